Context: an optimization exercise on an open-source flow, tuned for small area and a short achievable clock period. The choices shown serve that exercise and are no tape-out recipe. RTL that was checked went through simulation tests only; none was proved equivalent to the original. The runs stand in the order in which they began. Some may have run side by side, so a run need not build on the results above it, and the first need not be the original design. Some runs may be left out. An edit can pass the tests and still lose a function that they never use. The RTL of runs 11 to 14 and 21 was laid out without a check of its function. Power is estimated from default activity; no workload was simulated.

===== config.mk =====
export PLATFORM = sky130hd
export DESIGN_NAME = SPI_Wrapper
export DESIGN_NICKNAME = SPI_Wrapper
export VERILOG_FILES = /design/flow/design.v
export SDC_FILE = /design/flow/constraint.sdc
export NUM_CORES = 4
export LEC_CHECK = 0
export CAP_MARGIN = 20
export CORE_MARGIN = 2
export CORE_UTILIZATION = 45
export PLACE_DENSITY = 0.6
export SLEW_MARGIN = 20

===== constraint.sdc =====
create_clock -name core_clock -period 6.0 [get_ports {clk}]
set_input_delay 1.2000 -clock core_clock [delete_from_list [all_inputs] [get_ports {clk}]]
set_output_delay 1.2000 -clock core_clock [all_outputs]
set_load 0.01 [all_outputs]

===== design.v =====
module SPI_Slave(MOSI, MISO, SS_n, clk, rst_n, rx_data, rx_valid, tx_data, tx_valid);
	parameter IDLE = 3'b000;
	parameter CHK_CMD = 3'b001;
	parameter WRITE = 3'b010;
	parameter READ_ADD = 3'b011;
	parameter READ_DATA = 3'b100;
	parameter DONE = 3'b101;
	input MOSI, SS_n, clk, rst_n, tx_valid;
	input [7:0] tx_data;
	output reg rx_valid, MISO;
	output [9:0] rx_data;
	reg [2:0] CS, NS;
	reg read_add_received;
	reg [3:0] counter1;
	reg [2:0] counter2;
	reg tx_busy;
	reg [9:0] temp;
	assign rx_data = temp;
	always @(posedge clk or negedge rst_n) begin
		if (~rst_n)
			CS <= IDLE;
		else
			CS <= NS;
	end
	always @(*) begin
		NS = CS;
		case (CS)
			IDLE :
				if (~SS_n)
					NS = CHK_CMD;
			CHK_CMD :
				if (SS_n)
					NS = IDLE;
				else if (~MOSI)
					NS = WRITE;
				else if (~read_add_received)
					NS = READ_ADD;
				else
					NS = READ_DATA;
			WRITE, READ_ADD, READ_DATA :
				if (SS_n)
					NS = IDLE;
				else if (counter1 == 4'd9)
					NS = DONE;
			DONE :
				if (SS_n)
					NS = IDLE;
			default :
				NS = IDLE;
		endcase
	end
	always @(posedge clk or negedge rst_n) begin
		if (~rst_n) begin
			rx_valid <= 1'b0;
			temp <= 10'd0;
			counter1 <= 4'd0;
			read_add_received <= 1'b0;
		end
		else begin
			rx_valid <= 1'b0;
			if (CS == CHK_CMD)
				counter1 <= 4'd0;
			else if (((CS == WRITE) || (CS == READ_ADD) || (CS == READ_DATA)) && ~SS_n) begin
				temp <= {temp[8:0], MOSI};
				counter1 <= counter1 + 4'd1;
				if (counter1 == 4'd9) begin
					rx_valid <= 1'b1;
					if (CS == READ_ADD)
						read_add_received <= 1'b1;
					else if (CS == READ_DATA)
						read_add_received <= 1'b0;
				end
			end
		end
	end
	always @(posedge clk or negedge rst_n) begin
		if (~rst_n) begin
			MISO <= 1'b0;
			counter2 <= 3'd7;
			tx_busy <= 1'b0;
		end
		else if (tx_valid) begin
			MISO <= tx_data[7];
			counter2 <= 3'd6;
			tx_busy <= 1'b1;
		end
		else if (tx_busy) begin
			MISO <= tx_data[counter2];
			counter2 <= counter2 - 3'd1;
			if (counter2 == 3'd0)
				tx_busy <= 1'b0;
		end
		else
			MISO <= 1'b0;
	end
endmodule
module RAM(clk, rst_n, din, rx_valid, dout, tx_valid);
	parameter MEM_DEPTH = 256;
	parameter ADDR_SIZE = 8;
	input clk, rst_n, rx_valid;
	input [9:0] din;
	output reg tx_valid;
	output reg [7:0] dout;
	reg [ADDR_SIZE-1:0] wr_add, rd_add;
	reg [7:0] mem [MEM_DEPTH-1:0];
	always @(posedge clk or negedge rst_n) begin
		if (~rst_n) begin
			dout <= 8'd0;
			tx_valid <= 1'b0;
			wr_add <= {ADDR_SIZE{1'b0}};
			rd_add <= {ADDR_SIZE{1'b0}};
		end
		else begin
			tx_valid <= 1'b0;
			if (rx_valid) begin
				case (din[9:8])
					2'b00 : wr_add <= din[7:0];
					2'b10 : rd_add <= din[7:0];
					2'b11 : begin dout <= mem[rd_add]; tx_valid <= 1'b1; end
					default : ;
				endcase
			end
		end
	end
	always @(posedge clk) begin
		if (rx_valid && (din[9:8] == 2'b01))
			mem[wr_add] <= din[7:0];
	end
endmodule
module SPI_Wrapper(clk, rst_n, MOSI, MISO, SS_n);
	input clk, rst_n, MOSI, SS_n;
	output  MISO;
	wire [9:0] data_from_SPI_to_RAM;
	wire [7:0] data_from_RAM_to_SPI;
	wire data_from_SPI_to_RAM_valid, data_from_RAM_to_SPI_valid;
	SPI_Slave SPI (
		.MOSI(MOSI),
		.MISO(MISO),
		.SS_n(SS_n),
		.clk(clk),
		.rst_n(rst_n),
		.rx_data(data_from_SPI_to_RAM),
		.rx_valid(data_from_SPI_to_RAM_valid),
		.tx_data(data_from_RAM_to_SPI),
		.tx_valid(data_from_RAM_to_SPI_valid)
	);
	RAM RAM1 (
		.clk(clk),
		.rst_n(rst_n),
		.din(data_from_SPI_to_RAM),
		.rx_valid(data_from_SPI_to_RAM_valid),
		.dout(data_from_RAM_to_SPI),
		.tx_valid(data_from_RAM_to_SPI_valid)
	);
endmodule

===== run.sh =====
#!/bin/bash
# synth_recipe.tcl (not shown) runs the flow's synth.tcl, then flattens the netlist and writes it again
# the make line also repeats each setting of config.mk as NAME=value (left out here)
make -C /OpenROAD-flow-scripts/flow DESIGN_CONFIG=/design/flow/config.mk WORK_HOME=/design/flow/orfs CLKGATE_MAP_FILE= SYNTH_SCRIPT=/design/flow/synth_recipe.tcl finish

==> results of run 1 <==
## area by class of cell
class | count | area, sq um
multi-input combinational | 1845 | 17800
sequential | 2097 | 62800
clock inverter | 102 | 973
fill | 14504 | 90100
inverter | 10 | 42.5
clock buffer | 275 | 5510
timing repair buffer | 99 | 943
tap | 2370 | 2970
## worst min-delay path by stage
stage | startpoint | end | slack, ps | depth (start not counted)
floorplan | RAM1.tx_valid$_DFF_PN0_ | SPI.counter2[0]$_DFFE_PN1P_ | 430 | 1
global placement | RAM1.dout[4]$_DFFE_PN0P_ | RAM1.dout[4]$_DFFE_PN0P_ | 480 | 2
detailed placement | RAM1.tx_valid$_DFF_PN0_ | SPI.counter2[0]$_DFFE_PN1P_ | 480 | 1
CTS | RAM1.tx_valid$_DFF_PN0_ | SPI.counter2[0]$_DFFE_PN1P_ | 490 | 1
global route | RAM1.tx_valid$_DFF_PN0_ | SPI.counter2[0]$_DFFE_PN1P_ | 530 | 1
finish | rst_n | SPI.rx_valid$_DFF_PN0_ | 490 | 2
## sequential cells by signal, indices dropped and copies added, names as in the netlist
name / count
RAM1.dout: 8
SPI.rx_valid: 1
RAM1.tx_valid: 1
SPI.counter2: 3
RAM1.rd_add: 8
SPI.tx_busy: 1
SPI.MISO: 1
RAM1.mem: 2048
SPI.temp: 10
SPI.read_add_received: 1
SPI.CS: 3
RAM1.wr_add: 8
SPI.counter1: 4
## critical path, cell delays in order, from the launching register on
cell	delay [ps]
dfrtp_4	940
buf_4	640
nand3_1	740
buf_4	460
o22ai_1	120
a211oi_1	90
a211oi_1	780
o2111ai_1	300
o311ai_1	200
## cells by family after synthesis
group	synth area share
and+or+nand+nor	0.0308
adders and majority gates	0.000731
buffers and inverters	0.0206
AOI/OAI and AO/OA	0.0415
DFF	0.763
xor gates and xnor gates	0.000320
muxes	0.143
## stage by stage
stage	instance area [sq um]	utilization	power [mW]
floorplan	82200	-	19.8
global placement	84500	0.467	20.6
detailed placement	84500	0.467	20.8
CTS	91000	0.502	33.0
global route	91100	0.503	33.7
finish	91100	0.503	32.8
## cell usage after synthesis (all sizes together), types with 10 or more instances
cell type	number	area [sq um]
a221oi	19	166
nand2	158	596
mux2	34	383
mux4	333	7520
nor2	292	1100
mux2i	383	3830
a2111oi	26	245
a22oi	10	75.1
o221ai	67	587
dfrtp	46	1150
a21oi	87	435
nor2b	13	81.3
clkbuf	105	394
a31oi	11	68.8
o21ai	59	295
and2	10	62.6
nor3	20	100
or3	12	75.1
nand4	10	62.6
nand2b	15	93.8
a211oi	40	300
buf	153	1260
a211o	14	123
o22ai	124	776
nand3	36	180
edfxtp	2048	61500
inv	10	37.5
## layer usage
| metal | GRT usage | vias up |
|---|---|---|
| li1 | - | 17365 |
| met1 | 0.334 | 22341 |
| met2 | 0.370 | 1955 |
| met3 | 0.0429 | 381 |
| met4 | 0.0823 | 4 |
| met5 | 0 | - |
## power groups by stage
stage | logic (mW) | registers (mW) | clock network, mW
after floorplan | 0.0814 | 19.7 | 0
after detailed placement | 1.84 | 18.9 | 0
after global placement | 1.74 | 18.9 | 0
after global routing | 1.97 | 18.6 | 13.1
after CTS | 1.83 | 18.6 | 12.6
final | 1.82 | 18.6 | 12.4
==> results.sh, run 1 <==
export IMPL_globalRoute_totalOverflow=0
export IMPL_powerDensity_nw_per_um2=360
export IMPL_r2r_setup_slack_ps=1560
export IMPL_nets=4267
export IMPL_synthFlopType="edfxtp_1"
export IMPL_post_cts_buffers=0
export IMPL_cp_data_arrival_time_ps=5190
export IMPL_start_kind="register"
export IMPL_setup_tns_ps=0
export IMPL_slew_viol_final=0
export IMPL_vias=42046
export IMPL_ios=5
export IMPL_drive_gt1_frac=0.175
export IMPL_top_layer="met5"
export IMPL_worstMarginPinSlew_ps=1260
export IMPL_fin_crit_ps=4440
export IMPL_avgRoutedWirePerCell_um=32.3
export IMPL_grt_pass1_vias=41416
export IMPL_hpwl_mm=133
export IMPL_vdd_drop_max_uv=595
export IMPL_yosysSeqAreaShare=0.763
export IMPL_critPathCapture="RAM1.dout[4]$_DFFE_PN0P_"
export IMPL_rsz0062_at_grt="false"
export IMPL_syn_area_per_cell_sq_um=19.5
export IMPL_final_cell_mix="2048 x edfxtp_1, 383 x mux2i_1, 327 x mux4_2"
export IMPL_cts_sinks=2097
export IMPL_dp_cells=6420
export IMPL_dr_wl_met2_mm=104
export IMPL_reg2reg_to="RAM1.dout[4]$_DFFE_PN0P_"
export IMPL_insertion_delay_ps=870
export IMPL_synth_edf_count=2048
export IMPL_dieArea_sq_um=186000
export IMPL_pre_cts_ws_ps=1600
export IMPL_grt_usage=0.236
export IMPL_slew_headroom=0.160
export IMPL_drt_iter0_markers=5840
export IMPL_instances_no_fill=6798
export IMPL_synth_nets=4218
export IMPL_antenna_cells=0
export IMPL_p_switching_mw=7.73
export IMPL_synth_cells=4210
export IMPL_routabilityCongestion=0.844
export IMPL_cp_startpoint="RAM1.rd_add[0]$_DFFE_PN0P_"
export IMPL_hold_viol=0
export IMPL_p_sw_frac=0.236
export IMPL_fp_row_count=156
export IMPL_holdWs_ps=493
export IMPL_seqPwrFrac=0.566
export IMPL_wirelength_mm=219
export IMPL_cp_end_kind="register"
export IMPL_required_ps=6750
export IMPL_skew_ps=42.1
export IMPL_max_cap_violations=0
export IMPL_cts_root_buf="clkbuf_16"
export IMPL_reg2reg_depth=8
export IMPL_wl_met1_mm=89.1
export IMPL_run_status="no timing/DRC/antenna violations"
export IMPL_ys_warn_count=2
export IMPL_p_int_mw=25.1
export IMPL_areaGrowthSynthToFinish_pct=10.8
export IMPL_start_util=0.454
export IMPL_wl_met3_mm=18.7
export IMPL_synth_distinct_cells=67
export IMPL_fmax_mhz=225
export IMPL_die_w_um=431
export IMPL_numCtsBuffers=206
export IMPL_crit_type="register to register"
export IMPL_htreeDepth=4
export IMPL_setup_viol=0
export IMPL_r2r_start="RAM1.rd_add[0]$_DFFE_PN0P_"
export IMPL_cts_hold_buf=0
export IMPL_leakage_nw=27.1
export IMPL_viasPerCell=6.19
export IMPL_clk_path_buf_depth=3
export IMPL_combinationalPowerShare=0.056
export IMPL_coreArea_sq_um=181000
export IMPL_final_common_cell="edfxtp_1"
export IMPL_crit_path_max_fanout=33
export IMPL_die_height_um=431
export IMPL_power_frac_clock=0.378
export IMPL_syn_area_sq_um=82200
export IMPL_hp_class="primary input to async pin"
export IMPL_drc=0
export IMPL_synthArstFlopShare=0.0234
export IMPL_fin_crit_sh=0.740
export IMPL_drtAntennaViolNets=0
export IMPL_cts_tree="built"
export IMPL_antenna_found_initial=8
export IMPL_clk_pin_slew_ps=60
export IMPL_grt_max_degree=247
export IMPL_numPortBuffers=4
export IMPL_firstDrtPassIters=6
export IMPL_ys_ff_latch=2097
export IMPL_setup_slack_ps=1560
export IMPL_grt_pass1_wl_mm=313
export IMPL_ctsResizeCount=0
==> inputs of run 2 (changes only) <==
==> design.v (replaced) <==
module SPI_Slave(MOSI, MISO, SS_n, clk, rst_n, rx_data, rx_valid, tx_data, tx_valid);
	input MOSI, SS_n, clk, rst_n, tx_valid;
	input [7:0] tx_data;
	output reg rx_valid, MISO;
	output [9:0] rx_data;
	reg [3:0] st;
	reg [9:0] temp;
	reg [2:0] counter2;
	reg tx_busy;
	assign rx_data = temp;
	always @(posedge clk)
		temp <= {temp[8:0], MOSI};
	always @(posedge clk or negedge rst_n) begin
		if (~rst_n) begin
			st <= 4'd0;
			rx_valid <= 1'b0;
		end
		else begin
			rx_valid <= ~SS_n && (st == 4'd11);
			if (SS_n)
				st <= 4'd0;
			else if (st != 4'd12)
				st <= st + 4'd1;
		end
	end
	always @(posedge clk or negedge rst_n) begin
		if (~rst_n) begin
			MISO <= 1'b0;
			counter2 <= 3'd7;
			tx_busy <= 1'b0;
		end
		else if (tx_valid) begin
			counter2 <= 3'd7;
			tx_busy <= 1'b1;
			MISO <= 1'b0;
		end
		else if (tx_busy) begin
			MISO <= tx_data[counter2];
			counter2 <= counter2 - 3'd1;
			if (counter2 == 3'd0)
				tx_busy <= 1'b0;
		end
		else
			MISO <= 1'b0;
	end
endmodule
module RAM(clk, rst_n, din, rx_valid, dout, tx_valid);
	parameter MEM_DEPTH = 256;
	parameter ADDR_SIZE = 8;
	input clk, rst_n, rx_valid;
	input [9:0] din;
	output tx_valid;
	output [7:0] dout;
	reg [2047:0] ring;           
	reg [2:0] ph;
	reg [7:0] wr_add;            
	reg wr_zero;                 
	reg [7:0] rd_add;
	reg pend;
	reg [7:0] pdata;
	reg [7:0] rb;
	wire do_wa = rx_valid && (din[9:8] == 2'b00);
	wire do_wr = rx_valid && (din[9:8] == 2'b01);
	wire do_ra = rx_valid && (din[9:8] == 2'b10);
	assign tx_valid = rx_valid && (din[9:8] == 2'b11);
	assign dout = rb;
	wire land = pend && (wr_add[2:0] == ph);
	wire [2:0] ph1 = ph + 3'd1;
	wire refresh = (rd_add[2:0] == ph1);
	integer g, s;
	always @(posedge clk) begin
		for (g = 0; g < 32; g = g + 1) begin
			for (s = 7; s > 0; s = s - 1)
				ring[(g*8+s)*8 +: 8] <= ring[(g*8+s-1)*8 +: 8];
			if (land && (wr_add[7:3] == g))
				ring[(g*8)*8 +: 8] <= pdata;
			else
				ring[(g*8)*8 +: 8] <= ring[(g*8+7)*8 +: 8];
		end
	end
	always @(posedge clk) begin
		ph <= ph - 3'd1;
		if (refresh)
			rb <= ring[(rd_add[7:3]*8)*8 +: 8];
		if (do_wr) begin
			pend <= 1'b1;
			pdata <= din[7:0];
		end
		else if (land)
			pend <= 1'b0;
		if (do_wa)
			wr_add <= din[7:0];
		else if (do_wr && wr_zero)
			wr_add <= 8'd0;
	end
	always @(posedge clk or negedge rst_n) begin
		if (~rst_n) begin
			wr_zero <= 1'b1;
			rd_add <= {ADDR_SIZE{1'b0}};
		end
		else begin
			if (do_wa || do_wr)
				wr_zero <= 1'b0;
			if (do_ra)
				rd_add <= din[7:0];
		end
	end
endmodule
module SPI_Wrapper(clk, rst_n, MOSI, MISO, SS_n);
	input clk, rst_n, MOSI, SS_n;
	output  MISO;
	wire [9:0] data_from_SPI_to_RAM;
	wire [7:0] data_from_RAM_to_SPI;
	wire data_from_SPI_to_RAM_valid, data_from_RAM_to_SPI_valid;
	SPI_Slave SPI (
		.MOSI(MOSI),
		.MISO(MISO),
		.SS_n(SS_n),
		.clk(clk),
		.rst_n(rst_n),
		.rx_data(data_from_SPI_to_RAM),
		.rx_valid(data_from_SPI_to_RAM_valid),
		.tx_data(data_from_RAM_to_SPI),
		.tx_valid(data_from_RAM_to_SPI_valid)
	);
	RAM RAM1 (
		.clk(clk),
		.rst_n(rst_n),
		.din(data_from_SPI_to_RAM),
		.rx_valid(data_from_SPI_to_RAM_valid),
		.dout(data_from_RAM_to_SPI),
		.tx_valid(data_from_RAM_to_SPI_valid)
	);
endmodule
==> results.sh, run 2 <==
export IMPL_start_kind="register"
export IMPL_rsz0062_at_grt="false"
export IMPL_clk_pin_slew_ps=60
export IMPL_vias=18682
export IMPL_ys_warn_count=2
export IMPL_cp_data_arrival_time_ps=3860
export IMPL_syn_area_sq_um=48400
export IMPL_drtAntennaViolNets=0
export IMPL_slew_viol_final=0
export IMPL_run_status="no timing/DRC/antenna violations"
export IMPL_fin_crit_sh=0.560
export IMPL_hold_viol=0
export IMPL_firstDrtPassIters=4
export IMPL_grt_usage=0.147
export IMPL_hpwl_mm=46.4
export IMPL_r2r_setup_slack_ps=2640
export IMPL_crit_type="register to register"
export IMPL_fp_row_count=120
export IMPL_drc=0
export IMPL_ctsResizeCount=0
export IMPL_worstMarginPinSlew_ps=1180
export IMPL_final_common_cell="dfxtp_1"
export IMPL_max_cap_violations=0
export IMPL_crit_path_max_fanout=43
export IMPL_cts_root_buf="clkbuf_16"
export IMPL_cts_sinks=2105
export IMPL_top_regs="RAM1.ring: 2048 flops, SPI.temp: 10 flops"
export IMPL_synth_edf_count=24
export IMPL_n_fill_cell=8465
export IMPL_yosysTopAreaCell="dfxtp_1"
export IMPL_synthFlopType="dfxtp_1"
export IMPL_nets=2786
export IMPL_synth_distinct_cells=38
export IMPL_synth_top_area_frac=0.854
export IMPL_grt_pass1_wl_mm=121
export IMPL_clk_path_buf_depth=3
export IMPL_numCtsBuffers=179
export IMPL_drt_iter0_markers=807
export IMPL_synth_most_common_cell="dfxtp_1"
export IMPL_final_cell_mix="2062 x dfxtp_1, 185 x mux2_2, 183 x clkbuf_16"
export IMPL_cts_hold_buf=0
export IMPL_cts_tree="built"
export IMPL_ys_ff_latch=2105
export IMPL_start_util=0.452
export IMPL_dieArea_sq_um=110000
export IMPL_globalRoute_totalOverflow=0
export IMPL_ys_top_cells_by_count="2062 x dfxtp_1, 185 x mux2_2, 87 x mux2_1"
export IMPL_syn_area_per_cell_sq_um=18.4
export IMPL_wirelength_mm=79.0
export IMPL_fmax_mhz=298
export IMPL_grt_max_degree=66
export IMPL_skew_ps=31.5
export IMPL_grt_pass1_vias=19527
export IMPL_hp_class="register to register"
export IMPL_htreeDepth=4
export IMPL_routabilityCongestion=0.764
export IMPL_setup_viol=0
export IMPL_slew_headroom=0.216
export IMPL_die_height_um=332
export IMPL_avgRoutedWirePerCell_um=18.3
export IMPL_largest_reg_flops=2048
export IMPL_required_ps=6500
export IMPL_drive_gt1_frac=0.198
export IMPL_die_w_um=332
export IMPL_numPortBuffers=4
export IMPL_yosysSeqAreaShare=0.878
export IMPL_areaGrowthSynthToFinish_pct=15.7
export IMPL_synthArstFlopShare=0.00903
export IMPL_setup_tns_ps=0
export IMPL_fin_crit_ps=3360
export IMPL_post_cts_buffers=0
export IMPL_synth_top_cells_by_area="dfxtp_1 85%, mux2_2 4.3%, mux4_2 3.8%, mux2_1 2.0%, edfxtp_1 1.5%"
export IMPL_synth_cells=2632
export IMPL_cp_end_kind="register"
export IMPL_synth_nets=2642
export IMPL_largest_register="RAM1.ring"
export IMPL_antenna_found_initial=4
export IMPL_ios=5
export IMPL_viasPerCell=4.33
export IMPL_insertion_delay_ps=750
export IMPL_coreArea_sq_um=107000
-- run 2: per-stage QoR --
step	hold slack [ps]	instance area [sq um]	worst slack, ps	std cells	util
2_1_floorplan	310	48400	3640	2632	-
3_3_place_gp	310	50000	2640	3998	0.468
3_5_place_dp	312	50000	2550	3998	0.468
4_1_cts	293	55900	2540	4313	0.523
5_1_grt	311	55900	2450	4313	0.523
6_report	299	55900	2640	4318	0.523
-- run 2: area by class of cell --
| type | count | area [sq um] | area share |
|---|---|---|---|
| flip-flops and latches | 2105 | 42500 | 0.759 |
| multi-input cells | 467 | 5620 | 0.100 |
| clock buffers | 257 | 5220 | 0.0933 |
| well taps | 1403 | 1760 | 0.0314 |
| clock inverters | 58 | 711 | 0.0127 |
| repair buffers | 13 | 103 | 0.00183 |
| inverters | 10 | 37.5 | 0.000671 |
| diodes | 5 | 12.5 | 0.000224 |
-- run 2: worst paths after layout --
kind / startpoint / end / depth (start not counted)
hold reg to reg: RAM1.ring[409]$_DFF_P_ / RAM1.ring[417]$_DFF_P_ / 0
hold / removal: RAM1.ring[409]$_DFF_P_ / RAM1.ring[417]$_DFF_P_ / 0
setup reg to reg: RAM1.rd_add[4]$_DFFE_PN0P_ / RAM1.rb[5]$_DFFE_PN_ / 4
max in group asynchronous: rst_n / RAM1.rd_add[4]$_DFFE_PN0P_ / 1
setup / recovery: RAM1.rd_add[4]$_DFFE_PN0P_ / RAM1.rb[5]$_DFFE_PN_ / 4
min in group asynchronous: rst_n / SPI.st[1]$_DFFE_PN0P_ / 1
-- run 2: cell families (layout without fill, tap and decap cells) --
kind of cell             Yosys count  after routing  share of synthesized area
adder cells (fa/ha/maj)            6              6                    0.00155
AND/OR/NAND/NOR                   86             86                    0.00973
XOR/XNOR                          10             10                    0.00181
multiplexers                     356            356                      0.102
AO/OA/AOI/OAI                      9              9                    0.00101
buffers and inverters             60            338                    0.00561
flip-flops                      2105           2105                      0.878
other                              0              5                          0
-- run 2: routing by layer --
layer | GRT usage | part of all wire | vias to the layer above
met5 | 0 | 0 | -
met4 | 0.0579 | 0.027 | 0
met3 | 0.0344 | 0.044 | 139
met2 | 0.209 | 0.42 | 326
met1 | 0.216 | 0.51 | 9254
li1 | - | - | 8963
-- run 2: critical path: stages (launching register included) --
cell,delay [ps]
dfrtp_4,1090
buf_4,560
mux4_2,590
mux4_2,510
mux2_2,280
Power of run 2 is not shown: the default activity estimate is doubtful for this run.
==> inputs of run 3 (changes only) <==
--- a/config.mk
+++ b/config.mk
@@ -9,4 +9,5 @@
 export CORE_MARGIN = 2
 export CORE_UTILIZATION = 45
 export PLACE_DENSITY = 0.6
+export SETUP_SLACK_MARGIN = 3.5
 export SLEW_MARGIN = 20
==> results.sh, run 3 <==
export IMPL_setup_tns_ps=0
export IMPL_required_ps=4800
export IMPL_hp_class="register to register"
export IMPL_ys_top_cells_by_count="2062 x dfxtp_1, 185 x mux2_2, 87 x mux2_1"
export IMPL_slew_headroom=0.300
export IMPL_numPortBuffers=4
export IMPL_viasPerCell=4.33
export IMPL_grt_usage=0.149
export IMPL_die_w_um=332
export IMPL_instances_no_fill=4323
export IMPL_drtAntennaViolNets=0
export IMPL_start_util=0.452
export IMPL_grt_max_degree=33
export IMPL_yosysSeqAreaShare=0.878
export IMPL_synthFlopType="dfxtp_1"
export IMPL_numCtsBuffers=179
export IMPL_rsz0062_at_grt="true"
export IMPL_hpwl_mm=46.4
export IMPL_cts_sinks=2105
export IMPL_final_cell_area_sq_um=56100
export IMPL_coreArea_sq_um=107000
export IMPL_synth_distinct_cells=38
export IMPL_drt_iter0_markers=768
export IMPL_routabilityCongestion=0.764
export IMPL_use_met2=0.211
export IMPL_pre_cts_ws_ps=2550
export IMPL_ys_ff_latch=2105
export IMPL_cp_end_kind="output pin"
export IMPL_place_area_sq_um=50000
export IMPL_final_cell_mix="2062 x dfxtp_1, 185 x mux2_2, 183 x clkbuf_16"
export IMPL_worstPathCellList="buf_2"
export IMPL_met1_usage=0.218
export IMPL_synth_edf_count=24
export IMPL_cts_tree="built"
export IMPL_clk_path_buf_depth=3
export IMPL_crit_path_max_fanout=1
export IMPL_slew_viol_final=0
export IMPL_hold_viol=0
export IMPL_syn_area_sq_um=48400
export IMPL_dieArea_sq_um=110000
export IMPL_synthArstFlopShare=0.00903
export IMPL_setup_slack_ps=3500
export IMPL_synth_cells=2632
export IMPL_htreeDepth=4
export IMPL_syn_area_per_cell_sq_um=18.4
export IMPL_die_height_um=332
export IMPL_synth_top_area_frac=0.854
export IMPL_drive_gt1_frac=0.202
export IMPL_yosysTopAreaCell="dfxtp_1"
export IMPL_crit_type="register to output pin"
export IMPL_insertion_delay_ps=750
export IMPL_clk_pin_slew_ps=60
export IMPL_start_kind="register"
export IMPL_nets=2792
export IMPL_cts_root_buf="clkbuf_16"
export IMPL_setup_viol=0
export IMPL_largest_register="RAM1.ring"
export IMPL_final_common_cell="dfxtp_1"
export IMPL_synth_top_cells_by_area="dfxtp_1 85%, mux2_2 4.3%, mux4_2 3.8%, mux2_1 2.0%, edfxtp_1 1.5%"
export IMPL_critPathBufInv=1
export IMPL_cts_hold_buf=0
export IMPL_grt_pass1_wl_mm=122
export IMPL_busiest_layer="met1"
export IMPL_fin_crit_ps=2500
export IMPL_slowest_delay_ps=400
export IMPL_fp_row_count=120
export IMPL_areaGrowthSynthToFinish_pct=16.1
export IMPL_max_cap_violations=0
export IMPL_globalRoute_totalOverflow=0
export IMPL_synth_nets=2642
export IMPL_synth_most_common_cell="dfxtp_1"
export IMPL_fmax_mhz=400
export IMPL_worstMarginPinSlew_ps=1040
export IMPL_antenna_found_initial=4
export IMPL_grtUsageMet3=0.0369
export IMPL_skew_ps=32.6
export IMPL_ios=5
export IMPL_dp_cells=3998
export IMPL_wirelength_mm=79.8
export IMPL_grt_pass1_vias=19573
export IMPL_firstDrtPassIters=5
export IMPL_largest_reg_flops=2048
export IMPL_run_status="no timing/DRC/antenna violations"
export IMPL_vias=18711
export IMPL_crit_family="flip-flops"
export IMPL_fin_crit_sh=0.416
export IMPL_cp_data_arrival_time_ps=1300
export IMPL_ys_warn_count=2
export IMPL_drc=0
export IMPL_top_regs="RAM1.ring: 2048 flops, SPI.temp: 10 flops"
export IMPL_avgRoutedWirePerCell_um=18.5
export IMPL_crit_slowest_cell="dfrtp_1"
## run 3: cell counts after synthesis
Identical to the previous run, type by type.
## run 3: final timing paths
path / startpoint / end / slack [ps] / cells after the start
setup / recovery: SPI.MISO$_DFF_PN0_ / MISO / 3500 / 1
hold / removal: RAM1.ring[409]$_DFF_P_ / RAM1.ring[417]$_DFF_P_ / 300 / 0
setup reg to reg: RAM1.rd_add[4]$_DFFE_PN0P_ / RAM1.rb[1]$_DFFE_PN_ / 3530 / 4
hold reg to reg: RAM1.ring[409]$_DFF_P_ / RAM1.ring[417]$_DFF_P_ / 300 / 0
max in group asynchronous: rst_n / SPI.counter2[2]$_DFFE_PN1P_ / 4800 / 2
min in group asynchronous: rst_n / SPI.st[2]$_DFFE_PN0P_ / 690 / 1
## run 3: per-layer routing
layer,wire length (um),share of wire,vias up
met5,0,0,-
li1,-,-,8975
met2,33200,0.42,359
met3,4050,0.051,135
met1,40400,0.51,9242
met4,2220,0.028,0
## run 3: timing repair
item / CTS / global route
setup buffers: 5 / 0
gates resized for setup: 10 / 9
setup endpoints to repair: 41 / 136
## run 3: layout make-up
cell class,count,area [sq um]
Timing Repair Buffer,19,230
Clock inverter,58,711
Tap cell,1403,1760
Multi-Input combinational cell,467,5680
Inverter,10,37.5
Sequential cell,2105,42500
Clock buffer,257,5220
Antenna cell,4,10.0
Fill cell,8447,50800
## run 3: stage by stage
stage	hold slack, ps	utilization
2_1_floorplan	310	-
3_3_place_gp	310	0.468
4_1_cts	293	0.524
6_report	301	0.525
5_1_grt	311	0.525
3_5_place_dp	312	0.468
## run 3: cell families (layout without fill, tap and decap cells)
group | after synthesis | count (layout) | synth area share
other | 0 | 4 | 0
AND/OR/NAND/NOR | 86 | 86 | 0.00973
multiplexers | 356 | 356 | 0.102
adder cells (fa/ha/maj) | 6 | 6 | 0.00155
XOR/XNOR | 10 | 10 | 0.00181
buffers and inverters | 60 | 344 | 0.00561
flip-flops | 2105 | 2105 | 0.878
AO/OA/AOI/OAI | 9 | 9 | 0.00101
Power of run 3 is not shown: the default activity estimate is doubtful for this run.
==> inputs of run 4 (changes only) <==
--- a/config.mk
+++ b/config.mk
@@ -7,7 +7,7 @@
 export LEC_CHECK = 0
 export CAP_MARGIN = 20
 export CORE_MARGIN = 2
-export CORE_UTILIZATION = 45
-export PLACE_DENSITY = 0.6
-export SETUP_SLACK_MARGIN = 3.5
+export CORE_UTILIZATION = 65
+export PLACE_DENSITY = 0.75
+export SETUP_SLACK_MARGIN = 3.0
 export SLEW_MARGIN = 20
==> results.sh, run 4 <==
export IMPL_run_status="no timing/DRC/antenna violations"
export IMPL_final_cell_area_sq_um=55600
export IMPL_crit_type="register to output pin"
export IMPL_avgRoutedWirePerCell_um=21.5
export IMPL_yosysTopAreaCell="dfxtp_1"
export IMPL_synth_top_cells_by_area="dfxtp_1 85%, mux2_2 4.3%, mux4_2 3.8%, mux2_1 2.0%, edfxtp_1 1.5%"
export IMPL_holdCritStartpoint="RAM1.ring[866]$_DFF_P_"
export IMPL_firstDrtPassIters=5
export IMPL_dieArea_sq_um=76600
export IMPL_synthFlopType="dfxtp_1"
export IMPL_synthArstFlopShare=0.00903
export IMPL_slew_viol_final=0
export IMPL_hpwl_mm=45.8
export IMPL_coreArea_sq_um=74100
export IMPL_globalRoute_totalOverflow=0
export IMPL_syn_area_sq_um=48400
export IMPL_viasPerCell=4.96
export IMPL_r2r_setup_slack_ps=3150
export IMPL_whs_path_depth=0
export IMPL_hold_viol=0
export IMPL_clk_path_buf_depth=3
export IMPL_final_common_cell="dfxtp_1"
export IMPL_final_cell_mix="2062 x dfxtp_1, 185 x mux2_2, 181 x clkbuf_16"
export IMPL_fmax_mhz=340
export IMPL_clk_pin_slew_ps=70
export IMPL_cp_end_kind="output pin"
export IMPL_syn_area_per_cell_sq_um=18.4
export IMPL_n_fill_cell=3877
export IMPL_top_regs="RAM1.ring: 2048 flops, SPI.temp: 10 flops"
export IMPL_insertion_delay_ps=750
export IMPL_cts_sinks=2105
export IMPL_worstMarginPinSlew_ps=1100
export IMPL_grt_pass1_wl_mm=128
export IMPL_ios=5
export IMPL_htreeDepth=4
export IMPL_drtAntennaViolNets=0
export IMPL_fin_crit_sh=0.490
export IMPL_grt_max_degree=66
export IMPL_numCtsBuffers=175
export IMPL_synth_distinct_cells=38
export IMPL_synth_edf_count=24
export IMPL_routabilityCongestion=0.833
export IMPL_reg2reg_depth=4
export IMPL_yosysSeqAreaShare=0.878
export IMPL_r2r_start="RAM1.rd_add[4]$_DFFE_PN0P_"
export IMPL_setup_tns_ps=0
export IMPL_start_kind="register"
export IMPL_whs_endpoint="RAM1.ring[874]$_DFF_P_"
export IMPL_ys_ff_latch=2105
export IMPL_grt_usage=0.224
export IMPL_synth_nets=2642
export IMPL_slowest_delay_ps=570
export IMPL_areaGrowthSynthToFinish_pct=14.9
export IMPL_place_area_sq_um=49500
export IMPL_drc=0
export IMPL_drive_gt1_frac=0.201
export IMPL_skew_ps=17.7
export IMPL_synth_most_common_cell="dfxtp_1"
export IMPL_synth_top_area_frac=0.854
export IMPL_largest_register="RAM1.ring"
export IMPL_die_w_um=277
export IMPL_critPathBufInv=1
export IMPL_grt_pass1_vias=20598
export IMPL_slew_headroom=0.263
export IMPL_reg2reg_to="RAM1.rb[4]$_DFFE_PN_"
export IMPL_hp_class="register to register"
export IMPL_largest_reg_flops=2048
export IMPL_cts_root_buf="clkbuf_16"
export IMPL_antenna_found_initial=4
export IMPL_nets=2785
export IMPL_cts_tree="built"
export IMPL_cp_data_arrival_time_ps=1740
export IMPL_crit_path_max_fanout=1
export IMPL_fp_row_count=100
export IMPL_start_util=0.653
export IMPL_synth_cells=2632
export IMPL_die_height_um=277
export IMPL_crit_slowest_cell="clkdlybuf4s50_1"
export IMPL_ys_warn_count=2
export IMPL_worstPathCellList="clkdlybuf4s50_1"
export IMPL_wirelength_mm=83.6
export IMPL_max_cap_violations=0
export IMPL_required_ps=4800
export IMPL_drt_iter0_markers=1350
export IMPL_rsz0062_at_grt="false"
export IMPL_setup_viol=0
export IMPL_ys_top_cells_by_count="2062 x dfxtp_1, 185 x mux2_2, 87 x mux2_1"
export IMPL_fin_crit_ps=2940
export IMPL_cts_hold_buf=0
export IMPL_crit_family="buffers and inverters"
export IMPL_numPortBuffers=4
export IMPL_vias=19298
-- run 4: cell counts after synthesis --
No cell type changed its count.
-- run 4: area by class of cell --
class	instances	area (sq um)	area share
antenna	1	2.50	0.0000450
clock buffer	266	5370	0.0966
clock inverter	56	702	0.0126
inverter	10	37.5	0.000676
multi-input combinational	467	5610	0.101
sequential	2105	42500	0.765
tap	969	1210	0.0218
timing repair buffer	16	141	0.00254
-- run 4: metrics by stage --
stage | cells | setup WS, ps | hold WS [ps] | util
5_1_grt | 3889 | 3020 | 313 | 0.750
3_5_place_dp | 3566 | 2730 | 312 | 0.668
2_1_floorplan | 2632 | 3640 | 310 | -
3_3_place_gp | 3566 | 2820 | 310 | 0.668
4_1_cts | 3889 | 3010 | 305 | 0.750
6_report | 3890 | 3060 | 317 | 0.750
-- run 4: how the worst max path moves through the flow --
| stage | start | endpoint | slack [ps] | cells after the start |
|---|---|---|---|---|
| after floorplan | RAM1.rd_add[4]$_DFFE_PN0P_ | RAM1.rb[0]$_DFFE_PN_ | 3640 | 4 |
| after global placement | RAM1.rd_add[4]$_DFFE_PN0P_ | RAM1.rb[1]$_DFFE_PN_ | 2820 | 4 |
| after detailed placement | RAM1.rd_add[4]$_DFFE_PN0P_ | RAM1.rb[4]$_DFFE_PN_ | 2730 | 4 |
| after CTS | SPI.MISO$_DFF_PN0_ | MISO | 3010 | 1 |
| after global routing | SPI.MISO$_DFF_PN0_ | MISO | 3020 | 1 |
| final | SPI.MISO$_DFF_PN0_ | MISO | 3060 | 1 |
-- run 4: layer usage --
layer	wire length (um)	GRT usage	vias up
met2	38000	0.342	492
met3	4180	0.0460	139
met5	0	0	-
li1	-	-	8949
met4	2040	0.0757	0
met1	39400	0.325	9718
-- run 4: timing repair --
| item | CTS | global route |
|---|---|---|
| gates resized for setup | 2 | 0 |
| setup buffers | 1 | 0 |
| endpoints found under the setup margin | 9 | 0 |
-- run 4: logic make-up (layout without fill, tap and decap cells) --
family          Yosys count  in the layout  share of synthesized area
buf+inv                  60            348                    0.00561
other cells               0              1                          0
simple gates             86             86                    0.00973
mux                     356            356                      0.102
xor+xnor                 10             10                    0.00181
flops                  2105           2105                      0.878
compound gates            9              9                    0.00101
fa+ha+maj                 6              6                    0.00155
Power of run 4 is not shown: the default activity estimate is doubtful for this run.
==> inputs of run 5 (changes only) <==
--- a/config.mk
+++ b/config.mk
@@ -8,6 +8,8 @@
 export CAP_MARGIN = 20
 export CORE_MARGIN = 2
 export CORE_UTILIZATION = 65
+export CTS_BUF_LIST = sky130_fd_sc_hd__clkbuf_8
+export CTS_CLUSTER_SIZE = 24
 export PLACE_DENSITY = 0.75
-export SETUP_SLACK_MARGIN = 3.0
+export SETUP_SLACK_MARGIN = 3.8
 export SLEW_MARGIN = 20
==> results.sh, run 5 <==
export IMPL_largest_reg_flops=2048
export IMPL_reg2reg_depth=6
export IMPL_skew_ps=70.1
export IMPL_viasPerCell=4.87
export IMPL_cp_data_arrival_time_ps=1490
export IMPL_synth_edf_count=24
export IMPL_synth_top_cells_by_area="dfxtp_1 85%, mux2_2 4.3%, mux4_2 3.8%, mux2_1 2.0%, edfxtp_1 1.5%"
export IMPL_slew_headroom=0.382
export IMPL_run_status="no timing/DRC/antenna violations"
export IMPL_routabilityCongestion=0.811
export IMPL_final_cell_mix="2062 x dfxtp_1, 371 x clkbuf_8, 183 x mux2_2"
export IMPL_syn_area_sq_um=48400
export IMPL_hold_viol=0
export IMPL_vias=20037
export IMPL_firstDrtPassIters=5
export IMPL_start_kind="register"
export IMPL_rsz0062_at_grt="true"
export IMPL_setup_viol=0
export IMPL_r2r_setup_slack_ps=3490
export IMPL_grt_pass1_wl_mm=128
export IMPL_drc=0
export IMPL_required_ps=4800
export IMPL_max_cap_violations=0
export IMPL_die_w_um=277
export IMPL_clk_path_buf_depth=4
export IMPL_coreArea_sq_um=74100
export IMPL_synth_top_area_frac=0.854
export IMPL_ios=5
export IMPL_grt_usage=0.224
export IMPL_grt_max_degree=33
export IMPL_fp_row_count=100
export IMPL_areaGrowthSynthToFinish_pct=16.0
export IMPL_cts_hold_buf=0
export IMPL_synth_nets=2642
export IMPL_start_util=0.653
export IMPL_critPathBufInv=1
export IMPL_cts_tree="built"
export IMPL_fmax_mhz=372
export IMPL_die_height_um=277
export IMPL_r2r_start="RAM1.rd_add[4]$_DFFE_PN0P_"
export IMPL_final_common_cell="dfxtp_1"
export IMPL_dieArea_sq_um=76600
export IMPL_fin_crit_ps=2690
export IMPL_grt_pass1_vias=21632
export IMPL_drtAntennaViolNets=0
export IMPL_synth_distinct_cells=38
export IMPL_slew_viol_final=0
export IMPL_clk_pin_slew_ps=70
export IMPL_nets=2941
export IMPL_insertion_delay_ps=930
export IMPL_drive_gt1_frac=0.248
export IMPL_synth_cells=2632
export IMPL_globalRoute_totalOverflow=0
export IMPL_cts_root_buf="clkbuf_8"
export IMPL_crit_family="flip-flops"
export IMPL_antenna_found_initial=7
export IMPL_cp_end_kind="output pin"
export IMPL_cts_sinks=2105
export IMPL_hpwl_mm=46.2
export IMPL_synthArstFlopShare=0.00903
export IMPL_top_regs="RAM1.ring: 2048 flops, SPI.temp: 10 flops"
export IMPL_fin_crit_sh=0.448
export IMPL_wirelength_mm=85.3
export IMPL_crit_path_max_fanout=1
export IMPL_syn_area_per_cell_sq_um=18.4
export IMPL_numCtsBuffers=302
export IMPL_setup_tns_ps=0
export IMPL_hp_class="primary input to async pin"
export IMPL_largest_register="RAM1.ring"
export IMPL_ys_top_cells_by_count="2062 x dfxtp_1, 185 x mux2_2, 87 x mux2_1"
export IMPL_ys_ff_latch=2105
export IMPL_drt_iter0_markers=1223
export IMPL_synth_most_common_cell="dfxtp_1"
export IMPL_htreeDepth=5
export IMPL_crit_type="register to output pin"
export IMPL_slowest_delay_ps=450
export IMPL_synthFlopType="dfxtp_1"
export IMPL_reg2reg_to="RAM1.rb[3]$_DFFE_PN_"
export IMPL_worstPathCellList="buf_6"
export IMPL_crit_slowest_cell="dfrtp_2"
export IMPL_worstMarginPinSlew_ps=926
export IMPL_yosysSeqAreaShare=0.878
export IMPL_avgRoutedWirePerCell_um=20.7
export IMPL_yosysTopAreaCell="dfxtp_1"
export IMPL_ys_warn_count=2
export IMPL_numPortBuffers=4
==> run 5: changes by cell type in the layout (fill, tap and decap cells not counted), moves of 11 or more <==
cell	previous run	this run
nor2_4	0	12
buf_12	1	17
clkbuf_8	52	371
nor2_2	11	0
clkbuf_1	33	0
clkbuf_16	181	1
inv_1	10	100
nand2_2	0	14
nand2_1	26	12
==> run 5: final cells by class <==
class                      instances  area, sq um
clock buffer                     371         5110
clock inverter                   139          768
timing repair buffer              45          666
tap                              969         1210
inverter                          10         37.5
multi-input combinational        467         5810
antenna                            5         12.5
sequential                      2105        42500
fill                            3728        18000
==> run 5: kinds of logic after synthesis <==
logic type	count (synthesis)	share of synthesized area
fa+ha+maj	6	0.00155
compound gates	9	0.00101
simple gates	86	0.00973
xor+xnor	10	0.00181
mux	356	0.102
buf+inv	60	0.00561
flops	2105	0.878
==> run 5: worst max-delay path by stage <==
stage	start	to	slack, ps	cells past startpoint
3_5_place_dp	RAM1.rd_add[4]$_DFFE_PN0P_	RAM1.rb[6]$_DFFE_PN_	2660	4
3_3_place_gp	RAM1.rd_add[4]$_DFFE_PN0P_	RAM1.rb[7]$_DFFE_PN_	2800	4
4_1_cts	SPI.MISO$_DFF_PN0_	MISO	3230	1
6_report	SPI.MISO$_DFF_PN0_	MISO	3310	1
2_1_floorplan	RAM1.rd_add[4]$_DFFE_PN0P_	RAM1.rb[0]$_DFFE_PN_	3830	5
5_1_grt	SPI.MISO$_DFF_PN0_	MISO	3280	1
==> run 5: per-stage QoR <==
stage	instance area (sq um)	utilization	hold slack, ps	setup WS (ps)	instances
detailed placement	49500	0.668	312	2660	3565
floorplan	48400	-	310	3830	2632
finish	56100	0.757	278	3310	4111
global placement	49500	0.668	310	2800	3565
global route	56100	0.757	266	3280	4107
CTS	55900	0.755	271	3230	4098
==> run 5: timing repair <==
item,CTS,global route
cloned,3,2
resized for setup,50,18
pin swaps,13,4
endpoints found under the setup margin,229,192
buffers inserted,20,6
==> run 5: layer usage <==
metal,track usage,share of wire,wire [um]
met5,0,0.00015,13
met4,0.0893,0.027,2290
met3,0.0639,0.056,4810
met2,0.326,0.45,38200
met1,0.319,0.47,40000
Power of run 5 is not shown: the default activity estimate is doubtful for this run.
==> inputs of run 6 (changes only) <==
--- a/config.mk
+++ b/config.mk
@@ -8,8 +8,7 @@
 export CAP_MARGIN = 20
 export CORE_MARGIN = 2
 export CORE_UTILIZATION = 65
-export CTS_BUF_LIST = sky130_fd_sc_hd__clkbuf_8
-export CTS_CLUSTER_SIZE = 24
+export CTS_BUF_LIST = sky130_fd_sc_hd__clkbuf_4 sky130_fd_sc_hd__clkbuf_8
 export PLACE_DENSITY = 0.75
 export SETUP_SLACK_MARGIN = 3.8
 export SLEW_MARGIN = 20
==> results.sh, run 6 <==
export IMPL_synth_most_common_cell="dfxtp_1"
export IMPL_globalRoute_totalOverflow=0
export IMPL_numCtsBuffers=302
export IMPL_reg2reg_to="RAM1.rb[4]$_DFFE_PN_"
export IMPL_setup_tns_ps=0
export IMPL_holdCritStartpoint="RAM1.ring[112]$_DFF_P_"
export IMPL_synth_xor_area_share=0.00181
export IMPL_drc=0
export IMPL_top_regs="RAM1.ring: 2048 flops, SPI.temp: 10 flops"
export IMPL_required_ps=4800
export IMPL_syn_area_per_cell_sq_um=18.4
export IMPL_whs_endpoint="RAM1.ring[120]$_DFF_P_"
export IMPL_synth_cells=2632
export IMPL_antenna_found_initial=4
export IMPL_setup_viol=0
export IMPL_final_cell_mix="2062 x dfxtp_1, 370 x clkbuf_8, 182 x mux2_2"
export IMPL_syn_area_sq_um=48400
export IMPL_cts_root_buf="clkbuf_8"
export IMPL_largest_reg_flops=2048
export IMPL_utilization=0.763
export IMPL_yosys_area_share_simple=0.00973
export IMPL_die_height_um=277
export IMPL_hold_viol=0
export IMPL_synthArstFlopShare=0.00903
export IMPL_clk_path_buf_depth=4
export IMPL_fin_crit_sh=0.448
export IMPL_nets=2950
export IMPL_synth_top_family_by_area="multiplexers"
export IMPL_cts_hold_buf=0
export IMPL_dieArea_sq_um=76600
export IMPL_fin_crit_ps=2690
export IMPL_clk_pin_slew_ps=70
export IMPL_die_w_um=277
export IMPL_routabilityCongestion=0.811
export IMPL_reg2reg_depth=5
export IMPL_fmax_mhz=372
export IMPL_crit_slowest_cell="dfrtp_2"
export IMPL_numPortBuffers=4
export IMPL_cts_tree="built"
export IMPL_avgRoutedWirePerCell_um=20.9
export IMPL_drt_iter0_markers=1220
export IMPL_crit_type="register to output pin"
export IMPL_worstPathCellList="buf_6"
export IMPL_max_cap_violations=0
export IMPL_largest_register="RAM1.ring"
export IMPL_crit_path_max_fanout=1
export IMPL_grt_usage=0.230
export IMPL_synthFlopType="dfxtp_1"
export IMPL_n_fill_cell=3698
export IMPL_worstMarginPinSlew_ps=916
export IMPL_instances_no_fill=4123
export IMPL_pre_cts_ws_ps=2660
export IMPL_wirelength_mm=86.2
export IMPL_hpwl_mm=46.2
export IMPL_grt_max_degree=33
export IMPL_hp_class="register to register"
export IMPL_skew_ps=50.6
export IMPL_start_kind="register"
export IMPL_ios=5
export IMPL_firstDrtPassIters=6
export IMPL_crit_family="flip-flops"
export IMPL_dp_cells=3565
export IMPL_htreeDepth=5
export IMPL_synth_top_cells_by_area="dfxtp_1 85%, mux2_2 4.3%, mux4_2 3.8%, mux2_1 2.0%, edfxtp_1 1.5%"
export IMPL_ys_top_cells_by_count="2062 x dfxtp_1, 185 x mux2_2, 87 x mux2_1"
export IMPL_insertion_delay_ps=920
export IMPL_setup_slack_ps=3310
export IMPL_grt_pass1_vias=21905
export IMPL_slowest_delay_ps=450
export IMPL_synth_edf_count=24
export IMPL_final_common_cell="dfxtp_1"
export IMPL_start_util=0.653
export IMPL_cts_sinks=2105
export IMPL_viasPerCell=4.89
export IMPL_critPathBufInv=1
export IMPL_fp_row_count=100
export IMPL_path_depth=1
export IMPL_whs_path_depth=0
export IMPL_r2r_start="RAM1.rd_add[4]$_DFFE_PN0P_"
export IMPL_cp_data_arrival_time_ps=1490
export IMPL_synth_top_area_frac=0.854
export IMPL_drive_gt1_frac=0.279
export IMPL_slew_headroom=0.390
export IMPL_ys_warn_count=2
export IMPL_rsz0062_at_grt="true"
export IMPL_coreArea_sq_um=74100
export IMPL_r2r_setup_slack_ps=3520
export IMPL_synth_nets=2642
export IMPL_grt_pass1_wl_mm=130
export IMPL_slew_viol_final=0
export IMPL_synthMuxAreaShare=0.102
export IMPL_drtAntennaViolNets=0
export IMPL_vias=20175
export IMPL_run_status="no timing/DRC/antenna violations"
export IMPL_synth_compound_area_frac=0.00101
export IMPL_synthAdderAreaFrac=0.00155
export IMPL_yosysSeqAreaShare=0.878
export IMPL_areaGrowthSynthToFinish_pct=16.9
export IMPL_ys_ff_latch=2105
export IMPL_synth_distinct_cells=38
export IMPL_yosysTopAreaCell="dfxtp_1"
export IMPL_cp_end_kind="output pin"
-- run 6: cell type report --
type | count | area (sq um) | area share
clock inverters | 49 | 430 | 0.00762
diodes | 7 | 17.5 | 0.000310
flip-flops and latches | 2105 | 42500 | 0.752
multi-input cells | 467 | 5810 | 0.103
well taps | 969 | 1210 | 0.0215
repair buffers | 54 | 731 | 0.0129
inverters | 10 | 37.5 | 0.000664
clock buffers | 462 | 5780 | 0.102
-- run 6: how the worst max path moves through the flow --
stage | startpoint | to | slack (ps)
floorplan | RAM1.rd_add[4]$_DFFE_PN0P_ | RAM1.rb[0]$_DFFE_PN_ | 3830
global placement | RAM1.rd_add[4]$_DFFE_PN0P_ | RAM1.rb[7]$_DFFE_PN_ | 2800
finish | SPI.MISO$_DFF_PN0_ | MISO | 3310
detailed placement | RAM1.rd_add[4]$_DFFE_PN0P_ | RAM1.rb[6]$_DFFE_PN_ | 2660
global route | SPI.MISO$_DFF_PN0_ | MISO | 3270
CTS | SPI.MISO$_DFF_PN0_ | MISO | 3220
-- run 6: layer usage --
layer	up-vias	GRT usage	wire length, um
met5	-	0	0
li1	9331	-	-
met1	10054	0.323	39700
met2	617	0.338	38500
met3	173	0.0637	5420
met4	0	0.0984	2650
-- run 6: kinds of logic after synthesis --
kind of cell / after synthesis
multiplexers: 356
XOR/XNOR: 10
AO/OA/AOI/OAI: 9
flip-flops: 2105
adder cells (fa/ha/maj): 6
AND/OR/NAND/NOR: 86
buffers and inverters: 60
-- run 6: repair_timing --
action	CTS	global route
pin swaps	13	3
gates cloned	4	1
setup buffers	24	11
endpoints found under the setup margin	201	233
resized for setup	51	24
-- run 6: metrics by stage --
step / area, sq um / hold WS [ps]
global route: 56500 / 269
global placement: 49500 / 310
CTS: 56300 / 279
detailed placement: 49500 / 312
floorplan: 48400 / 310
finish: 56500 / 291
Power of run 6 is not shown: the default activity estimate is doubtful for this run.
==> inputs of run 7 (changes only) <==
--- a/config.mk
+++ b/config.mk
@@ -8,7 +8,9 @@
 export CAP_MARGIN = 20
 export CORE_MARGIN = 2
 export CORE_UTILIZATION = 65
-export CTS_BUF_LIST = sky130_fd_sc_hd__clkbuf_4 sky130_fd_sc_hd__clkbuf_8
+export CTS_BUF_LIST = sky130_fd_sc_hd__clkbuf_8
+export CTS_CLUSTER_DIAMETER = 80
+export CTS_CLUSTER_SIZE = 20
 export PLACE_DENSITY = 0.75
 export SETUP_SLACK_MARGIN = 3.8
 export SLEW_MARGIN = 20
==> results.sh, run 7 <==
export IMPL_skew_ps=29.5
export IMPL_ys_top_cells_by_count="2062 x dfxtp_1, 185 x mux2_2, 87 x mux2_1"
export IMPL_grt_pass1_vias=18585
export IMPL_cts_sinks=2105
export IMPL_synthFlopType="dfxtp_1"
export IMPL_fin_crit_ps=2550
export IMPL_crit_path_max_fanout=1
export IMPL_numPortBuffers=4
export IMPL_n_fill_cell=4436
export IMPL_multiInputGateArea_sq_um=5830
export IMPL_die_w_um=277
export IMPL_synth_top_area_frac=0.854
export IMPL_syn_area_per_cell_sq_um=18.4
export IMPL_avgRoutedWirePerCell_um=19.7
export IMPL_crit_slowest_cell="dfrtp_2"
export IMPL_antenna_found_initial=6
export IMPL_nets=2758
export IMPL_required_ps=4800
export IMPL_start_util=0.653
export IMPL_grt_usage=0.194
export IMPL_hpwl_mm=46.2
export IMPL_worstMarginPinSlew_ps=850
export IMPL_fmax_mhz=392
export IMPL_synth_top_cells_by_area="dfxtp_1 85%, mux2_2 4.3%, mux4_2 3.8%, mux2_1 2.0%, edfxtp_1 1.5%"
export IMPL_cp_data_arrival_time_ps=1350
export IMPL_start_kind="register"
export IMPL_cts_hold_buf=0
export IMPL_synth_cells=2632
export IMPL_top_regs="RAM1.ring: 2048 flops, SPI.temp: 10 flops"
export IMPL_drive_gt1_frac=0.176
export IMPL_coreArea_sq_um=74100
export IMPL_synth_nets=2642
export IMPL_fin_crit_sh=0.425
export IMPL_rsz0062_at_grt="true"
export IMPL_routabilityCongestion=0.811
export IMPL_synth_most_common_cell="dfxtp_1"
export IMPL_ys_ff_latch=2105
export IMPL_ios=5
export IMPL_clk_pin_slew_ps=120
export IMPL_insertion_delay_ps=760
export IMPL_final_common_cell="dfxtp_1"
export IMPL_yosysTopAreaCell="dfxtp_1"
export IMPL_clk_path_buf_depth=3
export IMPL_crit_family="flip-flops"
export IMPL_ys_warn_count=2
export IMPL_worstPathCellList="buf_6"
export IMPL_numCtsBuffers=115
export IMPL_slew_viol_final=0
export IMPL_firstDrtPassIters=4
export IMPL_syn_area_sq_um=48400
export IMPL_die_height_um=277
export IMPL_setup_viol=0
export IMPL_grt_max_degree=33
export IMPL_synthArstFlopShare=0.00903
export IMPL_wirelength_mm=73.7
export IMPL_cts_tree="built"
export IMPL_slew_headroom=0.434
export IMPL_drc=0
export IMPL_final_cell_mix="2062 x dfxtp_1, 180 x mux2_2, 117 x clkbuf_8"
export IMPL_crit_type="register to output pin"
export IMPL_hold_viol=0
export IMPL_largest_reg_flops=2048
export IMPL_hp_class="register to register"
export IMPL_grt_pass1_wl_mm=111
export IMPL_fp_row_count=100
export IMPL_setup_tns_ps=0
export IMPL_max_cap_violations=0
export IMPL_drt_iter0_markers=1215
export IMPL_vias=18235
export IMPL_cts_root_buf="clkbuf_8"
export IMPL_critPathBufInv=1
export IMPL_slowest_delay_ps=470
export IMPL_run_status="no timing/DRC/antenna violations"
export IMPL_largest_register="RAM1.ring"
export IMPL_dieArea_sq_um=76600
export IMPL_globalRoute_totalOverflow=0
export IMPL_drtAntennaViolNets=0
export IMPL_viasPerCell=4.87
export IMPL_regArea_sq_um=42500
export IMPL_areaGrowthSynthToFinish_pct=7.48
export IMPL_htreeDepth=3
export IMPL_cp_end_kind="output pin"
export IMPL_yosysSeqAreaShare=0.878
export IMPL_synth_edf_count=24
export IMPL_synth_distinct_cells=38
[run 7: changes by cell type in the layout (fill, tap and decap cells not counted), moves of 3 or more]
cell / delta
clkbuf_8: -253
buf_4: -6
buf_6: +3
inv_6: -4
bufinv_16: -6
clkinvlp_4: -3
clkbuf_4: -92
clkinv_2: -29
inv_1: +13
[run 7: worst paths after layout]
| path | startpoint | to | slack [ps] | cells after the start |
|---|---|---|---|---|
| min reg2reg | RAM1.ring[1899]$_DFF_P_ | RAM1.ring[1907]$_DFF_P_ | 310 | 0 |
| max in group asynchronous | rst_n | RAM1.rd_add[5]$_DFFE_PN0P_ | 5190 | 1 |
| min in group asynchronous | rst_n | RAM1.rd_add[7]$_DFFE_PN0P_ | 410 | 1 |
| max reg2reg | RAM1.rd_add[4]$_DFFE_PN0P_ | RAM1.rb[4]$_DFFE_PN_ | 3480 | 6 |
| max | SPI.MISO$_DFF_PN0_ | MISO | 3450 | 1 |
| min | RAM1.ring[1899]$_DFF_P_ | RAM1.ring[1907]$_DFF_P_ | 310 | 0 |
[run 7: kinds of logic (layout without fill, tap and decap cells)]
family / count (synthesis) / after routing / share of synthesized area
multiplexers: 356 / 356 / 0.102
adder cells (fa/ha/maj): 6 / 6 / 0.00155
XOR/XNOR: 10 / 10 / 0.00181
other: 0 / 6 / 0
AND/OR/NAND/NOR: 86 / 86 / 0.00973
AO/OA/AOI/OAI: 9 / 9 / 0.00101
flip-flops: 2105 / 2105 / 0.878
buffers and inverters: 60 / 195 / 0.00561
[run 7: metrics by stage]
step	hold slack, ps	instances	area (sq um)	worst slack (ps)	util
after floorplan	310	2632	48400	3830	-
after global placement	310	3565	49500	2800	0.668
after detailed placement	312	3565	49500	2660	0.668
after CTS	314	3724	51800	3340	0.699
after global routing	312	3737	52000	3370	0.702
final	312	3742	52000	3450	0.702
[run 7: area by class of cell]
cell class / count / share of cell area
timing repair buffer: 49 / 0.0132
clock buffer: 117 / 0.0310
antenna: 6 / 0.000289
inverter: 10 / 0.000722
tap: 969 / 0.0233
sequential: 2105 / 0.817
multi-input combinational: 467 / 0.112
clock inverter: 19 / 0.00202
[run 7: timing repair]
item / 4_1_cts / 5_1_grt
endpoints found under the setup margin: 203 / 240
resized for setup: 50 / 22
pin swaps: 11 / 6
gates cloned: 4 / 0
setup buffers: 19 / 12
[run 7: routing by layer]
layer  GRT usage  vias up  wire [um]
li1            -     8744          -
met1       0.308     9051      37900
met2       0.268      326      30300
met3      0.0368      114       3560
met4      0.0645        0       1880
met5           0        -          0
Power of run 7 is not shown: the default activity estimate is doubtful for this run.
==> inputs of run 8 (changes only) <==
--- a/config.mk
+++ b/config.mk
@@ -8,9 +8,9 @@
 export CAP_MARGIN = 20
 export CORE_MARGIN = 2
 export CORE_UTILIZATION = 65
-export CTS_BUF_LIST = sky130_fd_sc_hd__clkbuf_8
-export CTS_CLUSTER_DIAMETER = 80
-export CTS_CLUSTER_SIZE = 20
+export CTS_BUF_LIST = sky130_fd_sc_hd__clkbuf_16
+export CTS_CLUSTER_DIAMETER = 100
+export CTS_CLUSTER_SIZE = 30
 export PLACE_DENSITY = 0.75
 export SETUP_SLACK_MARGIN = 3.8
 export SLEW_MARGIN = 20
==> results.sh, run 8 <==
export IMPL_run_status="no timing/DRC/antenna violations"
export IMPL_slew_headroom=0.300
export IMPL_fin_crit_sh=0.410
export IMPL_wirelength_mm=75.4
export IMPL_drt_iter0_markers=1319
export IMPL_crit_path_max_fanout=1
export IMPL_syn_area_sq_um=48400
export IMPL_numPortBuffers=4
export IMPL_hpwl_mm=46.2
export IMPL_ys_warn_count=2
export IMPL_ios=5
export IMPL_grt_max_degree=33
export IMPL_largest_register="RAM1.ring"
export IMPL_drive_gt1_frac=0.161
export IMPL_fmax_mhz=407
export IMPL_hold_viol=0
export IMPL_routabilityCongestion=0.811
export IMPL_synth_nets=2642
export IMPL_worstPathCellList="buf_6"
export IMPL_die_height_um=277
export IMPL_grt_pass1_wl_mm=112
export IMPL_clk_path_buf_depth=3
export IMPL_slowest_delay_ps=470
export IMPL_crit_slowest_cell="dfrtp_2"
export IMPL_rsz0062_at_grt="true"
export IMPL_synth_cells=2632
export IMPL_globalRoute_totalOverflow=0
export IMPL_cts_tree="built"
export IMPL_synth_most_common_cell="dfxtp_1"
export IMPL_cp_end_kind="output pin"
export IMPL_coreArea_sq_um=74100
export IMPL_top_regs="RAM1.ring: 2048 flops, SPI.temp: 10 flops"
export IMPL_synthArstFlopShare=0.00903
export IMPL_setup_tns_ps=0
export IMPL_synth_top_cells_by_area="dfxtp_1 85%, mux2_2 4.3%, mux4_2 3.8%, mux2_1 2.0%, edfxtp_1 1.5%"
export IMPL_insertion_delay_ps=660
export IMPL_ys_top_cells_by_count="2062 x dfxtp_1, 185 x mux2_2, 87 x mux2_1"
export IMPL_worstMarginPinSlew_ps=1050
export IMPL_clk_pin_slew_ps=110
export IMPL_nets=2719
export IMPL_syn_area_per_cell_sq_um=18.4
export IMPL_synth_top_area_frac=0.854
export IMPL_skew_ps=27.1
export IMPL_synthFlopType="dfxtp_1"
export IMPL_synth_distinct_cells=38
export IMPL_areaGrowthSynthToFinish_pct=8.31
export IMPL_final_common_cell="dfxtp_1"
export IMPL_drc=0
export IMPL_crit_type="register to output pin"
export IMPL_yosysTopAreaCell="dfxtp_1"
export IMPL_dieArea_sq_um=76600
export IMPL_drtAntennaViolNets=0
export IMPL_fin_crit_ps=2460
export IMPL_max_cap_violations=0
export IMPL_required_ps=4800
export IMPL_numCtsBuffers=80
export IMPL_antenna_found_initial=5
export IMPL_avgRoutedWirePerCell_um=20.4
export IMPL_fp_row_count=100
export IMPL_largest_reg_flops=2048
export IMPL_die_w_um=277
export IMPL_firstDrtPassIters=5
export IMPL_crit_family="flip-flops"
export IMPL_grt_usage=0.197
export IMPL_cp_data_arrival_time_ps=1260
export IMPL_start_kind="register"
export IMPL_slew_viol_final=0
export IMPL_final_cell_mix="2062 x dfxtp_1, 180 x mux2_2, 87 x mux2_1"
export IMPL_ys_ff_latch=2105
export IMPL_critPathBufInv=1
export IMPL_setup_viol=0
export IMPL_vias=18207
export IMPL_cts_sinks=2105
export IMPL_grt_pass1_vias=18363
export IMPL_start_util=0.653
export IMPL_yosysSeqAreaShare=0.878
export IMPL_synth_edf_count=24
export IMPL_viasPerCell=4.92
export IMPL_hp_class="register to register"
export IMPL_cts_root_buf="clkbuf_16"
export IMPL_htreeDepth=3
run 8: cell counts after synthesis:
No cell type changed its count.
run 8: stage by stage:
| step | worst slack (ps) | std cells | utilization | hold slack (ps) | cell area (sq um) |
|---|---|---|---|---|---|
| final | 3540 | 3698 | 0.707 | 309 | 52400 |
| after global routing | 3500 | 3692 | 0.707 | 314 | 52400 |
| after CTS | 3490 | 3682 | 0.704 | 311 | 52200 |
| after detailed placement | 2660 | 3565 | 0.668 | 312 | 49500 |
| after global placement | 2800 | 3565 | 0.668 | 310 | 49500 |
| after floorplan | 3830 | 2632 | - | 310 | 48400 |
run 8: what timing repair did:
item	CTS	global route
setup buffers	18	9
hold endpoints to repair	0	0
gates cloned	3	1
hold buffers	0	0
endpoints found under the setup margin	193	205
pin swaps	8	4
resized for setup	43	23
run 8: cells by family (layout without fill, tap and decap cells):
group                      Yosys count  count (layout)  share of synthesized area
AOI/OAI and AO/OA                    9               9                    0.00101
xor gates and xnor gates            10              10                    0.00181
adders and majority gates            6               6                    0.00155
buffers and inverters               60             151                    0.00561
DFF                               2105            2105                      0.878
muxes                              356             356                      0.102
other                                0               6                          0
and+or+nand+nor                     86              86                    0.00973
run 8: area by class of cell:
type / count / area (sq um)
Timing Repair Buffer: 45 / 633
Fill cell: 4372 / 21700
Inverter: 10 / 37.5
Sequential cell: 2105 / 42500
Multi-Input combinational cell: 467 / 5800
Antenna cell: 6 / 15.0
Clock inverter: 12 / 88.8
Tap cell: 969 / 1210
Clock buffer: 84 / 2100
run 8: routing by layer:
layer | vias to the layer above | global-route usage | part of all wire
met4 | 0 | 0.0531 | 0.022
met1 | 9032 | 0.310 | 0.50
li1 | 8682 | - | -
met5 | - | 0 | 0
met2 | 376 | 0.281 | 0.43
met3 | 117 | 0.0356 | 0.050
run 8: worst paths after layout:
check                                           startpoint                    endpoint  slack, ps  cells after the start
worst max-delay path                    SPI.MISO$_DFF_PN0_                        MISO       3540                      1
worst min-delay path               RAM1.ring[1899]$_DFF_P_     RAM1.ring[1907]$_DFF_P_        310                      0
worst max register to register  RAM1.rd_add[4]$_DFFE_PN0P_        RAM1.rb[4]$_DFFE_PN_       3570                      5
worst min register to register     RAM1.ring[1899]$_DFF_P_     RAM1.ring[1907]$_DFF_P_        310                      0
max in group asynchronous                            rst_n  RAM1.rd_add[4]$_DFFE_PN0P_       4130                      1
min in group asynchronous                            rst_n  RAM1.rd_add[6]$_DFFE_PN0P_       1110                      1
Power of run 8 is not shown: the default activity estimate is doubtful for this run.
==> inputs of run 9 (changes only) <==
--- a/config.mk
+++ b/config.mk
@@ -12,5 +12,5 @@
 export CTS_CLUSTER_DIAMETER = 100
 export CTS_CLUSTER_SIZE = 30
 export PLACE_DENSITY = 0.75
-export SETUP_SLACK_MARGIN = 3.8
+export SETUP_SLACK_MARGIN = 4.0
 export SLEW_MARGIN = 20
==> results.sh, run 9 <==
export IMPL_coreArea_sq_um=74100
export IMPL_syn_area_per_cell_sq_um=18.4
export IMPL_n_fill_cell=4343
export IMPL_dieArea_sq_um=76600
export IMPL_r2r_start="RAM1.rd_add[4]$_DFFE_PN0P_"
export IMPL_synth_nets=2642
export IMPL_top_regs="RAM1.ring: 2048 flops, SPI.temp: 10 flops"
export IMPL_numPortBuffers=4
export IMPL_globalRoute_totalOverflow=0
export IMPL_drt_iter0_markers=1151
export IMPL_grt_max_degree=33
export IMPL_hold_viol=0
export IMPL_crit_path_max_fanout=8
export IMPL_rsz0062_at_grt="true"
export IMPL_vias=18372
export IMPL_synth_most_common_cell="dfxtp_1"
export IMPL_final_common_cell="dfxtp_1"
export IMPL_multiInputGateArea_sq_um=5900
export IMPL_reg2reg_to="RAM1.rb[7]$_DFFE_PN_"
export IMPL_slew_viol_final=0
export IMPL_cts_root_buf="clkbuf_16"
export IMPL_die_height_um=277
export IMPL_cts_hold_buf=0
export IMPL_slew_headroom=0.354
export IMPL_r2r_setup_slack_ps=3540
export IMPL_max_cap_violations=0
export IMPL_skew_ps=37.2
export IMPL_reg2reg_depth=5
export IMPL_final_cell_mix="2061 x dfxtp_1, 181 x mux2_2, 87 x mux2_1"
export IMPL_drive_gt1_frac=0.170
export IMPL_htreeDepth=3
export IMPL_fp_row_count=100
export IMPL_die_w_um=277
export IMPL_clk_pin_slew_ps=120
export IMPL_fin_crit_ps=2460
export IMPL_wirelength_mm=77.8
export IMPL_whs_endpoint="RAM1.ring[1630]$_DFF_P_"
export IMPL_syn_area_sq_um=48400
export IMPL_yosysSeqAreaShare=0.878
export IMPL_cp_end_kind="register"
export IMPL_viasPerCell=4.95
export IMPL_start_util=0.653
export IMPL_cp_startpoint="RAM1.rd_add[4]$_DFFE_PN0P_"
export IMPL_start_kind="register"
export IMPL_ys_top_cells_by_count="2062 x dfxtp_1, 185 x mux2_2, 87 x mux2_1"
export IMPL_synthArstFlopShare=0.00903
export IMPL_ys_warn_count=2
export IMPL_synthFlopType="dfxtp_1"
export IMPL_antenna_found_initial=4
export IMPL_holdCritStartpoint="RAM1.ring[1622]$_DFF_P_"
export IMPL_routabilityCongestion=0.803
export IMPL_drtAntennaViolNets=0
export IMPL_run_status="no timing/DRC/antenna violations"
export IMPL_largest_register="RAM1.ring"
export IMPL_synth_top_cells_by_area="dfxtp_1 85%, mux2_2 4.3%, mux4_2 3.8%, mux2_1 2.0%, edfxtp_1 1.5%"
export IMPL_fin_crit_sh=0.411
export IMPL_grt_pass1_vias=18801
export IMPL_nets=2733
export IMPL_ys_ff_latch=2105
export IMPL_synth_top_area_frac=0.854
export IMPL_synth_cells=2632
export IMPL_whs_path_depth=0
export IMPL_setup_tns_ps=0
export IMPL_grt_usage=0.203
export IMPL_synth_edf_count=24
export IMPL_insertion_delay_ps=680
export IMPL_worstMarginPinSlew_ps=969
export IMPL_cts_sinks=2105
export IMPL_avgRoutedWirePerCell_um=21.0
export IMPL_largest_reg_flops=2048
export IMPL_clk_path_buf_depth=3
export IMPL_drc=0
export IMPL_required_ps=6430
export IMPL_synth_distinct_cells=38
export IMPL_yosysTopAreaCell="dfxtp_1"
export IMPL_firstDrtPassIters=5
export IMPL_crit_type="register to register"
export IMPL_cp_data_arrival_time_ps=2900
export IMPL_setup_viol=0
export IMPL_grt_pass1_wl_mm=116
export IMPL_hpwl_mm=46.6
export IMPL_regArea_sq_um=42500
export IMPL_fmax_mhz=406
export IMPL_cts_tree="built"
export IMPL_numCtsBuffers=80
export IMPL_ios=5
export IMPL_hp_class="register to register"
export IMPL_areaGrowthSynthToFinish_pct=8.73
run 9: critical path: stages (launching register included):
cell,delay (ps)
dfrtp_4,490
buf_12,140
buf_12,150
mux4_2,560
mux4_2,580
mux2_2,290
run 9: worst max-delay path by stage:
stage / end / slack (ps) / cells past startpoint
floorplan: RAM1.rb[0]$_DFFE_PN_ / 3860 / 5
global placement: RAM1.rb[1]$_DFFE_PN_ / 2810 / 4
detailed placement: RAM1.rb[0]$_DFFE_PN_ / 2730 / 4
CTS: MISO / 3510 / 1
global route: RAM1.rb[7]$_DFFE_PN_ / 3510 / 5
finish: RAM1.rb[7]$_DFFE_PN_ / 3540 / 5
run 9: kinds of logic (layout without fill, tap and decap cells):
kind of cell	after synthesis	in the layout	share of synthesized area
buf+inv	60	167	0.00561
xor+xnor	10	10	0.00181
simple gates	86	86	0.00973
flops	2105	2105	0.878
fa+ha+maj	6	6	0.00155
mux	356	356	0.102
compound gates	9	9	0.00101
other cells	0	3	0
run 9: per-layer routing:
layer / share of wire / track usage / vias up
li1: - / - / 8733
met1: 0.49 / 0.312 / 9161
met2: 0.44 / 0.295 / 364
met3: 0.046 / 0.0336 / 112
met4: 0.028 / 0.0701 / 2
met5: 0.00017 / 0 / -
run 9: through the flow:
stage / hold WS, ps / cells / area, sq um / utilization / worst slack (ps)
2_1_floorplan: 310 / 2632 / 48400 / - / 3860
3_3_place_gp: 310 / 3566 / 49500 / 0.668 / 2810
3_5_place_dp: 312 / 3566 / 49500 / 0.668 / 2730
4_1_cts: 305 / 3695 / 52400 / 0.707 / 3510
5_1_grt: 302 / 3708 / 52600 / 0.710 / 3510
6_report: 302 / 3711 / 52600 / 0.710 / 3540
run 9: final cells by class:
| type | count | area share |
|---|---|---|
| clock inverter | 13 | 0.00162 |
| sequential | 2105 | 0.808 |
| antenna | 3 | 0.000143 |
| multi-input combinational | 467 | 0.112 |
| timing repair buffer | 59 | 0.0139 |
| clock buffer | 85 | 0.0404 |
| tap | 969 | 0.0231 |
| inverter | 10 | 0.000714 |
run 9: what timing repair did:
action                                  4_1_cts  5_1_grt
pin swaps                                    16       10
endpoints found under the setup margin      265      218
gates cloned                                  1        0
resized for setup                            59       22
buffers inserted                             30       13
endpoints found under the hold margin         0        0
Power of run 9 is not shown: the default activity estimate is doubtful for this run.
==> inputs of run 10 (changes only) <==
--- a/config.mk
+++ b/config.mk
@@ -12,5 +12,5 @@
 export CTS_CLUSTER_DIAMETER = 100
 export CTS_CLUSTER_SIZE = 30
 export PLACE_DENSITY = 0.75
-export SETUP_SLACK_MARGIN = 4.0
+export SETUP_SLACK_MARGIN = 3.65
 export SLEW_MARGIN = 20
==> results.sh, run 10 <==
export IMPL_run_status="no timing/DRC/antenna violations"
export IMPL_setup_viol=0
export IMPL_cts_hold_buf=0
export IMPL_hold_viol=0
export IMPL_ys_ff_latch=2105
export IMPL_vias=18044
export IMPL_nets=2706
export IMPL_required_ps=4800
export IMPL_crit_path_max_fanout=1
export IMPL_insertion_delay_ps=680
export IMPL_synth_nets=2642
export IMPL_clk_pin_slew_ps=110
export IMPL_yosysSeqAreaShare=0.878
export IMPL_htreeDepth=3
export IMPL_syn_area_sq_um=48400
export IMPL_start_util=0.653
export IMPL_syn_area_per_cell_sq_um=18.4
export IMPL_avgRoutedWirePerCell_um=19.9
export IMPL_holdCritStartpoint="RAM1.ring[1750]$_DFF_P_"
export IMPL_worstMarginPinSlew_ps=881
export IMPL_cp_end_kind="output pin"
export IMPL_crit_type="register to output pin"
export IMPL_grt_usage=0.195
export IMPL_rsz0062_at_grt="true"
export IMPL_dieArea_sq_um=76600
export IMPL_critPathBufInv=1
export IMPL_die_w_um=277
export IMPL_fin_crit_sh=0.410
export IMPL_fp_row_count=100
export IMPL_top_regs="RAM1.ring: 2048 flops, SPI.temp: 10 flops"
export IMPL_reg2reg_depth=6
export IMPL_viasPerCell=4.89
export IMPL_antenna_found_initial=5
export IMPL_crit_family="flip-flops"
export IMPL_cts_root_buf="clkbuf_16"
export IMPL_coreArea_sq_um=74100
export IMPL_start_kind="register"
export IMPL_ys_top_cells_by_count="2062 x dfxtp_1, 185 x mux2_2, 87 x mux2_1"
export IMPL_hp_class="register to register"
export IMPL_wirelength_mm=73.5
export IMPL_largest_register="RAM1.ring"
export IMPL_slew_viol_final=0
export IMPL_slew_headroom=0.413
export IMPL_cts_tree="built"
export IMPL_areaGrowthSynthToFinish_pct=7.77
export IMPL_cp_data_arrival_time_ps=1260
export IMPL_grt_pass1_wl_mm=112
export IMPL_synth_top_cells_by_area="dfxtp_1 85%, mux2_2 4.3%, mux4_2 3.8%, mux2_1 2.0%, edfxtp_1 1.5%"
export IMPL_fmax_mhz=407
export IMPL_synthFlopType="dfxtp_1"
export IMPL_hpwl_mm=45.1
export IMPL_synthArstFlopShare=0.00903
export IMPL_globalRoute_totalOverflow=0
export IMPL_cts_sinks=2105
export IMPL_slowest_delay_ps=460
export IMPL_drive_gt1_frac=0.153
export IMPL_setup_tns_ps=0
export IMPL_ios=5
export IMPL_grt_max_degree=33
export IMPL_r2r_setup_slack_ps=3550
export IMPL_r2r_start="RAM1.rd_add[4]$_DFFE_PN0P_"
export IMPL_whs_path_depth=0
export IMPL_final_common_cell="dfxtp_1"
export IMPL_largest_reg_flops=2048
export IMPL_grt_pass1_vias=18458
export IMPL_whs_endpoint="RAM1.ring[1758]$_DFF_P_"
export IMPL_synth_top_area_frac=0.854
export IMPL_cp_startpoint="SPI.MISO$_DFF_PN0_"
export IMPL_reg2reg_to="RAM1.rb[3]$_DFFE_PN_"
export IMPL_die_height_um=277
export IMPL_final_cell_mix="2062 x dfxtp_1, 182 x mux2_2, 87 x mux2_1, 87 x clkbuf_16, 82 x mux4_2"
export IMPL_synth_most_common_cell="dfxtp_1"
export IMPL_skew_ps=36.7
export IMPL_worstPathCellList="buf_6"
export IMPL_firstDrtPassIters=5
export IMPL_drc=0
export IMPL_numCtsBuffers=80
export IMPL_fin_crit_ps=2460
export IMPL_drt_iter0_markers=1236
export IMPL_routabilityCongestion=0.796
export IMPL_synth_distinct_cells=38
export IMPL_drtAntennaViolNets=0
export IMPL_synth_edf_count=24
export IMPL_synth_cells=2632
export IMPL_yosysTopAreaCell="dfxtp_1"
export IMPL_ys_warn_count=2
export IMPL_clk_path_buf_depth=3
export IMPL_max_cap_violations=0
export IMPL_numPortBuffers=4
export IMPL_crit_slowest_cell="dfrtp_2"
[run 10: changes by cell type in the layout (fill, tap and decap cells not counted), moves of 3 or more]
cell     before  now
and4_1        0    3
nor2_4       12    7
nand2_4       7    0
buf_12       17    7
buf_4        33   14
nand2_2       9    0
nand2_1      10   26
nor2_2        0    5
and4_4        3    0
[run 10: how the worst max path moves through the flow]
stage | endpoint | slack, ps | cells past startpoint
floorplan | RAM1.rb[0]$_DFFE_PN_ | 3720 | 5
global placement | RAM1.rb[5]$_DFFE_PN_ | 2740 | 4
detailed placement | RAM1.rb[3]$_DFFE_PN_ | 2660 | 4
CTS | MISO | 3490 | 1
global route | MISO | 3510 | 1
finish | MISO | 3540 | 1
[run 10: logic make-up after synthesis]
logic type                 after synthesis  share of synthesized area
xor gates and xnor gates                10                    0.00181
DFF                                   2105                      0.878
adders and majority gates                6                    0.00155
buffers and inverters                   60                    0.00561
and+or+nand+nor                         86                    0.00973
muxes                                  356                      0.102
AOI/OAI and AO/OA                        9                    0.00101
[run 10: repair_timing]
action | CTS | global route
cloned | 2 | 2
pin swaps | 0 | 1
setup buffers | 11 | 2
resized for setup | 26 | 12
endpoints found under the setup margin | 87 | 208
[run 10: per-layer routing]
metal  global-route usage  share of wire  vias to the layer above
met2                0.281           0.42                      298
met1                0.304           0.51                     8998
li1                     -              -                     8669
met5                    0              0                        -
met3               0.0330          0.043                       79
met4               0.0580          0.022                        0
[run 10: layout make-up]
class / instances / area [sq um]
fill: 4477 / 21900
clock inverter: 14 / 88.8
antenna: 5 / 12.5
tap: 969 / 1210
timing repair buffer: 32 / 437
sequential: 2105 / 42500
clock buffer: 85 / 2130
multi-input combinational: 467 / 5720
inverter: 10 / 37.5
[run 10: metrics by stage]
step / instances / hold WS, ps / worst slack, ps / instance area [sq um] / utilization
2_1_floorplan: 2632 / 310 / 3720 / 48400 / -
3_3_place_gp: 3566 / 309 / 2740 / 49500 / 0.668
6_report: 3687 / 306 / 3540 / 52100 / 0.704
4_1_cts: 3678 / 305 / 3490 / 52000 / 0.702
3_5_place_dp: 3566 / 312 / 2660 / 49500 / 0.668
5_1_grt: 3682 / 303 / 3510 / 52100 / 0.704
Power of run 10 is not shown: the default activity estimate is doubtful for this run.
==> inputs of run 11 (changes only) <==
--- a/design.v
+++ b/design.v
@@ -64,7 +64,9 @@
 	wire do_ra = rx_valid && (din[9:8] == 2'b10);
 	assign tx_valid = rx_valid && (din[9:8] == 2'b11);
 	assign dout = rb;
-	wire land = pend && (wr_add[2:0] == ph);
+	reg land_ph;
+	wire land = pend && land_ph;
+	wire [7:0] wr_add_nx = do_wa ? din[7:0] : ((do_wr && wr_zero) ? 8'd0 : wr_add);
 	wire [2:0] ph1 = ph + 3'd1;
 	wire refresh = (rd_add[2:0] == ph1);
 	integer g, s;
@@ -80,6 +82,7 @@
 	end
 	always @(posedge clk) begin
 		ph <= ph - 3'd1;
+		land_ph <= (wr_add_nx[2:0] == ph - 3'd1);
 		if (refresh)
 			rb <= ring[(rd_add[7:3]*8)*8 +: 8];
 		if (do_wr) begin
@@ -88,10 +91,7 @@
 		end
 		else if (land)
 			pend <= 1'b0;
-		if (do_wa)
-			wr_add <= din[7:0];
-		else if (do_wr && wr_zero)
-			wr_add <= 8'd0;
+		wr_add <= wr_add_nx;
 	end
 	always @(posedge clk or negedge rst_n) begin
 		if (~rst_n) begin
==> results.sh, run 11 <==
export IMPL_run_status="no timing/DRC/antenna violations"
export IMPL_die_w_um=277
export IMPL_syn_area_per_cell_sq_um=18.3
export IMPL_drtAntennaViolNets=0
export IMPL_n_fill_cell=4323
export IMPL_htreeDepth=3
export IMPL_numPortBuffers=4
export IMPL_drt_iter0_markers=1246
export IMPL_largest_reg_flops=2048
export IMPL_slew_viol_final=0
export IMPL_regArea_sq_um=42500
export IMPL_required_ps=4800
export IMPL_start_util=0.659
export IMPL_critPathBufInv=1
export IMPL_insertion_delay_ps=660
export IMPL_largest_register="RAM1.ring"
export IMPL_routabilityCongestion=0.819
export IMPL_r2r_setup_slack_ps=3570
export IMPL_crit_family="flip-flops"
export IMPL_antenna_found_initial=2
export IMPL_crit_path_max_fanout=1
export IMPL_cp_startpoint="SPI.MISO$_DFF_PN0_"
export IMPL_synth_most_common_cell="dfxtp_1"
export IMPL_start_kind="register"
export IMPL_final_cell_mix="2066 x dfxtp_1, 255 x mux2_2, 86 x clkbuf_16"
export IMPL_syn_area_sq_um=48300
export IMPL_grt_pass1_vias=18797
export IMPL_fmax_mhz=405
export IMPL_setup_tns_ps=0
export IMPL_avgRoutedWirePerCell_um=21.0
export IMPL_cp_data_arrival_time_ps=1270
export IMPL_ys_warn_count=2
export IMPL_whs_path_depth=0
export IMPL_fin_crit_ps=2470
export IMPL_dieArea_sq_um=76600
export IMPL_die_height_um=277
export IMPL_synthArstFlopShare=0.00902
export IMPL_hp_class="register to register"
export IMPL_synth_distinct_cells=34
export IMPL_multiInputGateArea_sq_um=5680
export IMPL_cts_sinks=2106
export IMPL_numCtsBuffers=80
export IMPL_ys_top_cells_by_count="2066 x dfxtp_1, 262 x mux2_2, 82 x mux4_2"
export IMPL_cp_end_kind="output pin"
export IMPL_critPathCapture="MISO"
export IMPL_reg2reg_depth=4
export IMPL_final_cell_area_sq_um=52100
export IMPL_grt_max_degree=33
export IMPL_viasPerCell=4.99
export IMPL_worstMarginPinSlew_ps=901
export IMPL_hold_viol=0
export IMPL_grt_usage=0.203
export IMPL_reg2reg_to="RAM1.rb[3]$_DFFE_PN_"
export IMPL_coreArea_sq_um=73300
export IMPL_setup_viol=0
export IMPL_place_area_sq_um=49500
export IMPL_yosysSeqAreaShare=0.879
export IMPL_worstPathCellList="buf_6"
export IMPL_drc=0
export IMPL_wirelength_mm=77.4
export IMPL_ios=5
export IMPL_slowest_delay_ps=470
export IMPL_synth_top_area_frac=0.856
export IMPL_ys_ff_latch=2106
export IMPL_grt_pass1_wl_mm=116
export IMPL_crit_type="register to output pin"
export IMPL_firstDrtPassIters=5
export IMPL_path_depth=1
export IMPL_final_common_cell="dfxtp_1"
export IMPL_synth_nets=2646
export IMPL_rsz0062_at_grt="true"
export IMPL_clk_path_buf_depth=3
export IMPL_yosysTopAreaCell="dfxtp_1"
export IMPL_top_regs="RAM1.ring: 2048 flops, SPI.temp: 10 flops"
export IMPL_slew_headroom=0.399
export IMPL_clk_pin_slew_ps=110
export IMPL_hpwl_mm=46.7
export IMPL_cts_root_buf="clkbuf_16"
export IMPL_synth_top_cells_by_area="dfxtp_1 86%, mux2_2 6.1%, mux4_2 3.8%, edfxtp_1 1.3%, dfrtp_1 0.78%"
export IMPL_nets=2715
export IMPL_crit_slowest_cell="dfrtp_2"
export IMPL_r2r_start="RAM1.rd_add[4]$_DFFE_PN0P_"
export IMPL_skew_ps=25.0
export IMPL_synth_edf_count=21
export IMPL_fin_crit_sh=0.411
export IMPL_vias=18379
export IMPL_cts_tree="built"
export IMPL_fp_row_count=99
export IMPL_drive_gt1_frac=0.181
export IMPL_max_cap_violations=0
export IMPL_globalRoute_totalOverflow=0
export IMPL_synth_cells=2636
export IMPL_areaGrowthSynthToFinish_pct=7.81
export IMPL_synthFlopType="dfxtp_1"
-- run 11: kinds of logic after synthesis --
group | after synthesis | synth area share
muxes | 356 | 0.102
buffers and inverters | 60 | 0.00567
xor gates and xnor gates | 10 | 0.00181
adders and majority gates | 6 | 0.00155
AOI/OAI and AO/OA | 11 | 0.00142
and+or+nand+nor | 87 | 0.00885
DFF | 2106 | 0.879
-- run 11: repair_timing --
item	4_1_cts	5_1_grt
gates resized for setup	28	15
endpoints found under the setup margin	113	113
pin swaps	0	1
buffers inserted	10	3
hold buffers	0	0
gates cloned	2	3
-- run 11: worst min path at each step --
stage                       startpoint                 endpoint  slack, ps
2_1_floorplan   RAM1.ring[992]$_DFF_P_  RAM1.ring[1000]$_DFF_P_        310
3_3_place_gp   RAM1.ring[1333]$_DFF_P_  RAM1.ring[1341]$_DFF_P_        310
3_5_place_dp   RAM1.ring[1490]$_DFF_P_  RAM1.ring[1498]$_DFF_P_        310
4_1_cts         RAM1.ring[942]$_DFF_P_   RAM1.ring[950]$_DFF_P_        320
5_1_grt        RAM1.ring[1498]$_DFF_P_  RAM1.ring[1506]$_DFF_P_        310
6_report       RAM1.ring[1514]$_DFF_P_  RAM1.ring[1522]$_DFF_P_        320
-- run 11: final cells by class --
cell class / count / share of cell area
Antenna cell: 1 / 0.0000480
Sequential cell: 2106 / 0.815
Multi-Input combinational cell: 470 / 0.109
Tap cell: 959 / 0.0230
Clock buffer: 84 / 0.0403
Inverter: 11 / 0.000792
Timing Repair Buffer: 36 / 0.00944
Clock inverter: 17 / 0.00207
-- run 11: per-layer routing --
| metal | track usage | up-vias | wire length [um] |
|---|---|---|---|
| met4 | 0.0545 | 0 | 1610 |
| met1 | 0.311 | 9223 | 37600 |
| met2 | 0.306 | 377 | 34400 |
| met5 | 0 | - | 0 |
| li1 | - | 8686 | - |
| met3 | 0.0323 | 93 | 3860 |
-- run 11: through the flow --
step                utilization  hold slack, ps  setup WS (ps)  instances
CTS                       0.708             321           3490       3677
detailed placement        0.674             312           2650       3564
global route              0.711             311           3510       3683
finish                    0.711             322           3530       3684
global placement          0.674             309           2740       3564
floorplan                     -             310           3720       2636
Power of run 11 is not shown: the default activity estimate is doubtful for this run.
==> inputs of run 12 (changes only) <==
==> flow/run.sh (new file) <==
#!/bin/bash
set -euo pipefail
export POST_DETAIL_PLACE_TCL="$(pwd)/flow/place_out_ff.tcl"
bash standard.sh > standard_sh.log 2>&1
==> flow/place_out_ff.tcl (new file) <==
# Runs inside ORFS detailed placement (POST_DETAIL_PLACE_TCL), with the design loaded.
# For every output port: find the buffer driving it and the register driving that buffer,
# and place the register right next to the buffer; then legalise again.
set block [ord::get_db_block]
foreach bt [$block getBTerms] {
  if { [$bt getIoType] != "OUTPUT" } { continue }
  set net [$bt getNet]
  if { $net == "NULL" } { continue }
  set buf ""
  foreach it [$net getITerms] { if { [$it isOutputSignal] } { set buf [$it getInst] } }
  if { $buf == "" } { continue }
  set ff ""
  foreach it [$buf getITerms] {
    if { [$it isInputSignal] && [$it getNet] != "NULL" } {
      foreach d [[$it getNet] getITerms] {
                if { [$d isOutputSignal] } { set drv [$d getInst] }
      }
    }
  }
  if { [info exists drv] && [[$drv getMaster] isSequential] } { set ff $drv }
  if { $ff == "" } { continue }
  set loc [$buf getLocation]
  puts "place_out_ff: [$ff getName] -> next to [$buf getName] at $loc"
  $ff setLocation [lindex $loc 0] [lindex $loc 1]
  $ff setPlacementStatus PLACED
}
detailed_placement
optimize_mirroring
utl::info FLW 12 "Placement violations [check_placement -verbose]."
estimate_parasitics -placement
==> standard.sh (new file) <==
#!/bin/bash
# synth_recipe.tcl (not shown) runs the flow's synth.tcl, then flattens the netlist and writes it again
# the make line also repeats each setting of config.mk as NAME=value (left out here)
make -C /OpenROAD-flow-scripts/flow DESIGN_CONFIG=/design/flow/config.mk WORK_HOME=/design/flow/orfs CLKGATE_MAP_FILE= SYNTH_SCRIPT=/design/flow/synth_recipe.tcl "${@:-finish}"
removed: run.sh
==> results.sh, run 12 <==
export IMPL_ys_top_cells_by_count="2066 x dfxtp_1, 262 x mux2_2, 82 x mux4_2"
export IMPL_setup_tns_ps=0
export IMPL_wirelength_mm=77.2
export IMPL_final_cell_mix="2066 x dfxtp_1, 254 x mux2_2, 84 x clkbuf_16"
export IMPL_place_area_sq_um=49500
export IMPL_hp_class="register to register"
export IMPL_run_status="no timing/DRC/antenna violations"
export IMPL_synth_distinct_cells=34
export IMPL_hpwl_mm=46.9
export IMPL_yosysTopAreaCell="dfxtp_1"
export IMPL_crit_type="register to register"
export IMPL_synthArstFlopShare=0.00902
export IMPL_insertion_delay_ps=660
export IMPL_fin_crit_ps=2520
export IMPL_die_w_um=277
export IMPL_viasPerCell=4.98
export IMPL_busiest_layer="met1"
export IMPL_setup_viol=0
export IMPL_met1_usage=0.312
export IMPL_nets=2715
export IMPL_slew_headroom=0.272
export IMPL_routabilityCongestion=0.819
export IMPL_coreArea_sq_um=73300
export IMPL_largest_register="RAM1.ring"
export IMPL_clk_path_buf_depth=3
export IMPL_grtUsageMet3=0.0337
export IMPL_drt_iter0_markers=1263
export IMPL_worstPathCellList="nand2_1, nor2_1, nand3_1, nor2_1, mux2_2"
export IMPL_crit_slowest_cell="nor2_1"
export IMPL_avgRoutedWirePerCell_um=20.9
export IMPL_final_common_cell="dfxtp_1"
export IMPL_cts_root_buf="clkbuf_16"
export IMPL_cts_tree="built"
export IMPL_yosysSeqAreaShare=0.879
export IMPL_top_regs="RAM1.ring: 2048 flops, SPI.temp: 10 flops"
export IMPL_required_ps=6540
export IMPL_synth_top_cells_by_area="dfxtp_1 86%, mux2_2 6.1%, mux4_2 3.8%, edfxtp_1 1.3%, dfrtp_1 0.78%"
export IMPL_start_util=0.659
export IMPL_grt_max_degree=33
export IMPL_synthFlopType="dfxtp_1"
export IMPL_clk_pin_slew_ps=120
export IMPL_crit_path_max_fanout=8
export IMPL_firstDrtPassIters=4
export IMPL_drive_gt1_frac=0.180
export IMPL_numCtsBuffers=80
export IMPL_drtAntennaViolNets=0
export IMPL_max_cap_violations=0
export IMPL_hold_viol=0
export IMPL_whs_path_depth=0
export IMPL_htreeDepth=3
export IMPL_synth_cells=2636
export IMPL_die_height_um=277
export IMPL_worstMarginPinSlew_ps=1090
export IMPL_numPortBuffers=4
export IMPL_synth_most_common_cell="dfxtp_1"
export IMPL_ys_ff_latch=2106
export IMPL_vias=18361
export IMPL_grt_pass1_vias=18916
export IMPL_areaGrowthSynthToFinish_pct=7.76
export IMPL_synth_edf_count=21
export IMPL_fp_row_count=99
export IMPL_slowest_delay_ps=750
export IMPL_syn_area_per_cell_sq_um=18.3
export IMPL_cp_data_arrival_time_ps=3060
export IMPL_skew_ps=27.0
export IMPL_synth_top_area_frac=0.856
export IMPL_rsz0062_at_grt="true"
export IMPL_use_met2=0.306
export IMPL_drc=0
export IMPL_slew_viol_final=0
export IMPL_ios=5
export IMPL_ys_warn_count=2
export IMPL_grt_usage=0.205
export IMPL_dieArea_sq_um=76600
export IMPL_reg2reg_depth=5
export IMPL_synth_nets=2646
export IMPL_fin_crit_sh=0.419
export IMPL_grt_pass1_wl_mm=117
export IMPL_instances_no_fill=3686
export IMPL_final_cell_area_sq_um=52100
export IMPL_globalRoute_totalOverflow=0
export IMPL_antenna_found_initial=3
export IMPL_crit_top_cell="nor2_1"
export IMPL_cts_sinks=2106
export IMPL_syn_area_sq_um=48300
export IMPL_fmax_mhz=397
export IMPL_largest_reg_flops=2048
export IMPL_start_kind="register"
export IMPL_cp_end_kind="register"
export IMPL_dp_cells=3564
==> run 12: critical path, delay by kind of cell, from the launching register on <==
kind          cells  cell delay, ps
simple gates      4            1570
flops             1             400
mux               1             420
==> run 12: layout make-up <==
| type | instances | area [sq um] |
|---|---|---|
| Multi-Input combinational cell | 470 | 5670 |
| Antenna cell | 2 | 5.00 |
| Timing Repair Buffer | 36 | 502 |
| Fill cell | 4314 | 21200 |
| Tap cell | 959 | 1200 |
| Clock inverter | 19 | 113 |
| Inverter | 11 | 41.3 |
| Sequential cell | 2106 | 42500 |
| Clock buffer | 83 | 2080 |
==> run 12: kinds of logic (layout without fill, tap and decap cells) <==
group	count (synthesis)	count (layout)	synth area share
compound gates	11	11	0.00142
xor+xnor	10	10	0.00181
fa+ha+maj	6	6	0.00155
buf+inv	60	149	0.00567
flops	2106	2106	0.879
mux	356	356	0.102
other cells	0	2	0
simple gates	87	87	0.00885
==> run 12: per-layer routing <==
layer	part of all wire	vias to the layer above
li1	-	8694
met1	0.49	9203
met2	0.44	360
met3	0.050	104
met4	0.023	0
met5	0	-
==> run 12: stage by stage <==
stage | worst slack (ps) | util | hold slack (ps)
after CTS | 3580 | 0.709 | 310
after global routing | 3460 | 0.710 | 304
after floorplan | 3720 | - | 310
final | 3480 | 0.710 | 309
after detailed placement | 2650 | 0.674 | 312
after global placement | 2740 | 0.674 | 309
==> run 12: final timing paths <==
| kind | from | end | slack, ps |
|---|---|---|---|
| setup / recovery | RAM1.land_ph$_DFF_P_ | RAM1.ring[963]$_DFF_P_ | 3480 |
| max in group asynchronous | rst_n | RAM1.rd_add[5]$_DFFE_PN0P_ | 4960 |
| setup reg to reg | RAM1.land_ph$_DFF_P_ | RAM1.ring[963]$_DFF_P_ | 3480 |
| hold reg to reg | RAM1.ring[1514]$_DFF_P_ | RAM1.ring[1522]$_DFF_P_ | 310 |
| hold / removal | RAM1.ring[1514]$_DFF_P_ | RAM1.ring[1522]$_DFF_P_ | 310 |
| min in group asynchronous | rst_n | SPI.st[0]$_DFFE_PN0P_ | 550 |
==> run 12: what timing repair did <==
action	in CTS	in global routing
pin swaps	0	0
hold buffers	0	0
resized for setup	32	15
setup endpoints to repair	106	113
setup buffers	12	0
cloned	5	1
Power of run 12 is not shown: the default activity estimate is doubtful for this run.
==> inputs of run 13 (changes only) <==
--- a/design.v
+++ b/design.v
@@ -64,12 +64,20 @@
 	wire do_ra = rx_valid && (din[9:8] == 2'b10);
 	assign tx_valid = rx_valid && (din[9:8] == 2'b11);
 	assign dout = rb;
-	reg land_ph;
-	wire land = pend && land_ph;
+	reg land;
 	wire [7:0] wr_add_nx = do_wa ? din[7:0] : ((do_wr && wr_zero) ? 8'd0 : wr_add);
+	wire pend_nx = do_wr || (pend && !land);
 	wire [2:0] ph1 = ph + 3'd1;
 	wire refresh = (rd_add[2:0] == ph1);
 	integer g, s;
+	reg [7:0] ra_hi;
+	reg [3:0] ra_lo;
+	reg [7:0] tap;
+	always @(*) begin
+		tap = 8'd0;
+		for (g = 0; g < 32; g = g + 1)
+			tap = tap | (ring[(g*8)*8 +: 8] & {8{ra_hi[g/4] & ra_lo[g%4]}});
+	end
 	always @(posedge clk) begin
 		for (g = 0; g < 32; g = g + 1) begin
 			for (s = 7; s > 0; s = s - 1)
@@ -82,27 +90,29 @@
 	end
 	always @(posedge clk) begin
 		ph <= ph - 3'd1;
-		land_ph <= (wr_add_nx[2:0] == ph - 3'd1);
+		land <= pend_nx && (wr_add_nx[2:0] == ph - 3'd1);
 		if (refresh)
-			rb <= ring[(rd_add[7:3]*8)*8 +: 8];
-		if (do_wr) begin
-			pend <= 1'b1;
+			rb <= tap;
+		pend <= pend_nx;
+		if (do_wr)
 			pdata <= din[7:0];
-		end
-		else if (land)
-			pend <= 1'b0;
 		wr_add <= wr_add_nx;
 	end
 	always @(posedge clk or negedge rst_n) begin
 		if (~rst_n) begin
 			wr_zero <= 1'b1;
 			rd_add <= {ADDR_SIZE{1'b0}};
+			ra_hi <= 8'd1;
+			ra_lo <= 4'd1;
 		end
 		else begin
 			if (do_wa || do_wr)
 				wr_zero <= 1'b0;
-			if (do_ra)
+			if (do_ra) begin
 				rd_add <= din[7:0];
+				ra_hi <= 8'd1 << din[7:5];
+				ra_lo <= 4'd1 << din[4:3];
+			end
 		end
 	end
 endmodule
==> run.sh (new file) <==
#!/bin/bash
# synth_recipe.tcl (not shown) runs the flow's synth.tcl, then flattens the netlist and writes it again
# the make line also repeats each setting of config.mk as NAME=value (left out here)
make -C /OpenROAD-flow-scripts/flow DESIGN_CONFIG=/design/flow/config.mk WORK_HOME=/design/flow/orfs CLKGATE_MAP_FILE= SYNTH_SCRIPT=/design/flow/synth_recipe.tcl finish
--- a/config.mk
+++ b/config.mk
@@ -12,5 +12,5 @@
 export CTS_CLUSTER_DIAMETER = 100
 export CTS_CLUSTER_SIZE = 30
 export PLACE_DENSITY = 0.75
-export SETUP_SLACK_MARGIN = 3.65
+export SETUP_SLACK_MARGIN = 3.7
 export SLEW_MARGIN = 20
removed: flow/run.sh
removed: flow/place_out_ff.tcl
removed: standard.sh
==> results.sh, run 13 <==
export IMPL_whs_path_depth=0
export IMPL_max_cap_violations=0
export IMPL_antenna_cells=0
export IMPL_numPortBuffers=4
export IMPL_synth_top_area_frac=0.856
export IMPL_synthArstFlopShare=0.0123
export IMPL_ios=5
export IMPL_fin_crit_sh=0.411
export IMPL_drive_gt1_frac=0.136
export IMPL_hpwl_mm=51.8
export IMPL_holdCritStartpoint="RAM1.ring[803]$_DFF_P_"
export IMPL_grt_max_degree=39
export IMPL_run_status="no timing/DRC/antenna violations"
export IMPL_final_cell_mix="2066 x dfxtp_1, 243 x mux2_2, 84 x a22oi_1, 84 x clkbuf_16, 69 x nand2_1"
export IMPL_setup_viol=0
export IMPL_die_w_um=277
export IMPL_wirelength_mm=84.2
export IMPL_r2r_start="RAM1.wr_add[7]$_DFFE_PP_"
export IMPL_yosysTopAreaCell="dfxtp_1"
export IMPL_drtAntennaViolNets=0
export IMPL_cp_data_arrival_time_ps=1270
export IMPL_avgRoutedWirePerCell_um=22.0
export IMPL_drc=0
export IMPL_fin_crit_ps=2470
export IMPL_setup_tns_ps=0
export IMPL_fp_row_count=99
export IMPL_largest_register="RAM1.ring"
export IMPL_fmax_mhz=406
export IMPL_skew_ps=43.4
export IMPL_ys_top_cells_by_count="2066 x dfxtp_1, 243 x mux2_2, 84 x a22oi_1"
export IMPL_synth_top_cells_by_area="dfxtp_1 86%, mux2_2 5.7%, a22oi_1 1.3%, edfxtp_1 1.3%, dfrtp_1 1.0%"
export IMPL_rsz0062_at_grt="true"
export IMPL_synth_cells=2815
export IMPL_ys_warn_count=2
export IMPL_vias=19722
export IMPL_synth_distinct_cells=42
export IMPL_largest_reg_flops=2048
export IMPL_r2r_setup_slack_ps=3570
export IMPL_crit_family="flip-flops"
export IMPL_syn_area_per_cell_sq_um=17.2
export IMPL_syn_area_sq_um=48300
export IMPL_reg2reg_to="RAM1.ring[69]$_DFF_P_"
export IMPL_routabilityCongestion=0.881
export IMPL_start_kind="register"
export IMPL_synth_most_common_cell="dfxtp_1"
export IMPL_cp_end_kind="output pin"
export IMPL_htreeDepth=3
export IMPL_firstDrtPassIters=8
export IMPL_critPathBufInv=1
export IMPL_worstPathCellList="buf_6"
export IMPL_grt_usage=0.221
export IMPL_crit_slowest_cell="dfrtp_1"
export IMPL_clk_pin_slew_ps=110
export IMPL_hp_class="register to register"
export IMPL_final_common_cell="dfxtp_1"
export IMPL_antenna_found_initial=2
export IMPL_grt_pass1_wl_mm=126
export IMPL_cts_root_buf="clkbuf_16"
export IMPL_n_fill_cell=4421
export IMPL_cts_tree="built"
export IMPL_clk_path_buf_depth=3
export IMPL_numCtsBuffers=80
export IMPL_coreArea_sq_um=73200
export IMPL_slew_headroom=0.322
export IMPL_place_area_sq_um=49500
export IMPL_hold_viol=0
export IMPL_required_ps=4800
export IMPL_nets=2864
export IMPL_areaGrowthSynthToFinish_pct=7.10
export IMPL_slowest_delay_ps=450
export IMPL_post_cts_buffers=0
export IMPL_utilization=0.707
export IMPL_ys_ff_latch=2113
export IMPL_viasPerCell=5.15
export IMPL_insertion_delay_ps=670
export IMPL_final_cell_area_sq_um=51700
export IMPL_crit_type="register to output pin"
export IMPL_grt_pass1_vias=19993
export IMPL_drt_iter0_markers=1584
export IMPL_synthFlopType="dfxtp_1"
export IMPL_die_height_um=277
export IMPL_dieArea_sq_um=76500
export IMPL_cts_hold_buf=0
export IMPL_crit_path_max_fanout=1
export IMPL_whs_endpoint="RAM1.ring[811]$_DFF_P_"
export IMPL_yosysSeqAreaShare=0.883
export IMPL_synth_nets=2825
export IMPL_synth_edf_count=21
export IMPL_cts_sinks=2113
export IMPL_worstMarginPinSlew_ps=1010
export IMPL_start_util=0.660
export IMPL_globalRoute_totalOverflow=0
export IMPL_reg2reg_depth=4
export IMPL_slew_viol_final=0
export IMPL_top_regs="RAM1.ring: 2048 flops, SPI.temp: 10 flops"
run 13: changes by cell type after synthesis, moves of 6 or more:
cell / delta
buf_1: +6
a22oi_1: +84
nand4_1: +7
mux4_2: -80
nand2_1: +56
clkbuf_1: +27
buf_6: -6
a222oi_1: +15
mux2_2: -19
o41ai_1: +8
mux2_1: +6
nor2_1: -10
a22o_1: +53
run 13: cells by family after synthesis:
logic type,synth area share
AO/OA/AOI/OAI,0.0308
XOR/XNOR,0.00127
adder cells (fa/ha/maj),0.00155
buffers and inverters,0.00676
flip-flops,0.883
multiplexers,0.0617
AND/OR/NAND/NOR,0.0150
run 13: worst max-delay path by stage:
stage / from / slack (ps) / to / cells past startpoint
2_1_floorplan: RAM1.ph[0]$_DFF_P_ / 3980 / RAM1.rb[0]$_DFFE_PN_ / 4
3_3_place_gp: RAM1.ra_lo[3]$_DFFE_PN0P_ / 3660 / RAM1.rb[0]$_DFFE_PN_ / 5
3_5_place_dp: RAM1.ph[0]$_DFF_P_ / 3650 / RAM1.rb[0]$_DFFE_PN_ / 4
4_1_cts: SPI.MISO$_DFF_PN0_ / 3510 / MISO / 1
5_1_grt: SPI.MISO$_DFF_PN0_ / 3490 / MISO / 1
6_report: SPI.MISO$_DFF_PN0_ / 3530 / MISO / 1
run 13: what timing repair did:
action	CTS	global route
gates resized for setup	10	17
gates cloned	0	0
setup endpoints to repair	26	123
run 13: final cells by class:
| class | instances | area [sq um] | share of cell area |
|---|---|---|---|
| Timing Repair Buffer | 30 | 240 | 0.00464 |
| Tap cell | 959 | 1200 | 0.0232 |
| Sequential cell | 2113 | 42600 | 0.824 |
| Multi-Input combinational cell | 615 | 5410 | 0.105 |
| Clock buffer | 84 | 2100 | 0.0406 |
| Inverter | 14 | 52.6 | 0.00102 |
| Clock inverter | 13 | 82.6 | 0.00160 |
run 13: through the flow:
step | worst slack, ps | hold WS, ps | cells
after detailed placement | 3650 | 312 | 3731
final | 3530 | 316 | 3828
after global routing | 3490 | 321 | 3828
after global placement | 3660 | 310 | 3730
after floorplan | 3980 | 310 | 2815
after CTS | 3510 | 324 | 3828
run 13: routing by layer:
metal  share of wire  wire length (um)  track usage  vias up
li1                -                 -            -     9283
met1            0.46             38900        0.314     9793
met2            0.45             37700        0.346      494
met3           0.056              4710       0.0410      152
met4           0.034              2870       0.0751        0
met5               0                 0            0        -
Power of run 13 is not shown: the default activity estimate is doubtful for this run.
==> inputs of run 14 (changes only) <==
==> flow/run.sh (new file) <==
#!/bin/bash
set -euo pipefail
export POST_DETAIL_PLACE_TCL="$(pwd)/flow/place_out_ff.tcl"
bash standard.sh > standard_sh.log 2>&1
==> flow/place_out_ff.tcl (new file) <==
# Runs inside ORFS detailed placement (POST_DETAIL_PLACE_TCL), with the design loaded.
# For every output port: find the buffer driving it and the register driving that buffer,
# and place the register right next to the buffer; then legalise again.
set block [ord::get_db_block]
foreach bt [$block getBTerms] {
  if { [$bt getIoType] != "OUTPUT" } { continue }
  set net [$bt getNet]
  if { $net == "NULL" } { continue }
  set buf ""
  foreach it [$net getITerms] { if { [$it isOutputSignal] } { set buf [$it getInst] } }
  if { $buf == "" } { continue }
  set ff ""
  foreach it [$buf getITerms] {
    if { [$it isInputSignal] && [$it getNet] != "NULL" } {
      foreach d [[$it getNet] getITerms] {
                if { [$d isOutputSignal] } { set drv [$d getInst] }
      }
    }
  }
  if { [info exists drv] && [[$drv getMaster] isSequential] } { set ff $drv }
  if { $ff == "" } { continue }
  set loc [$buf getLocation]
  puts "place_out_ff: [$ff getName] -> next to [$buf getName] at $loc"
  $ff setLocation [lindex $loc 0] [lindex $loc 1]
  $ff setPlacementStatus PLACED
}
detailed_placement
optimize_mirroring
utl::info FLW 12 "Placement violations [check_placement -verbose]."
estimate_parasitics -placement
==> standard.sh (new file) <==
#!/bin/bash
# synth_recipe.tcl (not shown) runs the flow's synth.tcl, then flattens the netlist and writes it again
# the make line also repeats each setting of config.mk as NAME=value (left out here)
make -C /OpenROAD-flow-scripts/flow DESIGN_CONFIG=/design/flow/config.mk WORK_HOME=/design/flow/orfs CLKGATE_MAP_FILE= SYNTH_SCRIPT=/design/flow/synth_recipe.tcl "${@:-finish}"
removed: run.sh
==> results.sh, run 14 <==
export IMPL_wirelength_mm=84.2
export IMPL_slew_viol_final=0
export IMPL_setup_slack_ps=3560
export IMPL_cts_sinks=2113
export IMPL_slew_headroom=0.315
export IMPL_slowest_delay_ps=570
export IMPL_crit_type="register to register"
export IMPL_met1_usage=0.318
export IMPL_largest_register="RAM1.ring"
export IMPL_worstMarginPinSlew_ps=1030
export IMPL_firstDrtPassIters=7
export IMPL_antenna_cells=0
export IMPL_regArea_sq_um=42600
export IMPL_drive_gt1_frac=0.134
export IMPL_cts_root_buf="clkbuf_16"
export IMPL_r2r_start="RAM1.wr_add[7]$_DFFE_PP_"
export IMPL_reg2reg_depth=4
export IMPL_coreArea_sq_um=73200
export IMPL_avgRoutedWirePerCell_um=22.0
export IMPL_required_ps=6550
export IMPL_cp_startpoint="RAM1.wr_add[7]$_DFFE_PP_"
export IMPL_crit_family="simple AND/OR/NAND/NOR gates"
export IMPL_drt_iter0_markers=1768
export IMPL_globalRoute_totalOverflow=0
export IMPL_cts_hold_buf=0
export IMPL_antenna_found_initial=2
export IMPL_start_kind="register"
export IMPL_fin_crit_ps=2440
export IMPL_die_w_um=277
export IMPL_ys_ff_latch=2113
export IMPL_vias=19625
export IMPL_grtUsageMet3=0.0369
export IMPL_path_depth=4
export IMPL_critPathBufInv=0
export IMPL_use_met2=0.347
export IMPL_die_height_um=277
export IMPL_synth_distinct_cells=42
export IMPL_viasPerCell=5.13
export IMPL_syn_area_sq_um=48300
export IMPL_hpwl_mm=52.0
export IMPL_busiest_layer="met2"
export IMPL_synth_top_cells_by_area="dfxtp_1 86%, mux2_2 5.7%, a22oi_1 1.3%, edfxtp_1 1.3%, dfrtp_1 1.0%"
export IMPL_n_fill_cell=4422
export IMPL_insertion_delay_ps=680
export IMPL_setup_viol=0
export IMPL_crit_path_max_fanout=8
export IMPL_synthArstFlopShare=0.0123
export IMPL_synth_edf_count=21
export IMPL_cp_data_arrival_time_ps=2990
export IMPL_dieArea_sq_um=76500
export IMPL_routabilityCongestion=0.881
export IMPL_grt_usage=0.221
export IMPL_setup_tns_ps=0
export IMPL_grt_max_degree=39
export IMPL_synth_top_area_frac=0.856
export IMPL_skew_ps=45.9
export IMPL_start_util=0.660
export IMPL_hold_viol=0
export IMPL_clk_path_buf_depth=3
export IMPL_ys_warn_count=2
export IMPL_cts_tree="built"
export IMPL_drtAntennaViolNets=0
export IMPL_htreeDepth=3
export IMPL_top_regs="RAM1.ring: 2048 flops, SPI.temp: 10 flops"
export IMPL_fin_crit_sh=0.407
export IMPL_multiInputGateArea_sq_um=5400
export IMPL_synth_most_common_cell="dfxtp_1"
export IMPL_synth_nets=2825
export IMPL_final_cell_mix="2066 x dfxtp_1, 243 x mux2_2, 84 x a22oi_1, 84 x clkbuf_16, 71 x nand2_1"
export IMPL_numCtsBuffers=80
export IMPL_areaGrowthSynthToFinish_pct=7.06
export IMPL_grt_pass1_wl_mm=126
export IMPL_synthFlopType="dfxtp_1"
export IMPL_clk_pin_slew_ps=110
export IMPL_whs_path_depth=0
export IMPL_rsz0062_at_grt="true"
export IMPL_hp_class="register to register"
export IMPL_crit_slowest_cell="nand3_1"
export IMPL_worstPathCellList="nand2b_1, nor3b_1, nand3_1, mux2_2"
export IMPL_fp_row_count=99
export IMPL_final_common_cell="dfxtp_1"
export IMPL_numPortBuffers=4
export IMPL_drc=0
export IMPL_pre_cts_ws_ps=3650
export IMPL_fmax_mhz=410
export IMPL_run_status="no timing/DRC/antenna violations"
export IMPL_nets=2864
export IMPL_yosysSeqAreaShare=0.883
export IMPL_cp_end_kind="register"
export IMPL_max_cap_violations=0
export IMPL_ys_top_cells_by_count="2066 x dfxtp_1, 243 x mux2_2, 84 x a22oi_1"
export IMPL_synth_cells=2815
export IMPL_grt_pass1_vias=20042
export IMPL_syn_area_per_cell_sq_um=17.2
export IMPL_holdCritStartpoint="RAM1.ring[2024]$_DFF_P_"
export IMPL_yosysTopAreaCell="dfxtp_1"
export IMPL_largest_reg_flops=2048
export IMPL_ios=5
## run 14: cell counts after synthesis
Identical to the previous run, type by type.
## run 14: cell families (layout without fill, tap and decap cells)
kind of cell | Yosys count | in the layout | share of synthesized area
AND/OR/NAND/NOR | 153 | 153 | 0.0150
XOR/XNOR | 7 | 7 | 0.00127
adder cells (fa/ha/maj) | 6 | 6 | 0.00155
flip-flops | 2113 | 2113 | 0.883
buffers and inverters | 87 | 141 | 0.00676
AO/OA/AOI/OAI | 186 | 186 | 0.0308
multiplexers | 263 | 263 | 0.0617
## run 14: layout make-up
type / instances / area share
clock inverter: 13 / 0.00160
inverter: 14 / 0.00102
multi-input combinational: 615 / 0.104
timing repair buffer: 30 / 0.00452
sequential: 2113 / 0.825
clock buffer: 84 / 0.0406
tap: 959 / 0.0232
## run 14: stage by stage
stage               std cells  cell area [sq um]  hold slack, ps  utilization
floorplan                2815              48300             310            -
CTS                      3828              51700             320        0.706
global route             3828              51700             326        0.706
detailed placement       3731              49500             312        0.676
global placement         3730              49500             310        0.676
finish                   3828              51700             312        0.706
## run 14: timing repair
item	CTS	global route
setup endpoints to repair	24	115
pin swaps	0	0
gates resized for setup	10	12
buffers inserted	0	0
## run 14: per-layer routing
metal  up-vias  share of wire
met3       154          0.053
met5         -              0
met2       488           0.45
li1       9295              -
met1      9688           0.47
met4         0          0.032
## run 14: final timing paths
| kind | to | slack [ps] |
|---|---|---|
| hold reg to reg | RAM1.ring[2032]$_DFF_P_ | 310 |
| hold / removal | RAM1.ring[2032]$_DFF_P_ | 310 |
| min in group asynchronous | SPI.st[2]$_DFFE_PN0P_ | 930 |
| setup / recovery | RAM1.ring[450]$_DFF_P_ | 3560 |
| setup reg to reg | RAM1.ring[450]$_DFF_P_ | 3560 |
| max in group asynchronous | RAM1.ra_hi[0]$_DFFE_PN1P_ | 4700 |
Power of run 14 is not shown: the default activity estimate is doubtful for this run.
==> inputs of run 15 (changes only) <==
--- a/design.v
+++ b/design.v
@@ -65,8 +65,12 @@
 	assign tx_valid = rx_valid && (din[9:8] == 2'b11);
 	assign dout = rb;
 	reg land;
+	reg [7:0] land_hi;
+	reg [3:0] wa_lo;
+	wire land_nx;
 	wire [7:0] wr_add_nx = do_wa ? din[7:0] : ((do_wr && wr_zero) ? 8'd0 : wr_add);
 	wire pend_nx = do_wr || (pend && !land);
+	assign land_nx = pend_nx && (wr_add_nx[2:0] == ph - 3'd1);
 	wire [2:0] ph1 = ph + 3'd1;
 	wire refresh = (rd_add[2:0] == ph1);
 	integer g, s;
@@ -82,7 +86,7 @@
 		for (g = 0; g < 32; g = g + 1) begin
 			for (s = 7; s > 0; s = s - 1)
 				ring[(g*8+s)*8 +: 8] <= ring[(g*8+s-1)*8 +: 8];
-			if (land && (wr_add[7:3] == g))
+			if (land_hi[g/4] && wa_lo[g%4])
 				ring[(g*8)*8 +: 8] <= pdata;
 			else
 				ring[(g*8)*8 +: 8] <= ring[(g*8+7)*8 +: 8];
@@ -90,7 +94,9 @@
 	end
 	always @(posedge clk) begin
 		ph <= ph - 3'd1;
-		land <= pend_nx && (wr_add_nx[2:0] == ph - 3'd1);
+		land <= land_nx;
+		land_hi <= {8{land_nx}} & (8'd1 << wr_add_nx[7:5]);
+		wa_lo <= 4'd1 << wr_add_nx[4:3];
 		if (refresh)
 			rb <= tap;
 		pend <= pend_nx;
--- a/config.mk
+++ b/config.mk
@@ -12,5 +12,5 @@
 export CTS_CLUSTER_DIAMETER = 100
 export CTS_CLUSTER_SIZE = 30
 export PLACE_DENSITY = 0.75
-export SETUP_SLACK_MARGIN = 3.7
+export SETUP_SLACK_MARGIN = 3.66
 export SLEW_MARGIN = 20
==> results.sh, run 15 <==
export IMPL_run_status="no timing/DRC/antenna violations"
export IMPL_synth_distinct_cells=45
export IMPL_hold_viol=0
export IMPL_synth_most_common_cell="dfxtp_1"
export IMPL_drc=0
export IMPL_required_ps=4800
export IMPL_start_kind="register"
export IMPL_nets=2875
export IMPL_firstDrtPassIters=8
export IMPL_grt_pass1_wl_mm=131
export IMPL_vias=19858
export IMPL_viasPerCell=5.16
export IMPL_synth_xor_area_share=0.00126
export IMPL_drive_gt1_frac=0.131
export IMPL_cts_root_buf="clkbuf_16"
export IMPL_synthAdderAreaFrac=0.00155
export IMPL_skew_ps=32.9
export IMPL_synth_top_cells_by_area="dfxtp_1 86%, mux2_2 6.0%, a22oi_1 1.3%, dfrtp_1 1.0%, edfxtp_1 0.99%"
export IMPL_hpwl_mm=56.6
export IMPL_largest_reg_flops=2048
export IMPL_ys_ff_latch=2125
export IMPL_yosys_area_share_simple=0.0151
export IMPL_synthMuxAreaShare=0.0612
export IMPL_globalRoute_totalOverflow=0
export IMPL_synth_nets=2847
export IMPL_antenna_cells=0
export IMPL_top_regs="RAM1.ring: 2048 flops, SPI.temp: 10 flops"
export IMPL_critPathBufInv=1
export IMPL_yosysSeqAreaShare=0.882
export IMPL_start_util=0.654
export IMPL_worstMarginPinSlew_ps=1150
export IMPL_whs_path_depth=0
export IMPL_cts_tree="built"
export IMPL_wirelength_mm=88.8
export IMPL_dieArea_sq_um=76900
export IMPL_place_area_sq_um=49600
export IMPL_slowest_delay_ps=380
export IMPL_rsz0062_at_grt="true"
export IMPL_fp_row_count=100
export IMPL_worstPathCellList="buf_2"
export IMPL_numPortBuffers=4
export IMPL_htreeDepth=3
export IMPL_coreArea_sq_um=74200
export IMPL_crit_family="flip-flops"
export IMPL_setup_tns_ps=0
export IMPL_path_depth=1
export IMPL_die_height_um=277
export IMPL_post_cts_buffers=0
export IMPL_crit_type="register to output pin"
export IMPL_routabilityCongestion=0.891
export IMPL_ios=5
export IMPL_crit_path_max_fanout=1
export IMPL_insertion_delay_ps=680
export IMPL_numCtsBuffers=80
export IMPL_clk_pin_slew_ps=110
export IMPL_synth_edf_count=16
export IMPL_cp_data_arrival_time_ps=1180
export IMPL_areaGrowthSynthToFinish_pct=6.53
export IMPL_syn_area_per_cell_sq_um=17.1
export IMPL_largest_register="RAM1.ring"
export IMPL_antenna_found_initial=0
export IMPL_clk_path_buf_depth=3
export IMPL_grt_usage=0.233
export IMPL_drt_iter0_markers=1701
export IMPL_grt_max_degree=39
export IMPL_final_cell_mix="2083 x dfxtp_1, 258 x mux2_2, 87 x a22oi_1"
export IMPL_synth_cells=2837
export IMPL_synthArstFlopShare=0.0122
export IMPL_cp_end_kind="output pin"
export IMPL_reg2reg_depth=5
export IMPL_synthFlopType="dfxtp_1"
export IMPL_slew_headroom=0.233
export IMPL_hp_class="register to register"
export IMPL_slew_viol_final=0
export IMPL_synth_top_family_by_area="multiplexers"
export IMPL_drtAntennaViolNets=0
export IMPL_synth_top_area_frac=0.859
export IMPL_avgRoutedWirePerCell_um=23.1
export IMPL_n_fill_cell=4612
export IMPL_setup_viol=0
export IMPL_fmax_mhz=420
export IMPL_ys_top_cells_by_count="2083 x dfxtp_1, 258 x mux2_2, 87 x a22oi_1"
export IMPL_fin_crit_sh=0.396
export IMPL_die_w_um=277
export IMPL_crit_slowest_cell="dfrtp_1"
export IMPL_syn_area_sq_um=48600
export IMPL_cts_sinks=2125
export IMPL_ys_warn_count=2
export IMPL_final_cell_area_sq_um=51700
export IMPL_synth_compound_area_frac=0.0314
export IMPL_max_cap_violations=0
export IMPL_cts_hold_buf=0
export IMPL_final_common_cell="dfxtp_1"
export IMPL_fin_crit_ps=2380
export IMPL_yosysTopAreaCell="dfxtp_1"
export IMPL_grt_pass1_vias=19827
-- run 15: changes by cell type after synthesis, sizes merged, moves of 5 or more --
cell and change:
o21ai +6, nand3 +17, and3 -5, edfxtp -5, dfxtp +17, clkbuf -9
buf +5, nor2b -5, inv +6, nand2 +8
-- run 15: logic make-up (layout without fill, tap and decap cells) --
group | count (synthesis) | count (layout)
buffers and inverters | 89 | 129
muxes | 262 | 262
and+or+nand+nor | 158 | 158
xor gates and xnor gates | 7 | 7
DFF | 2125 | 2125
adders and majority gates | 6 | 6
AOI/OAI and AO/OA | 190 | 190
-- run 15: timing repair --
item	4_1_cts	5_1_grt
hold endpoints to repair	0	0
gates resized for setup	4	0
gates cloned	0	0
setup endpoints to repair	1	1
-- run 15: layer usage --
layer  GRT usage  wire length, um
met4      0.0764             2970
met3      0.0349             4020
met1       0.338            41600
met5           0                0
met2       0.365            40200
-- run 15: stage by stage --
stage | utilization | cells | setup WS [ps] | hold WS [ps]
floorplan | - | 2837 | 3970 | 310
global placement | 0.669 | 3752 | 3650 | 310
detailed placement | 0.669 | 3752 | 3760 | 312
CTS | 0.697 | 3846 | 3580 | 311
global route | 0.697 | 3846 | 3580 | 322
finish | 0.697 | 3846 | 3620 | 317
-- run 15: final timing paths --
check	to	startpoint	slack [ps]
max reg2reg	RAM1.rb[2]$_DFFE_PN_	RAM1.ra_hi[3]$_DFFE_PN0P_	3780
max	MISO	SPI.MISO$_DFF_PN0_	3620
min in group asynchronous	SPI.st[2]$_DFFE_PN0P_	rst_n	910
min	RAM1.ring[438]$_DFF_P_	RAM1.ring[430]$_DFF_P_	320
min reg2reg	RAM1.ring[438]$_DFF_P_	RAM1.ring[430]$_DFF_P_	320
max in group asynchronous	SPI.MISO$_DFF_PN0_	rst_n	4730
-- run 15: cell type report --
| type | instances | area (sq um) | area share |
|---|---|---|---|
| sequential | 2125 | 42800 | 0.828 |
| multi-input combinational | 623 | 5370 | 0.104 |
| clock buffer | 81 | 2030 | 0.0392 |
| tap | 969 | 1210 | 0.0234 |
| timing repair buffer | 15 | 118 | 0.00227 |
| clock inverter | 13 | 82.6 | 0.00160 |
| inverter | 20 | 75.1 | 0.00145 |
Power of run 15 is not shown: the default activity estimate is doubtful for this run.
==> inputs of run 16 (changes only) <==
--- a/config.mk
+++ b/config.mk
@@ -12,5 +12,5 @@
 export CTS_CLUSTER_DIAMETER = 100
 export CTS_CLUSTER_SIZE = 30
 export PLACE_DENSITY = 0.75
-export SETUP_SLACK_MARGIN = 3.66
+export SETUP_SLACK_MARGIN = 3.6
 export SLEW_MARGIN = 20
==> results.sh, run 16 <==
export IMPL_synth_distinct_cells=45
export IMPL_skew_ps=32.9
export IMPL_yosysTopAreaCell="dfxtp_1"
export IMPL_max_cap_violations=0
export IMPL_syn_area_sq_um=48600
export IMPL_clk_path_buf_depth=3
export IMPL_drtAntennaViolNets=0
export IMPL_die_w_um=277
export IMPL_drt_iter0_markers=1701
export IMPL_antenna_cells=0
export IMPL_syn_area_per_cell_sq_um=17.1
export IMPL_setup_tns_ps=0
export IMPL_start_kind="register"
export IMPL_dieArea_sq_um=76900
export IMPL_viasPerCell=5.16
export IMPL_cts_sinks=2125
export IMPL_ys_top_cells_by_count="2083 x dfxtp_1, 258 x mux2_2, 87 x a22oi_1"
export IMPL_synthAdderAreaFrac=0.00155
export IMPL_synth_top_family_by_area="multiplexers"
export IMPL_worstPathCellList="buf_2"
export IMPL_start_util=0.654
export IMPL_grt_pass1_vias=19827
export IMPL_cts_hold_buf=0
export IMPL_cp_data_arrival_time_ps=1180
export IMPL_vias=19858
export IMPL_synth_xor_area_share=0.00126
export IMPL_cp_end_kind="output pin"
export IMPL_fin_crit_ps=2380
export IMPL_hp_class="register to register"
export IMPL_drive_gt1_frac=0.131
export IMPL_synth_top_cells_by_area="dfxtp_1 86%, mux2_2 6.0%, a22oi_1 1.3%, dfrtp_1 1.0%, edfxtp_1 0.99%"
export IMPL_crit_family="flip-flops"
export IMPL_htreeDepth=3
export IMPL_die_height_um=277
export IMPL_synth_edf_count=16
export IMPL_post_cts_buffers=0
export IMPL_synth_compound_area_frac=0.0314
export IMPL_ys_warn_count=2
export IMPL_largest_register="RAM1.ring"
export IMPL_slowest_delay_ps=380
export IMPL_slew_headroom=0.233
export IMPL_yosysSeqAreaShare=0.882
export IMPL_drc=0
export IMPL_slew_viol_final=0
export IMPL_largest_reg_flops=2048
export IMPL_fp_row_count=100
export IMPL_synth_cells=2837
export IMPL_final_cell_mix="2083 x dfxtp_1, 258 x mux2_2, 87 x a22oi_1"
export IMPL_synth_top_area_frac=0.859
export IMPL_crit_type="register to output pin"
export IMPL_hold_viol=0
export IMPL_synthMuxAreaShare=0.0612
export IMPL_globalRoute_totalOverflow=0
export IMPL_ios=5
export IMPL_avgRoutedWirePerCell_um=23.1
export IMPL_place_area_sq_um=49600
export IMPL_routabilityCongestion=0.891
export IMPL_numCtsBuffers=80
export IMPL_synthFlopType="dfxtp_1"
export IMPL_synth_most_common_cell="dfxtp_1"
export IMPL_wirelength_mm=88.8
export IMPL_top_regs="RAM1.ring: 2048 flops, SPI.temp: 10 flops"
export IMPL_numPortBuffers=4
export IMPL_grt_max_degree=39
export IMPL_coreArea_sq_um=74200
export IMPL_fmax_mhz=420
export IMPL_cts_tree="built"
export IMPL_final_cell_area_sq_um=51700
export IMPL_critPathBufInv=1
export IMPL_worstMarginPinSlew_ps=1150
export IMPL_nets=2875
export IMPL_run_status="no timing/DRC/antenna violations"
export IMPL_final_common_cell="dfxtp_1"
export IMPL_synth_nets=2847
export IMPL_antenna_found_initial=0
export IMPL_ys_ff_latch=2125
export IMPL_crit_path_max_fanout=1
export IMPL_hpwl_mm=56.6
export IMPL_required_ps=4800
export IMPL_firstDrtPassIters=8
export IMPL_grt_usage=0.233
export IMPL_synthArstFlopShare=0.0122
export IMPL_yosys_area_share_simple=0.0151
export IMPL_clk_pin_slew_ps=110
export IMPL_fin_crit_sh=0.396
export IMPL_setup_viol=0
export IMPL_n_fill_cell=4612
export IMPL_cts_root_buf="clkbuf_16"
export IMPL_insertion_delay_ps=680
export IMPL_grt_pass1_wl_mm=131
export IMPL_crit_slowest_cell="dfrtp_1"
export IMPL_rsz0062_at_grt="true"
export IMPL_areaGrowthSynthToFinish_pct=6.53
-- run 16: cell counts after synthesis --
No cell type changed its count.
-- run 16: final cells by class --
cell class                      instances  area, sq um  area share
Inverter                               20         75.1     0.00145
Timing Repair Buffer                   15          118     0.00227
Clock buffer                           81         2030      0.0392
Tap cell                              969         1210      0.0234
Sequential cell                      2125        42800       0.828
Multi-Input combinational cell        623         5370       0.104
Clock inverter                         13         82.6     0.00160
-- run 16: path summary, 6_finish.rpt --
kind | startpoint | to | slack, ps | cells past startpoint
min in group asynchronous | rst_n | SPI.st[2]$_DFFE_PN0P_ | 910 | 2
min reg2reg | RAM1.ring[430]$_DFF_P_ | RAM1.ring[438]$_DFF_P_ | 320 | 0
min | RAM1.ring[430]$_DFF_P_ | RAM1.ring[438]$_DFF_P_ | 320 | 0
max reg2reg | RAM1.ra_hi[3]$_DFFE_PN0P_ | RAM1.rb[2]$_DFFE_PN_ | 3780 | 5
max | SPI.MISO$_DFF_PN0_ | MISO | 3620 | 1
max in group asynchronous | rst_n | SPI.MISO$_DFF_PN0_ | 4730 | 2
-- run 16: what timing repair did --
action | CTS | global route
pin swaps | 0 | 0
gates resized for setup | 4 | 0
hold endpoints to repair | 0 | 0
gates cloned | 0 | 0
endpoints found under the setup margin | 1 | 1
-- run 16: per-layer routing --
layer  up-vias  track usage  part of all wire  wire [um]
met5         -            0                 0          0
met4         0       0.0764             0.034       2970
met3       172       0.0349             0.045       4020
met2       484        0.365              0.45      40200
met1      9863        0.338              0.47      41600
li1       9339            -                 -          -
-- run 16: through the flow --
step | hold WS, ps | utilization | worst slack (ps) | std cells
final | 317 | 0.697 | 3620 | 3846
after global routing | 322 | 0.697 | 3580 | 3846
after CTS | 311 | 0.697 | 3580 | 3846
after detailed placement | 312 | 0.669 | 3760 | 3752
after global placement | 310 | 0.669 | 3650 | 3752
after floorplan | 310 | - | 3970 | 2837
-- run 16: cell families after synthesis --
group | count (synthesis)
flops | 2125
fa+ha+maj | 6
mux | 262
compound gates | 190
simple gates | 158
buf+inv | 89
xor+xnor | 7
Power of run 16 is not shown: the default activity estimate is doubtful for this run.
==> inputs of run 17 (changes only) <==
--- a/config.mk
+++ b/config.mk
@@ -7,10 +7,10 @@
 export LEC_CHECK = 0
 export CAP_MARGIN = 20
 export CORE_MARGIN = 2
-export CORE_UTILIZATION = 65
+export CORE_UTILIZATION = 72
 export CTS_BUF_LIST = sky130_fd_sc_hd__clkbuf_16
 export CTS_CLUSTER_DIAMETER = 100
 export CTS_CLUSTER_SIZE = 30
-export PLACE_DENSITY = 0.75
+export PLACE_DENSITY = 0.82
 export SETUP_SLACK_MARGIN = 3.6
 export SLEW_MARGIN = 20
==> results.sh, run 17 <==
export IMPL_slew_headroom=0.216
export IMPL_start_util=0.726
export IMPL_drt_iter0_markers=1730
export IMPL_ys_warn_count=2
export IMPL_pre_cts_ws_ps=3640
export IMPL_setup_tns_ps=0
export IMPL_slew_viol_final=0
export IMPL_antenna_cells=0
export IMPL_largest_register="RAM1.ring"
export IMPL_avgRoutedWirePerCell_um=24.6
export IMPL_fin_crit_sh=0.394
export IMPL_required_ps=4800
export IMPL_crit_slowest_cell="dfrtp_1"
export IMPL_die_w_um=264
export IMPL_rsz0062_at_grt="true"
export IMPL_grt_max_degree=38
export IMPL_n_fill_cell=3414
export IMPL_clk_path_buf_depth=3
export IMPL_globalRoute_totalOverflow=0
export IMPL_numPortBuffers=4
export IMPL_final_common_cell="dfxtp_1"
export IMPL_slowest_delay_ps=380
export IMPL_cts_hold_buf=0
export IMPL_yosys_area_share_simple=0.0151
export IMPL_coreArea_sq_um=66900
export IMPL_cts_root_buf="clkbuf_16"
export IMPL_fin_crit_ps=2360
export IMPL_synth_xor_area_share=0.00126
export IMPL_dr_wl_met2_mm=43.1
export IMPL_crit_path_max_fanout=1
export IMPL_final_cell_mix="2083 x dfxtp_1, 258 x mux2_2, 87 x a22oi_1"
export IMPL_cp_data_arrival_time_ps=1160
export IMPL_top_regs="RAM1.ring: 2048 flops, SPI.temp: 10 flops"
export IMPL_skew_ps=38.0
export IMPL_synth_distinct_cells=45
export IMPL_synthMuxAreaShare=0.0612
export IMPL_hp_class="register to register"
export IMPL_clk_pin_slew_ps=110
export IMPL_whs_path_depth=0
export IMPL_synth_top_area_frac=0.859
export IMPL_critPathBufInv=1
export IMPL_synthArstFlopShare=0.0122
export IMPL_fp_row_count=95
export IMPL_synth_compound_area_frac=0.0314
export IMPL_cts_sinks=2125
export IMPL_cp_end_kind="output pin"
export IMPL_ys_top_cells_by_count="2083 x dfxtp_1, 258 x mux2_2, 87 x a22oi_1"
export IMPL_path_depth=1
export IMPL_synth_nets=2847
export IMPL_htreeDepth=3
export IMPL_post_cts_buffers=0
export IMPL_reg2reg_depth=4
export IMPL_grt_pass1_wl_mm=137
export IMPL_fmax_mhz=423
export IMPL_synthFlopType="dfxtp_1"
export IMPL_hpwl_mm=56.8
export IMPL_areaGrowthSynthToFinish_pct=6.53
export IMPL_instances_no_fill=3761
export IMPL_synth_cells=2837
export IMPL_wirelength_mm=92.4
export IMPL_insertion_delay_ps=680
export IMPL_setup_slack_ps=3640
export IMPL_drc=0
export IMPL_ys_ff_latch=2125
export IMPL_dp_cells=3660
export IMPL_syn_area_per_cell_sq_um=17.1
export IMPL_yosysSeqAreaShare=0.882
export IMPL_run_status="no timing/DRC/antenna violations"
export IMPL_wl_met1_mm=38.9
export IMPL_synth_top_family_by_area="multiplexers"
export IMPL_worstPathCellList="buf_2"
export IMPL_grt_usage=0.269
export IMPL_synthAdderAreaFrac=0.00155
export IMPL_synth_top_cells_by_area="dfxtp_1 86%, mux2_2 6.0%, a22oi_1 1.3%, dfrtp_1 1.0%, edfxtp_1 0.99%"
export IMPL_synth_edf_count=16
export IMPL_hold_viol=0
export IMPL_wl_met3_mm=5.92
export IMPL_max_cap_violations=0
export IMPL_yosysTopAreaCell="dfxtp_1"
export IMPL_grt_pass1_vias=21273
export IMPL_start_kind="register"
export IMPL_crit_family="flip-flops"
export IMPL_worstMarginPinSlew_ps=1180
export IMPL_viasPerCell=5.42
export IMPL_dieArea_sq_um=69500
export IMPL_syn_area_sq_um=48600
export IMPL_largest_reg_flops=2048
export IMPL_drive_gt1_frac=0.132
export IMPL_drtAntennaViolNets=0
export IMPL_setup_viol=0
export IMPL_firstDrtPassIters=6
export IMPL_numCtsBuffers=80
export IMPL_routabilityCongestion=0.903
export IMPL_vias=20377
export IMPL_ios=5
export IMPL_cts_tree="built"
export IMPL_antenna_found_initial=3
export IMPL_nets=2879
export IMPL_synth_most_common_cell="dfxtp_1"
export IMPL_die_height_um=264
export IMPL_crit_type="register to output pin"
export IMPL_top_layer="met5"
-- run 17: cell types whose count changed in the layout (fill, tap and decap cells not counted) --
cell,change
buf_4,+4
bufinv_16,+1
clkbuf_16,+2
clkinvlp_4,-1
dfrtp_1,+2
dfrtp_2,-2
inv_1,+6
inv_6,-1
nand3_1,-1
nand3_2,+1
-- run 17: layer usage --
metal | vias up | GRT usage
li1 | 9346 | -
met1 | 10031 | 0.358
met2 | 749 | 0.433
met3 | 249 | 0.0523
met4 | 2 | 0.123
met5 | - | 0.00208
-- run 17: final timing paths --
path	from	to	slack (ps)
min in group asynchronous	rst_n	SPI.st[2]$_DFFE_PN0P_	930
setup reg to reg	RAM1.ra_hi[7]$_DFFE_PN0P_	RAM1.rb[3]$_DFFE_PN_	3650
setup / recovery	SPI.MISO$_DFF_PN0_	MISO	3640
max in group asynchronous	rst_n	SPI.counter2[2]$_DFFE_PN1P_	4710
hold / removal	RAM1.ring[1777]$_DFF_P_	RAM1.ring[1785]$_DFF_P_	320
hold reg to reg	RAM1.ring[1777]$_DFF_P_	RAM1.ring[1785]$_DFF_P_	320
-- run 17: cells by family after synthesis --
kind of cell             Yosys count
flip-flops                      2125
multiplexers                     262
AO/OA/AOI/OAI                    190
AND/OR/NAND/NOR                  158
buffers and inverters             89
XOR/XNOR                           7
adder cells (fa/ha/maj)            6
-- run 17: area by class of cell --
type / instances / area [sq um] / share of cell area
Sequential cell: 2125 / 42800 / 0.828
Multi-Input combinational cell: 623 / 5370 / 0.104
Clock buffer: 83 / 2080 / 0.0402
Tap cell: 873 / 1090 / 0.0211
Timing Repair Buffer: 19 / 148 / 0.00285
Clock inverter: 18 / 119 / 0.00230
Inverter: 20 / 75.1 / 0.00145
-- run 17: worst reg2reg max path, stage by stage (launching register included) --
cell      delay (ps)
dfrtp_1          820
a22oi_1          430
nand4_1          250
a222oi_1         440
nand3_1          130
-- run 17: through the flow --
step / area (sq um) / util / hold slack [ps]
final: 51700 / 0.773 / 318
after global routing: 51700 / 0.773 / 331
after CTS: 51700 / 0.773 / 326
after detailed placement: 49500 / 0.740 / 312
after global placement: 49500 / 0.740 / 310
after floorplan: 48600 / - / 310
-- run 17: repair_timing --
action / 4_1_cts / 5_1_grt
endpoints found under the setup margin: 1 / 2
endpoints found under the hold margin: 0 / 0
cloned: 0 / 0
gates resized for setup: 4 / 1
Power of run 17 is not shown: the default activity estimate is doubtful for this run.
==> inputs of run 18 (changes only) <==
--- a/config.mk
+++ b/config.mk
@@ -7,10 +7,10 @@
 export LEC_CHECK = 0
 export CAP_MARGIN = 20
 export CORE_MARGIN = 2
-export CORE_UTILIZATION = 72
+export CORE_UTILIZATION = 58
 export CTS_BUF_LIST = sky130_fd_sc_hd__clkbuf_16
 export CTS_CLUSTER_DIAMETER = 100
 export CTS_CLUSTER_SIZE = 30
-export PLACE_DENSITY = 0.82
+export PLACE_DENSITY = 0.7
 export SETUP_SLACK_MARGIN = 3.6
 export SLEW_MARGIN = 20
==> results.sh, run 18 <==
export IMPL_ys_warn_count=2
export IMPL_yosysSeqAreaShare=0.882
export IMPL_firstDrtPassIters=5
export IMPL_ys_top_cells_by_count="2083 x dfxtp_1, 258 x mux2_2, 87 x a22oi_1"
export IMPL_clk_pin_slew_ps=110
export IMPL_crit_type="register to output pin"
export IMPL_holdWs_ps=314
export IMPL_grt_max_degree=39
export IMPL_whs_endpoint="RAM1.ring[145]$_DFF_P_"
export IMPL_reg2reg_depth=4
export IMPL_synth_nets=2847
export IMPL_yosys_area_share_simple=0.0151
export IMPL_top_regs="RAM1.ring: 2048 flops, SPI.temp: 10 flops"
export IMPL_multiInputGateArea_sq_um=5370
export IMPL_cts_hold_buf=0
export IMPL_fmax_mhz=421
export IMPL_routabilityCongestion=0.910
export IMPL_htreeDepth=3
export IMPL_crit_family="flip-flops"
export IMPL_avgRoutedWirePerCell_um=22.3
export IMPL_ys_ff_latch=2125
export IMPL_ios=5
export IMPL_antenna_found_initial=4
export IMPL_synth_xor_area_share=0.00126
export IMPL_final_common_cell="dfxtp_1"
export IMPL_cp_data_arrival_time_ps=1170
export IMPL_critPathBufInv=1
export IMPL_die_w_um=293
export IMPL_max_cap_violations=0
export IMPL_slowest_delay_ps=380
export IMPL_areaGrowthSynthToFinish_pct=6.94
export IMPL_r2r_setup_slack_ps=3780
export IMPL_dieArea_sq_um=86000
export IMPL_syn_area_sq_um=48600
export IMPL_r2r_start="RAM1.ra_hi[5]$_DFFE_PN0P_"
export IMPL_required_ps=4800
export IMPL_insertion_delay_ps=670
export IMPL_numPortBuffers=4
export IMPL_synth_top_area_frac=0.859
export IMPL_final_cell_area_sq_um=51900
export IMPL_drt_iter0_markers=1718
export IMPL_drive_gt1_frac=0.131
export IMPL_drtAntennaViolNets=0
export IMPL_cts_tree="built"
export IMPL_hold_viol=0
export IMPL_synth_edf_count=16
export IMPL_grt_pass1_wl_mm=130
export IMPL_holdCritStartpoint="RAM1.ring[137]$_DFF_P_"
export IMPL_run_status="no timing/DRC/antenna violations"
export IMPL_nets=2878
export IMPL_synth_top_family_by_area="multiplexers"
export IMPL_whs_path_depth=0
export IMPL_synth_compound_area_frac=0.0314
export IMPL_globalRoute_totalOverflow=0
export IMPL_rsz0062_at_grt="true"
export IMPL_slew_headroom=0.234
export IMPL_cts_sinks=2125
export IMPL_setup_tns_ps=0
export IMPL_n_fill_cell=5833
export IMPL_synth_top_cells_by_area="dfxtp_1 86%, mux2_2 6.0%, a22oi_1 1.3%, dfrtp_1 1.0%, edfxtp_1 0.99%"
export IMPL_fin_crit_ps=2370
export IMPL_regArea_sq_um=42800
export IMPL_fp_row_count=106
export IMPL_reg2reg_to="RAM1.rb[3]$_DFFE_PN_"
export IMPL_drc=0
export IMPL_grt_usage=0.207
export IMPL_slew_viol_final=0
export IMPL_setup_viol=0
export IMPL_synthAdderAreaFrac=0.00155
export IMPL_skew_ps=36.5
export IMPL_crit_path_max_fanout=1
export IMPL_viasPerCell=5.03
export IMPL_synth_cells=2837
export IMPL_grt_pass1_vias=19873
export IMPL_cts_root_buf="clkbuf_16"
export IMPL_start_util=0.583
export IMPL_yosysTopAreaCell="dfxtp_1"
export IMPL_place_area_sq_um=49800
export IMPL_synthMuxAreaShare=0.0612
export IMPL_synthArstFlopShare=0.0122
export IMPL_cp_startpoint="SPI.MISO$_DFF_PN0_"
export IMPL_wirelength_mm=88.5
export IMPL_synth_distinct_cells=45
export IMPL_largest_register="RAM1.ring"
export IMPL_cp_end_kind="output pin"
export IMPL_die_height_um=293
export IMPL_coreArea_sq_um=83300
export IMPL_worstPathCellList="buf_2"
export IMPL_vias=19970
export IMPL_largest_reg_flops=2048
export IMPL_hp_class="register to register"
export IMPL_crit_slowest_cell="dfrtp_1"
export IMPL_hpwl_mm=57.4
export IMPL_final_cell_mix="2083 x dfxtp_1, 258 x mux2_2, 87 x a22oi_1"
export IMPL_numCtsBuffers=80
export IMPL_synthFlopType="dfxtp_1"
export IMPL_synth_most_common_cell="dfxtp_1"
export IMPL_clk_path_buf_depth=3
export IMPL_start_kind="register"
export IMPL_fin_crit_sh=0.396
export IMPL_syn_area_per_cell_sq_um=17.1
export IMPL_worstMarginPinSlew_ps=1150
-- run 18: cell counts after synthesis --
No cell type changed its count.
-- run 18: how the worst max path moves through the flow --
stage / end / depth (start not counted)
5_1_grt: MISO / 1
3_5_place_dp: RAM1.rb[2]$_DFFE_PN_ / 5
4_1_cts: MISO / 1
3_3_place_gp: RAM1.rb[2]$_DFFE_PN_ / 5
2_1_floorplan: RAM1.rb[0]$_DFFE_PN_ / 4
6_report: MISO / 1
-- run 18: cell type report --
class	count	share of cell area
diodes	5	0.000241
clock buffers	82	0.0395
clock inverters	15	0.00159
inverters	20	0.00145
multi-input cells	623	0.103
flip-flops and latches	2125	0.825
well taps	1080	0.0260
repair buffers	18	0.00270
-- run 18: cells by family (layout without fill, tap and decap cells) --
kind of cell / Yosys count / after routing
compound gates: 190 / 190
simple gates: 158 / 158
buf+inv: 89 / 135
mux: 262 / 262
fa+ha+maj: 6 / 6
xor+xnor: 7 / 7
flops: 2125 / 2125
other cells: 0 / 5
-- run 18: per-stage QoR --
step	setup WS [ps]	utilization	instances
3_3_place_gp	3810	0.598	3866
2_1_floorplan	3970	-	2837
4_1_cts	3580	0.623	3963
5_1_grt	3570	0.623	3963
3_5_place_dp	3700	0.598	3866
6_report	3630	0.623	3968
-- run 18: repair_timing --
item / CTS / global route
setup endpoints to repair: 1 / 1
resized for setup: 4 / 0
setup buffers: 0 / 0
-- run 18: metal layers --
layer,wire length [um],track usage,part of all wire
met4,3380,0.0830,0.038
met3,5620,0.0431,0.063
met2,38300,0.310,0.43
met1,41200,0.295,0.47
met5,0,0,0
-- run 18: worst register-to-register path: stages (launching register included) --
cell	delay [ps]
dfrtp_1	830
a22oi_1	380
nand4_1	230
a222oi_1	430
nand3_1	110
Power of run 18 is not shown: the default activity estimate is doubtful for this run.
==> inputs of run 19 (changes only) <==
--- a/config.mk
+++ b/config.mk
@@ -7,10 +7,10 @@
 export LEC_CHECK = 0
 export CAP_MARGIN = 20
 export CORE_MARGIN = 2
-export CORE_UTILIZATION = 58
+export CORE_UTILIZATION = 65
 export CTS_BUF_LIST = sky130_fd_sc_hd__clkbuf_16
 export CTS_CLUSTER_DIAMETER = 100
 export CTS_CLUSTER_SIZE = 30
-export PLACE_DENSITY = 0.7
-export SETUP_SLACK_MARGIN = 3.6
+export PLACE_DENSITY = 0.75
+export SETUP_SLACK_MARGIN = 3.3
 export SLEW_MARGIN = 20
==> results.sh, run 19 <==
export IMPL_post_cts_buffers=0
export IMPL_wirelength_mm=88.7
export IMPL_synth_top_cells_by_area="dfxtp_1 86%, mux2_2 6.0%, a22oi_1 1.3%, dfrtp_1 1.0%, edfxtp_1 0.99%"
export IMPL_cts_root_buf="clkbuf_16"
export IMPL_numCtsBuffers=80
export IMPL_nets=2875
export IMPL_ys_top_cells_by_count="2083 x dfxtp_1, 258 x mux2_2, 87 x a22oi_1"
export IMPL_synthArstFlopShare=0.0122
export IMPL_insertion_delay_ps=680
export IMPL_htreeDepth=3
export IMPL_max_cap_violations=0
export IMPL_worstMarginPinSlew_ps=1140
export IMPL_cp_data_arrival_time_ps=1320
export IMPL_die_height_um=277
export IMPL_grt_usage=0.233
export IMPL_run_status="no timing/DRC/antenna violations"
export IMPL_crit_path_max_fanout=1
export IMPL_synth_nets=2847
export IMPL_synth_distinct_cells=45
export IMPL_synth_cells=2837
export IMPL_setup_tns_ps=0
export IMPL_ios=5
export IMPL_synthFlopType="dfxtp_1"
export IMPL_yosysTopAreaCell="dfxtp_1"
export IMPL_hp_class="register to register"
export IMPL_skew_ps=32.9
export IMPL_drc=0
export IMPL_globalRoute_totalOverflow=0
export IMPL_setup_viol=0
export IMPL_coreArea_sq_um=74200
export IMPL_vias=19865
export IMPL_slew_viol_final=0
export IMPL_syn_area_per_cell_sq_um=17.1
export IMPL_grt_pass1_vias=19827
export IMPL_clk_path_buf_depth=3
export IMPL_antenna_cells=0
export IMPL_viasPerCell=5.17
export IMPL_start_util=0.654
export IMPL_clk_pin_slew_ps=110
export IMPL_antenna_found_initial=0
export IMPL_drive_gt1_frac=0.130
export IMPL_fin_crit_ps=2520
export IMPL_areaGrowthSynthToFinish_pct=6.54
export IMPL_start_kind="register"
export IMPL_syn_area_sq_um=48600
export IMPL_fp_row_count=100
export IMPL_top_regs="RAM1.ring: 2048 flops, SPI.temp: 10 flops"
export IMPL_dieArea_sq_um=76900
export IMPL_worstPathCellList="dlygate4sd2_1"
export IMPL_drtAntennaViolNets=0
export IMPL_synth_edf_count=16
export IMPL_final_common_cell="dfxtp_1"
export IMPL_final_cell_mix="2083 x dfxtp_1, 258 x mux2_2, 87 x a22oi_1"
export IMPL_critPathBufInv=1
export IMPL_firstDrtPassIters=8
export IMPL_slowest_delay_ps=380
export IMPL_largest_reg_flops=2048
export IMPL_yosysSeqAreaShare=0.882
export IMPL_grt_pass1_wl_mm=131
export IMPL_numPortBuffers=4
export IMPL_grt_max_degree=39
export IMPL_fin_crit_sh=0.421
export IMPL_avgRoutedWirePerCell_um=23.1
export IMPL_crit_slowest_cell="dfrtp_1"
export IMPL_ys_warn_count=2
export IMPL_synth_most_common_cell="dfxtp_1"
export IMPL_die_w_um=277
export IMPL_synth_top_area_frac=0.859
export IMPL_required_ps=4800
export IMPL_fmax_mhz=396
export IMPL_crit_family="flip-flops"
export IMPL_hpwl_mm=56.6
export IMPL_hold_viol=0
export IMPL_cp_end_kind="output pin"
export IMPL_slew_headroom=0.239
export IMPL_drt_iter0_markers=1701
export IMPL_cts_tree="built"
export IMPL_rsz0062_at_grt="false"
export IMPL_largest_register="RAM1.ring"
export IMPL_cts_sinks=2125
export IMPL_crit_type="register to output pin"
export IMPL_ys_ff_latch=2125
export IMPL_routabilityCongestion=0.891
-- run 19: cell counts after synthesis --
No cell type changed its count.
-- run 19: cells by family after synthesis --
| group | synth area share |
|---|---|
| flops | 0.882 |
| fa+ha+maj | 0.00155 |
| buf+inv | 0.00719 |
| simple gates | 0.0151 |
| xor+xnor | 0.00126 |
| compound gates | 0.0314 |
| mux | 0.0612 |
-- run 19: worst paths after layout --
path                                      startpoint                endpoint  slack [ps]  cells past startpoint
setup / recovery                  SPI.MISO$_DFF_PN0_                    MISO        3480                      1
setup reg to reg           RAM1.ra_hi[3]$_DFFE_PN0P_    RAM1.rb[2]$_DFFE_PN_        3780                      5
max in group asynchronous                      rst_n      SPI.MISO$_DFF_PN0_        4730                      2
hold reg to reg               RAM1.ring[430]$_DFF_P_  RAM1.ring[438]$_DFF_P_         320                      0
min in group asynchronous                      rst_n   SPI.st[2]$_DFFE_PN0P_         910                      2
hold / removal                RAM1.ring[430]$_DFF_P_  RAM1.ring[438]$_DFF_P_         320                      0
-- run 19: per-stage QoR --
stage	util	cells	setup WS, ps	instance area, sq um	hold WS, ps
2_1_floorplan	-	2837	3970	48600	310
3_3_place_gp	0.669	3752	3650	49600	310
3_5_place_dp	0.669	3752	3760	49600	312
4_1_cts	0.697	3846	3430	51700	311
5_1_grt	0.697	3846	3430	51700	322
6_report	0.697	3846	3480	51700	318
-- run 19: cell type report --
cell class,instances,area [sq um]
clock buffers,81,2030
inverters,20,75.1
fillers,4613,22500
well taps,969,1210
clock inverters,13,82.6
multi-input cells,623,5370
repair buffers,15,121
flip-flops and latches,2125,42800
-- run 19: timing repair --
item	in CTS	in global routing
hold buffers	0	0
resized for setup	1	0
setup endpoints to repair	1	0
-- run 19: layer usage --
metal | share of wire | up-vias | global-route usage | wire, um
li1 | - | 9339 | - | -
met1 | 0.47 | 9865 | 0.338 | 41500
met2 | 0.45 | 487 | 0.365 | 40100
met3 | 0.046 | 174 | 0.0349 | 4100
met4 | 0.034 | 0 | 0.0764 | 3010
met5 | 0 | - | 0 | 0
Power of run 19 is not shown: the default activity estimate is doubtful for this run.
==> inputs of run 20 (changes only) <==
--- a/config.mk
+++ b/config.mk
@@ -12,5 +12,5 @@
 export CTS_CLUSTER_DIAMETER = 100
 export CTS_CLUSTER_SIZE = 30
 export PLACE_DENSITY = 0.75
-export SETUP_SLACK_MARGIN = 3.3
+export SETUP_SLACK_MARGIN = 3.45
 export SLEW_MARGIN = 20
==> results.sh, run 20 <==
export IMPL_run_status="no timing/DRC/antenna violations"
export IMPL_globalRoute_totalOverflow=0
export IMPL_multiInputGateArea_sq_um=5370
export IMPL_avgRoutedWirePerCell_um=23.1
export IMPL_critPathBufInv=1
export IMPL_dieArea_sq_um=76900
export IMPL_clk_path_buf_depth=3
export IMPL_final_common_cell="dfxtp_1"
export IMPL_viasPerCell=5.16
export IMPL_cp_data_arrival_time_ps=1280
export IMPL_insertion_delay_ps=680
export IMPL_crit_path_max_fanout=1
export IMPL_hpwl_mm=56.6
export IMPL_synth_most_common_cell="dfxtp_1"
export IMPL_crit_family="flip-flops"
export IMPL_start_kind="register"
export IMPL_synthFlopType="dfxtp_1"
export IMPL_yosysSeqAreaShare=0.882
export IMPL_cts_root_buf="clkbuf_16"
export IMPL_antenna_found_initial=0
export IMPL_fmax_mhz=403
export IMPL_nets=2875
export IMPL_rsz0062_at_grt="false"
export IMPL_largest_register="RAM1.ring"
export IMPL_synth_cells=2837
export IMPL_grt_pass1_wl_mm=131
export IMPL_slowest_delay_ps=380
export IMPL_clk_pin_slew_ps=110
export IMPL_n_fill_cell=4612
export IMPL_synth_nets=2847
export IMPL_cp_end_kind="output pin"
export IMPL_hp_class="register to register"
export IMPL_setup_tns_ps=0
export IMPL_cts_tree="built"
export IMPL_grt_pass1_vias=19827
export IMPL_hold_viol=0
export IMPL_numCtsBuffers=80
export IMPL_crit_slowest_cell="dfrtp_1"
export IMPL_drtAntennaViolNets=0
export IMPL_ys_top_cells_by_count="2083 x dfxtp_1, 258 x mux2_2, 87 x a22oi_1"
export IMPL_top_regs="RAM1.ring: 2048 flops, SPI.temp: 10 flops"
export IMPL_syn_area_per_cell_sq_um=17.1
export IMPL_drc=0
export IMPL_fin_crit_sh=0.413
export IMPL_drive_gt1_frac=0.130
export IMPL_post_cts_buffers=0
export IMPL_htreeDepth=3
export IMPL_regArea_sq_um=42800
export IMPL_largest_reg_flops=2048
export IMPL_numPortBuffers=4
export IMPL_firstDrtPassIters=8
export IMPL_skew_ps=32.9
export IMPL_ios=5
export IMPL_wirelength_mm=88.8
export IMPL_setup_viol=0
export IMPL_start_util=0.654
export IMPL_required_ps=4800
export IMPL_syn_area_sq_um=48600
export IMPL_ys_ff_latch=2125
export IMPL_final_cell_mix="2083 x dfxtp_1, 258 x mux2_2, 87 x a22oi_1"
export IMPL_synth_top_area_frac=0.859
export IMPL_fin_crit_ps=2480
export IMPL_worstMarginPinSlew_ps=1150
export IMPL_synthArstFlopShare=0.0122
export IMPL_grt_max_degree=39
export IMPL_routabilityCongestion=0.891
export IMPL_die_w_um=277
export IMPL_antenna_cells=0
export IMPL_worstPathCellList="clkdlybuf4s15_1"
export IMPL_slew_viol_final=0
export IMPL_areaGrowthSynthToFinish_pct=6.55
export IMPL_vias=19858
export IMPL_slew_headroom=0.233
export IMPL_die_height_um=277
export IMPL_synth_distinct_cells=45
export IMPL_crit_type="register to output pin"
export IMPL_max_cap_violations=0
export IMPL_synth_top_cells_by_area="dfxtp_1 86%, mux2_2 6.0%, a22oi_1 1.3%, dfrtp_1 1.0%, edfxtp_1 0.99%"
export IMPL_coreArea_sq_um=74200
export IMPL_grt_usage=0.233
export IMPL_drt_iter0_markers=1701
export IMPL_yosysTopAreaCell="dfxtp_1"
export IMPL_synth_edf_count=16
export IMPL_fp_row_count=100
export IMPL_cts_sinks=2125
export IMPL_ys_warn_count=2
==> run 20: changes by cell type in the layout (fill, tap and decap cells not counted), sizes merged <==
cell	delta
dlygate4sd2	-1
clkdlybuf4s15	+1
==> run 20: final timing paths <==
path / start / to / slack, ps / cells past startpoint
max: SPI.MISO$_DFF_PN0_ / MISO / 3520 / 1
min: RAM1.ring[430]$_DFF_P_ / RAM1.ring[438]$_DFF_P_ / 320 / 0
max reg2reg: RAM1.ra_hi[3]$_DFFE_PN0P_ / RAM1.rb[2]$_DFFE_PN_ / 3780 / 5
min reg2reg: RAM1.ring[430]$_DFF_P_ / RAM1.ring[438]$_DFF_P_ / 320 / 0
max in group asynchronous: rst_n / SPI.MISO$_DFF_PN0_ / 4730 / 2
min in group asynchronous: rst_n / SPI.st[2]$_DFFE_PN0P_ / 910 / 2
==> run 20: layout make-up <==
cell class	count	share of cell area
clock buffer	81	0.0392
sequential	2125	0.828
multi-input combinational	623	0.104
timing repair buffer	15	0.00237
clock inverter	13	0.00160
inverter	20	0.00145
tap	969	0.0234
==> run 20: kinds of logic after synthesis <==
logic type / count (synthesis) / share of synthesized area
DFF: 2125 / 0.882
muxes: 262 / 0.0612
adders and majority gates: 6 / 0.00155
AOI/OAI and AO/OA: 190 / 0.0314
and+or+nand+nor: 158 / 0.0151
xor gates and xnor gates: 7 / 0.00126
buffers and inverters: 89 / 0.00719
==> run 20: routing by layer <==
layer / track usage / up-vias / wire length, um
met3: 0.0349 / 172 / 4020
met1: 0.338 / 9863 / 41600
li1: - / 9339 / -
met5: 0 / - / 0
met2: 0.365 / 484 / 40200
met4: 0.0764 / 0 / 2970
==> run 20: timing repair <==
item,4_1_cts,5_1_grt
gates resized for setup,2,0
hold buffers,0,0
endpoints found under the setup margin,1,0
==> run 20: per-stage QoR <==
stage | cell area [sq um] | worst slack (ps) | util | instances | hold slack (ps)
2_1_floorplan | 48600 | 3970 | - | 2837 | 310
3_3_place_gp | 49600 | 3650 | 0.669 | 3752 | 310
3_5_place_dp | 49600 | 3760 | 0.669 | 3752 | 312
4_1_cts | 51700 | 3480 | 0.697 | 3846 | 311
5_1_grt | 51700 | 3470 | 0.697 | 3846 | 322
6_report | 51700 | 3520 | 0.697 | 3846 | 317
Power of run 20 is not shown: the default activity estimate is doubtful for this run.
==> inputs of run 21 (changes only) <==
--- a/design.v
+++ b/design.v
@@ -9,7 +9,8 @@
 	reg tx_busy;
 	assign rx_data = temp;
 	always @(posedge clk)
-		temp <= {temp[8:0], MOSI};
+		if (~SS_n && (st >= 4'd2) && (st <= 4'd11))
+			temp <= {temp[8:0], MOSI};
 	always @(posedge clk or negedge rst_n) begin
 		if (~rst_n) begin
 			st <= 4'd0;
@@ -52,72 +53,89 @@
 	output tx_valid;
 	output [7:0] dout;
 	reg [2047:0] ring;           
-	reg [2:0] ph;
+	reg [3:0] ph;
+	reg [7:0] mem0;
 	reg [7:0] wr_add;            
 	reg wr_zero;                 
+	reg wa_wait;                 
 	reg [7:0] rd_add;
+	reg rd_zero;                 
 	reg pend;
 	reg [7:0] pdata;
 	reg [7:0] rb;
+	reg fwd;
 	wire do_wa = rx_valid && (din[9:8] == 2'b00);
 	wire do_wr = rx_valid && (din[9:8] == 2'b01);
 	wire do_ra = rx_valid && (din[9:8] == 2'b10);
 	assign tx_valid = rx_valid && (din[9:8] == 2'b11);
-	assign dout = rb;
+	assign dout = rd_zero ? mem0 : (fwd ? pdata : rb);
 	reg land;
-	reg [7:0] land_hi;
+	reg [3:0] land_hi;
 	reg [3:0] wa_lo;
-	wire land_nx;
-	wire [7:0] wr_add_nx = do_wa ? din[7:0] : ((do_wr && wr_zero) ? 8'd0 : wr_add);
-	wire pend_nx = do_wr || (pend && !land);
-	assign land_nx = pend_nx && (wr_add_nx[2:0] == ph - 3'd1);
-	wire [2:0] ph1 = ph + 3'd1;
-	wire refresh = (rd_add[2:0] == ph1);
-	integer g, s;
+	wire busy = pend && !land;
+	wire wr_is0 = wr_zero || (wr_add == 8'd0);
+	wire do_wr0 = do_wr && wr_is0;
+	wire do_wrr = do_wr && !wr_is0;
+	wire [7:0] wr_add_nx = ((do_wa && !busy) || (wa_wait && land)) ? din[7:0] : wr_add;
+	wire pend_nx = do_wrr || busy;
+	wire land_nx = pend_nx && (wr_add_nx[3:0] == ph - 4'd1);
+	wire [7:0] rd_add_nx = do_ra ? din[7:0] : rd_add;
+	reg refr;
 	reg [7:0] ra_hi;
 	reg [3:0] ra_lo;
+	integer g, s;
 	reg [7:0] tap;
 	always @(*) begin
 		tap = 8'd0;
-		for (g = 0; g < 32; g = g + 1)
-			tap = tap | (ring[(g*8)*8 +: 8] & {8{ra_hi[g/4] & ra_lo[g%4]}});
+		for (g = 0; g < 16; g = g + 1)
+			for (s = 0; s < 2; s = s + 1)
+				tap = tap | (ring[(g*16+s*8)*8 +: 8] & {8{ra_hi[g/2] & ra_lo[(g%2)*2+s]}});
 	end
 	always @(posedge clk) begin
-		for (g = 0; g < 32; g = g + 1) begin
-			for (s = 7; s > 0; s = s - 1)
-				ring[(g*8+s)*8 +: 8] <= ring[(g*8+s-1)*8 +: 8];
+		for (g = 0; g < 16; g = g + 1) begin
+			for (s = 15; s > 0; s = s - 1)
+				ring[(g*16+s)*8 +: 8] <= ring[(g*16+s-1)*8 +: 8];
 			if (land_hi[g/4] && wa_lo[g%4])
-				ring[(g*8)*8 +: 8] <= pdata;
+				ring[(g*16)*8 +: 8] <= pdata;
 			else
-				ring[(g*8)*8 +: 8] <= ring[(g*8+7)*8 +: 8];
+				ring[(g*16)*8 +: 8] <= ring[(g*16+15)*8 +: 8];
 		end
 	end
 	always @(posedge clk) begin
-		ph <= ph - 3'd1;
+		ph <= ph - 4'd1;
 		land <= land_nx;
-		land_hi <= {8{land_nx}} & (8'd1 << wr_add_nx[7:5]);
-		wa_lo <= 4'd1 << wr_add_nx[4:3];
-		if (refresh)
+		land_hi <= {4{land_nx}} & (4'd1 << wr_add_nx[7:6]);
+		wa_lo <= 4'd1 << wr_add_nx[5:4];
+		pend <= pend_nx;
+		if (do_wrr)
+			pdata <= din[7:0];
+		if (do_wr0)
+			mem0 <= din[7:0];
+		wr_add <= wr_add_nx;
+		refr <= (rd_add_nx[2:0] == ph[2:0]);
+		ra_hi <= 8'd1 << rd_add_nx[7:5];
+		ra_lo <= 4'd1 << {rd_add_nx[4], rd_add_nx[3] ^ ph[3]};
+		if (refr)
 			rb <= tap;
-		pend <= pend_nx;
-		if (do_wr)
-			pdata <= din[7:0];
-		wr_add <= wr_add_nx;
+		fwd <= (pend_nx && (wr_add_nx == rd_add_nx)) || (fwd && !refr && !do_ra);
 	end
 	always @(posedge clk or negedge rst_n) begin
 		if (~rst_n) begin
 			wr_zero <= 1'b1;
+			wa_wait <= 1'b0;
 			rd_add <= {ADDR_SIZE{1'b0}};
-			ra_hi <= 8'd1;
-			ra_lo <= 4'd1;
+			rd_zero <= 1'b1;
 		end
 		else begin
-			if (do_wa || do_wr)
+			if (do_wa)
 				wr_zero <= 1'b0;
+			if (do_wa && busy)
+				wa_wait <= 1'b1;
+			else if (land)
+				wa_wait <= 1'b0;
 			if (do_ra) begin
 				rd_add <= din[7:0];
-				ra_hi <= 8'd1 << din[7:5];
-				ra_lo <= 4'd1 << din[4:3];
+				rd_zero <= (din[7:0] == 8'd0);
 			end
 		end
 	end
--- a/config.mk
+++ b/config.mk
@@ -12,5 +12,5 @@
 export CTS_CLUSTER_DIAMETER = 100
 export CTS_CLUSTER_SIZE = 30
 export PLACE_DENSITY = 0.75
-export SETUP_SLACK_MARGIN = 3.45
+export SETUP_SLACK_MARGIN = 3.6
 export SLEW_MARGIN = 20
==> results.sh, run 21 <==
export IMPL_fmax_mhz=418
export IMPL_slowest_delay_ps=610
export IMPL_worstMarginPinSlew_ps=1210
export IMPL_htreeDepth=3
export IMPL_syn_area_sq_um=47600
export IMPL_slew_headroom=0.194
export IMPL_numCtsBuffers=81
export IMPL_slew_viol_final=0
export IMPL_ys_warn_count=2
export IMPL_top_regs="RAM1.ring: 2048 flops, SPI.temp: 10 flops"
export IMPL_hpwl_mm=45.9
export IMPL_antenna_found_initial=0
export IMPL_cp_data_arrival_time_ps=2980
export IMPL_die_height_um=275
export IMPL_synth_edf_count=34
export IMPL_wirelength_mm=78.6
export IMPL_yosysTopAreaCell="dfxtp_1"
export IMPL_die_w_um=275
export IMPL_synth_distinct_cells=49
export IMPL_routabilityCongestion=0.816
export IMPL_drive_gt1_frac=0.0999
export IMPL_clk_pin_slew_ps=110
export IMPL_hp_class="register to register"
export IMPL_max_cap_violations=0
export IMPL_cts_tree="built"
export IMPL_hold_viol=0
export IMPL_syn_area_per_cell_sq_um=17.5
export IMPL_antenna_cells=0
export IMPL_ys_top_cells_by_count="2084 x dfxtp_1, 130 x mux2_2, 83 x a22oi_1"
export IMPL_synthArstFlopShare=0.00982
export IMPL_skew_ps=30.0
export IMPL_crit_slowest_cell="or4b_4"
export IMPL_run_status="no timing/DRC/antenna violations"
export IMPL_synth_top_cells_by_area="dfxtp_1 88%, mux2_2 3.1%, edfxtp_1 2.1%, a22oi_1 1.3%, dfrtp_1 0.84%"
export IMPL_dieArea_sq_um=75500
export IMPL_drt_iter0_markers=1215
export IMPL_synth_nets=2733
export IMPL_fin_crit_ps=2390
export IMPL_final_common_cell="dfxtp_1"
export IMPL_vias=18681
export IMPL_drc=0
export IMPL_setup_tns_ps=0
export IMPL_clk_path_buf_depth=3
export IMPL_grt_pass1_vias=19247
export IMPL_grt_usage=0.212
export IMPL_firstDrtPassIters=6
export IMPL_avgRoutedWirePerCell_um=20.9
export IMPL_synth_most_common_cell="dfxtp_1"
export IMPL_numPortBuffers=4
export IMPL_nets=2799
export IMPL_ios=5
export IMPL_setup_viol=0
export IMPL_cts_hold_buf=0
export IMPL_start_util=0.655
export IMPL_largest_reg_flops=2048
export IMPL_fin_crit_sh=0.399
export IMPL_worstPathCellList="or3b_4, o21a_4, mux2_4, xor2_1, or4b_4, nor3_2"
export IMPL_synthFlopType="dfxtp_1"
export IMPL_fp_row_count=99
export IMPL_synth_cells=2723
export IMPL_rsz0062_at_grt="true"
export IMPL_cts_sinks=2139
export IMPL_use_met2=0.342
export IMPL_met1_usage=0.290
export IMPL_final_cell_mix="2077 x dfxtp_1, 130 x mux2_2, 83 x a22oi_1"
export IMPL_drtAntennaViolNets=0
export IMPL_cp_end_kind="register"
export IMPL_required_ps=6590
export IMPL_ys_ff_latch=2139
export IMPL_crit_path_max_fanout=5
export IMPL_globalRoute_totalOverflow=0
export IMPL_start_kind="register"
export IMPL_grt_pass1_wl_mm=117
export IMPL_insertion_delay_ps=670
export IMPL_cts_root_buf="clkbuf_16"
export IMPL_grt_max_degree=33
export IMPL_yosysSeqAreaShare=0.908
export IMPL_crit_type="register to register"
export IMPL_coreArea_sq_um=72700
export IMPL_largest_register="RAM1.ring"
export IMPL_grtUsageMet3=0.0381
export IMPL_areaGrowthSynthToFinish_pct=7.29
export IMPL_synth_top_area_frac=0.876
export IMPL_busiest_layer="met2"
export IMPL_viasPerCell=4.97
[run 21: cell types whose count changed after synthesis, sizes merged, moves of 10 or more]
cell    change
a222oi     +10
a22o       -39
buf        -10
clkbuf     -11
edfxtp     +18
mux2      -126
mux2i      +10
nand2      -36
nand3      +15
nor2       +11
[run 21: critical path: cells and delay by family (launching register included)]
family           cells  cell delay (ps)
AND/OR/NAND/NOR      3             1200
flip-flops           1              400
multiplexers         1              310
AO/OA/AOI/OAI        1              250
XOR/XNOR             1              160
[run 21: cells by family after synthesis]
| kind of cell | count (synthesis) | share of synthesized area |
|---|---|---|
| XOR/XNOR | 19 | 0.00349 |
| AND/OR/NAND/NOR | 160 | 0.0160 |
| adder cells (fa/ha/maj) | 6 | 0.00158 |
| AO/OA/AOI/OAI | 175 | 0.0283 |
| buffers and inverters | 75 | 0.00622 |
| multiplexers | 149 | 0.0362 |
| flip-flops | 2139 | 0.908 |
[run 21: what timing repair did]
item                                    4_1_cts  5_1_grt
buffers inserted                              6        9
endpoints found under the setup margin        8       10
hold endpoints to repair                      0        0
gates resized for setup                      12        7
cloned                                        1        0
pin swaps                                     3        4
[run 21: cell type report]
| cell class | instances | area [sq um] |
|---|---|---|
| clock inverters | 15 | 104 |
| well taps | 959 | 1200 |
| multi-input cells | 510 | 4150 |
| inverters | 27 | 101 |
| repair buffers | 30 | 231 |
| clock buffers | 82 | 2050 |
| flip-flops and latches | 2139 | 43300 |
| fillers | 4399 | 21600 |
[run 21: stage by stage]
step	hold slack, ps	setup WS, ps	utilization	area [sq um]	cells
after floorplan	310	3550	-	47700	2723
after global placement	310	3250	0.671	48800	3649
after detailed placement	312	3200	0.671	48800	3649
after CTS	315	3540	0.702	51000	3753
after global routing	320	3500	0.703	51100	3762
final	308	3610	0.703	51100	3762
[run 21: path summary, 6_finish.rpt]
path | cells past startpoint | start | slack [ps] | end
max in group asynchronous | 1 | rst_n | 5100 | SPI.rx_valid$_DFF_PN0_
setup / recovery | 6 | SPI.temp[8]$_DFFE_PP_ | 3610 | RAM1.land_hi[1]$_DFF_P_
hold / removal | 0 | RAM1.ring[1257]$_DFF_P_ | 310 | RAM1.ring[1265]$_DFF_P_
min in group asynchronous | 1 | rst_n | 500 | SPI.st[3]$_DFFE_PN0P_
hold reg to reg | 0 | RAM1.ring[1257]$_DFF_P_ | 310 | RAM1.ring[1265]$_DFF_P_
setup reg to reg | 6 | SPI.temp[8]$_DFFE_PP_ | 3610 | RAM1.land_hi[1]$_DFF_P_
[run 21: layer usage]
metal  up-vias  routed length (um)
met5         -                   0
met4         0                2710
met3       163                3610
met2       397               36700
met1      9117               35600
li1       9004                   -
Power of run 21 is not shown: the default activity estimate is doubtful for this run.
==> inputs of run 22 (changes only) <==
--- a/design.v
+++ b/design.v
@@ -78,7 +78,7 @@
 	wire do_wrr = do_wr && !wr_is0;
 	wire [7:0] wr_add_nx = ((do_wa && !busy) || (wa_wait && land)) ? din[7:0] : wr_add;
 	wire pend_nx = do_wrr || busy;
-	wire land_nx = pend_nx && (wr_add_nx[3:0] == ph - 4'd1);
+	wire land_nx = pend_nx && (wr_add[3:0] == ph - 4'd1);
 	wire [7:0] rd_add_nx = do_ra ? din[7:0] : rd_add;
 	reg refr;
 	reg [7:0] ra_hi;
@@ -104,8 +104,8 @@
 	always @(posedge clk) begin
 		ph <= ph - 4'd1;
 		land <= land_nx;
-		land_hi <= {4{land_nx}} & (4'd1 << wr_add_nx[7:6]);
-		wa_lo <= 4'd1 << wr_add_nx[5:4];
+		land_hi <= {4{land_nx}} & (4'd1 << wr_add[7:6]);
+		wa_lo <= 4'd1 << wr_add[5:4];
 		pend <= pend_nx;
 		if (do_wrr)
 			pdata <= din[7:0];
@@ -117,7 +117,7 @@
 		ra_lo <= 4'd1 << {rd_add_nx[4], rd_add_nx[3] ^ ph[3]};
 		if (refr)
 			rb <= tap;
-		fwd <= (pend_nx && (wr_add_nx == rd_add_nx)) || (fwd && !refr && !do_ra);
+		fwd <= (pend_nx && (wr_add == rd_add_nx)) || (fwd && !refr && !do_ra);
 	end
 	always @(posedge clk or negedge rst_n) begin
 		if (~rst_n) begin
==> results.sh, run 22 <==
export IMPL_setup_viol=0
export IMPL_synth_cells=2697
export IMPL_setup_tns_ps=0
export IMPL_largest_register="RAM1.ring"
export IMPL_areaGrowthSynthToFinish_pct=7.09
export IMPL_yosysTopAreaCell="dfxtp_1"
export IMPL_synth_most_common_cell="dfxtp_1"
export IMPL_critPathBufInv=1
export IMPL_drive_gt1_frac=0.0897
export IMPL_viasPerCell=5.01
export IMPL_start_util=0.655
export IMPL_yosysSeqAreaShare=0.910
export IMPL_die_w_um=275
export IMPL_cts_sinks=2139
export IMPL_slowest_delay_ps=380
export IMPL_cts_tree="built"
export IMPL_synthArstFlopShare=0.00982
export IMPL_top_regs="RAM1.ring: 2048 flops, SPI.temp: 10 flops"
export IMPL_synth_top_area_frac=0.872
export IMPL_cts_root_buf="clkbuf_16"
export IMPL_grt_pass1_vias=18878
export IMPL_slew_viol_final=0
export IMPL_fmax_mhz=422
export IMPL_synth_nets=2707
export IMPL_syn_area_per_cell_sq_um=17.7
export IMPL_synthAdderAreaFrac=0.00158
export IMPL_coreArea_sq_um=72700
export IMPL_setup_slack_ps=3630
export IMPL_synth_edf_count=42
export IMPL_synthFlopType="dfxtp_1"
export IMPL_globalRoute_totalOverflow=0
export IMPL_slew_headroom=0.186
export IMPL_crit_path_max_fanout=1
export IMPL_firstDrtPassIters=5
export IMPL_syn_area_sq_um=47700
export IMPL_required_ps=4800
export IMPL_routabilityCongestion=0.787
export IMPL_die_height_um=275
export IMPL_yosys_area_share_simple=0.0132
export IMPL_crit_type="register to output pin"
export IMPL_instances_no_fill=3724
export IMPL_final_cell_mix="2072 x dfxtp_1, 131 x mux2_2, 86 x clkbuf_16"
export IMPL_ys_warn_count=2
export IMPL_dieArea_sq_um=75500
export IMPL_grt_max_degree=32
export IMPL_hold_viol=0
export IMPL_crit_slowest_cell="dfrtp_1"
export IMPL_antenna_found_initial=2
export IMPL_htreeDepth=3
export IMPL_fp_row_count=99
export IMPL_synth_compound_area_frac=0.0291
export IMPL_synth_distinct_cells=51
export IMPL_synth_top_cells_by_area="dfxtp_1 87%, mux2_2 3.1%, edfxtp_1 2.6%, a22oi_1 1.1%, dfrtp_1 0.84%"
export IMPL_avgRoutedWirePerCell_um=20.6
export IMPL_skew_ps=28.8
export IMPL_pre_cts_ws_ps=3220
export IMPL_start_kind="register"
export IMPL_vias=18644
export IMPL_fin_crit_sh=0.395
export IMPL_ys_top_cells_by_count="2076 x dfxtp_1, 131 x mux2_2, 70 x a22oi_1"
export IMPL_reg2reg_depth=5
export IMPL_cp_data_arrival_time_ps=1170
export IMPL_largest_reg_flops=2048
export IMPL_clk_path_buf_depth=3
export IMPL_synth_xor_area_share=0.00441
export IMPL_run_status="no timing/DRC/antenna violations"
export IMPL_max_cap_violations=0
export IMPL_r2r_setup_slack_ps=3670
export IMPL_synth_top_family_by_area="multiplexers"
export IMPL_clk_pin_slew_ps=110
export IMPL_whs_path_depth=0
export IMPL_holdWs_ps=318
export IMPL_rsz0062_at_grt="true"
export IMPL_drc=0
export IMPL_final_common_cell="dfxtp_1"
export IMPL_numCtsBuffers=81
export IMPL_ios=5
export IMPL_path_depth=1
export IMPL_crit_family="flip-flops"
export IMPL_drtAntennaViolNets=0
export IMPL_worstMarginPinSlew_ps=1220
export IMPL_worstPathCellList="clkbuf_2"
export IMPL_wirelength_mm=76.6
export IMPL_grt_pass1_wl_mm=115
export IMPL_grt_usage=0.207
export IMPL_hpwl_mm=44.9
export IMPL_numPortBuffers=4
export IMPL_cp_end_kind="output pin"
export IMPL_nets=2753
export IMPL_synthMuxAreaShare=0.0359
export IMPL_dp_cells=3619
export IMPL_fin_crit_ps=2370
export IMPL_hp_class="register to register"
export IMPL_drt_iter0_markers=1497
export IMPL_ys_ff_latch=2139
export IMPL_insertion_delay_ps=670
## run 22: changes by cell type after synthesis, sizes merged, moves of 5 or more
cell and change:
a22o +24, nand3 -21, a22oi -13, nor2 -10
dfxtp -8, edfxtp +8, xor2 +8, buf +5
## run 22: worst paths after layout
path,startpoint,end
worst max register to register,RAM1.ra_hi[1]$_SDFF_PP0_,RAM1.rb[0]$_DFFE_PP_
min in group asynchronous,rst_n,SPI.MISO$_DFF_PN0_
max in group asynchronous,rst_n,SPI.counter2[1]$_DFFE_PN1P_
worst max-delay path,SPI.MISO$_DFF_PN0_,MISO
worst min register to register,RAM1.ring[1061]$_DFF_P_,RAM1.ring[1069]$_DFF_P_
worst min-delay path,RAM1.ring[1061]$_DFF_P_,RAM1.ring[1069]$_DFF_P_
## run 22: layout make-up
type / instances / area, sq um
clock buffer: 86 / 2150
inverter: 24 / 90.1
timing repair buffer: 12 / 90.1
antenna: 1 / 2.50
multi-input combinational: 485 / 4050
clock inverter: 18 / 93.8
fill: 4390 / 21700
sequential: 2139 / 43400
tap: 959 / 1200
## run 22: kinds of logic after synthesis
logic type | Yosys count
flops | 2139
compound gates | 175
mux | 149
simple gates | 131
buf+inv | 73
xor+xnor | 24
fa+ha+maj | 6
## run 22: repair_timing
action | 4_1_cts | 5_1_grt
resized for setup | 3 | 3
setup buffers | 0 | 0
hold buffers | 0 | 0
setup endpoints to repair | 9 | 9
## run 22: per-layer routing
metal	wire [um]	share of wire	up-vias	track usage
li1	-	-	8863	-
met1	36900	0.48	9208	0.305
met2	33300	0.43	420	0.309
met3	3610	0.047	153	0.0356
met4	2720	0.035	0	0.0805
met5	0	0	-	0
## run 22: metrics by stage
step	utilization	cell area (sq um)
floorplan	-	47700
global placement	0.671	48800
detailed placement	0.671	48800
CTS	0.702	51000
global route	0.702	51000
finish	0.702	51000
Power of run 22 is not shown: the default activity estimate is doubtful for this run.
==> inputs of run 23 (changes only) <==
--- a/design.v
+++ b/design.v
@@ -81,6 +81,7 @@
 	wire land_nx = pend_nx && (wr_add[3:0] == ph - 4'd1);
 	wire [7:0] rd_add_nx = do_ra ? din[7:0] : rd_add;
 	reg refr;
+	wire refr_nx = (rd_add_nx[2:0] == ph[2:0]);
 	reg [7:0] ra_hi;
 	reg [3:0] ra_lo;
 	integer g, s;
@@ -112,11 +113,10 @@
 		if (do_wr0)
 			mem0 <= din[7:0];
 		wr_add <= wr_add_nx;
-		refr <= (rd_add_nx[2:0] == ph[2:0]);
-		ra_hi <= 8'd1 << rd_add_nx[7:5];
+		refr <= refr_nx;
+		ra_hi <= {8{refr_nx}} & (8'd1 << rd_add_nx[7:5]);
 		ra_lo <= 4'd1 << {rd_add_nx[4], rd_add_nx[3] ^ ph[3]};
-		if (refr)
-			rb <= tap;
+		rb <= tap | (rb & {8{~refr}});
 		fwd <= (pend_nx && (wr_add == rd_add_nx)) || (fwd && !refr && !do_ra);
 	end
 	always @(posedge clk or negedge rst_n) begin
==> results.sh, run 23 <==
export IMPL_grt_usage=0.209
export IMPL_holdWs_ps=319
export IMPL_globalRoute_totalOverflow=0
export IMPL_viasPerCell=5.02
export IMPL_synth_cells=2715
export IMPL_critPathBufInv=1
export IMPL_hold_viol=0
export IMPL_final_cell_mix="2080 x dfxtp_1, 129 x mux2_2, 83 x clkbuf_16"
export IMPL_fin_crit_ps=2370
export IMPL_ys_ff_latch=2139
export IMPL_largest_register="RAM1.ring"
export IMPL_cts_hold_buf=0
export IMPL_yosysTopAreaCell="dfxtp_1"
export IMPL_drt_iter0_markers=1308
export IMPL_drc=0
export IMPL_synth_top_area_frac=0.875
export IMPL_numCtsBuffers=81
export IMPL_synth_distinct_cells=48
export IMPL_top_regs="RAM1.ring: 2048 flops, SPI.temp: 10 flops"
export IMPL_slew_viol_final=0
export IMPL_die_height_um=275
export IMPL_setup_viol=0
export IMPL_synth_top_cells_by_area="dfxtp_1 88%, mux2_2 3.0%, edfxtp_1 2.1%, a22o_1 0.96%, a22oi_1 0.90%"
export IMPL_crit_family="flip-flops"
export IMPL_cts_tree="built"
export IMPL_start_kind="register"
export IMPL_wirelength_mm=77.8
export IMPL_clk_pin_slew_ps=100
export IMPL_crit_path_max_fanout=1
export IMPL_crit_slowest_cell="dfrtp_1"
export IMPL_dieArea_sq_um=75500
export IMPL_nets=2779
export IMPL_htreeDepth=3
export IMPL_grt_pass1_wl_mm=116
export IMPL_ys_warn_count=2
export IMPL_rsz0062_at_grt="true"
export IMPL_synthArstFlopShare=0.00982
export IMPL_fin_crit_sh=0.395
export IMPL_cts_sinks=2139
export IMPL_routabilityCongestion=0.796
export IMPL_worstPathCellList="buf_2"
export IMPL_ios=5
export IMPL_syn_area_per_cell_sq_um=17.6
export IMPL_run_status="no timing/DRC/antenna violations"
export IMPL_hpwl_mm=44.7
export IMPL_numPortBuffers=4
export IMPL_cp_end_kind="output pin"
export IMPL_coreArea_sq_um=72800
export IMPL_drive_gt1_frac=0.0906
export IMPL_areaGrowthSynthToFinish_pct=6.96
export IMPL_start_util=0.654
export IMPL_fp_row_count=99
export IMPL_syn_area_sq_um=47700
export IMPL_firstDrtPassIters=9
export IMPL_fmax_mhz=421
export IMPL_synth_edf_count=34
export IMPL_insertion_delay_ps=670
export IMPL_setup_tns_ps=0
export IMPL_slew_headroom=0.251
export IMPL_crit_type="register to output pin"
export IMPL_synth_nets=2725
export IMPL_cp_data_arrival_time_ps=1170
export IMPL_required_ps=4800
export IMPL_grt_pass1_vias=19176
export IMPL_vias=18792
export IMPL_clk_path_buf_depth=3
export IMPL_die_w_um=275
export IMPL_hp_class="register to register"
export IMPL_worstMarginPinSlew_ps=1120
export IMPL_drtAntennaViolNets=0
export IMPL_antenna_found_initial=1
export IMPL_avgRoutedWirePerCell_um=20.8
export IMPL_largest_reg_flops=2048
export IMPL_synth_most_common_cell="dfxtp_1"
export IMPL_slowest_delay_ps=380
export IMPL_skew_ps=20.0
export IMPL_synthFlopType="dfxtp_1"
export IMPL_ys_top_cells_by_count="2084 x dfxtp_1, 129 x mux2_2, 57 x a22oi_1"
export IMPL_yosysSeqAreaShare=0.908
export IMPL_grt_max_degree=32
export IMPL_final_common_cell="dfxtp_1"
export IMPL_max_cap_violations=0
export IMPL_cts_root_buf="clkbuf_16"
[run 23: metal layers]
metal | routed length [um] | vias up | GRT usage
li1 | - | 8952 | -
met1 | 37900 | 9323 | 0.310
met2 | 34200 | 371 | 0.318
met3 | 3150 | 146 | 0.0315
met4 | 2610 | 0 | 0.0720
met5 | 0 | - | 0
[run 23: final cells by class]
type | instances | area [sq um]
sequential | 2139 | 43300
fill | 4518 | 21800
multi-input combinational | 498 | 4100
clock buffer | 83 | 2080
tap | 959 | 1200
timing repair buffer | 19 | 143
inverter | 30 | 113
clock inverter | 12 | 75.1
antenna | 1 | 2.50
[run 23: per-stage QoR]
| step | setup WS [ps] | util | cells | area (sq um) |
|---|---|---|---|---|
| final | 3630 | 0.700 | 3741 | 51000 |
| after global routing | 3590 | 0.700 | 3740 | 51000 |
| after CTS | 3590 | 0.700 | 3737 | 51000 |
| after detailed placement | 3230 | 0.670 | 3642 | 48800 |
| after global placement | 3320 | 0.670 | 3642 | 48800 |
| after floorplan | 3940 | - | 2715 | 47700 |
[run 23: logic make-up (layout without fill, tap and decap cells)]
group,Yosys count,after routing,synth area share
muxes,149,149,0.0359
buffers and inverters,78,144,0.00633
xor gates and xnor gates,20,20,0.00367
AOI/OAI and AO/OA,176,176,0.0297
adders and majority gates,6,6,0.00157
other,0,1,0
DFF,2139,2139,0.908
and+or+nand+nor,147,147,0.0150
[run 23: final timing paths]
check | start | end | slack [ps] | cells past startpoint
max reg2reg | RAM1.pdata[3]$_DFFE_PP_ | SPI.MISO$_DFF_PN0_ | 3830 | 4
min in group asynchronous | rst_n | RAM1.wa_wait$_DFFE_PN0P_ | 520 | 1
max in group asynchronous | rst_n | SPI.MISO$_DFF_PN0_ | 5090 | 1
min reg2reg | RAM1.ring[1295]$_DFF_P_ | RAM1.ring[1303]$_DFF_P_ | 320 | 0
max | SPI.MISO$_DFF_PN0_ | MISO | 3630 | 1
min | RAM1.ring[1295]$_DFF_P_ | RAM1.ring[1303]$_DFF_P_ | 320 | 0
[run 23: timing repair]
action	CTS	global route
setup endpoints to repair	1	2
buffers inserted	0	3
gates resized for setup	4	0
cloned	0	0
Power of run 23 is not shown: the default activity estimate is doubtful for this run.
==> inputs of run 24 (changes only) <==
--- a/config.mk
+++ b/config.mk
@@ -9,8 +9,8 @@
 export CORE_MARGIN = 2
 export CORE_UTILIZATION = 65
 export CTS_BUF_LIST = sky130_fd_sc_hd__clkbuf_16
-export CTS_CLUSTER_DIAMETER = 100
-export CTS_CLUSTER_SIZE = 30
+export CTS_CLUSTER_DIAMETER = 85
+export CTS_CLUSTER_SIZE = 33
 export PLACE_DENSITY = 0.75
 export SETUP_SLACK_MARGIN = 3.6
 export SLEW_MARGIN = 20
==> results.sh, run 24 <==
export IMPL_fp_row_count=99
export IMPL_critPathCapture="MISO"
export IMPL_reg2reg_to="SPI.MISO$_DFF_PN0_"
export IMPL_vias=18810
export IMPL_slew_viol_final=0
export IMPL_ys_top_cells_by_count="2084 x dfxtp_1, 129 x mux2_2, 57 x a22oi_1"
export IMPL_holdWs_ps=313
export IMPL_synth_edf_count=34
export IMPL_r2r_start="RAM1.pdata[3]$_DFFE_PP_"
export IMPL_rsz0062_at_grt="true"
export IMPL_crit_type="register to output pin"
export IMPL_areaGrowthSynthToFinish_pct=6.75
export IMPL_ys_warn_count=2
export IMPL_cp_data_arrival_time_ps=1180
export IMPL_routabilityCongestion=0.796
export IMPL_fmax_mhz=421
export IMPL_path_depth=1
export IMPL_insertion_delay_ps=660
export IMPL_slowest_delay_ps=380
export IMPL_cts_root_buf="clkbuf_16"
export IMPL_slew_headroom=0.225
export IMPL_viasPerCell=5.03
export IMPL_globalRoute_totalOverflow=0
export IMPL_numCtsBuffers=75
export IMPL_synth_most_common_cell="dfxtp_1"
export IMPL_reg2reg_depth=4
export IMPL_start_kind="register"
export IMPL_setup_tns_ps=0
export IMPL_crit_family="flip-flops"
export IMPL_synthFlopType="dfxtp_1"
export IMPL_syn_area_sq_um=47700
export IMPL_cts_hold_buf=0
export IMPL_crit_slowest_cell="dfrtp_1"
export IMPL_grt_pass1_vias=19008
export IMPL_ys_ff_latch=2139
export IMPL_setup_viol=0
export IMPL_fin_crit_sh=0.396
export IMPL_skew_ps=46.0
export IMPL_synth_cells=2715
export IMPL_required_ps=4800
export IMPL_yosysTopAreaCell="dfxtp_1"
export IMPL_crit_path_max_fanout=1
export IMPL_nets=2773
export IMPL_syn_area_per_cell_sq_um=17.6
export IMPL_fin_crit_ps=2380
export IMPL_synth_distinct_cells=48
export IMPL_utilization=0.699
export IMPL_die_w_um=275
export IMPL_ios=5
export IMPL_regArea_sq_um=43300
export IMPL_coreArea_sq_um=72800
export IMPL_yosysSeqAreaShare=0.908
export IMPL_largest_reg_flops=2048
export IMPL_drtAntennaViolNets=0
export IMPL_start_util=0.654
export IMPL_cts_sinks=2139
export IMPL_numPortBuffers=4
export IMPL_drc=0
export IMPL_clk_pin_slew_ps=110
export IMPL_drt_iter0_markers=1472
export IMPL_grt_usage=0.207
export IMPL_holdCritStartpoint="RAM1.ring[1757]$_DFF_P_"
export IMPL_firstDrtPassIters=6
export IMPL_hold_viol=0
export IMPL_hp_class="register to register"
export IMPL_final_cell_mix="2080 x dfxtp_1, 129 x mux2_2, 77 x clkbuf_16"
export IMPL_antenna_found_initial=2
export IMPL_clk_path_buf_depth=3
export IMPL_grt_max_degree=35
export IMPL_avgRoutedWirePerCell_um=20.7
export IMPL_worstPathCellList="buf_2"
export IMPL_die_height_um=275
export IMPL_n_fill_cell=4557
export IMPL_cp_startpoint="SPI.MISO$_DFF_PN0_"
export IMPL_synth_top_cells_by_area="dfxtp_1 88%, mux2_2 3.0%, edfxtp_1 2.1%, a22o_1 0.96%, a22oi_1 0.90%"
export IMPL_worstMarginPinSlew_ps=1160
export IMPL_max_cap_violations=0
export IMPL_run_status="no timing/DRC/antenna violations"
export IMPL_final_cell_area_sq_um=50900
export IMPL_critPathBufInv=1
export IMPL_dieArea_sq_um=75500
export IMPL_hpwl_mm=44.7
export IMPL_place_area_sq_um=48800
export IMPL_drive_gt1_frac=0.0893
export IMPL_largest_register="RAM1.ring"
export IMPL_htreeDepth=3
export IMPL_grt_pass1_wl_mm=115
export IMPL_top_regs="RAM1.ring: 2048 flops, SPI.temp: 10 flops"
export IMPL_cts_tree="built"
export IMPL_final_common_cell="dfxtp_1"
export IMPL_synth_nets=2725
export IMPL_wirelength_mm=77.3
export IMPL_r2r_setup_slack_ps=3790
export IMPL_synthArstFlopShare=0.00982
export IMPL_synth_top_area_frac=0.875
export IMPL_cp_end_kind="output pin"
export IMPL_multiInputGateArea_sq_um=4100
==> run 24: cell count changes in the layout (fill, tap and decap cells not counted), sizes merged <==
cell	before	now
clkbuf	83	77
clkinv	0	4
inv	42	40
==> run 24: how the worst min path moves through the flow <==
| stage | endpoint | slack (ps) | depth (start not counted) |
|---|---|---|---|
| floorplan | RAM1.ring[1000]$_DFF_P_ | 310 | 0 |
| global placement | RAM1.ring[1726]$_DFF_P_ | 310 | 0 |
| detailed placement | RAM1.ring[1914]$_DFF_P_ | 310 | 0 |
| CTS | RAM1.ring[1765]$_DFF_P_ | 320 | 0 |
| global route | RAM1.ring[1765]$_DFF_P_ | 320 | 0 |
| finish | RAM1.ring[1765]$_DFF_P_ | 310 | 0 |
==> run 24: stage by stage <==
step                      setup WS (ps)  std cells
after floorplan                    3940       2715
after global placement             3320       3642
after detailed placement           3230       3642
after CTS                          3590       3733
after global routing               3590       3736
final                              3620       3737
==> run 24: worst register-to-register path, stage by stage (launching register included) <==
cell and delay (ps):
edfxtp_1 890, mux2i_1 160, mux4_2 500, a211oi_1 290
o211a_1 290
==> run 24: layout make-up <==
| class | count | share of cell area |
|---|---|---|
| multi-input combinational | 498 | 0.0806 |
| clock inverter | 14 | 0.00248 |
| antenna | 1 | 0.0000492 |
| clock buffer | 77 | 0.0379 |
| timing repair buffer | 19 | 0.00280 |
| tap | 959 | 0.0236 |
| inverter | 30 | 0.00221 |
| sequential | 2139 | 0.850 |
==> run 24: cell families (layout without fill, tap and decap cells) <==
group | after synthesis | in the layout | synth area share
fa+ha+maj | 6 | 6 | 0.00157
xor+xnor | 20 | 20 | 0.00367
simple gates | 147 | 147 | 0.0150
flops | 2139 | 2139 | 0.908
mux | 149 | 149 | 0.0359
compound gates | 176 | 176 | 0.0297
other cells | 0 | 1 | 0
buf+inv | 78 | 140 | 0.00633
==> run 24: what timing repair did <==
item,4_1_cts,5_1_grt
gates cloned,0,0
gates resized for setup,4,0
pin swaps,0,0
setup buffers,0,3
endpoints found under the setup margin,1,2
==> run 24: metal layers <==
metal	vias to the layer above	track usage	part of all wire
li1	8938	-	-
met1	9316	0.307	0.48
met2	398	0.317	0.44
met3	156	0.0285	0.042
met4	2	0.0748	0.034
met5	-	0	0.00016
Power of run 24 is not shown: the default activity estimate is doubtful for this run.

-- port drivers added, routing unchanged --
No port has a modelled driver above. Below, the same layouts with a new extraction and two added sets of constraints.
Step 1, drivers: a clkbuf_16 drives clk and a buf_2 each remaining input, both assumed.
Step 2 times the ports against the registers' clock, not the clock port: input delays grow and output delays shrink by t, the midpoint of the rising clock arrivals with the driver on.
a / b / c = ideal / step 1 / step 2; a / b = the first two.
run | t (ns) | setup slack, ns | worst hold slack (ns) | worst setup path at the end | cell pins on the clock port's net
run 1 | 0.943 | 1.559 / 1.559 / 1.559 | 0.492 / 0.426 / 0.492 | register to register | 1
run 2 | 0.810 | 2.643 / 2.643 / 2.643 | 0.299 / 0.299 / 0.299 | register to register | 1
run 3 | 0.810 | 3.503 / 3.433 / 3.530 | 0.301 / 0.301 / 0.301 | register to register | 1
run 4 | 0.815 | 3.061 / 2.991 / 3.147 | 0.317 / 0.317 / 0.317 | register to register | 1
run 5 | 0.962 | 3.313 / 3.244 / 3.487 | 0.278 / 0.281 / 0.281 | register to register | 1
run 6 | 0.948 | 3.312 / 3.252 / 3.523 | 0.291 / 0.291 / 0.291 | register to register | 1
run 7 | 0.803 | 3.451 / 3.387 / 3.482 | 0.312 / 0.312 / 0.312 | register to register | 1
run 8 | 0.705 | 3.541 / 3.475 / 3.404 | 0.309 / 0.309 / 0.309 | input, reset recovery | 1
run 9 | 0.720 | 3.536 / 3.486 / 3.536 | 0.302 / 0.302 / 0.302 | register to register | 1
run 10 | 0.717 | 3.540 / 3.474 / 3.550 | 0.306 / 0.306 / 0.306 | register to register | 1
run 11 | 0.709 | 3.532 / 3.465 / 3.568 | 0.322 / 0.322 / 0.322 | register to register | 1
run 12 | 0.712 | 3.484 / 3.484 / 3.484 | 0.309 / 0.309 / 0.309 | register to register | 1
run 13 | 0.716 | 3.534 / 3.471 / 3.574 | 0.316 / 0.316 / 0.316 | register to register | 1
run 14 | 0.724 | 3.559 / 3.559 / 3.559 | 0.312 / 0.312 / 0.312 | register to register | 1
run 15 | 0.734 | 3.621 / 3.553 / 3.777 | 0.317 / 0.317 / 0.317 | register to register | 1
run 16 | 0.734 | 3.621 / 3.553 / 3.777 | 0.317 / 0.317 / 0.317 | register to register | 1
run 17 | 0.721 | 3.636 / 3.571 / 3.653 | 0.318 / 0.318 / 0.318 | register to register | 1
run 18 | 0.724 | 3.627 / 3.558 / 3.781 | 0.314 / 0.314 / 0.314 | register to register | 1
run 19 | 0.734 | 3.475 / 3.407 / 3.779 | 0.318 / 0.318 / 0.318 | input to register | 1
run 20 | 0.734 | 3.521 / 3.453 / 3.777 | 0.317 / 0.317 / 0.317 | register to register | 1
run 21 | 0.720 | 3.606 / 3.561 / 3.255 | 0.308 / 0.308 / 0.308 | input to register | 1
run 22 | 0.718 | 3.629 / 3.565 / 3.231 | 0.318 / 0.318 / 0.318 | input to register | 1
run 23 | 0.726 | 3.627 / 3.559 / 3.248 | 0.319 / 0.319 / 0.319 | input to register | 1
run 24 | 0.710 | 3.622 / 3.556 / 3.251 | 0.313 / 0.313 / 0.313 | input to register | 1
After both steps setup and hold are still met in every run listed. For run 22, which loses most, drivers alone change the setup slack by -0.064 ns; drivers and shift together by -0.398 ns. Setup slack includes reset recovery checks.
